Background: an optimization exercise with open tools, aiming at small area. Do not read the settings as production practice. Where RTL was checked, it was by simulation tests only, not by an equivalence proof against the original. The runs stand in the order in which they began. Some may have run side by side, so a run need not build on the results above it, and the first need not be the original design. The series may have gaps, and a smaller design here may also do less where the tests do not look. Function not checked in run 7: the RTL went through the layout flow alone. Power figures rest on the tool's default switching activity, not on a simulated workload.

## config.mk

```make
export PLATFORM = sky130hd
export DESIGN_NAME = dds_synth
export DESIGN_NICKNAME = dds_synth
export VERILOG_FILES = /design/flow/design.v
export SDC_FILE = /design/flow/constraint.sdc
export NUM_CORES = 4
export LEC_CHECK = 0
export CAP_MARGIN = 20
export CORE_MARGIN = 2
export CORE_UTILIZATION = 30
export SLEW_MARGIN = 20
```

## constraint.sdc

```tcl
create_clock -name core_clock -period 6.0 [get_ports {CLK}]
set_input_delay 1.2000 -clock core_clock [delete_from_list [all_inputs] [get_ports {CLK}]]
set_output_delay 1.2000 -clock core_clock [all_outputs]
set_load 0.01 [all_outputs]
```

## design.v

```verilog
module note2dds_1st_gen(
input wire CLK,
input wire RESET,
input wire [7:0] NOTE,
output reg [31:0] ADDER
);
always @ (posedge CLK or posedge RESET)  begin
  if (RESET)
    ADDER <= 32'd0;
  else
    case(NOTE)
8'd00: ADDER <= 32'd0702;
8'd01: ADDER <= 32'd0744;
8'd02: ADDER <= 32'd0788;
8'd03: ADDER <= 32'd0835;
8'd04: ADDER <= 32'd0885;
8'd05: ADDER <= 32'd0937;
8'd06: ADDER <= 32'd0993;
8'd07: ADDER <= 32'd01052;
8'd08: ADDER <= 32'd01115;
8'd09: ADDER <= 32'd01181;
8'd010: ADDER <= 32'd01251;
8'd011: ADDER <= 32'd01326;
8'd012: ADDER <= 32'd01405;
8'd013: ADDER <= 32'd01488;
8'd014: ADDER <= 32'd01577;
8'd015: ADDER <= 32'd01670;
8'd016: ADDER <= 32'd01770;
8'd017: ADDER <= 32'd01875;
8'd018: ADDER <= 32'd01986;
8'd019: ADDER <= 32'd02105;
8'd020: ADDER <= 32'd02230;
8'd021: ADDER <= 32'd02362;
8'd022: ADDER <= 32'd02503;
8'd023: ADDER <= 32'd02652;
8'd024: ADDER <= 32'd02809;
8'd025: ADDER <= 32'd02976;
8'd026: ADDER <= 32'd03153;
8'd027: ADDER <= 32'd03341;
8'd028: ADDER <= 32'd03539;
8'd029: ADDER <= 32'd03750;
8'd030: ADDER <= 32'd03973;
8'd031: ADDER <= 32'd04209;
8'd032: ADDER <= 32'd04459;
8'd033: ADDER <= 32'd04724;
8'd034: ADDER <= 32'd05005;
8'd035: ADDER <= 32'd05303;
8'd036: ADDER <= 32'd05618;
8'd037: ADDER <= 32'd05952;
8'd038: ADDER <= 32'd06306;
8'd039: ADDER <= 32'd06681;
8'd040: ADDER <= 32'd07079;
8'd041: ADDER <= 32'd07500;
8'd042: ADDER <= 32'd07946;
8'd043: ADDER <= 32'd08418;
8'd044: ADDER <= 32'd08919;
8'd045: ADDER <= 32'd09449;
8'd046: ADDER <= 32'd010011;
8'd047: ADDER <= 32'd010606;
8'd048: ADDER <= 32'd011237;
8'd049: ADDER <= 32'd011905;
8'd050: ADDER <= 32'd012613;
8'd051: ADDER <= 32'd013363;
8'd052: ADDER <= 32'd014157;
8'd053: ADDER <= 32'd014999;
8'd054: ADDER <= 32'd015891;
8'd055: ADDER <= 32'd016836;
8'd056: ADDER <= 32'd017837;
8'd057: ADDER <= 32'd018898;
8'd058: ADDER <= 32'd020022;
8'd059: ADDER <= 32'd021212;
8'd060: ADDER <= 32'd022473;
8'd061: ADDER <= 32'd023810;
8'd062: ADDER <= 32'd025226;
8'd063: ADDER <= 32'd026726;
8'd064: ADDER <= 32'd028315;
8'd065: ADDER <= 32'd029998;
8'd066: ADDER <= 32'd031782;
8'd067: ADDER <= 32'd033672;
8'd068: ADDER <= 32'd035674;
8'd069: ADDER <= 32'd037796;
8'd070: ADDER <= 32'd040043;
8'd071: ADDER <= 32'd042424;
8'd072: ADDER <= 32'd044947;
8'd073: ADDER <= 32'd047620;
8'd074: ADDER <= 32'd050451;
8'd075: ADDER <= 32'd053451;
8'd076: ADDER <= 32'd056630;
8'd077: ADDER <= 32'd059997;
8'd078: ADDER <= 32'd063565;
8'd079: ADDER <= 32'd067344;
8'd080: ADDER <= 32'd071349;
8'd081: ADDER <= 32'd075591;
8'd082: ADDER <= 32'd080086;
8'd083: ADDER <= 32'd084849;
8'd084: ADDER <= 32'd089894;
8'd085: ADDER <= 32'd095239;
8'd086: ADDER <= 32'd0100902;
8'd087: ADDER <= 32'd0106902;
8'd088: ADDER <= 32'd0113259;
8'd089: ADDER <= 32'd0119994;
8'd090: ADDER <= 32'd0127129;
8'd091: ADDER <= 32'd0134689;
8'd092: ADDER <= 32'd0142698;
8'd093: ADDER <= 32'd0151183;
8'd094: ADDER <= 32'd0160173;
8'd095: ADDER <= 32'd0169697;
8'd096: ADDER <= 32'd0179788;
8'd097: ADDER <= 32'd0190478;
8'd098: ADDER <= 32'd0201805;
8'd099: ADDER <= 32'd0213805;
8'd0100: ADDER <= 32'd0226518;
8'd0101: ADDER <= 32'd0239988;
8'd0102: ADDER <= 32'd0254258;
8'd0103: ADDER <= 32'd0269377;
8'd0104: ADDER <= 32'd0285395;
8'd0105: ADDER <= 32'd0302366;
8'd0106: ADDER <= 32'd0320345;
8'd0107: ADDER <= 32'd0339394;
8'd0108: ADDER <= 32'd0359575;
8'd0109: ADDER <= 32'd0380957;
8'd0110: ADDER <= 32'd0403610;
8'd0111: ADDER <= 32'd0427610;
8'd0112: ADDER <= 32'd0453037;
8'd0113: ADDER <= 32'd0479976;
8'd0114: ADDER <= 32'd0508516;
8'd0115: ADDER <= 32'd0538754;
8'd0116: ADDER <= 32'd0570790;
8'd0117: ADDER <= 32'd0604731;
8'd0118: ADDER <= 32'd0640691;
8'd0119: ADDER <= 32'd0678788;
8'd0120: ADDER <= 32'd0719151;
8'd0121: ADDER <= 32'd0761914;
8'd0122: ADDER <= 32'd0807220;
8'd0123: ADDER <= 32'd0855219;
8'd0124: ADDER <= 32'd0906073;
8'd0125: ADDER <= 32'd0959951;
8'd0126: ADDER <= 32'd01017033;
8'd0127: ADDER <= 32'd01077509;
8'd0128: ADDER <= 32'd01141581;
8'd0129: ADDER <= 32'd01209463;
8'd0130: ADDER <= 32'd01281381;
8'd0131: ADDER <= 32'd01357576;
8'd0132: ADDER <= 32'd01438302;
8'd0133: ADDER <= 32'd01523828;
8'd0134: ADDER <= 32'd01614439;
8'd0135: ADDER <= 32'd01710439;
8'd0136: ADDER <= 32'd01812147;
8'd0137: ADDER <= 32'd01919903;
8'd0138: ADDER <= 32'd02034066;
8'd0139: ADDER <= 32'd02155018;
8'd0140: ADDER <= 32'd02283162;
8'd0141: ADDER <= 32'd02418926;
8'd0142: ADDER <= 32'd02562762;
8'd0143: ADDER <= 32'd02715152;
8'd0144: ADDER <= 32'd02876604;
8'd0145: ADDER <= 32'd03047655;
8'd0146: ADDER <= 32'd03228878;
8'd0147: ADDER <= 32'd03420877;
8'd0148: ADDER <= 32'd03624293;
8'd0149: ADDER <= 32'd03839805;
8'd0150: ADDER <= 32'd04068132;
8'd0151: ADDER <= 32'd04310035;
8'd0152: ADDER <= 32'd04566323;
8'd0153: ADDER <= 32'd04837851;
8'd0154: ADDER <= 32'd05125525;
8'd0155: ADDER <= 32'd05430304;
8'd0156: ADDER <= 32'd05753207;
8'd0157: ADDER <= 32'd06095311;
8'd0158: ADDER <= 32'd06457757;
8'd0159: ADDER <= 32'd06841755;
8'd0160: ADDER <= 32'd07248587;
8'd0161: ADDER <= 32'd07679610;
8'd0162: ADDER <= 32'd08136263;
8'd0163: ADDER <= 32'd08620071;
8'd0164: ADDER <= 32'd09132647;
8'd0165: ADDER <= 32'd09675702;
8'd0166: ADDER <= 32'd010251050;
8'd0167: ADDER <= 32'd010860609;
    endcase
end
endmodule
module DDS( 
input wire CLK,
input wire RESET,
input wire [31:0] ADDER,
output reg [31:0]  DDS 
);
always@(posedge CLK or posedge RESET)
begin
  if(RESET)
   DDS <= 0;
    else
   DDS <= DDS + ADDER;
 end
endmodule
module form_wave (
input  wire [31:0] DDS,
input  wire [2:0]  form,
output reg  [31:0] WAVE
);
always @(*)
case (form)
3'b000: WAVE = DDS;
3'b001: WAVE = -DDS;
3'b010: WAVE = DDS[31] ? -DDS : DDS;
3'b011: WAVE = {32{DDS[31]}};
3'b100: WAVE = {32{DDS[31:30] == 2'b11}};
default: WAVE = 32'd0;
endcase
endmodule
module dds_synth (
input  wire        CLK,
input  wire        RESET,
input  wire [7:0]  NOTE,
input  wire [2:0]  FORM,
output wire [31:0] WAVE
);
wire [31:0] ADDER;
wire [31:0] DDS;
note2dds_1st_gen n2d (.CLK(CLK), .RESET(RESET), .NOTE(NOTE), .ADDER(ADDER));
DDS dds2 (.CLK(CLK), .RESET(RESET), .ADDER(ADDER), .DDS(DDS));
form_wave formw (.DDS(DDS), .form(FORM), .WAVE(WAVE));
endmodule
```

## run.sh

```bash
#!/bin/bash
# synth_recipe.tcl (not shown) runs the flow's synth.tcl, then flattens the netlist and writes it again
# the make line also repeats each setting of config.mk as NAME=value (left out here)
make -C /OpenROAD-flow-scripts/flow DESIGN_CONFIG=/design/flow/config.mk WORK_HOME=/design/flow/orfs CLKGATE_MAP_FILE= SYNTH_SCRIPT=/design/flow/synth_recipe.tcl finish
```

==> results.json, run 1 <==
{
  "synth-main-ff-cell": "dfrtp_1",
  "fin_crit_sh": 0.865,
  "run_status": "finished clean",
  "timing.max_cap.violations": 0,
  "tightest_slew_ns": 1.18,
  "gr_overflow_total": 0,
  "synth_sequential_area_ratio": 0.156,
  "wire_length_of_the_first_global_routing_pass_mm": 78.2,
  "first_iter_violations": 2001,
  "start_util": 0.303,
  "clock-skew-final_ns": 0.00975,
  "grt_setup_unrepaired": "no",
  "synth_area_leader_cell": "dfrtp_1",
  "drive_gt1_frac": 0.107,
  "post_cts_hold_buffer_count": 0,
  "worstSetupPathType": "register to output pin",
  "syn-instance-count": 1311,
  "finalWeightedCongestion": 1.09,
  "worst_r2r_path_depth": 9,
  "number_of_global_route_vias_before_repair": 11100,
  "worst_ir_drop_vdd_uv": 134,
  "synthToLayoutAreaGrowth_pct": 13.8,
  "cts_root_buf": "clkbuf_16",
  "netlist_area_sq_um": 8970,
  "die_area_sq_um": 31300,
  "floorplan.io_pins": 45,
  "dp.final_hpwl_mm": 38.1,
  "synth-edff-count": 0,
  "tritoncts.num_buffers": 5,
  "rows": 63,
  "crit_arrival_ns": 3.99,
  "footprint_of_the_multi_input_gates_sq_um": 6930,
  "synth_nets": 1351,
  "max_slew_margin": 0.210,
  "fin_tns_setup_ns": 0,
  "port_buffers": 44,
  "synth-async-reset-ratio": 1.00,
  "max_clock_freq_mhz": 193,
  "layout.core_utilization": 0.345,
  "vias": 11900,
  "combined_flip_flop_and_latch_cell_area_sq_um": 1400,
  "critical_path_required_ns": 4.80,
  "clk_pin_slew_ns": 0.07,
  "hold-path-cell-count": 1,
  "worst-path-max-fanout": 8,
  "detail_route.drc_violations": 0,
  "setup_viol_count_final": 0,
  "power.density_cell_area_nw_per_um2": 272,
  "vias_per_cell": 7.03,
  "power.static_leakage_nw": 3.79,
  "yosysWarningCount": 3,
  "endpoint_kind": "output pin",
  "drv_slew": 0,
  "synth_area_leaders": "dfrtp_1 (16%), a21oi_1 (7.1%), o21ai_0 (5.9%), nand2_1 (4.5%), nor2_1 (4.5%)",
  "tritoncts": "done",
  "antenna_left": 0,
  "track_usage": 0.338,
  "wl_mm": 53.5,
  "clock_insertion_delay_worst_skew_ns": 0.30,
  "post-cts-setup-buffer-count": 0,
  "layout.filler_cells": 3206,
  "timing_hold_violations_final": 0,
  "die_y_um": 177,
  "grt_antenna_before_repair": 0,
  "clkSinkCount": 56,
  "type_of_element_launching_the_critical_path": "register",
  "cts.path.max_buffers": 2,
  "share_of_yosys_cell_area_claimed_by_the_top_area_cell_type": 0.156,
  "layout_net_count": 1345,
  "core-area_sq_um": 29600,
  "h-tree-depth": 2,
  "routed_wire_length_per_instance_um": 31.5,
  "pin_count_of_the_biggest_net_entering_global_routing": 57,
  "finalWorstPathRequiredPeriod_ns": 5.19,
  "synthesis.area_per_instance_sq_um": 6.84,
  "yosys_register_bits": 56,
  "min_path_type": "register to register",
  "cts-resized-gates": 0,
  "drt-pass1-iter-count": 9,
  "die_w_um": 177,
  "synth_cell_type_count": 80
}
-- critical path, cell delays in order (launching register included) --
cell             delay [ns]
dfrtp_1                0.45
inv_1                  0.11
ha_1                   0.19
or3b_4                 0.41
or4_4                  0.47
or4_4                  0.54
or4_4                  0.57
nor4_2                 0.15
o21ai_0                0.12
o311ai_1               0.11
clkdlybuf4s50_1        0.59
-- flip-flops by register name, indices dropped and copies added (netlist names) --
register   flops
dds2.DDS      32
n2d.ADDER     24
-- per-stage QoR --
| step | instances | hold WS, ns | power (mW) | area [sq um] | setup WS [ns] |
|---|---|---|---|---|---|
| final | 1697 | 0.493 | 2.77 | 10200 | 0.809 |
| after global routing | 1696 | 0.529 | 2.99 | 10200 | 0.656 |
| after CTS | 1696 | 0.498 | 2.75 | 10200 | 0.806 |
| after detailed placement | 1688 | 0.482 | 2.38 | 10000 | 0.971 |
| after global placement | 1688 | 0.480 | 2.35 | 10000 | 0.967 |
| after floorplan | 1311 | 0.456 | 1.83 | 8970 | 1.78 |
-- cell usage after synthesis, types with 13 or more instances --
| master | count |
|---|---|
| ha_1 | 26 |
| a22oi_1 | 20 |
| a21oi_1 | 127 |
| o211ai_1 | 24 |
| nand2_1 | 108 |
| o311ai_0 | 17 |
| a211oi_1 | 17 |
| nand4_1 | 17 |
| buf_2 | 40 |
| nor3_1 | 51 |
| nand2b_1 | 13 |
| xnor2_1 | 13 |
| nor4_1 | 19 |
| nor2b_1 | 17 |
| inv_1 | 29 |
| nor2_1 | 107 |
| a31oi_1 | 22 |
| dfrtp_1 | 56 |
| nand3_1 | 38 |
| buf_1 | 17 |
| a32oi_1 | 17 |
| a21o_1 | 18 |
| o21ai_0 | 106 |
| o22ai_1 | 46 |
| clkbuf_1 | 86 |
| xor2_1 | 17 |
-- where the power goes --
| group | leakage (nW) | switching (mW) | internal (mW) |
|---|---|---|---|
| clock network | 0.0901 | 0.134 | 0.220 |
| logic | 3.03 | 0.953 | 0.712 |
| registers | 0.666 | 0.226 | 0.527 |
| total | 3.79 | 1.31 | 1.46 |
-- area by class of cell --
type	instances	area share
Multi-Input combinational cell	1078	0.678
Clock buffer	7	0.0150
Sequential cell	56	0.137
Timing Repair Buffer	133	0.107
Clock inverter	1	0.00294
Tap cell	390	0.0478
Antenna cell	1	0.000245
Inverter	31	0.0114
-- cell usage in the layout, fill, tap and decap left out, types with 8 or more instances in the layout --
master / netlist / final
or3_1: 10 / 10
a2111oi_0: 8 / 8
a22oi_1: 20 / 20
nand3_1: 38 / 38
dfrtp_1: 56 / 56
and3_1: 9 / 9
clkdlybuf4s50_1: 0 / 40
a211oi_1: 17 / 17
nand2b_1: 13 / 13
nand3b_1: 9 / 9
o21ai_0: 106 / 105
a211o_1: 9 / 9
o221ai_1: 8 / 8
a32oi_1: 17 / 17
nor2_1: 107 / 107
nand2_1: 108 / 108
a21oi_1: 127 / 127
xor2_1: 17 / 17
nor2b_1: 17 / 16
o211ai_1: 24 / 24
o22ai_1: 46 / 46
buf_4: 2 / 90
nand4_1: 17 / 17
a21o_1: 18 / 18
a31oi_1: 22 / 22
a2111o_1: 8 / 8
inv_1: 29 / 28
xnor2_1: 13 / 13
nand4b_1: 8 / 8
ha_1: 26 / 26
o2111ai_1: 10 / 10
a221oi_1: 9 / 9
nand4bb_1: 9 / 9
o211a_1: 10 / 10
nor3_1: 51 / 50
o311ai_0: 17 / 17
nor4_1: 19 / 18
-- metal layers --
metal | routed length, um | global-route usage
met1 | 20900 | 0.437
met4 | 4090 | 0.203
met2 | 22400 | 0.511
met3 | 6070 | 0.0745
met5 | 0 | 0
-- path summary, 6_finish.rpt --
check	startpoint	endpoint	slack, ns
min in group asynchronous	RESET	dds2.DDS[29]$_DFF_PP0_	1.41
max in group asynchronous	RESET	dds2.DDS[1]$_DFF_PP0_	4.09
min reg2reg	n2d.ADDER[22]$_DFFE_PP0P_	n2d.ADDER[22]$_DFFE_PP0P_	0.49
max reg2reg	n2d.ADDER[0]$_DFFE_PP0P_	dds2.DDS[30]$_DFF_PP0_	2.91
max	dds2.DDS[1]$_DFF_PP0_	WAVE[26]	0.81
min	n2d.ADDER[22]$_DFFE_PP0P_	n2d.ADDER[22]$_DFFE_PP0P_	0.49
-- logic make-up (layout without fill, tap and decap cells) --
logic type | after synthesis | count (layout) | share of synthesized area
simple gates | 483 | 483 | 0.294
xor+xnor | 30 | 30 | 0.0293
other cells | 0 | 1 | 0
fa+ha+maj | 27 | 27 | 0.0385
flops | 56 | 56 | 0.156
compound gates | 534 | 534 | 0.396
mux | 4 | 4 | 0.00460
buf+inv | 177 | 172 | 0.0813
==> run 2, diff against run 1 <==
==> design.v (replaced) <==
module note2dds_1st_gen(
input wire CLK,
input wire RESET,
input wire [7:0] NOTE,
output wire [31:0] ADDER,
output wire ROUND
);
reg [3:0] K;
reg [3:0] S;
wire [5:0] m = NOTE[7:2];
reg [3:0] k_n;
reg [1:0] r_n;
always @(*) begin
  case (m)
    6'd0, 6'd1, 6'd2:    begin k_n = 4'd13; end
    6'd3, 6'd4, 6'd5:    begin k_n = 4'd12; end
    6'd6, 6'd7, 6'd8:    begin k_n = 4'd11; end
    6'd9, 6'd10, 6'd11:  begin k_n = 4'd10; end
    6'd12, 6'd13, 6'd14: begin k_n = 4'd9; end
    6'd15, 6'd16, 6'd17: begin k_n = 4'd8; end
    6'd18, 6'd19, 6'd20: begin k_n = 4'd7; end
    6'd21, 6'd22, 6'd23: begin k_n = 4'd6; end
    6'd24, 6'd25, 6'd26: begin k_n = 4'd5; end
    6'd27, 6'd28, 6'd29: begin k_n = 4'd4; end
    6'd30, 6'd31, 6'd32: begin k_n = 4'd3; end
    6'd33, 6'd34, 6'd35: begin k_n = 4'd2; end
    6'd36, 6'd37, 6'd38: begin k_n = 4'd1; end
    default:             begin k_n = 4'd0; end
  endcase
  r_n = m % 3;
end
wire valid = NOTE < 8'd168;
always @(posedge CLK or posedge RESET) begin
  if (RESET) begin
    K <= 4'd0;
    S <= 4'b1100;
  end else if (valid) begin
    K <= k_n;
    S <= {r_n, NOTE[1:0]};
  end
end
reg [24:0] B;
always @(*) begin
  case (S)
    4'd0: B = 25'd11506414;
    4'd1: B = 25'd12190621;
    4'd2: B = 25'd12915513;
    4'd3: B = 25'd13683509;
    4'd4: B = 25'd14497173;
    4'd5: B = 25'd15359220;
    4'd6: B = 25'd16272526;
    4'd7: B = 25'd17240141;
    4'd8: B = 25'd18265293;
    4'd9: B = 25'd19351404;
    4'd10: B = 25'd20502099;
    4'd11: B = 25'd21721217;
    default: B = 25'd0;
  endcase
end
wire [24:0] C = B >> K;
assign ADDER = {8'd0, C[24:1]};
assign ROUND = C[0];
endmodule
module DDS(
input wire CLK,
input wire RESET,
input wire [31:0] ADDER,
input wire ROUND,
output reg [31:0] DDS
);
always @(posedge CLK or posedge RESET)
begin
  if (RESET)
    DDS <= 0;
  else
    DDS <= DDS + ADDER + {31'd0, ROUND};
end
endmodule
module form_wave (
input  wire [31:0] DDS,
input  wire [2:0]  form,
output wire [31:0] WAVE
);
wire [31:0] lower_or;
assign lower_or[0] = 1'b0;
genvar i;
generate
  for (i = 1; i < 32; i = i + 1) begin : g_or
    assign lower_or[i] = lower_or[i-1] | DDS[i-1];
  end
endgenerate
wire ramp = ~form[2] & ~(form[1] & form[0]);          
wire neg  = ~form[2] & (form[1] ? DDS[31] : form[0]) & ~(form[1] & form[0]);
wire sq   = (form == 3'b011) ? DDS[31] :
            (form == 3'b100) ? (DDS[31] & DDS[30]) : 1'b0;
assign WAVE = ({32{ramp}} & (DDS ^ ({32{neg}} & lower_or))) | {32{sq}};
endmodule
module dds_synth (
input  wire        CLK,
input  wire        RESET,
input  wire [7:0]  NOTE,
input  wire [2:0]  FORM,
output wire [31:0] WAVE
);
wire [31:0] ADDER;
wire        ROUND;
wire [31:0] DDS;
note2dds_1st_gen n2d (.CLK(CLK), .RESET(RESET), .NOTE(NOTE), .ADDER(ADDER), .ROUND(ROUND));
DDS dds2 (.CLK(CLK), .RESET(RESET), .ADDER(ADDER), .ROUND(ROUND), .DDS(DDS));
form_wave formw (.DDS(DDS), .form(FORM), .WAVE(WAVE));
endmodule
--- a/config.mk
+++ b/config.mk
@@ -5,6 +5,7 @@
 export SDC_FILE = /design/flow/constraint.sdc
 export NUM_CORES = 4
 export LEC_CHECK = 0
+export ABC_AREA = 1
 export CAP_MARGIN = 20
 export CORE_MARGIN = 2
 export CORE_UTILIZATION = 30
==> run 2 against run 1 <==
  * Still clean
  * Synthesized cell count is 41% lower
  * Design area decreased by 42%
  * Cell count shrank 40%
  * Fmax fell by 4.9%
  * Setup slack got worse by 0.27 ns
  * Sequential power is 25% lower
  * Non-clock buffer count decreased by 81
  * Via count fell by 58%
  * Clock power down 3%
  * Combinational power barely moved
  * Register-to-register slack worse by 2.4 ns
  * Largest power group unchanged
  * Highest routed layer unchanged
==> results.json, run 2 <==
{
  "rows": 47,
  "synth_nets": 829,
  "hold-path-cell-count": 1,
  "synth-main-ff-cell": "dfrtp_1",
  "drive_gt1_frac": 0.0659,
  "worst_hold_path.endpoint": "dds2.DDS[29]$_DFF_PP0_",
  "type_of_element_launching_the_critical_path": "input pin",
  "largest_register_ff_count": 32,
  "die_y_um": 134,
  "timing.max_cap.violations": 0,
  "share_of_yosys_cell_area_claimed_by_the_top_area_cell_type": 0.187,
  "routed_wire_length_per_instance_um": 12.6,
  "hold_path.startpoint": "dds2.DDS[29]$_DFF_PP0_",
  "finalWorstPathRequiredPeriod_ns": 5.46,
  "synth-edff-count": 0,
  "die_area_sq_um": 18000,
  "critPathSlowestCell": "clkdlybuf4s50_1",
  "tightest_slew_ns": 0.650,
  "power.density_cell_area_nw_per_um2": 434,
  "tritoncts.num_buffers": 5,
  "netlist_area_sq_um": 5090,
  "port_buffers": 44,
  "die_w_um": 134,
  "layout.cells.most_common_list": "nand2_1 (185), o21ai_0 (126), inv_1 (73), nor2_1 (57), a21oi_1 (45)",
  "vias": 5045,
  "drv_slew": 0,
  "floorplan.io_pins": 45,
  "clock-skew-final_ns": 0.00438,
  "crit-reg2reg-launch": "n2d.S[1]$_DFFE_PP0N_",
  "diodes": 0,
  "timing_hold_violations_final": 0,
  "clkSinkCount": 40,
  "setup_viol_count_final": 0,
  "clk_pin_slew_ns": 0.06,
  "wl_mm": 12.9,
  "timing.critical_path.cells": "clkdlybuf4s50_1 > nor2_1 > a21oi_1 > nand2_1 > inv_1 > nand2_1 > nand4_4 > nor2_4 > nand4_4 > nor2_4 > nand4_2 > nor2_4 > nand4_4 > nor2_2 > nand3_1 > nand2_1 > nand3_1 > nand2_1 > clkdlybuf4s50_1",
  "cts_root_buf": "clkbuf_16",
  "critPathTopFamily": "simple AND/OR/NAND/NOR gates",
  "tritoncts": "done",
  "synthesis.area_per_instance_sq_um": 6.54,
  "gr_overflow_total": 0,
  "h-tree-depth": 2,
  "worst_ir_drop_vdd_uv": 148,
  "dr_wl_met3_um": 542,
  "vias_per_cell": 4.93,
  "crit_arrival_ns": 4.26,
  "synthMostInstantiatedCell": "nand2_1",
  "yosys-top-cells-count": "nand2_1 (185), o21ai_0 (127), inv_1 (74)",
  "first_iter_violations": 274,
  "synth_area_leader_cell": "dfrtp_1",
  "critical_path.n_buffers_inverters": 3,
  "detail_route.drc_violations": 0,
  "synth_sequential_area_ratio": 0.197,
  "drt-pass1-iter-count": 5,
  "syn-instance-count": 779,
  "worstSetupPathType": "input pin to output pin",
  "post-cts-setup-buffer-count": 0,
  "max_clock_freq_mhz": 183,
  "synth-async-reset-ratio": 1.00,
  "yosys_register_bits": 40,
  "dp.final_hpwl_mm": 10.4,
  "finalInstanceArea_sq_um": 5910,
  "synthToLayoutAreaGrowth_pct": 16.1,
  "grt_setup_unrepaired": "no",
  "wire_length_of_the_first_global_routing_pass_mm": 22.0,
  "footprint_of_the_multi_input_gates_sq_um": 3640,
  "track_usage": 0.146,
  "endpoint_kind": "output pin",
  "placement.cell_area_sq_um": 5720,
  "maxUsedRoutingLayer": "met4",
  "synth_area_leaders": "dfrtp_1 (19%), nand2_1 (14%), o21ai_0 (12%), ha_1 (8.6%), xor2_1 (6.2%)",
  "worst-path-max-fanout": 15,
  "core-area_sq_um": 16600,
  "cts.path.max_buffers": 2,
  "critPathMaxStageDelay_ns": 0.55,
  "start_util": 0.307,
  "fin_crit_sh": 0.910,
  "synth_cell_type_count": 51,
  "detailroute.wirelength.met2_mm": 6.15,
  "r2r_setup_slack_ns": 0.56,
  "layout_commonest_cell": "nand2_1",
  "fin_tns_setup_ns": 0,
  "critical_path_required_ns": 4.80,
  "run_status": "finished clean",
  "layout_net_count": 854,
  "combined_flip_flop_and_latch_cell_area_sq_um": 1000,
  "finalWeightedCongestion": 0.918,
  "number_of_global_route_vias_before_repair": 4704,
  "max_slew_margin": 0.566,
  "critical-path-top-cell-by-count": "nand2_1",
  "pin_count_of_the_biggest_net_entering_global_routing": 41,
  "yosysWarningCount": 2,
  "grt_antenna_before_repair": 0,
  "clock_insertion_delay_worst_skew_ns": 0.28,
  "routed_metal_1_wirelength_mm": 6.08,
  "power.static_leakage_nw": 2.72,
  "worstReg2RegEnd": "dds2.DDS[30]$_DFF_PP0_",
  "antenna_left": 0,
  "layout.filler_cells": 1836,
  "worst_r2r_path_depth": 26,
  "reg.largest.list": "dds2.DDS (32), n2d.K (4), n2d.S (4)",
  "min_path_type": "register to register",
  "register_with_the_highest_flop_count": "dds2.DDS"
}
-- run 2: cells by family (layout without fill, tap and decap cells) --
| family | after synthesis | in the layout | synth area share |
|---|---|---|---|
| XOR/XNOR | 47 | 47 | 0.0809 |
| adder cells (fa/ha/maj) | 37 | 37 | 0.0939 |
| flip-flops | 40 | 40 | 0.197 |
| AND/OR/NAND/NOR | 311 | 311 | 0.282 |
| buffers and inverters | 114 | 139 | 0.0880 |
| AO/OA/AOI/OAI | 224 | 224 | 0.246 |
| multiplexers | 6 | 6 | 0.0118 |
-- run 2: worst max path at each step --
stage	startpoint	endpoint	slack, ns	cells after the start
2_1_floorplan	n2d.S[1]$_DFFE_PP0N_	dds2.DDS[30]$_DFF_PP0_	1.39	28
3_3_place_gp	n2d.S[1]$_DFFE_PP0N_	dds2.DDS[30]$_DFF_PP0_	0.53	28
3_5_place_dp	n2d.S[1]$_DFFE_PP0N_	dds2.DDS[30]$_DFF_PP0_	0.48	28
4_1_cts	n2d.S[1]$_DFFE_PP0N_	dds2.DDS[30]$_DFF_PP0_	0.44	26
5_1_grt	n2d.S[1]$_DFFE_PP0N_	dds2.DDS[30]$_DFF_PP0_	0.03	29
6_report	FORM[1]	WAVE[31]	0.54	19
-- run 2: layer usage --
metal / global-route usage / vias to the layer above
met2: 0.256 / 110
met3: 0.0238 / 8
met5: 0 / -
met1: 0.190 / 2270
met4: 0.0269 / 0
li1: - / 2657
-- run 2: metrics by stage --
stage / total power, mW / hold slack (ns) / setup WS [ns] / utilization / instances
finish: 2.57 / 0.549 / 0.541 / 0.356 / 1024
global route: 2.84 / 0.582 / 0.0331 / 0.356 / 1024
CTS: 2.59 / 0.556 / 0.441 / 0.356 / 1024
detailed placement: 2.23 / 0.548 / 0.475 / 0.345 / 1017
global placement: 2.21 / 0.542 / 0.533 / 0.345 / 1017
floorplan: 1.79 / 0.497 / 1.39 / - / 779
-- run 2: final cells by class --
| cell class | count | share of cell area |
|---|---|---|
| Timing Repair Buffer | 52 | 0.0847 |
| Clock inverter | 2 | 0.0102 |
| Multi-Input combinational cell | 625 | 0.617 |
| Inverter | 80 | 0.0508 |
| Clock buffer | 5 | 0.0212 |
| Sequential cell | 40 | 0.170 |
| Tap cell | 220 | 0.0466 |
-- run 2: timing repair --
action                     4_1_cts  5_1_grt
hold buffers                     0        0
gates resized for setup          0        1
setup endpoints to repair        0        2
hold endpoints to repair         0        0
-- run 2: where the power goes --
part           internal [mW]  switching, mW  total, mW  leakage (nW)
combinational          0.693          0.967       1.66          2.15
clock                  0.236          0.107      0.343        0.0899
sequential             0.400          0.162      0.562         0.480
-- run 2: worst register-to-register path, cell delays in order, from the launching register on --
cell,delay (ns)
dfrtp_1,0.52
inv_1,0.18
ha_1,0.36
o21ai_0,0.27
o21ai_0,0.19
o22ai_1,0.25
o21ai_0,0.16
o21ai_0,0.25
o21ai_0,0.15
fa_1,0.44
fa_1,0.43
nor2_1,0.12
a211oi_1,0.08
o21ai_1,0.24
a21oi_1,0.10
o21ai_1,0.22
a21boi_1,0.16
inv_1,0.08
nand2_1,0.04
nand2_1,0.12
a21oi_2,0.10
o21bai_1,0.21
a21boi_1,0.15
nor2_1,0.17
nand2_1,0.12
nor2_1,0.12
xor2_1,0.15
==> run 3, diff against run 2 <==
--- a/design.v
+++ b/design.v
@@ -9,34 +9,36 @@
 reg [3:0] S;
 wire [5:0] m = NOTE[7:2];
 reg [3:0] k_n;
-reg [1:0] r_n;
 always @(*) begin
   case (m)
-    6'd0, 6'd1, 6'd2:    begin k_n = 4'd13; end
-    6'd3, 6'd4, 6'd5:    begin k_n = 4'd12; end
-    6'd6, 6'd7, 6'd8:    begin k_n = 4'd11; end
-    6'd9, 6'd10, 6'd11:  begin k_n = 4'd10; end
-    6'd12, 6'd13, 6'd14: begin k_n = 4'd9; end
-    6'd15, 6'd16, 6'd17: begin k_n = 4'd8; end
-    6'd18, 6'd19, 6'd20: begin k_n = 4'd7; end
-    6'd21, 6'd22, 6'd23: begin k_n = 4'd6; end
-    6'd24, 6'd25, 6'd26: begin k_n = 4'd5; end
-    6'd27, 6'd28, 6'd29: begin k_n = 4'd4; end
-    6'd30, 6'd31, 6'd32: begin k_n = 4'd3; end
-    6'd33, 6'd34, 6'd35: begin k_n = 4'd2; end
-    6'd36, 6'd37, 6'd38: begin k_n = 4'd1; end
-    default:             begin k_n = 4'd0; end
+    6'd0, 6'd1, 6'd2: k_n = 4'd13;
+    6'd3, 6'd4, 6'd5: k_n = 4'd12;
+    6'd6, 6'd7, 6'd8: k_n = 4'd11;
+    6'd9, 6'd10, 6'd11: k_n = 4'd10;
+    6'd12, 6'd13, 6'd14: k_n = 4'd9;
+    6'd15, 6'd16, 6'd17: k_n = 4'd8;
+    6'd18, 6'd19, 6'd20: k_n = 4'd7;
+    6'd21, 6'd22, 6'd23: k_n = 4'd6;
+    6'd24, 6'd25, 6'd26: k_n = 4'd5;
+    6'd27, 6'd28, 6'd29: k_n = 4'd4;
+    6'd30, 6'd31, 6'd32: k_n = 4'd3;
+    6'd33, 6'd34, 6'd35: k_n = 4'd2;
+    6'd36, 6'd37, 6'd38: k_n = 4'd1;
+    default: k_n = 4'd0;
   endcase
-  r_n = m % 3;
-end
+end
+wire [1:0] r_n = m % 3;
 wire valid = NOTE < 8'd168;
 always @(posedge CLK or posedge RESET) begin
-  if (RESET) begin
-    K <= 4'd0;
-    S <= 4'b1100;
-  end else if (valid) begin
+  if (RESET)
+    S[3:2] <= 2'b11;
+  else if (valid)
+    S[3:2] <= r_n;
+end
+always @(posedge CLK) begin
+  if (valid) begin
     K <= k_n;
-    S <= {r_n, NOTE[1:0]};
+    S[1:0] <= NOTE[1:0];
   end
 end
 reg [24:0] B;
@@ -57,7 +59,11 @@
     default: B = 25'd0;
   endcase
 end
-wire [24:0] C = B >> K;
+wire [24:0] c0 = K[0] ? (B >> 1) : B;
+wire [24:0] c1 = K[1] ? (c0 >> 2) : c0;
+wire [24:0] c2 = K[2] ? (c1 >> 4) : c1;
+wire [24:0] c3 = K[3] ? (c2 >> 8) : c2;
+wire [24:0] C = c3;
 assign ADDER = {8'd0, C[24:1]};
 assign ROUND = C[0];
 endmodule
@@ -66,14 +72,136 @@
 input wire RESET,
 input wire [31:0] ADDER,
 input wire ROUND,
-output reg [31:0] DDS
-);
+output wire [31:0] DDS
+);
+reg [31:0] P;
+assign DDS = P;
+wire [31:0] sum;
+wire [24:0] c;
+assign c[0] = ROUND;
+wire [23:0] p = P[23:0] ^ ADDER[23:0];
+wire [23:0] g = P[23:0] & ADDER[23:0];
+wire g0c = g[0] | (p[0] & ROUND);
+wire x1g = g[1] | (p[1] & g0c);
+wire x1p = p[1] & p[0];
+wire x2g = g[3] | (p[3] & g[2]);
+wire x2p = p[3] & p[2];
+wire x3g = g[5] | (p[5] & g[4]);
+wire x3p = p[5] & p[4];
+wire x4g = g[7] | (p[7] & g[6]);
+wire x4p = p[7] & p[6];
+wire x5g = g[9] | (p[9] & g[8]);
+wire x5p = p[9] & p[8];
+wire x6g = g[11] | (p[11] & g[10]);
+wire x6p = p[11] & p[10];
+wire x7g = g[13] | (p[13] & g[12]);
+wire x7p = p[13] & p[12];
+wire x8g = g[15] | (p[15] & g[14]);
+wire x8p = p[15] & p[14];
+wire x9g = g[17] | (p[17] & g[16]);
+wire x9p = p[17] & p[16];
+wire x10g = g[19] | (p[19] & g[18]);
+wire x10p = p[19] & p[18];
+wire x11g = g[21] | (p[21] & g[20]);
+wire x11p = p[21] & p[20];
+wire x12g = g[23] | (p[23] & g[22]);
+wire x12p = p[23] & p[22];
+wire x13g = x2g | (x2p & x1g);
+wire x13p = x2p & x1p;
+wire x14g = x4g | (x4p & x3g);
+wire x14p = x4p & x3p;
+wire x15g = x6g | (x6p & x5g);
+wire x15p = x6p & x5p;
+wire x16g = x8g | (x8p & x7g);
+wire x16p = x8p & x7p;
+wire x17g = x10g | (x10p & x9g);
+wire x17p = x10p & x9p;
+wire x18g = x12g | (x12p & x11g);
+wire x18p = x12p & x11p;
+wire x19g = x14g | (x14p & x13g);
+wire x19p = x14p & x13p;
+wire x20g = x16g | (x16p & x15g);
+wire x20p = x16p & x15p;
+wire x21g = x18g | (x18p & x17g);
+wire x21p = x18p & x17p;
+wire x22g = x20g | (x20p & x19g);
+wire x22p = x20p & x19p;
+wire x23g = x21g | (x21p & x22g);
+wire x23p = x21p & x22p;
+wire x24g = x15g | (x15p & x19g);
+wire x24p = x15p & x19p;
+wire x25g = x17g | (x17p & x22g);
+wire x25p = x17p & x22p;
+wire x26g = x3g | (x3p & x13g);
+wire x26p = x3p & x13p;
+wire x27g = x5g | (x5p & x19g);
+wire x27p = x5p & x19p;
+wire x28g = x7g | (x7p & x24g);
+wire x28p = x7p & x24p;
+wire x29g = x9g | (x9p & x22g);
+wire x29p = x9p & x22p;
+wire x30g = x11g | (x11p & x25g);
+wire x30p = x11p & x25p;
+wire x31g = g[2] | (p[2] & x1g);
+wire x31p = p[2] & x1p;
+wire x32g = g[4] | (p[4] & x13g);
+wire x32p = p[4] & x13p;
+wire x33g = g[6] | (p[6] & x26g);
+wire x33p = p[6] & x26p;
+wire x34g = g[8] | (p[8] & x19g);
+wire x34p = p[8] & x19p;
+wire x35g = g[10] | (p[10] & x27g);
+wire x35p = p[10] & x27p;
+wire x36g = g[12] | (p[12] & x24g);
+wire x36p = p[12] & x24p;
+wire x37g = g[14] | (p[14] & x28g);
+wire x37p = p[14] & x28p;
+wire x38g = g[16] | (p[16] & x22g);
+wire x38p = p[16] & x22p;
+wire x39g = g[18] | (p[18] & x29g);
+wire x39p = p[18] & x29p;
+wire x40g = g[20] | (p[20] & x25g);
+wire x40p = p[20] & x25p;
+wire x41g = g[22] | (p[22] & x30g);
+wire x41p = p[22] & x30p;
+assign c[1] = g0c;
+assign c[2] = x1g;
+assign c[3] = x31g;
+assign c[4] = x13g;
+assign c[5] = x32g;
+assign c[6] = x26g;
+assign c[7] = x33g;
+assign c[8] = x19g;
+assign c[9] = x34g;
+assign c[10] = x27g;
+assign c[11] = x35g;
+assign c[12] = x24g;
+assign c[13] = x36g;
+assign c[14] = x28g;
+assign c[15] = x37g;
+assign c[16] = x22g;
+assign c[17] = x38g;
+assign c[18] = x29g;
+assign c[19] = x39g;
+assign c[20] = x25g;
+assign c[21] = x40g;
+assign c[22] = x30g;
+assign c[23] = x41g;
+assign c[24] = x23g;
+assign sum[23:0] = p ^ c[23:0];
+wire [7:0] hp;
+assign hp[0] = 1'b1;
+genvar k;
+generate for (k=1;k<8;k=k+1) begin: ginc
+ assign hp[k] = hp[k-1] & P[23+k];
+end endgenerate
+assign sum[31:24] = P[31:24] ^ ({8{c[24]}} & hp);
 always @(posedge CLK or posedge RESET)
 begin
   if (RESET)
-    DDS <= 0;
+    P <= 32'd0;
   else
-    DDS <= DDS + ADDER + {31'd0, ROUND};
+    P <= sum;
 end
 endmodule
 module form_wave (
--- a/config.mk
+++ b/config.mk
@@ -8,5 +8,6 @@
 export ABC_AREA = 1
 export CAP_MARGIN = 20
 export CORE_MARGIN = 2
-export CORE_UTILIZATION = 30
+export CORE_UTILIZATION = 60
+export CTS_BUF_LIST = sky130_fd_sc_hd__clkbuf_8
 export SLEW_MARGIN = 20
==> run 3 against run 2 <==
  * Critical path depth down 1
  * Largest cell class unchanged
  * Sequential power barely moved
  * Fmax down 2.3%
  * First-iteration DRC count decreased by 13%
  * Largest power group unchanged
==> results.json, run 3 <==
{
  "run_status": "finished clean",
  "layout.cells.most_common_list": "nand2_1 (170), o21ai_0 (105), inv_1 (73), nor2_1 (58), clkdlybuf4s50_1 (44)",
  "dr_wl_met3_um": 492,
  "synth_sequential_area_ratio": 0.212,
  "layout_net_count": 800,
  "share_of_yosys_cell_area_claimed_by_the_top_area_cell_type": 0.164,
  "max_clock_freq_mhz": 179,
  "cts_root_buf": "clkbuf_8",
  "clkSinkCount": 40,
  "power.switching_mw": 1.19,
  "min_path_type": "register to register",
  "power.density_cell_area_nw_per_um2": 426,
  "endpoint_kind": "output pin",
  "number_of_global_route_vias_before_repair": 4666,
  "wire_length_of_the_first_global_routing_pass_mm": 20.7,
  "die_y_um": 94.2,
  "synth_area_leader_cell": "dfrtp_1",
  "layout_commonest_cell": "nand2_1",
  "h-tree-depth": 2,
  "hold-worst-slack_ns": 0.566,
  "worstSetupPathType": "input pin to output pin",
  "netlist_area_sq_um": 4880,
  "synthToLayoutAreaGrowth_pct": 12.1,
  "detail_route.drc_violations": 0,
  "synthesis.area_per_instance_sq_um": 6.87,
  "power.combinational.fraction": 0.677,
  "synth_nets": 771,
  "pin_count_of_the_biggest_net_entering_global_routing": 37,
  "port_buffers": 44,
  "synth-async-reset-ratio": 0.850,
  "yosys_register_bits": 40,
  "drv_slew": 0,
  "tritoncts": "done",
  "finalWeightedCongestion": 0.939,
  "vias": 4842,
  "rows": 32,
  "detailroute.wirelength.met2_mm": 6.11,
  "yosysWarningCount": 2,
  "worst-path-max-fanout": 28,
  "crit_arrival_ns": 4.39,
  "routed_metal_1_wirelength_mm": 5.13,
  "post-cts-setup-buffer-count": 0,
  "synth-main-ff-cell": "dfrtp_1",
  "max_slew_margin": 0.440,
  "clock_power_share": 0.082,
  "swShare": 0.511,
  "synth-edff-count": 6,
  "vias_per_cell": 5.75,
  "fin_tns_setup_ns": 0,
  "yosys-top-cells-count": "nand2_1 (170), o21ai_0 (105), inv_1 (73)",
  "clk_pin_slew_ns": 0.09,
  "diodes": 0,
  "first_iter_violations": 238,
  "finalWorstPathRequiredPeriod_ns": 5.59,
  "power.static_leakage_nw": 2.59,
  "synthMostInstantiatedCell": "nand2_1",
  "grt_antenna_before_repair": 0,
  "timing.max_cap.violations": 0,
  "drt-pass1-iter-count": 5,
  "floorplan.io_pins": 45,
  "internal-power_mw": 1.14,
  "synth_area_leaders": "dfrtp_1 (16%), nand2_1 (13%), o21ai_0 (11%), ha_1 (9.0%), inv_1 (5.6%)",
  "gr_overflow_total": 0,
  "dp.final_hpwl_mm": 9.37,
  "antenna_left": 0,
  "synth_cell_type_count": 51,
  "tightest_slew_ns": 0.840,
  "syn-instance-count": 710,
  "largest_register_ff_count": 32,
  "grt_setup_unrepaired": "no",
  "die_area_sq_um": 8870,
  "clock_insertion_delay_worst_skew_ns": 0.30,
  "reg.largest.list": "dds2.P (32), n2d.K (4), n2d.S (4)",
  "drive_gt1_frac": 0.0662,
  "worst_ir_drop_vdd_uv": 166,
  "cts-resized-gates": 0,
  "start_util": 0.625,
  "routed_wire_length_per_instance_um": 14.1,
  "critical_path_required_ns": 4.80,
  "tritoncts.num_buffers": 5,
  "type_of_element_launching_the_critical_path": "input pin",
  "post_cts_hold_buffer_count": 0,
  "die_w_um": 94.2,
  "cts.path.max_buffers": 2,
  "track_usage": 0.285,
  "timing_hold_violations_final": 0,
  "setup_viol_count_final": 0,
  "maxUsedRoutingLayer": "met4",
  "register_with_the_highest_flop_count": "dds2.P",
  "sequentialPowerShare": 0.241,
  "fin_crit_sh": 0.931,
  "wl_mm": 11.9,
  "clock-skew-final_ns": 0.00535,
  "core-area_sq_um": 7810
}
run 3: through the flow:
stage               power, mW   util  instances  area, sq um  setup slack [ns]
global route             2.57  0.701        842         5470            0.0135
CTS                      2.32  0.700        842         5470             0.429
detailed placement       2.11  0.689        834         5380             0.434
floorplan                1.68      -        710         4880              1.27
finish                   2.33  0.701        842         5470             0.414
global placement         2.02  0.689        834         5380             0.524
run 3: path summary, 6_finish.rpt:
kind                                       from              endpoint  slack [ns]  depth (start not counted)
max                                     FORM[1]              WAVE[30]        0.41                         18
min                        dds2.P[25]$_DFF_PP0_  dds2.P[25]$_DFF_PP0_        0.57                          1
max reg2reg                n2d.S[2]$_DFFE_PP1N_  dds2.P[22]$_DFF_PP0_        0.56                         25
min reg2reg                dds2.P[25]$_DFF_PP0_  dds2.P[25]$_DFF_PP0_        0.57                          1
max in group asynchronous                 RESET  n2d.S[2]$_DFFE_PP1N_        4.35                          3
min in group asynchronous                 RESET  dds2.P[25]$_DFF_PP0_        1.30                          3
run 3: logic make-up (layout without fill, tap and decap cells):
kind of cell	count (synthesis)	count (layout)	synth area share
xor+xnor	30	30	0.0539
flops	40	40	0.212
simple gates	290	290	0.275
buf+inv	110	140	0.0887
compound gates	185	185	0.213
mux	7	7	0.0144
fa+ha+maj	48	48	0.143
run 3: layout make-up:
cell class	count	area, sq um
Multi-Input combinational cell	560	3420
Fill cell	677	2340
Sequential cell	40	1030
Timing Repair Buffer	53	508
Inverter	79	297
Tap cell	102	128
Clock buffer	5	68.8
Clock inverter	3	18.8
run 3: per-layer routing:
metal / vias up / GRT usage
li1: 2436 / -
met1: 2267 / 0.353
met2: 124 / 0.526
met3: 15 / 0.0273
met4: 0 / 0.0737
met5: - / 0
run 3: power groups by stage:
stage	registers (mW)	logic, mW	clock network (mW)
CTS	0.561	1.56	0.193
detailed placement	0.567	1.55	0
floorplan	0.516	1.16	0
global route	0.583	1.78	0.201
finish	0.563	1.58	0.191
global placement	0.560	1.46	0
run 3: critical path, stage by stage:
cell             delay (ns)
clkdlybuf4s50_1        0.52
a21oi_2                0.14
nand2_2                0.20
inv_2                  0.23
nand2_1                0.19
nand4_4                0.14
nor2_4                 0.13
nand4_4                0.11
nor2_4                 0.14
nand4_4                0.11
nor2_4                 0.17
nand4_4                0.13
nor2_4                 0.16
nand2_1                0.06
nand2_1                0.06
nand3_1                0.07
nand2_1                0.08
clkdlybuf4s50_1        0.55
==> run 4, diff against run 3 <==
==> flow/run.sh (new file) <==
#!/bin/bash
# Standard ORFS layout (standard.sh) with two changes:
#  - synthesis maps with the ABC script in flow/abc_area.script (no change to
#    the rest of the synthesis: same registers, same names and cell types);
#  - the port buffers that buffer_ports inserts are sky130_fd_sc_hd__buf_1.
# Every tool's output is kept in the ORFS logs under orfs/logs/ and in
# flow_make.log here.
set -euo pipefail
rm -rf scripts_local
cp -r "$FLOW_HOME/scripts" scripts_local
cp flow/abc_area.script scripts_local/abc_area.script
bash standard.sh "SCRIPTS_DIR=$PWD/scripts_local" \
  "BUFFER_PORTS_ARGS=-buffer_cell sky130_fd_sc_hd__buf_1" finish > flow_make.log 2>&1
==> flow/abc_area.script (new file) <==
strash
dch
map -D 4000
topo
stime -c
==> standard.sh (new file) <==
#!/bin/bash
# synth_recipe.tcl (not shown) runs the flow's synth.tcl, then flattens the netlist and writes it again
# the make line also repeats each setting of config.mk as NAME=value (left out here)
make -C /OpenROAD-flow-scripts/flow DESIGN_CONFIG=/design/flow/config.mk WORK_HOME=/design/flow/orfs CLKGATE_MAP_FILE= SYNTH_SCRIPT=/design/flow/synth_recipe.tcl "${@:-finish}"
removed: run.sh
==> run 4 against run 3 <==
  * The layout now fails its checks (negative setup slack)
  * Synthesized area shrank 7.0%
  * Sequential power shrank 2%
  * Die area shrank 6.7%
  * Largest cell class unchanged
  * Largest power group unchanged
  * Highest routed layer unchanged
==> results.json, run 4 <==
{
  "synth-main-ff-cell": "dfrtp_1",
  "synth-async-reset-ratio": 0.850,
  "synthSimpleGateAreaFrac": 0.250,
  "layout.cells.most_common_list": "nand2_1 (139), clkinv_1 (89), o21ai_0 (81), buf_4 (79), nor2_1 (67)",
  "finalInstanceArea_sq_um": 5810,
  "tritoncts": "done",
  "clock_insertion_delay_worst_skew_ns": 0.32,
  "drv_slew": 0,
  "dp.final_hpwl_mm": 9.16,
  "synth-edff-count": 6,
  "finalWorstPathRequiredPeriod_ns": 6.19,
  "share_of_yosys_cell_area_claimed_by_the_top_area_cell_type": 0.176,
  "port_buffers": 44,
  "layoutNonFillerInstCount": 922,
  "tightest_slew_ns": 1.17,
  "syn-instance-count": 690,
  "rows": 31,
  "worst-path-max-fanout": 3,
  "preCtsSetupSlack_ns": -0.454,
  "detail_route.drc_violations": 0,
  "crit_arrival_ns": 4.99,
  "synth_area_leader_cell": "dfrtp_1",
  "timing.critical_path.depth": 42,
  "hold-worst-slack_ns": 0.507,
  "first_iter_violations": 350,
  "worstSetupPathType": "register to output pin",
  "min_path_type": "register to register",
  "yosysWarningCount": 2,
  "gr_overflow_total": 0,
  "layout_setup_ws_ns": -0.193,
  "max_slew_margin": 0.216,
  "clock-skew-final_ns": 0.00751,
  "drive_gt1_frac": 0.194,
  "antenna_left": 0,
  "synthToLayoutAreaGrowth_pct": 28.0,
  "h-tree-depth": 2,
  "netlist_area_sq_um": 4540,
  "pin_count_of_the_biggest_net_entering_global_routing": 35,
  "die_area_sq_um": 8280,
  "crit-reg2reg-launch": "n2d.S[1]$_DFFE_PN_",
  "timing_hold_violations_final": 0,
  "wire_length_of_the_first_global_routing_pass_mm": 21.1,
  "yosys-top-cells-count": "nand2_1 (148), o21ai_0 (103), clkinv_1 (100)",
  "place_inst": 886,
  "routed_wire_length_per_instance_um": 15.5,
  "synth_nets": 751,
  "synth_sequential_area_ratio": 0.228,
  "drt-pass1-iter-count": 5,
  "vias_per_cell": 5.70,
  "power.total_mw": 2.46,
  "wl_mm": 14.3,
  "worst_r2r_path_depth": 38,
  "worst_ir_drop_vdd_uv": 192,
  "critical_path.n_buffers_inverters": 11,
  "power.density_cell_area_nw_per_um2": 424,
  "r2r_setup_slack_ns": 0.16,
  "grt_antenna_before_repair": 0,
  "fin_crit_sh": 1.03,
  "critPathMaxStageDelay_ns": 0.39,
  "finalWeightedCongestion": 0.932,
  "critical-path-top-cell-by-count": "nor2_4",
  "floorplan.io_pins": 45,
  "critical_path_required_ns": 4.80,
  "placement.cell_area_sq_um": 5230,
  "layout_commonest_cell": "nand2_1",
  "synthesis.area_per_instance_sq_um": 6.58,
  "diodes": 0,
  "worstSetupStartpoint": "dds2.P[0]$_DFF_PP0_",
  "yosys.area_share.xor_xnor": 0.0618,
  "layout_net_count": 883,
  "reg.largest.list": "dds2.P (32), n2d.K (4), n2d.S (4)",
  "grt_setup_unrepaired": "yes",
  "synth-adder-area-share": 0.154,
  "number_of_global_route_vias_before_repair": 4695,
  "clk_pin_slew_ns": 0.08,
  "die_w_um": 91.0,
  "core-area_sq_um": 7290,
  "synth_top_family_by_area": "simple AND/OR/NAND/NOR gates",
  "max_clock_freq_mhz": 161,
  "type_of_element_launching_the_critical_path": "register",
  "die_y_um": 91.0,
  "vias": 5253,
  "checkFailReasons": "negative setup slack",
  "run_status": "complete, but fails checks",
  "synthMostInstantiatedCell": "nand2_1",
  "clkSinkCount": 40,
  "critPathSlowestCell": "dfrtp_1",
  "worstReg2RegEnd": "dds2.P[31]$_DFF_PP0_",
  "synth_compound_area_frac": 0.216,
  "cts.path.max_buffers": 2,
  "timing.max_cap.violations": 0,
  "synth_cell_type_count": 28,
  "critPathTopFamily": "simple AND/OR/NAND/NOR gates",
  "largest_register_ff_count": 32,
  "cts_root_buf": "clkbuf_8",
  "muxShareOfSynthArea": 0.00662,
  "setup_viol_count_final": 2,
  "track_usage": 0.311,
  "start_util": 0.622,
  "power.static_leakage_nw": 2.56,
  "endpoint": "WAVE[30]",
  "yosys_register_bits": 40,
  "endpoint_kind": "output pin",
  "tritoncts.num_buffers": 5,
  "register_with_the_highest_flop_count": "dds2.P",
  "synth_area_leaders": "dfrtp_1 (18%), nand2_1 (12%), o21ai_0 (11%), ha_1 (9.6%), clkinv_1 (8.3%)"
}
[run 4: power breakdown]
part           total, mW  internal [mW]  leakage, nW  switching (mW)
combinational       1.66          0.690         2.03           0.972
clock              0.248          0.136       0.0614           0.112
sequential         0.553          0.403        0.468           0.149
[run 4: layout make-up]
type                       instances  area, sq um
inverter                         100          379
sequential                        40         1030
timing repair buffer             126          798
multi-input combinational        549         3350
clock inverter                     2         38.8
tap                               99          124
fill                             529         1480
clock buffer                       6         82.6
[run 4: repair_timing]
action                                  in CTS  in global routing
setup buffers                               20                 13
endpoints found under the setup margin      11                 23
hold buffers                                 0                  0
pin swaps                                    3                 29
resized for setup                           27                 80
[run 4: cells by family after synthesis]
group,after synthesis
simple gates,285
compound gates,181
buf+inv,101
fa+ha+maj,48
flops,40
xor+xnor,32
mux,3
[run 4: worst min-delay path by stage]
stage,start,end,slack (ns),depth (start not counted)
after global placement,dds2.P[31]$_DFF_PP0_,dds2.P[31]$_DFF_PP0_,0.49,1
after global routing,dds2.P[31]$_DFF_PP0_,dds2.P[31]$_DFF_PP0_,0.52,1
after CTS,dds2.P[31]$_DFF_PP0_,dds2.P[31]$_DFF_PP0_,0.51,1
after detailed placement,dds2.P[31]$_DFF_PP0_,dds2.P[31]$_DFF_PP0_,0.49,1
after floorplan,dds2.P[26]$_DFF_PP0_,dds2.P[26]$_DFF_PP0_,0.47,2
final,dds2.P[31]$_DFF_PP0_,dds2.P[31]$_DFF_PP0_,0.51,1
[run 4: worst reg2reg max path: cells and delay by family (launching register included)]
family | cells | cell delay [ns]
compound gates | 12 | 1.65
fa+ha+maj | 3 | 0.97
mux | 1 | 0.16
xor+xnor | 1 | 0.16
simple gates | 16 | 1.79
flops | 1 | 0.47
buf+inv | 5 | 0.56
[run 4: through the flow]
stage | util | TNS, ns
6_report | 0.797 | -0.368
5_1_grt | 0.797 | -2.31
4_1_cts | 0.761 | -0.637
3_5_place_dp | 0.717 | -1.54
3_3_place_gp | 0.717 | -0.279
2_1_floorplan | - | 0
[run 4: routing by layer]
layer	GRT usage	vias up	wire length [um]
met5	0	-	0
met4	0.117	0	597
met3	0.0432	62	716
met2	0.578	220	7390
met1	0.360	2403	5570
li1	-	2568	-
==> run 5, diff against run 4 <==
==> flow/abc_area.script (replaced) <==
strash
dch
map -B 0.9
topo
stime -c
==> run 5 against run 4 <==
  * Now clean on timing, DRC and antenna
  * Worst hold slack better by 0.056 ns
  * Sequential cell count stayed put
  * Routed wire length down 20%
  * Cell count fell by 8.7%
  * First-iteration DRC count fell by 21%
  * Non-clock buffer count shrank 70
  * Global-route usage fell by 2.2 points
  * Core utilization decreased by 11 points
  * Largest power group unchanged
==> results.json, run 5 <==
{
  "run_status": "finished clean",
  "first_iter_violations": 275,
  "share_of_yosys_cell_area_claimed_by_the_top_area_cell_type": 0.175,
  "yosys_register_bits": 40,
  "synth_cell_type_count": 34,
  "power.switching_mw": 1.15,
  "power.density_cell_area_nw_per_um2": 438,
  "critical_path_required_ns": 4.80,
  "synth-edff-count": 6,
  "cts_root_buf": "clkbuf_8",
  "power.static_leakage_nw": 2.21,
  "wl_mm": 11.4,
  "clock_insertion_delay_worst_skew_ns": 0.30,
  "drive_gt1_frac": 0.0431,
  "tightest_slew_ns": 1.02,
  "hold-worst-slack_ns": 0.564,
  "setup_viol_count_final": 0,
  "max_clock_freq_mhz": 182,
  "synth-main-ff-cell": "dfrtp_1",
  "finalInstanceArea_sq_um": 5050,
  "synthMostInstantiatedCell": "nand2_1",
  "diodes": 0,
  "grt_antenna_before_repair": 0,
  "max_slew_margin": 0.319,
  "detail_route.drc_violations": 0,
  "die_area_sq_um": 8340,
  "clk_pin_slew_ns": 0.08,
  "cts.path.max_buffers": 2,
  "largest_register_ff_count": 32,
  "worst-path-max-fanout": 15,
  "worst_ir_drop_vdd_uv": 206,
  "start_util": 0.624,
  "drt-pass1-iter-count": 5,
  "type_of_element_launching_the_critical_path": "input pin",
  "placement.cell_area_sq_um": 4950,
  "core-area_sq_um": 7330,
  "layout.cells.most_common_list": "nand2_1 (172), o21ai_0 (106), clkinv_1 (79), nor2_1 (66), buf_1 (44)",
  "timing.max_cap.violations": 0,
  "h-tree-depth": 2,
  "finalWeightedCongestion": 0.927,
  "yosys-top-cells-count": "nand2_1 (172), o21ai_0 (107), clkinv_1 (79)",
  "synth-async-reset-ratio": 0.850,
  "floorplan.io_pins": 45,
  "syn-instance-count": 680,
  "routed_wire_length_per_instance_um": 13.6,
  "antenna_left": 0,
  "crit_arrival_ns": 4.30,
  "synth_sequential_area_ratio": 0.226,
  "sequentialPowerShare": 0.250,
  "wire_length_of_the_first_global_routing_pass_mm": 20.0,
  "drv_slew": 0,
  "power.combinational.fraction": 0.667,
  "clock-skew-final_ns": 0.00599,
  "register_with_the_highest_flop_count": "dds2.P",
  "die_y_um": 91.3,
  "hold-path-cell-count": 1,
  "port_buffers": 44,
  "synth_nets": 741,
  "worst_r2r_path_depth": 27,
  "synthToLayoutAreaGrowth_pct": 10.3,
  "reg.largest.list": "dds2.P (32), n2d.K (4), n2d.S (4)",
  "rows": 31,
  "layout_net_count": 803,
  "fin_crit_sh": 0.917,
  "pin_count_of_the_biggest_net_entering_global_routing": 37,
  "tritoncts.num_buffers": 5,
  "die_w_um": 91.3,
  "dp.final_hpwl_mm": 9.12,
  "layout_commonest_cell": "nand2_1",
  "grt_setup_unrepaired": "yes",
  "number_of_global_route_vias_before_repair": 4513,
  "synth_area_leaders": "dfrtp_1 (18%), nand2_1 (14%), o21ai_0 (12%), ha_1 (9.6%), clkinv_1 (6.5%)",
  "clock_power_share": 0.083,
  "post-cts-setup-buffer-count": 0,
  "timing_hold_violations_final": 0,
  "track_usage": 0.289,
  "clkSinkCount": 40,
  "endpoint_kind": "output pin",
  "tritoncts": "done",
  "min_path_type": "register to register",
  "vias": 4872,
  "yosysWarningCount": 2,
  "gr_overflow_total": 0,
  "swShare": 0.520,
  "worstSetupPathType": "input pin to output pin",
  "vias_per_cell": 5.79,
  "synth_area_leader_cell": "dfrtp_1",
  "synthesis.area_per_instance_sq_um": 6.73,
  "finalWorstPathRequiredPeriod_ns": 5.50,
  "internal-power_mw": 1.06,
  "post_cts_hold_buffer_count": 0,
  "netlist_area_sq_um": 4570
}
## run 5: cell count changes after synthesis, sizes merged, moves of 4 or more
cell	before	now
nand2	148	172
nor2	90	66
clkinv	100	79
nor3	18	7
nand4	2	9
o22ai	6	0
mux2i	3	7
nand3	23	27
o211ai	5	9
o21ai	103	107
xor2	25	21
## run 5: final timing paths
kind / startpoint / slack, ns / end
min reg2reg: dds2.P[25]$_DFF_PP0_ / 0.56 / dds2.P[25]$_DFF_PP0_
max: FORM[1] / 0.50 / WAVE[31]
min in group asynchronous: RESET / 0.96 / dds2.P[24]$_DFF_PP0_
max reg2reg: n2d.S[0]$_DFFE_PN_ / 0.57 / dds2.P[22]$_DFF_PP0_
min: dds2.P[25]$_DFF_PP0_ / 0.56 / dds2.P[25]$_DFF_PP0_
max in group asynchronous: RESET / 4.69 / n2d.S[2]$_DFFE_PP1N_
## run 5: what timing repair did
action,4_1_cts,5_1_grt
endpoints found under the setup margin,0,8
endpoints found under the hold margin,0,0
gates resized for setup,0,4
## run 5: metrics by stage
stage,power [mW],TNS (ns),utilization,setup slack [ns],cells
after floorplan,1.63,0,-,0.937,680
after global placement,1.92,0,0.675,0.517,834
after detailed placement,2.00,0,0.675,0.342,834
final,2.21,0,0.688,0.496,842
after CTS,2.19,0,0.687,0.324,842
after global routing,2.47,-0.00541,0.688,-0.00541,842
## run 5: final cells by class
cell class	instances	area, sq um
repair buffers	56	255
multi-input cells	560	3250
well taps	99	124
clock inverters	3	18.8
flip-flops and latches	40	1030
fillers	651	2280
inverters	79	297
clock buffers	5	68.8
## run 5: worst max-delay path, cell delays in order
cell and delay (ns):
buf_1 0.12, a21oi_1 0.22, nand2_1 0.16, clkinv_1 0.32
nand2_1 0.23, nand4_1 0.18, nor2_1 0.17, nand4_1 0.16
nor2_1 0.16, nand4_1 0.14, nor2_1 0.25, nand4_1 0.20
nor2_1 0.29, nand3_1 0.11, nand2_1 0.07, nand3_1 0.06
nand2_1 0.08, buf_1 0.17
## run 5: per-layer routing
| layer | up-vias | routed length, um | global-route usage |
|---|---|---|---|
| met5 | - | 0 | 0 |
| met4 | 0 | 272 | 0.0947 |
| met3 | 24 | 505 | 0.0299 |
| met2 | 163 | 5710 | 0.522 |
| met1 | 2240 | 4930 | 0.360 |
| li1 | 2445 | - | - |
## run 5: kinds of logic after synthesis
family	after synthesis	share of synthesized area
compound gates	185	0.225
xor+xnor	30	0.0574
fa+ha+maj	48	0.153
buf+inv	80	0.0656
flops	40	0.226
mux	7	0.0153
simple gates	290	0.258
## run 5: power groups by stage
stage	registers, mW	logic [mW]	clock network [mW]
after floorplan	0.537	1.09	0
after global placement	0.548	1.37	0
after detailed placement	0.556	1.44	0
after CTS	0.551	1.45	0.187
after global routing	0.573	1.70	0.196
final	0.552	1.47	0.184
==> run 6, diff against run 5 <==
==> flow/run.sh (replaced) <==
#!/bin/bash
# Standard ORFS layout (standard.sh) with three changes:
#  - synthesis maps with the ABC script in flow/abc_area.script;
#  - synthesis does not extract full/half adder cells (ADDER_MAP_FILE empty),
#    so ABC maps the adder logic itself.
#    Registers are unchanged: same count, names and cell types;
#  - the port buffers that buffer_ports inserts are sky130_fd_sc_hd__buf_1.
# Every tool's output is kept in the ORFS logs under orfs/logs/ and in
# flow_make.log here.
set -euo pipefail
rm -rf scripts_local
cp -r "$FLOW_HOME/scripts" scripts_local
cp flow/abc_area.script scripts_local/abc_area.script
bash standard.sh "SCRIPTS_DIR=$PWD/scripts_local" "ADDER_MAP_FILE=" \
  "BUFFER_PORTS_ARGS=-buffer_cell sky130_fd_sc_hd__buf_1" finish > flow_make.log 2>&1
==> run 6 against run 5 <==
  * Still clean
  * Count of clock-buffer cells in the layout unchanged
  * Core utilization is 0.41 points lower
  * Sequential cell count stayed put
  * Setup slack better by 0.53 ns
  * Routed wire length increased by 11%
  * Critical path depth rose by 1
  * Critical path type is now register to output pin
  * Largest power group unchanged
==> results.json, run 6 <==
{
  "drv_slew": 0,
  "track_usage": 0.315,
  "endpoint_kind": "output pin",
  "tightest_slew_ns": 0.874,
  "rows": 31,
  "power.switching_mw": 1.15,
  "sequentialPowerShare": 0.253,
  "hold-worst-slack_ns": 0.559,
  "power.density_cell_area_nw_per_um2": 428,
  "synthToLayoutAreaGrowth_pct": 9.71,
  "h-tree-depth": 2,
  "critPathTopFamily": "simple AND/OR/NAND/NOR gates",
  "clk_pin_slew_ns": 0.10,
  "synth_sequential_area_ratio": 0.227,
  "clkSinkCount": 40,
  "core-area_sq_um": 7290,
  "share_of_yosys_cell_area_claimed_by_the_top_area_cell_type": 0.239,
  "yosys_register_bits": 40,
  "type_of_element_launching_the_critical_path": "register",
  "clock_insertion_delay_worst_skew_ns": 0.31,
  "timing_hold_violations_final": 0,
  "layout_commonest_cell": "nand2_1",
  "internal-power_mw": 0.986,
  "first_iter_violations": 413,
  "vias_per_cell": 5.74,
  "tritoncts": "done",
  "critical_path.n_buffers_inverters": 1,
  "crit_arrival_ns": 3.77,
  "yosys-top-cells-count": "nand2_1 (289), nand3_1 (139), clkinv_1 (85)",
  "number_of_global_route_vias_before_repair": 4938,
  "cts-resized-gates": 0,
  "vias": 5492,
  "dp.final_hpwl_mm": 9.78,
  "worst-path-max-fanout": 6,
  "layout_net_count": 869,
  "drive_gt1_frac": 0.0292,
  "pin_count_of_the_biggest_net_entering_global_routing": 33,
  "diodes": 0,
  "post-cts-setup-buffer-count": 0,
  "synth_cell_type_count": 24,
  "netlist_area_sq_um": 4550,
  "layout.filler_cells": 756,
  "routed_wire_length_per_instance_um": 13.3,
  "start_util": 0.624,
  "die_area_sq_um": 8290,
  "gr_overflow_total": 0,
  "syn-instance-count": 801,
  "timing.max_cap.violations": 0,
  "timing.critical_path.cells": "nor2_1 > nand4_1 > nor2_1 > nand4_1 > nor3_1 > nand4_1 > nor2_1 > nand4_1 > nor2_1 > nand4_1 > nor2_1 > nand4_1 > nor2_1 > nand4_1 > nand2_1 > nand3_1 > nand3_1 > nand2_1 > buf_1",
  "synth-edff-count": 6,
  "grt_setup_unrepaired": "no",
  "synth_nets": 814,
  "port_buffers": 44,
  "wire_length_of_the_first_global_routing_pass_mm": 21.9,
  "layout.cells.most_common_list": "nand2_1 (289), nand3_1 (138), clkinv_1 (85), o21ai_0 (62), nor2_1 (57)",
  "synthMostInstantiatedCell": "nand2_1",
  "grt_antenna_before_repair": 0,
  "die_y_um": 91.1,
  "cts.path.max_buffers": 2,
  "cts_root_buf": "clkbuf_8",
  "critical_path_required_ns": 4.80,
  "swShare": 0.538,
  "finalWeightedCongestion": 1.02,
  "power.combinational.fraction": 0.633,
  "critical-path-top-cell-by-count": "nand4_1",
  "synth_area_leaders": "nand2_1 (24%), dfrtp_1 (18%), nand3_1 (15%), clkinv_1 (7.0%), o21ai_0 (6.8%)",
  "largest_register_ff_count": 32,
  "power.static_leakage_nw": 2.26,
  "worstSetupPathType": "register to output pin",
  "synth-main-ff-cell": "dfrtp_1",
  "max_slew_margin": 0.418,
  "detail_route.drc_violations": 0,
  "floorplan.io_pins": 45,
  "min_path_type": "register to register",
  "synthesis.area_per_instance_sq_um": 5.68,
  "fin_crit_sh": 0.829,
  "clock_power_share": 0.113,
  "register_with_the_highest_flop_count": "dds2.P",
  "setup_viol_count_final": 0,
  "worst_ir_drop_vdd_uv": 340,
  "yosysWarningCount": 2,
  "antenna_left": 0,
  "wl_mm": 12.7,
  "reg.largest.list": "dds2.P (32), n2d.K (4), n2d.S (4)",
  "run_status": "finished clean",
  "synth-async-reset-ratio": 0.850,
  "synth_area_leader_cell": "nand2_1",
  "finalWorstPathRequiredPeriod_ns": 4.97,
  "post_cts_hold_buffer_count": 0,
  "max_clock_freq_mhz": 201,
  "die_w_um": 91.1,
  "tritoncts.num_buffers": 5,
  "fin_tns_setup_ns": 0,
  "critPathMaxStageDelay_ns": 0.45,
  "clock-skew-final_ns": 0.0142,
  "critPathSlowestCell": "dfrtp_1",
  "drt-pass1-iter-count": 5
}
[run 6: cell types whose count changed after synthesis, sizes merged, moves of 7 or more]
cell    before  now
o211ai       9   25
fa          13    0
nand2      172  289
nor2        66   57
a21oi       39   30
nand4        9   17
nand3       27  139
a31oi        7    0
o21ai      107   62
ha          35    0
[run 6: final cells by class]
type | instances | area, sq um | area share
Inverter | 85 | 319 | 0.0639
Clock inverter | 3 | 45.0 | 0.00903
Clock buffer | 5 | 68.8 | 0.0138
Multi-Input combinational cell | 676 | 3200 | 0.642
Timing Repair Buffer | 48 | 195 | 0.0391
Tap cell | 99 | 124 | 0.0248
Sequential cell | 40 | 1030 | 0.207
[run 6: logic make-up (layout without fill, tap and decap cells)]
group           count (synthesis)  count (layout)  synth area share
simple gates                  516             516             0.479
compound gates                131             131             0.168
buf+inv                        85             141            0.0702
flops                          40              40             0.227
xor+xnor                       28              28            0.0539
mux                             1               1           0.00220
[run 6: worst reg2reg max path, cell delays in order, from the launching register on]
cell,delay (ns)
edfxtp_1,0.80
clkinv_1,0.72
nand4_1,0.30
o21ai_0,0.15
o21ai_0,0.25
nand2_1,0.09
nand2_1,0.13
nand2_1,0.06
nand2_1,0.13
o21ai_0,0.14
nand2_1,0.10
nand2_1,0.10
nand2_1,0.08
nand2_1,0.10
nand2_1,0.08
nand2_1,0.14
nand2_1,0.10
nand2_1,0.10
nand2_1,0.08
nand2_1,0.13
a21oi_1,0.52
nor2_1,0.09
nand2_1,0.08
nand2_1,0.05
[run 6: worst paths after layout]
check / from / endpoint / slack, ns / depth (start not counted)
min: dds2.P[31]$_DFF_PP0_ / dds2.P[31]$_DFF_PP0_ / 0.56 / 2
min reg2reg: dds2.P[31]$_DFF_PP0_ / dds2.P[31]$_DFF_PP0_ / 0.56 / 2
max in group asynchronous: RESET / n2d.S[3]$_DFFE_PP1N_ / 4.61 / 3
max reg2reg: n2d.K[0]$_DFFE_PN_ / dds2.P[28]$_DFF_PP0_ / 1.38 / 23
max: dds2.P[0]$_DFF_PP0_ / WAVE[31] / 1.03 / 19
min in group asynchronous: RESET / dds2.P[1]$_DFF_PP0_ / 0.72 / 2
[run 6: stage by stage]
step	cell area (sq um)	cells	util	worst slack, ns	total power, mW
after floorplan	4550	801	-	1.16	1.56
after global placement	4870	948	0.668	1.51	1.82
after detailed placement	4870	948	0.668	1.43	1.87
after CTS	4980	956	0.684	1.07	2.12
after global routing	4990	956	0.684	0.554	2.36
final	4990	956	0.684	1.03	2.14
[run 6: power by group through the flow]
stage          combinational [mW]  sequential, mW  clock [mW]
2_1_floorplan                1.05           0.508           0
3_3_place_gp                 1.28           0.541           0
3_5_place_dp                 1.32           0.544           0
4_1_cts                      1.34           0.539       0.241
5_1_grt                      1.55           0.562       0.253
6_report                     1.35           0.541       0.242
[run 6: layer usage]
| layer | global-route usage | wire length [um] | up-vias |
|---|---|---|---|
| li1 | - | - | 2810 |
| met1 | 0.432 | 5720 | 2424 |
| met2 | 0.502 | 5640 | 227 |
| met3 | 0.0465 | 937 | 31 |
| met4 | 0.116 | 367 | 0 |
| met5 | 0 | 0 | - |
==> run 7, diff against run 6 <==
--- a/design.v
+++ b/design.v
@@ -209,18 +209,53 @@
 input  wire [2:0]  form,
 output wire [31:0] WAVE
 );
+wire ramp = ~form[2] & ~(form[1] & form[0]);          
+wire neg  = ~form[2] & ~(form[1] & form[0]) & (form[1] ? DDS[31] : form[0]);
+wire sq   = (form == 3'b011) ? DDS[31] :
+            (form == 3'b100) ? (DDS[31] & DDS[30]) : 1'b0;
 wire [31:0] lower_or;
 assign lower_or[0] = 1'b0;
-genvar i;
-generate
-  for (i = 1; i < 32; i = i + 1) begin : g_or
-    assign lower_or[i] = lower_or[i-1] | DDS[i-1];
-  end
-endgenerate
-wire ramp = ~form[2] & ~(form[1] & form[0]);          
-wire neg  = ~form[2] & (form[1] ? DDS[31] : form[0]) & ~(form[1] & form[0]);
-wire sq   = (form == 3'b011) ? DDS[31] :
-            (form == 3'b100) ? (DDS[31] & DDS[30]) : 1'b0;
+wire [8:0] grp;
+assign grp[0] = 1'b0;
+assign grp[1] = grp[0] | (|DDS[3:0]);
+assign lower_or[1] = grp[0] | (|DDS[0:0]);
+assign lower_or[2] = grp[0] | (|DDS[1:0]);
+assign lower_or[3] = grp[0] | (|DDS[2:0]);
+assign grp[2] = grp[1] | (|DDS[7:4]);
+assign lower_or[5] = grp[1] | (|DDS[4:4]);
+assign lower_or[6] = grp[1] | (|DDS[5:4]);
+assign lower_or[7] = grp[1] | (|DDS[6:4]);
+assign lower_or[4] = grp[1];
+assign grp[3] = grp[2] | (|DDS[11:8]);
+assign lower_or[9] = grp[2] | (|DDS[8:8]);
+assign lower_or[10] = grp[2] | (|DDS[9:8]);
+assign lower_or[11] = grp[2] | (|DDS[10:8]);
+assign lower_or[8] = grp[2];
+assign grp[4] = grp[3] | (|DDS[15:12]);
+assign lower_or[13] = grp[3] | (|DDS[12:12]);
+assign lower_or[14] = grp[3] | (|DDS[13:12]);
+assign lower_or[15] = grp[3] | (|DDS[14:12]);
+assign lower_or[12] = grp[3];
+assign grp[5] = grp[4] | (|DDS[19:16]);
+assign lower_or[17] = grp[4] | (|DDS[16:16]);
+assign lower_or[18] = grp[4] | (|DDS[17:16]);
+assign lower_or[19] = grp[4] | (|DDS[18:16]);
+assign lower_or[16] = grp[4];
+assign grp[6] = grp[5] | (|DDS[23:20]);
+assign lower_or[21] = grp[5] | (|DDS[20:20]);
+assign lower_or[22] = grp[5] | (|DDS[21:20]);
+assign lower_or[23] = grp[5] | (|DDS[22:20]);
+assign lower_or[20] = grp[5];
+assign grp[7] = grp[6] | (|DDS[27:24]);
+assign lower_or[25] = grp[6] | (|DDS[24:24]);
+assign lower_or[26] = grp[6] | (|DDS[25:24]);
+assign lower_or[27] = grp[6] | (|DDS[26:24]);
+assign lower_or[24] = grp[6];
+assign grp[8] = grp[7] | (|DDS[31:28]);
+assign lower_or[29] = grp[7] | (|DDS[28:28]);
+assign lower_or[30] = grp[7] | (|DDS[29:28]);
+assign lower_or[31] = grp[7] | (|DDS[30:28]);
+assign lower_or[28] = grp[7];
 assign WAVE = ({32{ramp}} & (DDS ^ ({32{neg}} & lower_or))) | {32{sq}};
 endmodule
 module dds_synth (
==> flow/abc_area.script (replaced) <==
strash
dch
map -a
topo
stime -c
==> run 7 against run 6 <==
  * Still clean
  * Core utilization grew 3.1 points
  * Routed wire length shrank 8.2%
  * Clock power shrank 25%
  * Largest cell class unchanged
==> results.json, run 7 <==
{
  "yosys_register_bits": 40,
  "synth-async-reset-ratio": 0.850,
  "synth-main-ff-cell": "dfrtp_1",
  "synth_sequential_area_ratio": 0.245,
  "yosysWarningCount": 2,
  "critPathSlowestCell": "dfrtp_2",
  "layout_commonest_cell": "nand2_1",
  "drive_gt1_frac": 0.0873,
  "critical-path-top-cell-by-count": "nor2_2",
  "number_of_global_route_vias_before_repair": 4181,
  "synth_cell_type_count": 33,
  "timing_hold_violations_final": 0,
  "endpoint_kind": "output pin",
  "power.density_cell_area_nw_per_um2": 413,
  "diodes": 0,
  "setup_viol_count_final": 0,
  "min_path_type": "register to register",
  "max_slew_margin": 0.424,
  "worst_ir_drop_vdd_uv": 247,
  "track_usage": 0.300,
  "start_util": 0.621,
  "tightest_slew_ns": 0.864,
  "power.static_leakage_nw": 1.94,
  "layout_net_count": 792,
  "type_of_element_launching_the_critical_path": "register",
  "dp.final_hpwl_mm": 8.75,
  "tritoncts.num_buffers": 5,
  "finalWorstPathRequiredPeriod_ns": 5.68,
  "hold-worst-slack_ns": 0.481,
  "routed_wire_length_per_instance_um": 13.3,
  "h-tree-depth": 2,
  "finalInstanceArea_sq_um": 4860,
  "post_cts_hold_buffer_count": 0,
  "r2r_setup_slack_ns": 0.45,
  "synth_area_leaders": "dfrtp_1 (19%), nand2_1 (13%), nor2_1 (12%), o21ai_0 (12%), clkinv_1 (8.4%)",
  "tritoncts": "done",
  "core-area_sq_um": 6790,
  "place_inst": 858,
  "run_status": "finished clean",
  "drt-pass1-iter-count": 7,
  "synth_area_leader_cell": "dfrtp_1",
  "synthMostInstantiatedCell": "nand2_1",
  "share_of_yosys_cell_area_claimed_by_the_top_area_cell_type": 0.190,
  "largest_register_ff_count": 32,
  "preCtsSetupSlack_ns": -0.0588,
  "worstSetupPathType": "register to output pin",
  "synthToLayoutAreaGrowth_pct": 15.1,
  "clkSinkCount": 40,
  "wl_mm": 11.6,
  "synth_nets": 721,
  "fin_crit_sh": 0.947,
  "synthesis.area_per_instance_sq_um": 5.96,
  "layout.cells.most_common_list": "nand2_1 (145), nor2_1 (117), o21ai_0 (92), clkinv_1 (90), a21oi_1 (55)",
  "layout.filler_cells": 608,
  "clock_insertion_delay_worst_skew_ns": 0.30,
  "vias": 4962,
  "detail_route.drc_violations": 0,
  "antenna_left": 0,
  "clock-skew-final_ns": 0.00732,
  "timing.max_cap.violations": 0,
  "netlist_area_sq_um": 4220,
  "floorplan.io_pins": 45,
  "max_clock_freq_mhz": 176,
  "layoutNonFillerInstCount": 875,
  "rows": 30,
  "port_buffers": 44,
  "finalWeightedCongestion": 0.987,
  "critical_path_required_ns": 4.80,
  "drv_slew": 0,
  "wire_length_of_the_first_global_routing_pass_mm": 18.7,
  "reg.largest.list": "dds2.P (32), n2d.K (4), n2d.S (4)",
  "placement.cell_area_sq_um": 4590,
  "die_area_sq_um": 7720,
  "yosys-top-cells-count": "nand2_1 (145), nor2_1 (130), o21ai_0 (97)",
  "synth-edff-count": 6,
  "die_w_um": 87.9,
  "grt_antenna_before_repair": 0,
  "clk_pin_slew_ns": 0.09,
  "register_with_the_highest_flop_count": "dds2.P",
  "die_y_um": 87.9,
  "crit_arrival_ns": 4.48,
  "critPathMaxStageDelay_ns": 0.45,
  "pin_count_of_the_biggest_net_entering_global_routing": 35,
  "layout_setup_ws_ns": 0.317,
  "cts_root_buf": "clkbuf_8",
  "first_iter_violations": 474,
  "cts.path.max_buffers": 2,
  "vias_per_cell": 5.67,
  "worst-path-max-fanout": 5,
  "gr_overflow_total": 0,
  "syn-instance-count": 708
}
-- run 7: cell types whose count changed in the layout (fill, tap and decap cells not counted), moves of 16 or more --
| cell | change |
|---|---|
| nor2_1 | +60 |
| nand2_1 | -144 |
| o211ai_1 | -17 |
| o21ai_0 | +30 |
| a21oi_1 | +26 |
| nand3_1 | -119 |
| buf_4 | +16 |
-- run 7: power breakdown --
part / internal [mW] / leakage (nW) / switching (mW)
Combinational: 0.467 / 1.43 / 0.819
Sequential: 0.400 / 0.461 / 0.137
Clock: 0.0790 / 0.0400 / 0.103
-- run 7: per-stage QoR --
stage | util | setup TNS (ns) | power [mW]
after floorplan | - | 0 | 1.46
after global placement | 0.675 | 0 | 1.70
after detailed placement | 0.675 | -0.198 | 1.73
after CTS | 0.690 | 0 | 1.92
after global routing | 0.715 | -0.192 | 2.20
final | 0.715 | 0 | 2.01
-- run 7: final cells by class --
cell class / instances / area [sq um] / area share
tap: 96 / 120 / 0.0247
clock inverter: 2 / 12.5 / 0.00258
sequential: 40 / 1030 / 0.213
multi-input combinational: 574 / 2950 / 0.606
timing repair buffer: 64 / 315 / 0.0649
clock buffer: 5 / 68.8 / 0.0142
inverter: 94 / 360 / 0.0742
-- run 7: cell families (layout without fill, tap and decap cells) --
logic type,after synthesis,after routing,synth area share
xor+xnor,35,35,0.0726
fa+ha+maj,2,2,0.00474
buf+inv,94,165,0.0836
flops,40,40,0.245
mux,3,3,0.00712
compound gates,211,211,0.280
simple gates,323,323,0.307
-- run 7: worst paths after layout --
check | from | to | cells after the start
max in group asynchronous | RESET | n2d.S[3]$_DFFE_PP1N_ | 3
min in group asynchronous | RESET | dds2.P[3]$_DFF_PP0_ | 3
max | dds2.P[1]$_DFF_PP0_ | WAVE[31] | 29
max reg2reg | n2d.S[3]$_DFFE_PP1N_ | dds2.P[15]$_DFF_PP0_ | 29
min | dds2.P[31]$_DFF_PP0_ | dds2.P[31]$_DFF_PP0_ | 1
min reg2reg | dds2.P[31]$_DFF_PP0_ | dds2.P[31]$_DFF_PP0_ | 1
-- run 7: worst max-delay path, delay by kind of cell (launching register included) --
| kind | cells | cell delay, ns |
|---|---|---|
| flip-flops | 1 | 0.45 |
| buffers and inverters | 5 | 0.46 |
| AO/OA/AOI/OAI | 4 | 0.50 |
| AND/OR/NAND/NOR | 20 | 2.75 |
-- run 7: what timing repair did --
action / in CTS / in global routing
endpoints found under the setup margin: 11 / 22
resized for setup: 4 / 34
pin swaps: 0 / 7
setup buffers: 0 / 10
endpoints found under the hold margin: 0 / 0
-- run 7: metal layers --
metal  track usage  routed length [um]
met4        0.0643                 185
met5             0                   0
met1         0.423                5310
met2         0.501                5400
met3        0.0311                 738
==> run 8, diff against run 7 <==
--- a/design.v
+++ b/design.v
@@ -215,47 +215,43 @@
             (form == 3'b100) ? (DDS[31] & DDS[30]) : 1'b0;
 wire [31:0] lower_or;
 assign lower_or[0] = 1'b0;
-wire [8:0] grp;
+wire [4:0] grp;
 assign grp[0] = 1'b0;
-assign grp[1] = grp[0] | (|DDS[3:0]);
+assign grp[1] = grp[0] | (|DDS[7:0]);
 assign lower_or[1] = grp[0] | (|DDS[0:0]);
 assign lower_or[2] = grp[0] | (|DDS[1:0]);
 assign lower_or[3] = grp[0] | (|DDS[2:0]);
-assign grp[2] = grp[1] | (|DDS[7:4]);
-assign lower_or[5] = grp[1] | (|DDS[4:4]);
-assign lower_or[6] = grp[1] | (|DDS[5:4]);
-assign lower_or[7] = grp[1] | (|DDS[6:4]);
-assign lower_or[4] = grp[1];
-assign grp[3] = grp[2] | (|DDS[11:8]);
-assign lower_or[9] = grp[2] | (|DDS[8:8]);
-assign lower_or[10] = grp[2] | (|DDS[9:8]);
-assign lower_or[11] = grp[2] | (|DDS[10:8]);
-assign lower_or[8] = grp[2];
-assign grp[4] = grp[3] | (|DDS[15:12]);
-assign lower_or[13] = grp[3] | (|DDS[12:12]);
-assign lower_or[14] = grp[3] | (|DDS[13:12]);
-assign lower_or[15] = grp[3] | (|DDS[14:12]);
-assign lower_or[12] = grp[3];
-assign grp[5] = grp[4] | (|DDS[19:16]);
-assign lower_or[17] = grp[4] | (|DDS[16:16]);
-assign lower_or[18] = grp[4] | (|DDS[17:16]);
-assign lower_or[19] = grp[4] | (|DDS[18:16]);
-assign lower_or[16] = grp[4];
-assign grp[6] = grp[5] | (|DDS[23:20]);
-assign lower_or[21] = grp[5] | (|DDS[20:20]);
-assign lower_or[22] = grp[5] | (|DDS[21:20]);
-assign lower_or[23] = grp[5] | (|DDS[22:20]);
-assign lower_or[20] = grp[5];
-assign grp[7] = grp[6] | (|DDS[27:24]);
-assign lower_or[25] = grp[6] | (|DDS[24:24]);
-assign lower_or[26] = grp[6] | (|DDS[25:24]);
-assign lower_or[27] = grp[6] | (|DDS[26:24]);
-assign lower_or[24] = grp[6];
-assign grp[8] = grp[7] | (|DDS[31:28]);
-assign lower_or[29] = grp[7] | (|DDS[28:28]);
-assign lower_or[30] = grp[7] | (|DDS[29:28]);
-assign lower_or[31] = grp[7] | (|DDS[30:28]);
-assign lower_or[28] = grp[7];
+assign lower_or[4] = grp[0] | (|DDS[3:0]);
+assign lower_or[5] = grp[0] | (|DDS[4:0]);
+assign lower_or[6] = grp[0] | (|DDS[5:0]);
+assign lower_or[7] = grp[0] | (|DDS[6:0]);
+assign grp[2] = grp[1] | (|DDS[15:8]);
+assign lower_or[9] = grp[1] | (|DDS[8:8]);
+assign lower_or[10] = grp[1] | (|DDS[9:8]);
+assign lower_or[11] = grp[1] | (|DDS[10:8]);
+assign lower_or[12] = grp[1] | (|DDS[11:8]);
+assign lower_or[13] = grp[1] | (|DDS[12:8]);
+assign lower_or[14] = grp[1] | (|DDS[13:8]);
+assign lower_or[15] = grp[1] | (|DDS[14:8]);
+assign lower_or[8] = grp[1];
+assign grp[3] = grp[2] | (|DDS[23:16]);
+assign lower_or[17] = grp[2] | (|DDS[16:16]);
+assign lower_or[18] = grp[2] | (|DDS[17:16]);
+assign lower_or[19] = grp[2] | (|DDS[18:16]);
+assign lower_or[20] = grp[2] | (|DDS[19:16]);
+assign lower_or[21] = grp[2] | (|DDS[20:16]);
+assign lower_or[22] = grp[2] | (|DDS[21:16]);
+assign lower_or[23] = grp[2] | (|DDS[22:16]);
+assign lower_or[16] = grp[2];
+assign grp[4] = grp[3] | (|DDS[31:24]);
+assign lower_or[25] = grp[3] | (|DDS[24:24]);
+assign lower_or[26] = grp[3] | (|DDS[25:24]);
+assign lower_or[27] = grp[3] | (|DDS[26:24]);
+assign lower_or[28] = grp[3] | (|DDS[27:24]);
+assign lower_or[29] = grp[3] | (|DDS[28:24]);
+assign lower_or[30] = grp[3] | (|DDS[29:24]);
+assign lower_or[31] = grp[3] | (|DDS[30:24]);
+assign lower_or[24] = grp[3];
 assign WAVE = ({32{ramp}} & (DDS ^ ({32{neg}} & lower_or))) | {32{sq}};
 endmodule
 module dds_synth (
--- a/config.mk
+++ b/config.mk
@@ -10,4 +10,6 @@
 export CORE_MARGIN = 2
 export CORE_UTILIZATION = 60
 export CTS_BUF_LIST = sky130_fd_sc_hd__clkbuf_8
+export CTS_CLUSTER_DIAMETER = 500
+export CTS_CLUSTER_SIZE = 40
 export SLEW_MARGIN = 20
==> run 8 against run 7 <==
  * Largest cell class unchanged
  * Still clean on timing, DRC and antenna
  * Fmax rose by 2.7%
  * Critical path depth grew 2
  * Highest routed layer unchanged
  * Via count is 1.4% lower
  * Critical endpoint unchanged
  * Non-clock buffer count is 1 higher
==> results.json, run 8 <==
{
  "rows": 30,
  "die_w_um": 87.5,
  "clock_insertion_delay_worst_skew_ns": 0.31,
  "register_with_the_highest_flop_count": "dds2.P",
  "number_of_global_route_vias_before_repair": 4260,
  "run_status": "finished clean",
  "post_cts_hold_buffer_count": 0,
  "core-area_sq_um": 6760,
  "largest_register_ff_count": 32,
  "diodes": 0,
  "synth-main-ff-cell": "dfrtp_1",
  "synthToLayoutAreaGrowth_pct": 14.2,
  "place_inst": 830,
  "detail_route.drc_violations": 0,
  "h-tree-depth": 2,
  "fin_tns_setup_ns": 0,
  "worst-path-max-fanout": 5,
  "floorplan.io_pins": 45,
  "wire_length_of_the_first_global_routing_pass_mm": 18.1,
  "port_buffers": 44,
  "timing.max_cap.violations": 0,
  "synthesis.area_per_instance_sq_um": 6.05,
  "power.density_cell_area_nw_per_um2": 402,
  "drive_gt1_frac": 0.0772,
  "critPathMaxStageDelay_ns": 0.45,
  "antenna_left": 0,
  "critPathSlowestCell": "dfrtp_2",
  "wl_mm": 11.1,
  "first_iter_violations": 195,
  "gr_overflow_total": 0,
  "tightest_slew_ns": 0.592,
  "worstSetupPathType": "register to output pin",
  "max_slew_margin": 0.603,
  "drv_slew": 0,
  "syn-instance-count": 691,
  "synthMostInstantiatedCell": "nand2_1",
  "grt_antenna_before_repair": 0,
  "synth_area_leaders": "dfrtp_1 (19%), nand2_1 (13%), nor2_1 (11%), o21ai_0 (11%), clkinv_1 (8.1%)",
  "clk_pin_slew_ns": 0.09,
  "synth_area_leader_cell": "dfrtp_1",
  "share_of_yosys_cell_area_claimed_by_the_top_area_cell_type": 0.192,
  "crit_arrival_ns": 4.33,
  "synth_cell_type_count": 29,
  "synth_nets": 704,
  "cts.path.max_buffers": 2,
  "synth_sequential_area_ratio": 0.247,
  "dp.final_hpwl_mm": 8.63,
  "layout_commonest_cell": "nand2_1",
  "layoutNonFillerInstCount": 844,
  "track_usage": 0.293,
  "critical_path_required_ns": 4.80,
  "drt-pass1-iter-count": 6,
  "min_path_type": "register to register",
  "synth-async-reset-ratio": 0.850,
  "max_clock_freq_mhz": 181,
  "endpoint_kind": "output pin",
  "routed_wire_length_per_instance_um": 13.2,
  "finalWorstPathRequiredPeriod_ns": 5.53,
  "preCtsSetupSlack_ns": 0.110,
  "type_of_element_launching_the_critical_path": "register",
  "yosysWarningCount": 2,
  "reg.largest.list": "dds2.P (32), n2d.K (4), n2d.S (4)",
  "start_util": 0.619,
  "netlist_area_sq_um": 4180,
  "clock-skew-final_ns": 0.0148,
  "vias_per_cell": 5.80,
  "setup_viol_count_final": 0,
  "pin_count_of_the_biggest_net_entering_global_routing": 35,
  "power.static_leakage_nw": 1.91,
  "cts_root_buf": "clkbuf_8",
  "yosys-top-cells-count": "nand2_1 (150), nor2_1 (120), clkinv_1 (90), o21ai_0 (90), a21oi_1 (49)",
  "layout.cells.most_common_list": "nand2_1 (150), nor2_1 (107), clkinv_1 (87), o21ai_0 (87), a21oi_1 (45)",
  "layout_setup_ws_ns": 0.467,
  "critical-path-top-cell-by-count": "nor2_2",
  "fin_crit_sh": 0.922,
  "vias": 4893,
  "die_area_sq_um": 7650,
  "yosys_register_bits": 40,
  "synth-edff-count": 6,
  "clkSinkCount": 40,
  "tritoncts": "done",
  "die_y_um": 87.5,
  "finalInstanceArea_sq_um": 4780,
  "layout.core_utilization": 0.707,
  "placement.cell_area_sq_um": 4560,
  "worst_ir_drop_vdd_uv": 169,
  "timing_hold_violations_final": 0,
  "tritoncts.num_buffers": 5,
  "finalWeightedCongestion": 0.944,
  "layout_net_count": 776
}
## run 8: routing by layer
metal / wire (um) / GRT usage / vias up
li1: - / - / 2493
met1: 4880 / 0.352 / 2203
met2: 5410 / 0.532 / 170
met3: 550 / 0.0341 / 27
met4: 290 / 0.108 / 0
met5: 0 / 0 / -
## run 8: logic make-up (layout without fill, tap and decap cells)
kind of cell             count (synthesis)  in the layout  synth area share
AND/OR/NAND/NOR                        311            311             0.295
AO/OA/AOI/OAI                          204            204             0.279
buffers and inverters                   90            163            0.0808
flip-flops                              40             40             0.247
XOR/XNOR                                39             39            0.0817
multiplexers                             5              5            0.0120
adder cells (fa/ha/maj)                  2              2           0.00479
## run 8: worst paths after layout
kind	from	endpoint	slack (ns)	cells past startpoint
setup / recovery	dds2.P[1]$_DFF_PP0_	WAVE[31]	0.47	31
hold reg to reg	dds2.P[31]$_DFF_PP0_	dds2.P[31]$_DFF_PP0_	0.49	1
hold / removal	dds2.P[31]$_DFF_PP0_	dds2.P[31]$_DFF_PP0_	0.49	1
max in group asynchronous	RESET	n2d.S[3]$_DFFE_PP1N_	4.68	3
setup reg to reg	n2d.S[2]$_DFFE_PP1N_	dds2.P[23]$_DFF_PP0_	0.50	36
min in group asynchronous	RESET	dds2.P[12]$_DFF_PP0_	0.96	3
## run 8: area by class of cell
type | count | area [sq um]
inverters | 90 | 342
fillers | 609 | 1980
clock buffers | 5 | 68.8
multi-input cells | 561 | 2890
flip-flops and latches | 40 | 1030
repair buffers | 65 | 324
well taps | 80 | 100
clock inverters | 3 | 18.8
## run 8: critical path, delay by kind of cell (launching register included)
family / cells / cell delay, ns
simple gates: 22 / 2.61
xor+xnor: 1 / 0.14
compound gates: 2 / 0.21
flops: 1 / 0.45
buf+inv: 6 / 0.62
## run 8: stage by stage
step	hold WS (ns)	power, mW
after floorplan	0.449	1.40
after global placement	0.472	1.63
after detailed placement	0.476	1.67
after CTS	0.492	1.85
after global routing	0.514	2.10
final	0.489	1.92
## run 8: where the power goes
part           switching, mW  total (mW)  internal (mW)
sequential             0.145       0.545          0.400
clock                  0.102       0.183         0.0812
combinational          0.752        1.19          0.438
## run 8: repair_timing
item	4_1_cts	5_1_grt
gates resized for setup	0	32
setup endpoints to repair	0	23
setup buffers	0	6
hold endpoints to repair	0	0
==> run 9, diff against run 8 <==
--- a/config.mk
+++ b/config.mk
@@ -6,10 +6,8 @@
 export NUM_CORES = 4
 export LEC_CHECK = 0
 export ABC_AREA = 1
-export CAP_MARGIN = 20
+export CAP_MARGIN = 0
 export CORE_MARGIN = 2
 export CORE_UTILIZATION = 60
 export CTS_BUF_LIST = sky130_fd_sc_hd__clkbuf_8
-export CTS_CLUSTER_DIAMETER = 500
-export CTS_CLUSTER_SIZE = 40
-export SLEW_MARGIN = 20
+export SLEW_MARGIN = 0
==> run 9 against run 8 <==
  * Synthesized area unchanged
  * Power unchanged
  * Register-to-register slack about the same
  * Global-route usage unchanged
  * Setup slack unchanged
  * Highest routed layer unchanged
  * Routed wire length unchanged
  * Cell count unchanged
==> results.json, run 9 <==
{
  "run_status": "finished clean",
  "synth_area_leader_cell": "dfrtp_1",
  "post_cts_hold_buffer_count": 0,
  "power.static_leakage_nw": 1.91,
  "synth_compound_area_frac": 0.279,
  "clock-skew-final_ns": 0.0148,
  "min_path_type": "register to register",
  "power.density_cell_area_nw_per_um2": 402,
  "number_of_global_route_vias_before_repair": 4260,
  "synth_sequential_area_ratio": 0.247,
  "h-tree-depth": 2,
  "start_util": 0.619,
  "first_iter_violations": 195,
  "critical-path-top-cell-by-count": "nor2_2",
  "die_area_sq_um": 7650,
  "maxUsedRoutingLayer": "met4",
  "type_of_element_launching_the_critical_path": "register",
  "critical_path_required_ns": 4.80,
  "worstSetupPathType": "register to output pin",
  "pin_count_of_the_biggest_net_entering_global_routing": 35,
  "yosys_register_bits": 40,
  "yosys.area_share.xor_xnor": 0.0817,
  "synthSimpleGateAreaFrac": 0.295,
  "drt-pass1-iter-count": 6,
  "core-area_sq_um": 6760,
  "largest_register_ff_count": 32,
  "die_y_um": 87.5,
  "hold_path.startpoint": "dds2.P[31]$_DFF_PP0_",
  "port_buffers": 44,
  "reg.largest.list": "dds2.P (32), n2d.K (4), n2d.S (4)",
  "layout.core_utilization": 0.707,
  "vias_per_cell": 5.80,
  "floorplan.io_pins": 45,
  "layout_commonest_cell": "nand2_1",
  "worst-path-max-fanout": 5,
  "timing_hold_violations_final": 0,
  "critical_path.n_buffers_inverters": 6,
  "setup_viol_count_final": 0,
  "synthToLayoutAreaGrowth_pct": 14.2,
  "dp.final_hpwl_mm": 8.63,
  "synth-adder-area-share": 0.00479,
  "finalWorstPathRequiredPeriod_ns": 5.53,
  "worst_ir_drop_vdd_uv": 169,
  "max_clock_freq_mhz": 181,
  "critPathTopFamily": "simple AND/OR/NAND/NOR gates",
  "timing.max_cap.violations": 0,
  "tritoncts.num_buffers": 5,
  "max_slew_margin": 0.603,
  "fin_crit_sh": 0.922,
  "gr_overflow_total": 0,
  "rows": 30,
  "synth_area_leaders": "dfrtp_1 (19%), nand2_1 (13%), nor2_1 (11%), o21ai_0 (11%), clkinv_1 (8.1%)",
  "routed_wire_length_per_instance_um": 13.2,
  "layout.cells.most_common_list": "nand2_1 (150), nor2_1 (107), clkinv_1 (87), o21ai_0 (87), a21oi_1 (45)",
  "r2r_setup_slack_ns": 0.50,
  "vias": 4893,
  "finalInstanceArea_sq_um": 4780,
  "synth-edff-count": 6,
  "layout.filler_cells": 609,
  "synth_top_family_by_area": "simple AND/OR/NAND/NOR gates",
  "critPathSlowestCell": "dfrtp_2",
  "muxShareOfSynthArea": 0.0120,
  "wl_mm": 11.1,
  "synth_nets": 704,
  "die_w_um": 87.5,
  "tritoncts": "done",
  "worstReg2RegEnd": "dds2.P[23]$_DFF_PP0_",
  "endpoint_kind": "output pin",
  "detail_route.drc_violations": 0,
  "worst_r2r_path_depth": 36,
  "yosysWarningCount": 2,
  "finalWeightedCongestion": 0.944,
  "share_of_yosys_cell_area_claimed_by_the_top_area_cell_type": 0.192,
  "crit_arrival_ns": 4.33,
  "hold-path-cell-count": 1,
  "detailroute.wirelength.met2_mm": 5.41,
  "layoutNonFillerInstCount": 844,
  "synthesis.area_per_instance_sq_um": 6.05,
  "netlist_area_sq_um": 4180,
  "yosys-top-cells-count": "nand2_1 (150), nor2_1 (120), clkinv_1 (90), o21ai_0 (90), a21oi_1 (49)",
  "cts.path.max_buffers": 2,
  "clk_pin_slew_ns": 0.09,
  "cts_root_buf": "clkbuf_8",
  "antenna_left": 0,
  "placement.cell_area_sq_um": 4560,
  "syn-instance-count": 691,
  "register_with_the_highest_flop_count": "dds2.P",
  "drv_slew": 0,
  "clock_insertion_delay_worst_skew_ns": 0.31,
  "synthMostInstantiatedCell": "nand2_1",
  "crit-reg2reg-launch": "n2d.S[2]$_DFFE_PP1N_",
  "diodes": 0,
  "dr_wl_met3_um": 550,
  "worst_hold_path.endpoint": "dds2.P[31]$_DFF_PP0_",
  "layout_net_count": 776,
  "track_usage": 0.293,
  "synth_cell_type_count": 29,
  "power.total_mw": 1.92,
  "critPathMaxStageDelay_ns": 0.45,
  "place_inst": 830,
  "wire_length_of_the_first_global_routing_pass_mm": 18.1,
  "synth-async-reset-ratio": 0.850,
  "routed_metal_1_wirelength_mm": 4.88,
  "drive_gt1_frac": 0.0772,
  "clkSinkCount": 40,
  "fin_tns_setup_ns": 0,
  "synth-main-ff-cell": "dfrtp_1",
  "grt_antenna_before_repair": 0,
  "tightest_slew_ns": 0.592
}
## run 9: cell counts in the layout (fill, tap and decap cells not counted)
No cell type changed its count.
## run 9: per-stage QoR
step,hold WS (ns),setup WS (ns)
2_1_floorplan,0.449,0.694
3_3_place_gp,0.472,0.296
3_5_place_dp,0.476,0.110
4_1_cts,0.492,0.0323
5_1_grt,0.514,-0.0578
6_report,0.489,0.467
## run 9: layout make-up
cell class / count / area [sq um] / share of cell area
Inverter: 90 / 342 / 0.0715
Clock inverter: 3 / 18.8 / 0.00393
Tap cell: 80 / 100 / 0.0210
Sequential cell: 40 / 1030 / 0.217
Multi-Input combinational cell: 561 / 2890 / 0.605
Clock buffer: 5 / 68.8 / 0.0144
Timing Repair Buffer: 65 / 324 / 0.0679
## run 9: routing by layer
| layer | global-route usage | up-vias |
|---|---|---|
| met5 | 0 | - |
| met3 | 0.0341 | 27 |
| met1 | 0.352 | 2203 |
| met4 | 0.108 | 0 |
| li1 | - | 2493 |
| met2 | 0.532 | 170 |
## run 9: how the worst max path moves through the flow
| stage | slack [ns] | cells after the start | endpoint | start |
|---|---|---|---|---|
| 2_1_floorplan | 0.69 | 37 | dds2.P[23]$_DFF_PP0_ | n2d.S[1]$_DFFE_PN_ |
| 3_5_place_dp | 0.11 | 38 | dds2.P[30]$_DFF_PP0_ | n2d.S[1]$_DFFE_PN_ |
| 3_3_place_gp | 0.30 | 38 | dds2.P[30]$_DFF_PP0_ | n2d.S[1]$_DFFE_PN_ |
| 4_1_cts | 0.03 | 31 | WAVE[31] | dds2.P[1]$_DFF_PP0_ |
| 5_1_grt | -0.06 | 31 | WAVE[31] | dds2.P[1]$_DFF_PP0_ |
| 6_report | 0.47 | 31 | WAVE[31] | dds2.P[1]$_DFF_PP0_ |
## run 9: where the power goes
part           switching [mW]  total, mW  internal (mW)
clock                   0.102      0.183         0.0812
combinational           0.752       1.19          0.438
sequential              0.145      0.545          0.400
## run 9: worst register-to-register path, delay by kind of cell, from the launching register on
kind / cells / cell delay, ns
AO/OA/AOI/OAI: 13 / 1.90
AND/OR/NAND/NOR: 16 / 1.72
flip-flops: 1 / 0.63
buffers and inverters: 5 / 0.61
adder cells (fa/ha/maj): 1 / 0.38
XOR/XNOR: 1 / 0.15
## run 9: logic make-up (layout without fill, tap and decap cells)
logic type               after synthesis  in the layout
buffers and inverters                 90            163
flip-flops                            40             40
AND/OR/NAND/NOR                      311            311
adder cells (fa/ha/maj)                2              2
multiplexers                           5              5
XOR/XNOR                              39             39
AO/OA/AOI/OAI                        204            204
## run 9: repair_timing
| item | CTS | global route |
|---|---|---|
| buffers inserted | 0 | 6 |
| endpoints found under the setup margin | 0 | 23 |
| gates resized for setup | 0 | 32 |
| endpoints found under the hold margin | 0 | 0 |
==> run 10, diff against run 9 <==
==> flow/run.sh (replaced) <==
#!/bin/bash
# Standard ORFS layout (standard.sh) with these changes:
#  - synthesis maps with the ABC script in flow/abc_area.script;
#  - synthesis does not extract full/half adder cells (ADDER_MAP_FILE empty),
#    so ABC maps the adder logic itself.
#    Registers are unchanged: same count, names and cell types;
#  - the port buffers that buffer_ports inserts are sky130_fd_sc_hd__buf_1;
#  - extra make variables, one per line, from flow/make_args.txt (if any).
# Every tool's output is kept in the ORFS logs under orfs/logs/ and in
# flow_make.log here.
set -euo pipefail
rm -rf scripts_local
cp -r "$FLOW_HOME/scripts" scripts_local
cp flow/abc_area.script scripts_local/abc_area.script
extra=()
if [[ -f flow/make_args.txt ]]; then
  while IFS= read -r line; do
    [[ -n "$line" ]] && extra+=("$line")
  done < flow/make_args.txt
fi
bash standard.sh "SCRIPTS_DIR=$PWD/scripts_local" "ADDER_MAP_FILE=" \
  "BUFFER_PORTS_ARGS=-buffer_cell sky130_fd_sc_hd__buf_1" "${extra[@]}" finish > flow_make.log 2>&1
==> flow/make_args.txt (new file) <==
CTS_ARGS=-sink_clustering_enable -repair_clock_nets -buf_list sky130_fd_sc_hd__clkbuf_16 -root_buf sky130_fd_sc_hd__clkbuf_16 -sink_clustering_size 40 -sink_clustering_max_diameter 500 -sink_buffer_max_cap_derate 1.0
--- a/config.mk
+++ b/config.mk
@@ -6,8 +6,8 @@
 export NUM_CORES = 4
 export LEC_CHECK = 0
 export ABC_AREA = 1
-export CAP_MARGIN = 0
+export CAP_MARGIN = 20
 export CORE_MARGIN = 2
 export CORE_UTILIZATION = 60
 export CTS_BUF_LIST = sky130_fd_sc_hd__clkbuf_8
-export SLEW_MARGIN = 0
+export SLEW_MARGIN = 20
==> run 10 against run 9 <==
  * Synthesized cell count stayed put
  * Via count is 0.72% higher
  * Routed wire length is 1.3% higher
  * Sequential share of layout area is 0.27 points lower
  * Fmax is 0.65% lower
  * Power is 5.0% higher
  * Critical path type unchanged
  * Highest routed layer unchanged
==> results.json, run 10 <==
{
  "drt-pass1-iter-count": 5,
  "power.static_leakage_nw": 1.94,
  "hold-worst-slack_ns": 0.485,
  "reg.largest.list": "dds2.P (32), n2d.K (4), n2d.S (4)",
  "netlist_area_sq_um": 4180,
  "synth_nets": 704,
  "floorplan.io_pins": 45,
  "synthesis.area_per_instance_sq_um": 6.05,
  "clock_power_share": 0.131,
  "worst-path-max-fanout": 5,
  "setup_viol_count_final": 0,
  "vias_per_cell": 5.83,
  "start_util": 0.619,
  "first_iter_violations": 252,
  "cts_root_buf": "clkbuf_16",
  "power.density_cell_area_nw_per_um2": 416,
  "antenna_left": 0,
  "h-tree-depth": 2,
  "diodes": 0,
  "die_y_um": 87.5,
  "die_w_um": 87.5,
  "share_of_yosys_cell_area_claimed_by_the_top_area_cell_type": 0.192,
  "muxShareOfSynthArea": 0.0120,
  "critical-path-top-cell-by-count": "nor2_2",
  "syn-instance-count": 691,
  "synth_area_leader_cell": "dfrtp_1",
  "grt_antenna_before_repair": 0,
  "die_area_sq_um": 7650,
  "max_clock_freq_mhz": 180,
  "synthToLayoutAreaGrowth_pct": 15.7,
  "finalWorstPathRequiredPeriod_ns": 5.57,
  "wire_length_of_the_first_global_routing_pass_mm": 18.3,
  "yosys_register_bits": 40,
  "timing_hold_violations_final": 0,
  "synth_compound_area_frac": 0.279,
  "synth-edff-count": 6,
  "crit-reg2reg-launch": "n2d.S[0]$_DFFE_PN_",
  "layout.cells.most_common_list": "nand2_1 (150), nor2_1 (108), clkinv_1 (87), o21ai_0 (87), a21oi_1 (45)",
  "vias": 4928,
  "routed_wire_length_per_instance_um": 13.3,
  "number_of_global_route_vias_before_repair": 4299,
  "synth-main-ff-cell": "dfrtp_1",
  "timing.max_cap.violations": 0,
  "worst_ir_drop_vdd_uv": 195,
  "synthMostInstantiatedCell": "nand2_1",
  "run_status": "finished clean",
  "drive_gt1_frac": 0.0771,
  "yosys-top-cells-count": "nand2_1 (150), nor2_1 (120), clkinv_1 (90), o21ai_0 (90), a21oi_1 (49)",
  "fin_crit_sh": 0.928,
  "clock-skew-final_ns": 0.00803,
  "detail_route.drc_violations": 0,
  "clock_insertion_delay_worst_skew_ns": 0.29,
  "critPathSlowestCell": "dfrtp_2",
  "track_usage": 0.295,
  "r2r_setup_slack_ns": 0.48,
  "synth-async-reset-ratio": 0.850,
  "min_path_type": "register to register",
  "preCtsSetupSlack_ns": 0.110,
  "internal-power_mw": 0.998,
  "critPathMaxStageDelay_ns": 0.44,
  "hold_path.startpoint": "dds2.P[31]$_DFF_PP0_",
  "tightest_slew_ns": 0.586,
  "type_of_element_launching_the_critical_path": "register",
  "worstSetupPathType": "register to output pin",
  "core-area_sq_um": 6760,
  "power.switching_mw": 1.02,
  "layout_commonest_cell": "nand2_1",
  "placement.cell_area_sq_um": 4560,
  "synth_top_family_by_area": "simple AND/OR/NAND/NOR gates",
  "synth_area_leaders": "dfrtp_1 (19%), nand2_1 (13%), nor2_1 (11%), o21ai_0 (11%), clkinv_1 (8.1%)",
  "worst_hold_path.endpoint": "dds2.P[31]$_DFF_PP0_",
  "register_with_the_highest_flop_count": "dds2.P",
  "layout_net_count": 777,
  "sequentialPowerShare": 0.271,
  "layout_setup_ws_ns": 0.431,
  "synth-adder-area-share": 0.00479,
  "synthSimpleGateAreaFrac": 0.295,
  "tritoncts.num_buffers": 5,
  "critical_path_required_ns": 4.80,
  "cts.path.max_buffers": 2,
  "largest_register_ff_count": 32,
  "synth_sequential_area_ratio": 0.247,
  "swShare": 0.504,
  "worstReg2RegEnd": "dds2.P[23]$_DFF_PP0_",
  "fin_tns_setup_ns": 0,
  "power.combinational.fraction": 0.599,
  "rows": 30,
  "endpoint_kind": "output pin",
  "max_slew_margin": 0.607,
  "clkSinkCount": 40,
  "yosysWarningCount": 2,
  "yosys.area_share.xor_xnor": 0.0817,
  "worst_r2r_path_depth": 35,
  "pin_count_of_the_biggest_net_entering_global_routing": 35,
  "crit_arrival_ns": 4.37,
  "gr_overflow_total": 0,
  "finalInstanceArea_sq_um": 4840,
  "wl_mm": 11.3,
  "tritoncts": "done",
  "port_buffers": 44,
  "finalWeightedCongestion": 0.944,
  "drv_slew": 0,
  "synth_cell_type_count": 29,
  "hold-path-cell-count": 1,
  "dp.final_hpwl_mm": 8.63,
  "clk_pin_slew_ns": 0.06
}
## run 10: cell count changes in the layout (fill, tap and decap cells not counted)
cell / delta
clkbuf_16: +5
clkbuf_2: +1
buf_2: -1
clkbuf_8: -5
nor2_1: +1
buf_4: +1
nor2_2: -1
## run 10: what timing repair did
action | CTS | global route
hold endpoints to repair | 0 | 0
setup buffers | 0 | 7
gates resized for setup | 0 | 30
hold buffers | 0 | 0
endpoints found under the setup margin | 0 | 23
## run 10: kinds of logic after synthesis
logic type                 after synthesis
and+or+nand+nor                        311
AOI/OAI and AO/OA                      204
buffers and inverters                   90
DFF                                     40
xor gates and xnor gates                39
muxes                                    5
adders and majority gates                2
## run 10: layout make-up
class                           count  area, sq um
Sequential cell                    40         1030
Clock buffer                        5          125
Fill cell                         596         1920
Multi-Input combinational cell    561         2890
Tap cell                           80          100
Timing Repair Buffer               66          332
Clock inverter                      3         18.8
Inverter                           90          342
## run 10: power by group through the flow
stage,combinational (mW),sequential (mW),clock (mW)
6_report,1.21,0.545,0.263
5_1_grt,1.36,0.563,0.275
4_1_cts,1.14,0.531,0.265
3_5_place_dp,1.13,0.536,0
3_3_place_gp,1.10,0.528,0
2_1_floorplan,0.885,0.516,0
## run 10: worst max path at each step
stage	endpoint	from
6_report	WAVE[31]	dds2.P[1]$_DFF_PP0_
5_1_grt	WAVE[31]	dds2.P[1]$_DFF_PP0_
4_1_cts	WAVE[31]	dds2.P[1]$_DFF_PP0_
3_5_place_dp	dds2.P[30]$_DFF_PP0_	n2d.S[1]$_DFFE_PN_
3_3_place_gp	dds2.P[30]$_DFF_PP0_	n2d.S[1]$_DFFE_PN_
2_1_floorplan	dds2.P[23]$_DFF_PP0_	n2d.S[1]$_DFFE_PN_
## run 10: through the flow
step / cells / power, mW / util
detailed placement: 830 / 1.67 / 0.675
CTS: 838 / 1.94 / 0.696
global placement: 830 / 1.63 / 0.675
floorplan: 691 / 1.40 / -
finish: 845 / 2.01 / 0.716
global route: 845 / 2.19 / 0.716
## run 10: critical path: cells and delay by family, from the launching register on
kind	cells	cell delay, ns
buffers and inverters	6	0.64
xor gates and xnor gates	1	0.14
DFF	1	0.44
AOI/OAI and AO/OA	2	0.22
and+or+nand+nor	22	2.64
## run 10: routing by layer
metal | routed length (um) | GRT usage
met1 | 4880 | 0.349
met5 | 0 | 0
met3 | 520 | 0.0332
met4 | 296 | 0.112
met2 | 5580 | 0.542
==> run 11, diff against run 10 <==
==> flow/make_args.txt (replaced) <==
CTS_ARGS=-repair_clock_nets -buf_list sky130_fd_sc_hd__clkbuf_8 -root_buf sky130_fd_sc_hd__clkbuf_16
==> run 11 against run 10 <==
  * Register-to-register slack about the same
  * Clock skew is the same
  * Critical endpoint unchanged
  * Core utilization is the same
  * Still clean
  * Sequential power about the same
  * Critical path depth unchanged
  * Largest cell class unchanged
  * Global-route usage stayed put
  * Sequential share of layout area stayed put
==> results.json, run 11 <==
{
  "run_status": "finished clean",
  "synthMostInstantiatedCell": "nand2_1",
  "crit_arrival_ns": 4.37,
  "synth_area_leaders": "dfrtp_1 (19%), nand2_1 (13%), nor2_1 (11%), o21ai_0 (11%), clkinv_1 (8.1%)",
  "timing.max_cap.violations": 0,
  "synth_cell_type_count": 29,
  "layout.cells.most_common_list": "nand2_1 (150), nor2_1 (108), clkinv_1 (87), o21ai_0 (87), a21oi_1 (45)",
  "synth_nets": 704,
  "type_of_element_launching_the_critical_path": "register",
  "finalWorstPathRequiredPeriod_ns": 5.57,
  "clk_pin_slew_ns": 0.06,
  "power.combinational.fraction": 0.599,
  "worst_ir_drop_vdd_uv": 195,
  "die_w_um": 87.5,
  "fin_crit_sh": 0.928,
  "start_util": 0.619,
  "synth-async-reset-ratio": 0.850,
  "min_path_type": "register to register",
  "yosys_register_bits": 40,
  "yosysWarningCount": 2,
  "timing_hold_violations_final": 0,
  "floorplan.io_pins": 45,
  "vias_per_cell": 5.83,
  "drive_gt1_frac": 0.0771,
  "wire_length_of_the_first_global_routing_pass_mm": 18.3,
  "critPathSlowestCell": "dfrtp_2",
  "layout_net_count": 777,
  "synth-edff-count": 6,
  "synth_sequential_area_ratio": 0.247,
  "post_cts_hold_buffer_count": 0,
  "worstSetupPathType": "register to output pin",
  "core-area_sq_um": 6760,
  "synth-main-ff-cell": "dfrtp_1",
  "rows": 30,
  "wl_mm": 11.3,
  "layout_commonest_cell": "nand2_1",
  "diodes": 0,
  "syn-instance-count": 691,
  "sequentialPowerShare": 0.271,
  "clock-skew-final_ns": 0.00803,
  "internal-power_mw": 0.998,
  "swShare": 0.504,
  "preCtsSetupSlack_ns": 0.110,
  "die_area_sq_um": 7650,
  "pin_count_of_the_biggest_net_entering_global_routing": 35,
  "power.switching_mw": 1.02,
  "fin_tns_setup_ns": 0,
  "place_inst": 830,
  "grt_antenna_before_repair": 0,
  "finalWeightedCongestion": 0.944,
  "yosys-top-cells-count": "nand2_1 (150), nor2_1 (120), clkinv_1 (90), o21ai_0 (90), a21oi_1 (49)",
  "r2r_setup_slack_ns": 0.48,
  "tightest_slew_ns": 0.586,
  "track_usage": 0.295,
  "layout.core_utilization": 0.716,
  "layout.filler_cells": 596,
  "cts_root_buf": "clkbuf_16",
  "critPathMaxStageDelay_ns": 0.44,
  "worst-path-max-fanout": 5,
  "power.static_leakage_nw": 1.94,
  "gr_overflow_total": 0,
  "max_clock_freq_mhz": 180,
  "layoutNonFillerInstCount": 845,
  "detail_route.drc_violations": 0,
  "register_with_the_highest_flop_count": "dds2.P",
  "port_buffers": 44,
  "number_of_global_route_vias_before_repair": 4299,
  "clkSinkCount": 40,
  "routed_wire_length_per_instance_um": 13.3,
  "tritoncts.num_buffers": 5,
  "synth_area_leader_cell": "dfrtp_1",
  "drt-pass1-iter-count": 5,
  "setup_viol_count_final": 0,
  "netlist_area_sq_um": 4180,
  "clock_insertion_delay_worst_skew_ns": 0.29,
  "largest_register_ff_count": 32,
  "antenna_left": 0,
  "power.density_cell_area_nw_per_um2": 416,
  "layout_setup_ws_ns": 0.431,
  "die_y_um": 87.5,
  "vias": 4928,
  "first_iter_violations": 252,
  "synthToLayoutAreaGrowth_pct": 15.7,
  "clock_power_share": 0.131,
  "share_of_yosys_cell_area_claimed_by_the_top_area_cell_type": 0.192,
  "reg.largest.list": "dds2.P (32), n2d.K (4), n2d.S (4)",
  "endpoint_kind": "output pin",
  "dp.final_hpwl_mm": 8.63,
  "synthesis.area_per_instance_sq_um": 6.05,
  "cts.path.max_buffers": 2,
  "max_slew_margin": 0.607,
  "critical-path-top-cell-by-count": "nor2_2",
  "h-tree-depth": 2,
  "critical_path_required_ns": 4.80,
  "tritoncts": "done",
  "drv_slew": 0
}
run 11: cell counts after synthesis:
Identical to the previous run, type by type.
run 11: metrics by stage:
step | power (mW) | area, sq um | hold slack, ns
6_report | 2.01 | 4840 | 0.485
2_1_floorplan | 1.40 | 4180 | 0.449
3_3_place_gp | 1.63 | 4560 | 0.472
4_1_cts | 1.94 | 4700 | 0.489
3_5_place_dp | 1.67 | 4560 | 0.476
5_1_grt | 2.19 | 4840 | 0.510
run 11: path summary, 6_finish.rpt:
kind | start | end | cells after the start
worst max-delay path | dds2.P[1]$_DFF_PP0_ | WAVE[31] | 31
worst min-delay path | dds2.P[31]$_DFF_PP0_ | dds2.P[31]$_DFF_PP0_ | 1
worst max register to register | n2d.S[0]$_DFFE_PN_ | dds2.P[23]$_DFF_PP0_ | 35
worst min register to register | dds2.P[31]$_DFF_PP0_ | dds2.P[31]$_DFF_PP0_ | 1
max in group asynchronous | RESET | n2d.S[3]$_DFFE_PP1N_ | 3
min in group asynchronous | RESET | dds2.P[12]$_DFF_PP0_ | 3
run 11: layer usage:
layer / up-vias / track usage / part of all wire
met5: - / 0 / 0
met4: 0 / 0.112 / 0.026
met3: 27 / 0.0332 / 0.046
met2: 180 / 0.542 / 0.50
met1: 2226 / 0.349 / 0.43
li1: 2495 / - / -
run 11: worst max-delay path: cells and delay by family, from the launching register on:
kind / cells / cell delay (ns)
AO/OA/AOI/OAI: 2 / 0.22
XOR/XNOR: 1 / 0.14
AND/OR/NAND/NOR: 22 / 2.64
buffers and inverters: 6 / 0.64
flip-flops: 1 / 0.44
run 11: area by class of cell:
cell class,count,area (sq um),area share
Multi-Input combinational cell,561,2890,0.596
Inverter,90,342,0.0706
Tap cell,80,100,0.0207
Sequential cell,40,1030,0.214
Clock inverter,3,18.8,0.00388
Timing Repair Buffer,66,332,0.0685
Clock buffer,5,125,0.0259
run 11: power groups by stage:
stage	clock [mW]	combinational [mW]	sequential [mW]
after floorplan	0	0.885	0.516
after global placement	0	1.10	0.528
after detailed placement	0	1.13	0.536
after CTS	0.265	1.14	0.531
after global routing	0.275	1.36	0.563
final	0.263	1.21	0.545
run 11: logic make-up after synthesis:
kind of cell | synth area share
AO/OA/AOI/OAI | 0.279
XOR/XNOR | 0.0817
adder cells (fa/ha/maj) | 0.00479
buffers and inverters | 0.0808
flip-flops | 0.247
multiplexers | 0.0120
AND/OR/NAND/NOR | 0.295
run 11: what timing repair did:
item / 4_1_cts / 5_1_grt
endpoints found under the setup margin: 0 / 23
setup buffers: 0 / 7
gates resized for setup: 0 / 30
==> run 12, diff against run 11 <==
--- a/design.v
+++ b/design.v
@@ -59,10 +59,10 @@
     default: B = 25'd0;
   endcase
 end
-wire [24:0] c0 = K[0] ? (B >> 1) : B;
-wire [24:0] c1 = K[1] ? (c0 >> 2) : c0;
-wire [24:0] c2 = K[2] ? (c1 >> 4) : c1;
-wire [24:0] c3 = K[3] ? (c2 >> 8) : c2;
+wire [24:0] c0 = K[3] ? (B >> 8) : B;
+wire [24:0] c1 = K[2] ? (c0 >> 4) : c0;
+wire [24:0] c2 = K[1] ? (c1 >> 2) : c1;
+wire [24:0] c3 = K[0] ? (c2 >> 1) : c2;
 wire [24:0] C = c3;
 assign ADDER = {8'd0, C[24:1]};
 assign ROUND = C[0];
==> flow/run.sh (replaced) <==
#!/bin/bash
# Standard ORFS layout (standard.sh) with three changes:
#  - synthesis maps with the ABC script in flow/abc_area.script;
#  - synthesis does not extract full/half adder cells (ADDER_MAP_FILE empty),
#    so ABC maps the adder logic itself.
#    Registers are unchanged: same count, names and cell types;
#  - the port buffers that buffer_ports inserts are sky130_fd_sc_hd__buf_1.
# Every tool's output is kept in the ORFS logs under orfs/logs/ and in
# flow_make.log here.
set -euo pipefail
rm -rf scripts_local
cp -r "$FLOW_HOME/scripts" scripts_local
cp flow/abc_area.script scripts_local/abc_area.script
bash standard.sh "SCRIPTS_DIR=$PWD/scripts_local" "ADDER_MAP_FILE=" \
  "BUFFER_PORTS_ARGS=-buffer_cell sky130_fd_sc_hd__buf_1" finish > flow_make.log 2>&1
==> flow/abc_area.script (replaced) <==
strash
dch
amap
topo
stime -c
removed: flow/make_args.txt
==> run 12 against run 11 <==
  * Still clean on timing, DRC and antenna
  * Die area is 5.7% lower
  * Core utilization grew 1.6 points
  * Via count decreased by 0.57%
  * Design area is 3.9% lower
  * Cell count shrank 11%
  * Sequential share of layout area increased by 0.91 points
  * Global-route usage up 0.56 points
  * First-iteration DRC count increased to 2.7 times the previous value
  * Critical path depth is 2 higher
  * Synthesized area fell by 6.0%
  * Critical endpoint is now dds2.P[31]$_DFF_PP0_
  * Largest cell class unchanged
  * Highest routed layer unchanged
==> results.json, run 12 <==
{
  "synth_cell_type_count": 34,
  "crit_arrival_ns": 6.05,
  "yosysWarningCount": 2,
  "die_y_um": 84.9,
  "die_w_um": 84.9,
  "share_of_yosys_cell_area_claimed_by_the_top_area_cell_type": 0.204,
  "cts_root_buf": "clkbuf_8",
  "internal-power_mw": 1.09,
  "floorplan.io_pins": 45,
  "r2r_setup_slack_ns": 0.17,
  "port_buffers": 44,
  "clock_power_share": 0.122,
  "worstSetupPathType": "register to register",
  "netlist_area_sq_um": 3930,
  "wire_length_of_the_first_global_routing_pass_mm": 18.0,
  "critPathMaxStageDelay_ns": 0.72,
  "core-area_sq_um": 6350,
  "worst_r2r_path_depth": 33,
  "tritoncts": "done",
  "worstReg2RegEnd": "dds2.P[31]$_DFF_PP0_",
  "finalWorstPathRequiredPeriod_ns": 5.83,
  "clock-skew-final_ns": 0.0164,
  "fin_crit_sh": 0.971,
  "largest_register_ff_count": 32,
  "tritoncts.num_buffers": 5,
  "crit-reg2reg-launch": "n2d.S[3]$_DFFE_PP1N_",
  "critPathSlowestCell": "dfstp_4",
  "worst_hold_path.endpoint": "dds2.P[29]$_DFF_PP0_",
  "grt_antenna_before_repair": 0,
  "layout_commonest_cell": "nor2_1",
  "yosys-top-cells-count": "nor2_1 (128), nand2_1 (81), clkinv_1 (63)",
  "synth-main-ff-cell": "dfrtp_1",
  "first_iter_violations": 676,
  "max_clock_freq_mhz": 172,
  "die_area_sq_um": 7210,
  "gr_overflow_total": 0,
  "layout.cells.most_common_list": "nor2_1 (119), nand2_1 (76), clkinv_1 (57), a21oi_1 (53), o21ai_0 (48)",
  "clkSinkCount": 40,
  "critical_path_required_ns": 6.23,
  "antenna_left": 0,
  "synthMostInstantiatedCell": "nor2_1",
  "power.switching_mw": 1.10,
  "diodes": 0,
  "cts.path.max_buffers": 2,
  "pin_count_of_the_biggest_net_entering_global_routing": 35,
  "fin_tns_setup_ns": 0,
  "drive_gt1_frac": 0.108,
  "swShare": 0.503,
  "finalWeightedCongestion": 0.970,
  "drt-pass1-iter-count": 5,
  "syn-instance-count": 604,
  "drv_slew": 0,
  "register_with_the_highest_flop_count": "dds2.P",
  "track_usage": 0.301,
  "synth_nets": 617,
  "synth_sequential_area_ratio": 0.263,
  "sequentialPowerShare": 0.232,
  "synthesis.area_per_instance_sq_um": 6.51,
  "power.combinational.fraction": 0.646,
  "worst-path-max-fanout": 16,
  "yosys_register_bits": 40,
  "reg.largest.list": "dds2.P (32), n2d.K (4), n2d.S (4)",
  "dp.final_hpwl_mm": 8.13,
  "timing_hold_violations_final": 0,
  "rows": 29,
  "synthToLayoutAreaGrowth_pct": 18.3,
  "synth-async-reset-ratio": 0.850,
  "routed_wire_length_per_instance_um": 15.1,
  "number_of_global_route_vias_before_repair": 4053,
  "synth_area_leaders": "dfrtp_1 (20%), nor2_1 (12%), o22a_1 (8.7%), nand2_1 (7.7%), a21oi_1 (7.1%)",
  "clk_pin_slew_ns": 0.08,
  "setup_viol_count_final": 0,
  "hold-path-cell-count": 2,
  "endpoint_kind": "register",
  "hold-worst-slack_ns": 0.543,
  "start_util": 0.619,
  "clock_insertion_delay_worst_skew_ns": 0.31,
  "critical-path-top-cell-by-count": "nand2_1",
  "detail_route.drc_violations": 0,
  "timing.max_cap.violations": 0,
  "post_cts_hold_buffer_count": 0,
  "vias": 4900,
  "worst_ir_drop_vdd_uv": 339,
  "min_path_type": "register to register",
  "h-tree-depth": 2,
  "synth-edff-count": 6,
  "tightest_slew_ns": 0.707,
  "vias_per_cell": 6.49,
  "layout_net_count": 691,
  "synth_area_leader_cell": "dfrtp_1",
  "type_of_element_launching_the_critical_path": "register",
  "power.density_cell_area_nw_per_um2": 471,
  "run_status": "finished clean",
  "wl_mm": 11.4,
  "max_slew_margin": 0.526,
  "hold_path.startpoint": "dds2.P[29]$_DFF_PP0_",
  "power.static_leakage_nw": 1.69
}
==> run 12: cells by family after synthesis <==
family / count (synthesis) / synth area share
flops: 40 / 0.263
simple gates: 244 / 0.248
compound gates: 256 / 0.426
buf+inv: 63 / 0.0602
xor+xnor: 1 / 0.00223
==> run 12: what timing repair did <==
action | in CTS | in global routing
hold endpoints to repair | 0 | 0
cloned | 0 | 0
pin swaps | 0 | 16
setup endpoints to repair | 1 | 21
setup buffers | 0 | 9
gates resized for setup | 1 | 49
==> run 12: layout make-up <==
cell class	instances	area, sq um
Multi-Input combinational cell	501	2800
Fill cell	502	1700
Sequential cell	40	1040
Timing Repair Buffer	67	338
Inverter	63	246
Tap cell	77	96.3
Clock buffer	5	68.8
Clock inverter	2	60.1
==> run 12: how the worst max path moves through the flow <==
stage,start,depth (start not counted),end
global placement,n2d.S[2]$_DFFE_PP1N_,36,dds2.P[31]$_DFF_PP0_
finish,n2d.S[3]$_DFFE_PP1N_,33,dds2.P[31]$_DFF_PP0_
global route,n2d.S[1]$_DFFE_PN_,37,dds2.P[31]$_DFF_PP0_
CTS,n2d.S[1]$_DFFE_PN_,38,dds2.P[31]$_DFF_PP0_
detailed placement,n2d.S[2]$_DFFE_PP1N_,36,dds2.P[31]$_DFF_PP0_
floorplan,n2d.S[2]$_DFFE_PP1N_,36,dds2.P[31]$_DFF_PP0_
==> run 12: per-layer routing <==
| metal | part of all wire | wire (um) | global-route usage | vias up |
|---|---|---|---|---|
| met5 | 0 | 0 | 0 | - |
| met4 | 0.017 | 195 | 0.0736 | 0 |
| met3 | 0.067 | 761 | 0.0447 | 29 |
| met2 | 0.46 | 5260 | 0.491 | 212 |
| met1 | 0.45 | 5170 | 0.423 | 2273 |
| li1 | - | - | - | 2386 |
==> run 12: critical path, delay by kind of cell (launching register included) <==
kind,cells,cell delay (ns)
flip-flops,1,0.72
AND/OR/NAND/NOR,15,2.26
buffers and inverters,3,0.46
AO/OA/AOI/OAI,15,2.33
==> run 12: power groups by stage <==
stage | clock (mW) | combinational, mW | sequential, mW
2_1_floorplan | 0 | 0.968 | 0.496
3_3_place_gp | 0 | 1.22 | 0.497
3_5_place_dp | 0 | 1.25 | 0.503
4_1_cts | 0.268 | 1.26 | 0.497
5_1_grt | 0.276 | 1.57 | 0.523
6_report | 0.267 | 1.41 | 0.507
==> run 12: per-stage QoR <==
step | total power [mW] | instance area (sq um) | util | instances | worst slack (ns)
finish | 2.19 | 4650 | 0.732 | 755 | 0.175
detailed placement | 1.75 | 4300 | 0.677 | 739 | 0.0191
global placement | 1.72 | 4300 | 0.677 | 739 | 0.322
floorplan | 1.46 | 3930 | - | 604 | 0.797
global route | 2.37 | 4650 | 0.732 | 755 | -0.184
CTS | 2.02 | 4430 | 0.697 | 746 | 0.0365
==> run 13, diff against run 12 <==
--- a/design.v
+++ b/design.v
@@ -59,10 +59,10 @@
     default: B = 25'd0;
   endcase
 end
-wire [24:0] c0 = K[3] ? (B >> 8) : B;
-wire [24:0] c1 = K[2] ? (c0 >> 4) : c0;
-wire [24:0] c2 = K[1] ? (c1 >> 2) : c1;
-wire [24:0] c3 = K[0] ? (c2 >> 1) : c2;
+wire [24:0] c0 = K[0] ? (B >> 1) : B;
+wire [24:0] c1 = K[1] ? (c0 >> 2) : c0;
+wire [24:0] c2 = K[2] ? (c1 >> 4) : c1;
+wire [24:0] c3 = K[3] ? (c2 >> 8) : c2;
 wire [24:0] C = c3;
 assign ADDER = {8'd0, C[24:1]};
 assign ROUND = C[0];
==> flow/abc_area.script (replaced) <==
strash
dch
map -a
topo
stime -c
==> run 13 against run 12 <==
  * Still clean
  * Fmax grew 5.3%
  * Clock power shrank 31%
  * Design area is 2.7% higher
  * Count of clock-buffer cells in the layout did not move
  * Register-to-register slack improved by 0.33 ns
  * Routed wire length shrank 2.3%
  * Cell count grew 12%
  * Combinational power down 16%
  * Sequential power grew 7.5%
  * Critical endpoint is now WAVE[31]
  * Largest cell class unchanged
  * Highest routed layer unchanged
==> results.json, run 13 <==
{
  "first_iter_violations": 195,
  "start_util": 0.619,
  "register_with_the_highest_flop_count": "dds2.P",
  "core-area_sq_um": 6760,
  "finalWorstPathRequiredPeriod_ns": 5.53,
  "preCtsSetupSlack_ns": 0.110,
  "clkSinkCount": 40,
  "wl_mm": 11.1,
  "synth_area_leaders": "dfrtp_1 (19%), nand2_1 (13%), nor2_1 (11%), o21ai_0 (11%), clkinv_1 (8.1%)",
  "floorplan.io_pins": 45,
  "grt_antenna_before_repair": 0,
  "place_inst": 830,
  "clock-skew-final_ns": 0.0148,
  "synthMostInstantiatedCell": "nand2_1",
  "finalWeightedCongestion": 0.944,
  "yosysWarningCount": 2,
  "post_cts_hold_buffer_count": 0,
  "layout_net_count": 776,
  "synth-main-ff-cell": "dfrtp_1",
  "die_w_um": 87.5,
  "track_usage": 0.293,
  "critical_path_required_ns": 4.80,
  "cts_root_buf": "clkbuf_8",
  "layout.cells.most_common_list": "nand2_1 (150), nor2_1 (107), clkinv_1 (87), o21ai_0 (87), a21oi_1 (45)",
  "synth_nets": 704,
  "yosys-top-cells-count": "nand2_1 (150), nor2_1 (120), clkinv_1 (90), o21ai_0 (90), a21oi_1 (49)",
  "critical-path-top-cell-by-count": "nor2_2",
  "wire_length_of_the_first_global_routing_pass_mm": 18.1,
  "worst_ir_drop_vdd_uv": 169,
  "power.density_cell_area_nw_per_um2": 402,
  "crit-reg2reg-launch": "n2d.S[2]$_DFFE_PP1N_",
  "endpoint_kind": "output pin",
  "tightest_slew_ns": 0.592,
  "critPathTopFamily": "simple AND/OR/NAND/NOR gates",
  "diodes": 0,
  "drive_gt1_frac": 0.0772,
  "worstReg2RegEnd": "dds2.P[23]$_DFF_PP0_",
  "vias": 4893,
  "timing.max_cap.violations": 0,
  "largest_register_ff_count": 32,
  "worst-path-max-fanout": 5,
  "share_of_yosys_cell_area_claimed_by_the_top_area_cell_type": 0.192,
  "pin_count_of_the_biggest_net_entering_global_routing": 35,
  "detail_route.drc_violations": 0,
  "die_y_um": 87.5,
  "timing_hold_violations_final": 0,
  "layout_commonest_cell": "nand2_1",
  "max_slew_margin": 0.603,
  "drt-pass1-iter-count": 6,
  "critPathMaxStageDelay_ns": 0.45,
  "number_of_global_route_vias_before_repair": 4260,
  "clk_pin_slew_ns": 0.09,
  "reg.largest.list": "dds2.P (32), n2d.K (4), n2d.S (4)",
  "power.static_leakage_nw": 1.91,
  "synth_cell_type_count": 29,
  "hold_path.startpoint": "dds2.P[31]$_DFF_PP0_",
  "tritoncts.num_buffers": 5,
  "rows": 30,
  "r2r_setup_slack_ns": 0.50,
  "tritoncts": "done",
  "gr_overflow_total": 0,
  "routed_wire_length_per_instance_um": 13.2,
  "antenna_left": 0,
  "worst_r2r_path_depth": 36,
  "dp.final_hpwl_mm": 8.63,
  "critPathSlowestCell": "dfrtp_2",
  "synthToLayoutAreaGrowth_pct": 14.2,
  "vias_per_cell": 5.80,
  "type_of_element_launching_the_critical_path": "register",
  "synthesis.area_per_instance_sq_um": 6.05,
  "worst_hold_path.endpoint": "dds2.P[31]$_DFF_PP0_",
  "setup_viol_count_final": 0,
  "hold-worst-slack_ns": 0.489,
  "footprint_of_the_multi_input_gates_sq_um": 2890,
  "synth_area_leader_cell": "dfrtp_1",
  "combined_flip_flop_and_latch_cell_area_sq_um": 1030,
  "netlist_area_sq_um": 4180,
  "synth-edff-count": 6,
  "hold-path-cell-count": 1,
  "worstSetupPathType": "register to output pin",
  "crit_arrival_ns": 4.33,
  "syn-instance-count": 691,
  "h-tree-depth": 2,
  "layout.filler_cells": 609,
  "cts.path.max_buffers": 2,
  "critical_path.n_buffers_inverters": 6,
  "port_buffers": 44,
  "synth_sequential_area_ratio": 0.247,
  "max_clock_freq_mhz": 181,
  "drv_slew": 0,
  "min_path_type": "register to register",
  "run_status": "finished clean",
  "fin_crit_sh": 0.922,
  "layout_setup_ws_ns": 0.467,
  "yosys_register_bits": 40,
  "die_area_sq_um": 7650,
  "clock_insertion_delay_worst_skew_ns": 0.31,
  "layout.core_utilization": 0.707,
  "synth-async-reset-ratio": 0.850,
  "layoutNonFillerInstCount": 844
}
-- run 13: worst max path at each step --
stage / startpoint / endpoint / slack (ns) / depth (start not counted)
global placement: n2d.S[1]$_DFFE_PN_ / dds2.P[30]$_DFF_PP0_ / 0.30 / 38
CTS: dds2.P[1]$_DFF_PP0_ / WAVE[31] / 0.03 / 31
finish: dds2.P[1]$_DFF_PP0_ / WAVE[31] / 0.47 / 31
floorplan: n2d.S[1]$_DFFE_PN_ / dds2.P[23]$_DFF_PP0_ / 0.69 / 37
detailed placement: n2d.S[1]$_DFFE_PN_ / dds2.P[30]$_DFF_PP0_ / 0.11 / 38
global route: dds2.P[1]$_DFF_PP0_ / WAVE[31] / -0.06 / 31
-- run 13: final cells by class --
cell class / instances / area share
Clock buffer: 5 / 0.0144
Clock inverter: 3 / 0.00393
Inverter: 90 / 0.0715
Multi-Input combinational cell: 561 / 0.605
Sequential cell: 40 / 0.217
Tap cell: 80 / 0.0210
Timing Repair Buffer: 65 / 0.0679
-- run 13: logic make-up (layout without fill, tap and decap cells) --
family,count (synthesis),count (layout),synth area share
AOI/OAI and AO/OA,204,204,0.279
xor gates and xnor gates,39,39,0.0817
adders and majority gates,2,2,0.00479
buffers and inverters,90,163,0.0808
DFF,40,40,0.247
muxes,5,5,0.0120
and+or+nand+nor,311,311,0.295
-- run 13: metal layers --
| layer | up-vias | global-route usage | share of wire |
|---|---|---|---|
| li1 | 2493 | - | - |
| met1 | 2203 | 0.352 | 0.44 |
| met2 | 170 | 0.532 | 0.49 |
| met3 | 27 | 0.0341 | 0.049 |
| met4 | 0 | 0.108 | 0.026 |
| met5 | - | 0 | 0 |
-- run 13: repair_timing --
item	4_1_cts	5_1_grt
setup endpoints to repair	0	23
hold endpoints to repair	0	0
resized for setup	0	32
buffers inserted	0	6
-- run 13: through the flow --
stage	setup TNS, ns	power (mW)	area [sq um]
4_1_cts	0	1.85	4650
6_report	0	1.92	4780
3_3_place_gp	0	1.63	4560
3_5_place_dp	0	1.67	4560
2_1_floorplan	0	1.40	4180
5_1_grt	-0.0652	2.10	4780
-- run 13: where the power goes --
| group | internal, mW | leakage, nW | switching, mW |
|---|---|---|---|
| combinational | 0.438 | 1.39 | 0.752 |
| sequential | 0.400 | 0.465 | 0.145 |
| clock | 0.0812 | 0.0479 | 0.102 |
-- run 13: worst reg2reg max path, delay by kind of cell, from the launching register on --
family / cells / cell delay [ns]
AOI/OAI and AO/OA: 13 / 1.90
DFF: 1 / 0.63
buffers and inverters: 5 / 0.61
xor gates and xnor gates: 1 / 0.15
and+or+nand+nor: 16 / 1.72
adders and majority gates: 1 / 0.38
==> run 14, diff against run 13 <==
--- a/design.v
+++ b/design.v
@@ -59,10 +59,10 @@
     default: B = 25'd0;
   endcase
 end
-wire [24:0] c0 = K[0] ? (B >> 1) : B;
-wire [24:0] c1 = K[1] ? (c0 >> 2) : c0;
-wire [24:0] c2 = K[2] ? (c1 >> 4) : c1;
-wire [24:0] c3 = K[3] ? (c2 >> 8) : c2;
+wire [24:0] c0 = K[3] ? (B >> 8) : B;
+wire [24:0] c1 = K[2] ? (c0 >> 4) : c0;
+wire [24:0] c2 = K[1] ? (c1 >> 2) : c1;
+wire [24:0] c3 = K[0] ? (c2 >> 1) : c2;
 wire [24:0] C = c3;
 assign ADDER = {8'd0, C[24:1]};
 assign ROUND = C[0];
==> flow/abc_area.script (replaced) <==
strash
dch
amap -m
topo
stime -c
==> run 14 against run 13 <==
  * Still clean
  * Count of clock-buffer cells in the layout rose by 1
  * Cell count fell by 12%
  * Synthesized cell count fell by 14%
  * Routed wire length fell by 0.97%
  * Sequential power fell by 4.0%
  * Fmax fell by 1.7%
  * Non-clock buffer count rose by 3
  * Critical endpoint is now dds2.P[31]$_DFF_PP0_
==> results.json, run 14 <==
{
  "first_iter_violations": 370,
  "yosys_register_bits": 40,
  "layout.core_utilization": 0.727,
  "post_cts_hold_buffer_count": 0,
  "clk_pin_slew_ns": 0.09,
  "syn-instance-count": 592,
  "synth-main-ff-cell": "dfrtp_1",
  "crit-reg2reg-launch": "n2d.S[1]$_DFFE_PN_",
  "synthMostInstantiatedCell": "nor2_1",
  "synth-edff-count": 6,
  "wl_mm": 11.0,
  "synth_cell_type_count": 33,
  "synthesis.area_per_instance_sq_um": 6.60,
  "tritoncts": "done",
  "grt_use_met3": 0.0511,
  "worst_ir_drop_vdd_uv": 341,
  "vias_per_cell": 6.37,
  "die_area_sq_um": 7170,
  "run_status": "finished clean",
  "clock_insertion_delay_worst_skew_ns": 0.30,
  "endpoint_kind": "register",
  "grt.met1_usage": 0.420,
  "cts_root_buf": "clkbuf_8",
  "globalRoute.busiestLayer": "met2",
  "finalInstanceArea_sq_um": 4590,
  "clock_power_share": 0.115,
  "type_of_element_launching_the_critical_path": "register",
  "routed_wire_length_per_instance_um": 14.8,
  "netlist_area_sq_um": 3910,
  "gr_overflow_total": 0,
  "grt_setup_unrepaired": "yes",
  "synth-async-reset-ratio": 0.850,
  "detail_route.drc_violations": 0,
  "timing_hold_violations_final": 0,
  "layout_commonest_cell": "nor2_1",
  "reg.largest.list": "dds2.P (32), n2d.K (4), n2d.S (4)",
  "synth_area_leader_cell": "dfrtp_1",
  "placement.cell_area_sq_um": 4270,
  "internal-power_mw": 1.05,
  "hold_path.startpoint": "dds2.P[29]$_DFF_PP0_",
  "track_usage": 0.298,
  "critical-path-top-cell-by-count": "nor2_1",
  "setup_viol_count_final": 0,
  "pin_count_of_the_biggest_net_entering_global_routing": 35,
  "layout.filler_cells": 518,
  "place_inst": 727,
  "combined_flip_flop_and_latch_cell_area_sq_um": 1030,
  "synth_nets": 605,
  "wire_length_of_the_first_global_routing_pass_mm": 18.0,
  "clkSinkCount": 40,
  "layoutNonFillerInstCount": 745,
  "crit_arrival_ns": 5.81,
  "port_buffers": 44,
  "timing.max_cap.violations": 0,
  "critical_path_required_ns": 6.19,
  "drt-pass1-iter-count": 5,
  "tightest_slew_ns": 0.764,
  "preCtsSetupSlack_ns": -0.0143,
  "worst-path-max-fanout": 6,
  "global_route.usage.met2": 0.472,
  "register_with_the_highest_flop_count": "dds2.P",
  "cts.path.max_buffers": 2,
  "number_of_global_route_vias_before_repair": 4051,
  "synth_area_leaders": "dfrtp_1 (20%), o22a_1 (11%), nor2_1 (11%), o21ai_0 (9.5%), nand2_1 (8.1%)",
  "power.density_cell_area_nw_per_um2": 459,
  "layout_net_count": 680,
  "power.combinational.fraction": 0.637,
  "drive_gt1_frac": 0.0988,
  "max_slew_margin": 0.491,
  "swShare": 0.501,
  "floorplan.io_pins": 45,
  "drv_slew": 0,
  "tritoncts.num_buffers": 5,
  "fin_crit_sh": 0.938,
  "sequentialPowerShare": 0.248,
  "grt_antenna_before_repair": 0,
  "clock-skew-final_ns": 0.0153,
  "start_util": 0.619,
  "diodes": 0,
  "finalWeightedCongestion": 0.932,
  "h-tree-depth": 2,
  "worstSetupStartpoint": "n2d.S[1]$_DFFE_PN_",
  "dp.final_hpwl_mm": 8.05,
  "finalWorstPathRequiredPeriod_ns": 5.63,
  "hold-worst-slack_ns": 0.518,
  "footprint_of_the_multi_input_gates_sq_um": 2780,
  "core-area_sq_um": 6310,
  "layout.cells.most_common_list": "nor2_1 (104), nand2_1 (81), o21ai_0 (69), clkinv_1 (51), o22a_1 (50)",
  "share_of_yosys_cell_area_claimed_by_the_top_area_cell_type": 0.205,
  "worstSetupPathType": "register to register",
  "power.switching_mw": 1.06,
  "layout_setup_ws_ns": 0.371,
  "die_w_um": 84.7,
  "min_path_type": "register to register",
  "critPathSlowestCell": "edfxtp_1",
  "fin_tns_setup_ns": 0,
  "synthToLayoutAreaGrowth_pct": 17.6,
  "power.static_leakage_nw": 1.68,
  "yosys-top-cells-count": "nor2_1 (110), nand2_1 (84), o21ai_0 (74)",
  "die_y_um": 84.7,
  "yosysWarningCount": 2,
  "critPathMaxStageDelay_ns": 0.45,
  "vias": 4745,
  "rows": 29,
  "largest_register_ff_count": 32,
  "synth_sequential_area_ratio": 0.265,
  "max_clock_freq_mhz": 178,
  "antenna_left": 0,
  "power.total_mw": 2.11
}
-- run 14: cell count changes in the layout (fill, tap and decap cells not counted), sizes merged, moves of 18 or more --
cell    change
o22ai      +21
nand2      -66
o22a       +50
clkinv     -37
xor2       -31
nand3      -18
-- run 14: cells by family after synthesis --
family,after synthesis,share of synthesized area
and+or+nand+nor,229,0.236
xor gates and xnor gates,1,0.00224
AOI/OAI and AO/OA,266,0.444
buffers and inverters,56,0.0538
DFF,40,0.265
-- run 14: layout make-up --
type / count / area share
Clock buffer: 6 / 0.0180
Clock inverter: 2 / 0.00845
Inverter: 56 / 0.0469
Multi-Input combinational cell: 496 / 0.606
Sequential cell: 40 / 0.225
Tap cell: 77 / 0.0210
Timing Repair Buffer: 68 / 0.0747
-- run 14: layer usage --
layer	up-vias	routed length, um
li1	2384	-
met1	2182	5270
met2	153	4970
met3	26	558
met4	0	232
met5	-	0
-- run 14: worst max-delay path, delay by kind of cell (launching register included) --
kind	cells	cell delay, ns
DFF	1	0.45
and+or+nand+nor	18	2.01
AOI/OAI and AO/OA	16	2.31
buffers and inverters	6	0.72
-- run 14: power groups by stage --
stage	combinational (mW)	sequential, mW	clock (mW)
after floorplan	0.923	0.508	0
after global placement	1.17	0.515	0
after detailed placement	1.20	0.520	0
after CTS	1.21	0.515	0.245
after global routing	1.51	0.542	0.254
final	1.34	0.523	0.243
-- run 14: final timing paths --
path	to	slack [ns]	depth (start not counted)
max	dds2.P[31]$_DFF_PP0_	0.37	40
max in group asynchronous	n2d.S[3]$_DFFE_PP1N_	4.69	3
max reg2reg	dds2.P[31]$_DFF_PP0_	0.37	40
min reg2reg	dds2.P[29]$_DFF_PP0_	0.52	2
min in group asynchronous	dds2.P[0]$_DFF_PP0_	0.95	3
min	dds2.P[29]$_DFF_PP0_	0.52	2
-- run 14: what timing repair did --
action	CTS	global route
cloned	0	0
endpoints found under the setup margin	3	21
pin swaps	0	7
resized for setup	1	36
setup buffers	0	10
==> run 15, diff against run 14 <==
==> flow/run.sh (replaced) <==
#!/bin/bash
# Standard ORFS layout (standard.sh) with these changes:
#  - synthesis maps with the ABC script in flow/abc_area.script;
#  - synthesis does not extract full/half adder cells (ADDER_MAP_FILE empty),
#    so ABC maps the adder logic itself.
#    Registers are unchanged: same count, names and cell types;
#  - the port buffers that buffer_ports inserts are sky130_fd_sc_hd__buf_1;
#  - extra make variables, one per line, from flow/make_args.txt (if any).
# Every tool's output is kept in the ORFS logs under orfs/logs/ and in
# flow_make.log here.
set -euo pipefail
rm -rf scripts_local
cp -r "$FLOW_HOME/scripts" scripts_local
cp flow/abc_area.script scripts_local/abc_area.script
extra=()
if [[ -f flow/make_args.txt ]]; then
  while IFS= read -r line; do
    [[ -n "$line" ]] && extra+=("$line")
  done < flow/make_args.txt
fi
bash standard.sh "SCRIPTS_DIR=$PWD/scripts_local" "ADDER_MAP_FILE=" \
  "BUFFER_PORTS_ARGS=-buffer_cell sky130_fd_sc_hd__buf_1" "${extra[@]}" finish > flow_make.log 2>&1
==> flow/abc_area.script (replaced) <==
strash
dch
amap
topo
stime -c
==> flow/make_args.txt (new file) <==
CTS_ARGS=-sink_clustering_enable -repair_clock_nets -buf_list sky130_fd_sc_hd__clkbuf_8 -dont_use_dummy_load
==> run 15 against run 14 <==
  * Still clean on timing, DRC and antenna
  * Critical path depth is 7 lower
  * Sequential share of layout area is 0.088 points higher
  * First-iteration DRC count is 66% higher
  * Count of clock-buffer cells in the layout is 1 lower
  * Clock skew is 0.013 ns higher
  * Core utilization is 0.44 points lower
  * Synthesized cell count is 2.0% higher
  * Largest cell class unchanged
==> results.json, run 15 <==
{
  "run_status": "finished clean",
  "grt_use_met3": 0.0477,
  "max_slew_margin": 0.515,
  "grt_antenna_before_repair": 0,
  "syn-instance-count": 604,
  "yosys_register_bits": 40,
  "die_y_um": 84.9,
  "antenna_left": 0,
  "synth-edff-count": 6,
  "endpoint_kind": "register",
  "fin_tns_setup_ns": 0,
  "yosysWarningCount": 2,
  "core-area_sq_um": 6350,
  "grt.met1_usage": 0.421,
  "clkSinkCount": 40,
  "port_buffers": 44,
  "dp.final_hpwl_mm": 8.13,
  "yosys-top-cells-count": "nor2_1 (128), nand2_1 (81), clkinv_1 (63)",
  "layout_net_count": 691,
  "clock-skew-final_ns": 0.0278,
  "synthSimpleGateAreaFrac": 0.248,
  "power.density_cell_area_nw_per_um2": 456,
  "synth_top_family_by_area": "compound AO/OA/AOI/OAI gates",
  "number_of_global_route_vias_before_repair": 4072,
  "global_route.usage.met2": 0.490,
  "synth_sequential_area_ratio": 0.263,
  "globalRoute.busiestLayer": "met2",
  "muxShareOfSynthArea": 0,
  "max_clock_freq_mhz": 173,
  "critPathMaxStageDelay_ns": 0.72,
  "setup_viol_count_final": 0,
  "finalWeightedCongestion": 0.970,
  "critical_path_required_ns": 6.23,
  "synthToLayoutAreaGrowth_pct": 16.8,
  "synthesis.area_per_instance_sq_um": 6.51,
  "power.static_leakage_nw": 1.67,
  "register_with_the_highest_flop_count": "dds2.P",
  "synth_area_leaders": "dfrtp_1 (20%), nor2_1 (12%), o22a_1 (8.7%), nand2_1 (7.7%), a21oi_1 (7.1%)",
  "vias_per_cell": 6.45,
  "tritoncts.num_buffers": 5,
  "vias": 4854,
  "worstSetupPathType": "register to register",
  "drive_gt1_frac": 0.105,
  "tightest_slew_ns": 0.722,
  "detail_route.drc_violations": 0,
  "routed_wire_length_per_instance_um": 15.2,
  "fin_crit_sh": 0.966,
  "synth_cell_type_count": 34,
  "drv_slew": 0,
  "synth_nets": 617,
  "layout_commonest_cell": "nor2_1",
  "clock_insertion_delay_worst_skew_ns": 0.31,
  "synth-async-reset-ratio": 0.850,
  "first_iter_violations": 616,
  "start_util": 0.619,
  "layout.filler_cells": 507,
  "type_of_element_launching_the_critical_path": "register",
  "clk_pin_slew_ns": 0.08,
  "wl_mm": 11.5,
  "tritoncts": "done",
  "share_of_yosys_cell_area_claimed_by_the_top_area_cell_type": 0.204,
  "synth_area_leader_cell": "dfrtp_1",
  "synth-main-ff-cell": "dfrtp_1",
  "pin_count_of_the_biggest_net_entering_global_routing": 35,
  "finalWorstPathRequiredPeriod_ns": 5.79,
  "worst-path-max-fanout": 16,
  "critical-path-top-cell-by-count": "nand2_1",
  "layout.core_utilization": 0.723,
  "rows": 29,
  "h-tree-depth": 2,
  "critPathSlowestCell": "dfstp_4",
  "cts.path.max_buffers": 2,
  "gr_overflow_total": 0,
  "layout_setup_ws_ns": 0.207,
  "preCtsSetupSlack_ns": 0.0191,
  "synth-adder-area-share": 0,
  "yosys.area_share.xor_xnor": 0.00223,
  "cts_root_buf": "clkbuf_8",
  "synthMostInstantiatedCell": "nor2_1",
  "drt-pass1-iter-count": 5,
  "layout.cells.most_common_list": "nor2_1 (119), nand2_1 (76), clkinv_1 (57), a21oi_1 (53), o21ai_0 (48)",
  "netlist_area_sq_um": 3930,
  "largest_register_ff_count": 32,
  "die_area_sq_um": 7210,
  "worst_ir_drop_vdd_uv": 308,
  "floorplan.io_pins": 45,
  "die_w_um": 84.9,
  "diodes": 0,
  "min_path_type": "register to register",
  "reg.largest.list": "dds2.P (32), n2d.K (4), n2d.S (4)",
  "synth_compound_area_frac": 0.426,
  "crit_arrival_ns": 6.02,
  "timing_hold_violations_final": 0,
  "track_usage": 0.303,
  "wire_length_of_the_first_global_routing_pass_mm": 18.0,
  "timing.max_cap.violations": 0
}
-- run 15: changes by cell type in the layout (fill, tap and decap cells not counted), moves of 5 or more --
| cell | before | now |
|---|---|---|
| o22ai_1 | 24 | 30 |
| clkinv_1 | 51 | 57 |
| nand2_1 | 81 | 76 |
| a21oi_1 | 46 | 53 |
| o21a_1 | 8 | 14 |
| nor2_1 | 104 | 119 |
| o21ai_0 | 69 | 48 |
| o22a_1 | 50 | 39 |
-- run 15: path summary, 6_finish.rpt --
check	start	end	slack (ns)	cells after the start
max	n2d.S[3]$_DFFE_PP1N_	dds2.P[31]$_DFF_PP0_	0.21	33
min	dds2.P[29]$_DFF_PP0_	dds2.P[29]$_DFF_PP0_	0.54	2
max reg2reg	n2d.S[3]$_DFFE_PP1N_	dds2.P[31]$_DFF_PP0_	0.21	33
min reg2reg	dds2.P[29]$_DFF_PP0_	dds2.P[29]$_DFF_PP0_	0.54	2
max in group asynchronous	RESET	n2d.S[2]$_DFFE_PP1N_	4.69	3
min in group asynchronous	RESET	dds2.P[19]$_DFF_PP0_	0.96	3
-- run 15: logic make-up (layout without fill, tap and decap cells) --
family | Yosys count | in the layout
xor gates and xnor gates | 1 | 1
buffers and inverters | 63 | 135
and+or+nand+nor | 244 | 244
DFF | 40 | 40
AOI/OAI and AO/OA | 256 | 256
-- run 15: cell type report --
| type | instances | area, sq um | area share |
|---|---|---|---|
| multi-input cells | 501 | 2800 | 0.611 |
| flip-flops and latches | 40 | 1040 | 0.226 |
| repair buffers | 67 | 338 | 0.0736 |
| inverters | 63 | 246 | 0.0537 |
| well taps | 77 | 96.3 | 0.0210 |
| clock buffers | 5 | 68.8 | 0.0150 |
-- run 15: stage by stage --
stage | power, mW | std cells | hold WS, ns | cell area [sq um]
global placement | 1.72 | 739 | 0.537 | 4300
finish | 2.09 | 753 | 0.543 | 4590
CTS | 1.93 | 744 | 0.551 | 4370
global route | 2.27 | 753 | 0.599 | 4590
floorplan | 1.46 | 604 | 0.474 | 3930
detailed placement | 1.75 | 739 | 0.532 | 4300
-- run 15: what timing repair did --
action / CTS / global route
pin swaps: 0 / 16
resized for setup: 1 / 49
hold buffers: 0 / 0
setup endpoints to repair: 1 / 21
buffers inserted: 0 / 9
-- run 15: routing by layer --
| layer | up-vias | wire length (um) |
|---|---|---|
| li1 | 2385 | - |
| met1 | 2243 | 5190 |
| met2 | 207 | 5340 |
| met3 | 19 | 775 |
| met4 | 0 | 150 |
| met5 | - | 0 |
-- run 15: where the power goes --
group / internal (mW) / switching [mW] / total, mW / leakage [nW]
clock network: 0.0752 / 0.0948 / 0.170 / 0.0359
registers: 0.403 / 0.105 / 0.508 / 0.452
logic: 0.520 / 0.895 / 1.41 / 1.18
total: 0.998 / 1.09 / 2.09 / 1.67
-- run 15: worst max-delay path: cells and delay by family (launching register included) --
kind	cells	cell delay, ns
compound gates	15	2.29
simple gates	15	2.25
flops	1	0.72
buf+inv	3	0.46
==> run 16, diff against run 15 <==
==> flow/abc_area.script (replaced) <==
strash
dch
amap -m
topo
stime -c
==> flow/make_args.txt (replaced) <==
CTS_ARGS=-sink_clustering_enable -repair_clock_nets -buf_list sky130_fd_sc_hd__clkbuf_8 -dont_use_dummy_load -sink_clustering_size 20 -sink_buffer_max_cap_derate 1.0
==> run 16 against run 15 <==
  * Still clean on timing, DRC and antenna
  * Critical path depth grew 6
  * Register-to-register slack improved by 0.18 ns
  * Synthesized area shrank 0.60%
  * Synthesized cell count shrank 2.0%
  * Sequential power up 3%
==> results.json, run 16 <==
{
  "run_status": "finished clean",
  "clock-skew-final_ns": 0.0196,
  "synthToLayoutAreaGrowth_pct": 16.2,
  "synth_nets": 605,
  "drv_slew": 0,
  "worstReg2RegEnd": "dds2.P[31]$_DFF_PP0_",
  "layout.cells.most_common_list": "nor2_1 (104), nand2_1 (81), o21ai_0 (69), clkinv_1 (51), o22a_1 (50)",
  "tritoncts.num_buffers": 5,
  "min_path_type": "register to register",
  "preCtsSetupSlack_ns": -0.0143,
  "critical_path.n_buffers_inverters": 6,
  "tritoncts": "done",
  "critPathSlowestCell": "edfxtp_1",
  "worst_r2r_path_depth": 39,
  "timing_hold_violations_final": 0,
  "netlist_area_sq_um": 3910,
  "maxUsedRoutingLayer": "met4",
  "start_util": 0.619,
  "first_iter_violations": 331,
  "worst-path-max-fanout": 6,
  "share_of_yosys_cell_area_claimed_by_the_top_area_cell_type": 0.205,
  "worst_ir_drop_vdd_uv": 341,
  "power.density_cell_area_nw_per_um2": 449,
  "yosys-top-cells-count": "nor2_1 (110), nand2_1 (84), o21ai_0 (74)",
  "critical_path_required_ns": 6.18,
  "rows": 29,
  "wl_mm": 11.0,
  "detail_route.drc_violations": 0,
  "layout_setup_ws_ns": 0.385,
  "place_inst": 727,
  "synth_area_leaders": "dfrtp_1 (20%), o22a_1 (11%), nor2_1 (11%), o21ai_0 (9.5%), nand2_1 (8.1%)",
  "r2r_setup_slack_ns": 0.39,
  "finalWeightedCongestion": 0.932,
  "clkSinkCount": 40,
  "dr_wl_met3_um": 632,
  "port_buffers": 44,
  "wire_length_of_the_first_global_routing_pass_mm": 17.9,
  "grt_antenna_before_repair": 0,
  "clk_pin_slew_ns": 0.08,
  "gr_overflow_total": 0,
  "h-tree-depth": 2,
  "placement.cell_area_sq_um": 4270,
  "worst_hold_path.endpoint": "dds2.P[29]$_DFF_PP0_",
  "synth_area_leader_cell": "dfrtp_1",
  "dp.final_hpwl_mm": 8.05,
  "post_cts_hold_buffer_count": 0,
  "drt-pass1-iter-count": 5,
  "drive_gt1_frac": 0.0947,
  "yosys_register_bits": 40,
  "largest_register_ff_count": 32,
  "die_area_sq_um": 7170,
  "finalWorstPathRequiredPeriod_ns": 5.61,
  "max_slew_margin": 0.485,
  "diodes": 0,
  "synthMostInstantiatedCell": "nor2_1",
  "layout_commonest_cell": "nor2_1",
  "synth_cell_type_count": 33,
  "layout_net_count": 680,
  "hold_path.startpoint": "dds2.P[29]$_DFF_PP0_",
  "worstSetupPathType": "register to register",
  "register_with_the_highest_flop_count": "dds2.P",
  "cts_root_buf": "clkbuf_8",
  "setup_viol_count_final": 0,
  "floorplan.io_pins": 45,
  "synthesis.area_per_instance_sq_um": 6.60,
  "cts.path.max_buffers": 2,
  "crit-reg2reg-launch": "n2d.S[1]$_DFFE_PN_",
  "detailroute.wirelength.met2_mm": 4.97,
  "layoutNonFillerInstCount": 742,
  "antenna_left": 0,
  "fin_crit_sh": 0.936,
  "endpoint_kind": "register",
  "routed_wire_length_per_instance_um": 14.8,
  "type_of_element_launching_the_critical_path": "register",
  "number_of_global_route_vias_before_repair": 4049,
  "power.static_leakage_nw": 1.65,
  "track_usage": 0.297,
  "layout.core_utilization": 0.719,
  "critPathTopFamily": "compound AO/OA/AOI/OAI gates",
  "tightest_slew_ns": 0.773,
  "critPathMaxStageDelay_ns": 0.44,
  "synth-async-reset-ratio": 0.850,
  "vias": 4732,
  "reg.largest.list": "dds2.P (32), n2d.K (4), n2d.S (4)",
  "die_w_um": 84.7,
  "synth-edff-count": 6,
  "syn-instance-count": 592,
  "die_y_um": 84.7,
  "finalInstanceArea_sq_um": 4540,
  "hold-worst-slack_ns": 0.516,
  "yosysWarningCount": 2,
  "grt_setup_unrepaired": "yes",
  "crit_arrival_ns": 5.79,
  "synth-main-ff-cell": "dfrtp_1",
  "hold-path-cell-count": 2,
  "timing.max_cap.violations": 0,
  "max_clock_freq_mhz": 178,
  "pin_count_of_the_biggest_net_entering_global_routing": 35,
  "critical-path-top-cell-by-count": "nor2_1",
  "synth_sequential_area_ratio": 0.265,
  "clock_insertion_delay_worst_skew_ns": 0.30,
  "vias_per_cell": 6.38,
  "core-area_sq_um": 6310,
  "routed_metal_1_wirelength_mm": 5.14
}
## run 16: cell types whose count changed after synthesis, sizes merged, moves of 2 or more
cell	before	now
a21o	3	1
a21oi	56	51
clkinv	63	56
nand2	81	84
nor2	128	110
o21a	14	8
o21ai	55	74
o221ai	5	7
o22a	39	50
o22ai	31	26
o32a	3	0
or2	1	3
## run 16: timing repair
action	CTS	global route
buffers inserted	0	10
gates resized for setup	1	36
hold endpoints to repair	0	0
pin swaps	0	7
setup endpoints to repair	2	21
## run 16: cell families after synthesis
kind of cell	synth area share
flops	0.265
xor+xnor	0.00224
compound gates	0.444
buf+inv	0.0538
simple gates	0.236
## run 16: layout make-up
cell class	count	area, sq um
clock buffers	5	68.8
fillers	532	1770
inverters	56	215
multi-input cells	496	2780
flip-flops and latches	40	1030
well taps	77	96.3
repair buffers	68	343
## run 16: worst max-delay path by stage
stage | depth (start not counted) | to | start | slack [ns]
after global placement | 35 | dds2.P[31]$_DFF_PP0_ | n2d.S[2]$_DFFE_PP1N_ | 0.20
after detailed placement | 35 | dds2.P[31]$_DFF_PP0_ | n2d.S[2]$_DFFE_PP1N_ | -0.01
final | 39 | dds2.P[31]$_DFF_PP0_ | n2d.S[1]$_DFFE_PN_ | 0.39
after floorplan | 33 | dds2.P[31]$_DFF_PP0_ | n2d.K[3]$_SDFFCE_PP0N_ | 0.34
after CTS | 38 | dds2.P[31]$_DFF_PP0_ | n2d.S[1]$_DFFE_PN_ | 0.02
after global routing | 39 | dds2.P[31]$_DFF_PP0_ | n2d.S[1]$_DFFE_PN_ | -0.16
## run 16: power by group
group          internal [mW]  switching [mW]
clock network         0.0752          0.0941
logic                  0.513           0.831
registers              0.403           0.121
## run 16: routing by layer
layer / GRT usage / vias up
li1: - / 2378
met5: 0 / -
met3: 0.0501 / 23
met1: 0.418 / 2169
met4: 0.0924 / 0
met2: 0.468 / 162
## run 16: worst min-delay path: cells and delay by family, from the launching register on
family / cells / cell delay, ns
flip-flops: 1 / 0.36
AND/OR/NAND/NOR: 2 / 0.12
## run 16: through the flow
step / setup TNS (ns) / power [mW]
detailed placement: -0.0143 / 1.72
finish: 0 / 2.04
floorplan: 0 / 1.43
global route: -0.671 / 2.23
global placement: 0 / 1.69
CTS: 0 / 1.90
==> run 17, diff against run 16 <==
==> flow/make_args.txt (replaced) <==
CTS_ARGS=-sink_clustering_enable -repair_clock_nets -buf_list sky130_fd_sc_hd__clkbuf_8 -dont_use_dummy_load
==> run 17 against run 16 <==
  * Sequential share of layout area unchanged
  * Sequential cell count unchanged
  * Clock skew unchanged
  * Design area unchanged
  * Combinational power about the same
  * Non-clock buffer count unchanged
  * Critical path depth unchanged
  * Power unchanged
  * Worst hold slack unchanged
  * Clock power about the same
  * Core utilization unchanged
  * Global-route usage unchanged
  * Critical endpoint unchanged
  * Largest power group unchanged
==> results.json, run 17 <==
{
  "synth-main-ff-cell": "dfrtp_1",
  "internal-power_mw": 0.991,
  "layout_commonest_cell": "nor2_1",
  "drt-pass1-iter-count": 5,
  "synth_area_leader_cell": "dfrtp_1",
  "synth-edff-count": 6,
  "max_slew_margin": 0.485,
  "number_of_global_route_vias_before_repair": 4049,
  "register_with_the_highest_flop_count": "dds2.P",
  "fin_crit_sh": 0.936,
  "sequentialPowerShare": 0.257,
  "pin_count_of_the_biggest_net_entering_global_routing": 35,
  "synthMostInstantiatedCell": "nor2_1",
  "yosys_register_bits": 40,
  "power.switching_mw": 1.05,
  "clk_pin_slew_ns": 0.08,
  "combined_flip_flop_and_latch_cell_area_sq_um": 1030,
  "cts_root_buf": "clkbuf_8",
  "critical-path-top-cell-by-count": "nor2_1",
  "drv_slew": 0,
  "timing_hold_violations_final": 0,
  "finalWorstPathRequiredPeriod_ns": 5.61,
  "first_iter_violations": 331,
  "muxShareOfSynthArea": 0,
  "crit_arrival_ns": 5.79,
  "die_area_sq_um": 7170,
  "floorplan.io_pins": 45,
  "grt_antenna_before_repair": 0,
  "clock-skew-final_ns": 0.0196,
  "detail_route.drc_violations": 0,
  "layout.core_utilization": 0.719,
  "clkSinkCount": 40,
  "grt_setup_unrepaired": "yes",
  "hold-worst-slack_ns": 0.516,
  "yosys-top-cells-count": "nor2_1 (110), nand2_1 (84), o21ai_0 (74)",
  "tightest_slew_ns": 0.773,
  "clock_power_share": 0.083,
  "port_buffers": 44,
  "cts.path.max_buffers": 2,
  "synth-adder-area-share": 0,
  "h-tree-depth": 2,
  "synthSimpleGateAreaFrac": 0.236,
  "layout.cells.most_common_list": "nor2_1 (104), nand2_1 (81), o21ai_0 (69), clkinv_1 (51), o22a_1 (50)",
  "synth_compound_area_frac": 0.444,
  "critPathSlowestCell": "edfxtp_1",
  "vias_per_cell": 6.38,
  "tritoncts.num_buffers": 5,
  "layout_setup_ws_ns": 0.385,
  "wire_length_of_the_first_global_routing_pass_mm": 17.9,
  "tritoncts": "done",
  "wl_mm": 11.0,
  "synth_nets": 605,
  "max_clock_freq_mhz": 178,
  "synthToLayoutAreaGrowth_pct": 16.2,
  "post_cts_hold_buffer_count": 0,
  "footprint_of_the_multi_input_gates_sq_um": 2780,
  "min_path_type": "register to register",
  "share_of_yosys_cell_area_claimed_by_the_top_area_cell_type": 0.205,
  "clock_insertion_delay_worst_skew_ns": 0.30,
  "layout.filler_cells": 532,
  "yosysWarningCount": 2,
  "worstSetupPathType": "register to register",
  "die_y_um": 84.7,
  "layout_net_count": 680,
  "worst-path-max-fanout": 6,
  "setup_viol_count_final": 0,
  "core-area_sq_um": 6310,
  "type_of_element_launching_the_critical_path": "register",
  "power.combinational.fraction": 0.660,
  "routed_wire_length_per_instance_um": 14.8,
  "gr_overflow_total": 0,
  "worst_ir_drop_vdd_uv": 341,
  "syn-instance-count": 592,
  "preCtsSetupSlack_ns": -0.0143,
  "placement.cell_area_sq_um": 4270,
  "synthesis.area_per_instance_sq_um": 6.60,
  "reg.largest.list": "dds2.P (32), n2d.K (4), n2d.S (4)",
  "run_status": "finished clean",
  "yosys.area_share.xor_xnor": 0.00224,
  "start_util": 0.619,
  "antenna_left": 0,
  "power.density_cell_area_nw_per_um2": 449,
  "synth_area_leaders": "dfrtp_1 (20%), o22a_1 (11%), nor2_1 (11%), o21ai_0 (9.5%), nand2_1 (8.1%)",
  "rows": 29,
  "die_w_um": 84.7,
  "swShare": 0.513,
  "largest_register_ff_count": 32,
  "timing.max_cap.violations": 0,
  "drive_gt1_frac": 0.0947,
  "finalWeightedCongestion": 0.932,
  "vias": 4732,
  "netlist_area_sq_um": 3910,
  "critPathMaxStageDelay_ns": 0.44,
  "critical_path_required_ns": 6.18,
  "diodes": 0,
  "finalInstanceArea_sq_um": 4540,
  "synth-async-reset-ratio": 0.850,
  "synth_top_family_by_area": "compound AO/OA/AOI/OAI gates",
  "synth_sequential_area_ratio": 0.265,
  "fin_tns_setup_ns": 0,
  "synth_cell_type_count": 33,
  "power.static_leakage_nw": 1.65,
  "endpoint_kind": "register",
  "track_usage": 0.297,
  "dp.final_hpwl_mm": 8.05
}
run 17: cell counts in the layout (fill, tap and decap cells not counted):
No cell type changed its count.
run 17: logic make-up after synthesis:
group	Yosys count
XOR/XNOR	1
buffers and inverters	56
flip-flops	40
AO/OA/AOI/OAI	266
AND/OR/NAND/NOR	229
run 17: final cells by class:
cell class,instances,share of cell area
inverters,56,0.0474
multi-input cells,496,0.613
repair buffers,68,0.0755
well taps,77,0.0212
flip-flops and latches,40,0.228
clock buffers,5,0.0152
run 17: final timing paths:
check	cells past startpoint	endpoint	slack, ns	start
min	2	dds2.P[29]$_DFF_PP0_	0.52	dds2.P[29]$_DFF_PP0_
max in group asynchronous	3	n2d.S[3]$_DFFE_PP1N_	4.67	RESET
max	39	dds2.P[31]$_DFF_PP0_	0.39	n2d.S[1]$_DFFE_PN_
min in group asynchronous	3	dds2.P[3]$_DFF_PP0_	0.95	RESET
max reg2reg	39	dds2.P[31]$_DFF_PP0_	0.39	n2d.S[1]$_DFFE_PN_
min reg2reg	2	dds2.P[29]$_DFF_PP0_	0.52	dds2.P[29]$_DFF_PP0_
run 17: power groups by stage:
stage	registers, mW	logic, mW	clock network [mW]
CTS	0.515	1.21	0.170
global route	0.542	1.51	0.179
detailed placement	0.520	1.20	0
global placement	0.515	1.17	0
finish	0.523	1.34	0.169
floorplan	0.508	0.923	0
run 17: metrics by stage:
stage / power (mW) / instances
5_1_grt: 2.23 / 742
2_1_floorplan: 1.43 / 592
6_report: 2.04 / 742
3_3_place_gp: 1.69 / 727
3_5_place_dp: 1.72 / 727
4_1_cts: 1.90 / 732
run 17: critical path, delay by kind of cell, from the launching register on:
| family | cells | cell delay (ns) |
|---|---|---|
| buf+inv | 6 | 0.71 |
| compound gates | 16 | 2.47 |
| simple gates | 17 | 1.87 |
| flops | 1 | 0.44 |
run 17: what timing repair did:
action,in CTS,in global routing
pin swaps,0,7
endpoints found under the setup margin,2,21
buffers inserted,0,10
resized for setup,1,36
run 17: layer usage:
layer	track usage	wire, um	up-vias
li1	-	-	2378
met1	0.418	5140	2169
met2	0.468	4970	162
met3	0.0501	632	23
met4	0.0924	243	0
met5	0	0	-
==> run 18, diff against run 17 <==
--- a/config.mk
+++ b/config.mk
@@ -8,6 +8,7 @@
 export ABC_AREA = 1
 export CAP_MARGIN = 20
 export CORE_MARGIN = 2
-export CORE_UTILIZATION = 60
+export CORE_UTILIZATION = 67
 export CTS_BUF_LIST = sky130_fd_sc_hd__clkbuf_8
+export GPL_TIMING_DRIVEN = 0
 export SLEW_MARGIN = 20
==> run 18 against run 17 <==
  * Synthesized cell count stayed put
  * Core utilization is 11 points higher
  * Count of clock-buffer cells in the layout stayed put
  * Cell count is 1.1% lower
  * Critical endpoint is now WAVE[26]
  * Setup slack worse by 0.17 ns
  * Clock power hardly changed
  * Die area is 10% lower
  * Sequential share of layout area is 0.28 points lower
  * Critical path depth is 31 lower
  * Via count is 7.5% higher
==> results.json, run 18 <==
{
  "drive_gt1_frac": 0.116,
  "yosys_register_bits": 40,
  "die_w_um": 80.4,
  "layout_setup_ws_ns": 0.211,
  "worst-path-max-fanout": 18,
  "timing.critical_path.cells": "buf_1 > a21oi_2 > clkinvlp_4 > o211ai_1 > clkinv_1 > a31oi_1 > o21ai_0 > buf_1",
  "start_util": 0.701,
  "place_inst": 710,
  "worst_ir_drop_vdd_uv": 355,
  "floorplan.io_pins": 45,
  "share_of_yosys_cell_area_claimed_by_the_top_area_cell_type": 0.205,
  "layout_net_count": 677,
  "post_cts_hold_buffer_count": 0,
  "critPathMaxStageDelay_ns": 0.84,
  "first_iter_violations": 776,
  "placement.cell_area_sq_um": 4190,
  "max_clock_freq_mhz": 173,
  "routed_wire_length_per_instance_um": 16.7,
  "preCtsSetupSlack_ns": -1.18,
  "finalWorstPathRequiredPeriod_ns": 5.79,
  "register_with_the_highest_flop_count": "dds2.P",
  "vias": 5089,
  "antenna_left": 0,
  "worstSetupPathType": "input pin to output pin",
  "gr_overflow_total": 0,
  "largest_register_ff_count": 32,
  "finalWeightedCongestion": 1.01,
  "synth_sequential_area_ratio": 0.265,
  "clock_insertion_delay_worst_skew_ns": 0.32,
  "finalInstanceArea_sq_um": 4610,
  "synthMostInstantiatedCell": "nor2_1",
  "port_buffers": 44,
  "critical_path_required_ns": 4.80,
  "run_status": "finished clean",
  "synthToLayoutAreaGrowth_pct": 18.1,
  "synth_area_leaders": "dfrtp_1 (20%), o22a_1 (11%), nor2_1 (11%), o21ai_0 (9.5%), nand2_1 (8.1%)",
  "synth_cell_type_count": 33,
  "tritoncts.num_buffers": 5,
  "layout.core_utilization": 0.827,
  "synth_nets": 605,
  "netlist_area_sq_um": 3910,
  "layoutNonFillerInstCount": 734,
  "min_path_type": "register to register",
  "detail_route.drc_violations": 0,
  "wire_length_of_the_first_global_routing_pass_mm": 17.9,
  "max_slew_margin": 0.301,
  "number_of_global_route_vias_before_repair": 4193,
  "layout.cells.most_common_list": "nor2_1 (98), nand2_1 (82), o21ai_0 (70), o22a_1 (50)",
  "reg.largest.list": "dds2.P (32), n2d.K (4), n2d.S (4)",
  "power.density_cell_area_nw_per_um2": 466,
  "rows": 27,
  "timing_hold_violations_final": 0,
  "fin_crit_sh": 0.965,
  "critPathSlowestCell": "a21oi_2",
  "track_usage": 0.348,
  "syn-instance-count": 592,
  "layout_commonest_cell": "nor2_1",
  "endpoint_kind": "output pin",
  "type_of_element_launching_the_critical_path": "input pin",
  "setup_viol_count_final": 0,
  "drt-pass1-iter-count": 7,
  "grt_antenna_before_repair": 0,
  "synthesis.area_per_instance_sq_um": 6.60,
  "pin_count_of_the_biggest_net_entering_global_routing": 35,
  "diodes": 0,
  "clkSinkCount": 40,
  "synth-main-ff-cell": "dfrtp_1",
  "vias_per_cell": 6.93,
  "core-area_sq_um": 5570,
  "die_area_sq_um": 6460,
  "tightest_slew_ns": 1.05,
  "cts_root_buf": "clkbuf_8",
  "yosys-top-cells-count": "nor2_1 (110), nand2_1 (84), o21ai_0 (74)",
  "clock-skew-final_ns": 0.0229,
  "tritoncts": "done",
  "clk_pin_slew_ns": 0.08,
  "drv_slew": 0,
  "fin_tns_setup_ns": 0,
  "synth-async-reset-ratio": 0.850,
  "cts.path.max_buffers": 2,
  "wl_mm": 12.3,
  "timing.max_cap.violations": 0,
  "h-tree-depth": 2,
  "layout.filler_cells": 369,
  "power.static_leakage_nw": 1.66,
  "die_y_um": 80.4,
  "dp.final_hpwl_mm": 7.98,
  "synth_area_leader_cell": "dfrtp_1",
  "hold-worst-slack_ns": 0.511,
  "yosysWarningCount": 2,
  "critical-path-top-cell-by-count": "buf_1",
  "crit_arrival_ns": 4.59,
  "synth-edff-count": 6,
  "power.total_mw": 2.15
}
## run 18: changes by cell type in the layout (fill, tap and decap cells not counted), moves of 2 or more
cell,change
nor4_1,-2
buf_4,-3
nor2_4,+2
clkinv_2,+4
clkinv_1,-6
nor2_2,+4
nor2_1,-6
clkinvlp_4,+2
## run 18: final timing paths
check	start	slack (ns)	depth (start not counted)	end
min in group asynchronous	RESET	0.92	2	dds2.P[22]$_DFF_PP0_
setup / recovery	FORM[0]	0.21	8	WAVE[26]
hold / removal	dds2.P[29]$_DFF_PP0_	0.51	2	dds2.P[29]$_DFF_PP0_
max in group asynchronous	RESET	4.66	2	dds2.P[10]$_DFF_PP0_
setup reg to reg	n2d.S[3]$_DFFE_PP1N_	0.21	35	dds2.P[31]$_DFF_PP0_
hold reg to reg	dds2.P[29]$_DFF_PP0_	0.51	2	dds2.P[29]$_DFF_PP0_
## run 18: power breakdown
| group | switching [mW] | internal [mW] |
|---|---|---|
| Combinational | 0.902 | 0.530 |
| Clock | 0.0966 | 0.0751 |
| Sequential | 0.141 | 0.404 |
## run 18: critical path, delay by kind of cell
family                 cells  cell delay, ns
AO/OA/AOI/OAI              4            1.88
buffers and inverters      4            1.49
## run 18: cell type report
cell class	count	area [sq um]	area share
clock buffer	5	68.8	0.0149
sequential	40	1040	0.225
timing repair buffer	65	327	0.0708
multi-input combinational	496	2860	0.620
tap	72	90.1	0.0195
inverter	56	230	0.0499
## run 18: per-layer routing
metal / part of all wire / global-route usage / routed length, um / vias to the layer above
met3: 0.11 / 0.0629 / 1300 / 74
met5: 0 / 0 / 0 / -
met4: 0.038 / 0.142 / 461 / 0
met2: 0.47 / 0.583 / 5720 / 363
li1: - / - / - / 2374
met1: 0.39 / 0.440 / 4790 / 2278
## run 18: cell families after synthesis
| group | Yosys count | share of synthesized area |
|---|---|---|
| XOR/XNOR | 1 | 0.00224 |
| buffers and inverters | 56 | 0.0538 |
| flip-flops | 40 | 0.265 |
| AND/OR/NAND/NOR | 229 | 0.236 |
| AO/OA/AOI/OAI | 266 | 0.444 |
## run 18: what timing repair did
item | CTS | global route
pin swaps | 4 | 10
resized for setup | 15 | 42
buffers inserted | 8 | 11
setup endpoints to repair | 11 | 24
==> run 19, diff against run 18 <==
--- a/config.mk
+++ b/config.mk
@@ -8,7 +8,7 @@
 export ABC_AREA = 1
 export CAP_MARGIN = 20
 export CORE_MARGIN = 2
-export CORE_UTILIZATION = 67
+export CORE_UTILIZATION = 50
 export CTS_BUF_LIST = sky130_fd_sc_hd__clkbuf_8
 export GPL_TIMING_DRIVEN = 0
 export SLEW_MARGIN = 20
==> run 19 against run 18 <==
  * Clock power hardly changed
  * Routed wire length is 8.7% lower
  * Worst hold slack worse by 0.0019 ns
  * Register-to-register slack better by 0.18 ns
  * Global-route usage is 8.5 points lower
  * Highest routed layer unchanged
  * Clock skew is 0.0048 ns higher
  * Sequential power hardly changed
  * Critical path type is now register to register
==> results.json, run 19 <==
{
  "run_status": "finished clean",
  "layout.core_utilization": 0.607,
  "layout_commonest_cell": "nor2_1",
  "place_inst": 741,
  "drive_gt1_frac": 0.116,
  "synth_sequential_area_ratio": 0.265,
  "diodes": 0,
  "drv_slew": 0,
  "worstSetupPathType": "register to register",
  "cts_root_buf": "clkbuf_8",
  "port_buffers": 44,
  "synth_area_leader_cell": "dfrtp_1",
  "synth_cell_type_count": 33,
  "share_of_yosys_cell_area_claimed_by_the_top_area_cell_type": 0.205,
  "core-area_sq_um": 7650,
  "pin_count_of_the_biggest_net_entering_global_routing": 35,
  "preCtsSetupSlack_ns": -1.18,
  "worst-path-max-fanout": 17,
  "layout_net_count": 678,
  "layout_setup_ws_ns": 0.394,
  "power.combinational.fraction": 0.660,
  "endpoint_kind": "register",
  "largest_register_ff_count": 32,
  "yosys-top-cells-count": "nor2_1 (110), nand2_1 (84), o21ai_0 (74)",
  "timing_hold_violations_final": 0,
  "h-tree-depth": 2,
  "power.density_cell_area_nw_per_um2": 453,
  "cts.path.max_buffers": 2,
  "synth_nets": 605,
  "wire_length_of_the_first_global_routing_pass_mm": 18.6,
  "clock_insertion_delay_worst_skew_ns": 0.31,
  "yosysWarningCount": 2,
  "finalWeightedCongestion": 0.903,
  "vias_per_cell": 6.09,
  "detail_route.drc_violations": 0,
  "globalRoute.busiestLayer": "met2",
  "timing.max_cap.violations": 0,
  "yosys_register_bits": 40,
  "first_iter_violations": 253,
  "layoutNonFillerInstCount": 765,
  "synthMostInstantiatedCell": "nor2_1",
  "type_of_element_launching_the_critical_path": "register",
  "internal-power_mw": 1.02,
  "rows": 32,
  "clock-skew-final_ns": 0.0277,
  "sequentialPowerShare": 0.260,
  "critical_path_required_ns": 6.18,
  "min_path_type": "register to register",
  "max_slew_margin": 0.408,
  "routed_wire_length_per_instance_um": 14.6,
  "critPathSlowestCell": "edfxtp_1",
  "netlist_area_sq_um": 3910,
  "critical-path-top-cell-by-count": "nor2_1",
  "antenna_left": 0,
  "dp.final_hpwl_mm": 8.02,
  "layout.cells.most_common_list": "nor2_1 (99), nand2_1 (80), o21ai_0 (69), o22a_1 (50), a21oi_1 (46)",
  "tritoncts": "done",
  "swShare": 0.515,
  "r2r_setup_slack_ns": 0.39,
  "tightest_slew_ns": 0.888,
  "fin_tns_setup_ns": 0,
  "clkSinkCount": 40,
  "finalWorstPathRequiredPeriod_ns": 5.61,
  "syn-instance-count": 592,
  "fin_crit_sh": 0.934,
  "worst_ir_drop_vdd_uv": 272,
  "reg.largest.list": "dds2.P (32), n2d.K (4), n2d.S (4)",
  "synth_area_leaders": "dfrtp_1 (20%), o22a_1 (11%), nor2_1 (11%), o21ai_0 (9.5%), nand2_1 (8.1%)",
  "drt-pass1-iter-count": 5,
  "synth-main-ff-cell": "dfrtp_1",
  "die_y_um": 92.4,
  "grt_use_met3": 0.0374,
  "wl_mm": 11.2,
  "synthesis.area_per_instance_sq_um": 6.60,
  "die_w_um": 92.4,
  "grt_antenna_before_repair": 0,
  "register_with_the_highest_flop_count": "dds2.P",
  "max_clock_freq_mhz": 178,
  "power.switching_mw": 1.08,
  "synth-async-reset-ratio": 0.850,
  "die_area_sq_um": 8540,
  "grt_setup_unrepaired": "yes",
  "crit_arrival_ns": 5.78,
  "post_cts_hold_buffer_count": 0,
  "grt.met1_usage": 0.360,
  "gr_overflow_total": 0,
  "vias": 4659,
  "critPathMaxStageDelay_ns": 0.74,
  "synthToLayoutAreaGrowth_pct": 18.8,
  "number_of_global_route_vias_before_repair": 4222,
  "floorplan.io_pins": 45,
  "clock_power_share": 0.080,
  "start_util": 0.511,
  "clk_pin_slew_ns": 0.08,
  "power.static_leakage_nw": 1.67,
  "synth-edff-count": 6,
  "global_route.usage.met2": 0.428,
  "setup_viol_count_final": 0,
  "track_usage": 0.262,
  "tritoncts.num_buffers": 5
}
## run 19: cell types whose count changed in the layout (fill, tap and decap cells not counted), sizes merged
cell      change
clkbuf        +1
clkinvlp      -1
clkinv        +1
## run 19: kinds of logic (layout without fill, tap and decap cells)
logic type             count (synthesis)  in the layout  share of synthesized area
buffers and inverters                 56            127                     0.0538
AO/OA/AOI/OAI                        266            266                      0.444
flip-flops                            40             40                      0.265
AND/OR/NAND/NOR                      229            229                      0.236
XOR/XNOR                               1              1                    0.00224
## run 19: critical path: cells and delay by family (launching register included)
family,cells,cell delay (ns)
compound gates,14,2.58
buf+inv,3,0.66
flops,1,0.74
simple gates,14,1.51
## run 19: area by class of cell
cell class	instances	area (sq um)
well taps	102	128
flip-flops and latches	40	1030
inverters	56	228
repair buffers	66	335
multi-input cells	496	2850
fillers	756	3010
clock buffers	5	68.8
## run 19: path summary, 6_finish.rpt
path / from / to / depth (start not counted)
worst min-delay path: dds2.P[29]$_DFF_PP0_ / dds2.P[29]$_DFF_PP0_ / 2
min in group asynchronous: RESET / dds2.P[2]$_DFF_PP0_ / 2
worst max register to register: n2d.K[3]$_SDFFCE_PP0N_ / dds2.P[25]$_DFF_PP0_ / 31
worst max-delay path: n2d.K[3]$_SDFFCE_PP0N_ / dds2.P[25]$_DFF_PP0_ / 31
max in group asynchronous: RESET / dds2.P[8]$_DFF_PP0_ / 2
worst min register to register: dds2.P[29]$_DFF_PP0_ / dds2.P[29]$_DFF_PP0_ / 2
## run 19: per-layer routing
layer	vias up	share of wire
met3	18	0.043
met1	2132	0.48
met4	0	0.017
li1	2373	-
met5	-	0
met2	136	0.46
## run 19: power by group through the flow
stage          combinational (mW)  clock, mW  sequential (mW)
3_3_place_gp                 1.12          0            0.538
3_5_place_dp                 1.15          0            0.543
5_1_grt                      1.56      0.182            0.564
2_1_floorplan               0.923          0            0.508
4_1_cts                      1.24      0.173            0.533
6_report                     1.39      0.169            0.547
## run 19: per-stage QoR
stage / instance area, sq um / hold WS, ns / total power [mW]
after floorplan: 3910 / 0.474 / 1.43
after global placement: 4200 / 0.498 / 1.66
after detailed placement: 4240 / 0.501 / 1.70
after CTS: 4430 / 0.520 / 1.95
after global routing: 4640 / 0.542 / 2.31
final: 4640 / 0.509 / 2.10
## run 19: repair_timing
item                       4_1_cts  5_1_grt
setup endpoints to repair       11       17
pin swaps                        4       14
setup buffers                   10        9
gates resized for setup         17       39
==> run 20, diff against run 19 <==
==> flow/abc_area.script (replaced) <==
strash
dch
amap -m -Q 0.1
topo
stime -c
--- a/config.mk
+++ b/config.mk
@@ -8,7 +8,7 @@
 export ABC_AREA = 1
 export CAP_MARGIN = 20
 export CORE_MARGIN = 2
-export CORE_UTILIZATION = 50
+export CORE_UTILIZATION = 60
 export CTS_BUF_LIST = sky130_fd_sc_hd__clkbuf_8
 export GPL_TIMING_DRIVEN = 0
 export SLEW_MARGIN = 20
==> run 20 against run 19 <==
  * Clock skew up 0.0027 ns
  * Sequential share of layout area up 0.62 points
  * Clock power about the same
  * First-iteration DRC count up 10%
  * Critical path type is now register to output pin
==> results.json, run 20 <==
{
  "reg.largest.list": "dds2.P (32), n2d.K (4), n2d.S (4)",
  "detail_route.drc_violations": 0,
  "tritoncts": "done",
  "clock_power_share": 0.082,
  "rows": 29,
  "cts.path.max_buffers": 2,
  "grt_antenna_before_repair": 0,
  "synth-edff-count": 6,
  "port_buffers": 44,
  "setup_viol_count_final": 0,
  "worst_ir_drop_vdd_uv": 325,
  "internal-power_mw": 1.00,
  "synth_area_leader_cell": "dfrtp_1",
  "cts_root_buf": "clkbuf_8",
  "vias_per_cell": 6.54,
  "clkSinkCount": 40,
  "synth_nets": 578,
  "number_of_global_route_vias_before_repair": 4137,
  "power.static_leakage_nw": 1.58,
  "worstReg2RegEnd": "dds2.P[31]$_DFF_PP0_",
  "synthesis.area_per_instance_sq_um": 7.00,
  "tritoncts.num_buffers": 5,
  "worst-path-max-fanout": 4,
  "floorplan.io_pins": 45,
  "h-tree-depth": 2,
  "layout.filler_cells": 556,
  "r2r_setup_slack_ns": 0.44,
  "core-area_sq_um": 6350,
  "power.switching_mw": 1.04,
  "layout.cells.most_common_list": "nor2_1 (78), nand2_1 (74), clkinv_1 (55), o22a_1 (51), o21ai_0 (50)",
  "start_util": 0.623,
  "die_area_sq_um": 7260,
  "antenna_left": 0,
  "wire_length_of_the_first_global_routing_pass_mm": 18.0,
  "share_of_yosys_cell_area_claimed_by_the_top_area_cell_type": 0.202,
  "hold_path.startpoint": "dds2.P[31]$_DFF_PP0_",
  "drv_slew": 0,
  "layout_commonest_cell": "nor2_1",
  "gr_overflow_total": 0,
  "sequentialPowerShare": 0.273,
  "layout_setup_ws_ns": 0.377,
  "yosys-top-cells-count": "nor2_1 (86), nand2_1 (75), clkinv_1 (64)",
  "synth_area_leaders": "dfrtp_1 (20%), o22a_1 (11%), nor2_1 (8.2%), nand2_1 (7.1%), o21ai_0 (6.6%)",
  "clk_pin_slew_ns": 0.09,
  "yosysWarningCount": 2,
  "finalWeightedCongestion": 0.940,
  "type_of_element_launching_the_critical_path": "register",
  "endpoint_kind": "output pin",
  "drive_gt1_frac": 0.0800,
  "synth_sequential_area_ratio": 0.261,
  "diodes": 0,
  "swShare": 0.509,
  "track_usage": 0.298,
  "timing.max_cap.violations": 0,
  "synth-main-ff-cell": "dfrtp_1",
  "die_w_um": 85.2,
  "synth_cell_type_count": 40,
  "synthToLayoutAreaGrowth_pct": 14.2,
  "power.combinational.fraction": 0.645,
  "min_path_type": "register to register",
  "run_status": "finished clean",
  "clock-skew-final_ns": 0.0304,
  "worstSetupPathType": "register to output pin",
  "drt-pass1-iter-count": 6,
  "routed_wire_length_per_instance_um": 15.3,
  "hold-path-cell-count": 1,
  "critical_path_required_ns": 4.80,
  "grt_setup_unrepaired": "yes",
  "layout.core_utilization": 0.711,
  "synthMostInstantiatedCell": "nor2_1",
  "synth-async-reset-ratio": 0.850,
  "first_iter_violations": 279,
  "power.density_cell_area_nw_per_um2": 453,
  "worst_hold_path.endpoint": "dds2.P[31]$_DFF_PP0_",
  "crit-reg2reg-launch": "n2d.S[2]$_DFFE_PP1N_",
  "layout_net_count": 640,
  "die_y_um": 85.2,
  "clock_insertion_delay_worst_skew_ns": 0.31,
  "preCtsSetupSlack_ns": -0.618,
  "tightest_slew_ns": 0.880,
  "syn-instance-count": 565,
  "max_slew_margin": 0.413,
  "fin_crit_sh": 0.937,
  "yosys_register_bits": 40,
  "wl_mm": 10.7,
  "timing_hold_violations_final": 0,
  "largest_register_ff_count": 32,
  "crit_arrival_ns": 4.42,
  "dp.final_hpwl_mm": 7.84,
  "finalWorstPathRequiredPeriod_ns": 5.62,
  "register_with_the_highest_flop_count": "dds2.P",
  "max_clock_freq_mhz": 178,
  "worst_r2r_path_depth": 28,
  "netlist_area_sq_um": 3960,
  "pin_count_of_the_biggest_net_entering_global_routing": 35,
  "vias": 4594
}
run 20: changes by cell type after synthesis, sizes merged, moves of 4 or more:
cell / previous run / this run
o21a: 8 / 12
nand2: 84 / 75
o2bb2ai: 0 / 5
o21ai: 74 / 52
clkinv: 56 / 64
a31o: 0 / 4
a31oi: 13 / 9
nor2: 110 / 86
a2bb2oi: 0 / 9
o311ai: 10 / 15
a21oi: 51 / 32
run 20: logic make-up (layout without fill, tap and decap cells):
logic type / count (synthesis) / count (layout) / share of synthesized area
AOI/OAI and AO/OA: 260 / 260 / 0.465
DFF: 40 / 40 / 0.261
xor gates and xnor gates: 5 / 5 / 0.0111
and+or+nand+nor: 196 / 196 / 0.202
buffers and inverters: 64 / 124 / 0.0607
run 20: repair_timing:
action | CTS | global route
hold buffers | 0 | 0
setup endpoints to repair | 11 | 20
gates resized for setup | 9 | 25
setup buffers | 2 | 6
cloned | 0 | 0
endpoints found under the hold margin | 0 | 0
pin swaps | 1 | 3
run 20: layer usage:
metal | share of wire | GRT usage
met5 | 0 | 0
met4 | 0.012 | 0.0794
met3 | 0.053 | 0.0340
met2 | 0.47 | 0.494
met1 | 0.46 | 0.414
run 20: worst max-delay path by stage:
stage | from | to | depth (start not counted)
global route | n2d.S[0]$_DFFE_PN_ | dds2.P[31]$_DFF_PP0_ | 32
finish | dds2.P[0]$_DFF_PP0_ | WAVE[31] | 27
detailed placement | n2d.K[3]$_SDFFCE_PP0N_ | dds2.P[31]$_DFF_PP0_ | 26
CTS | dds2.P[0]$_DFF_PP0_ | WAVE[31] | 27
global placement | FORM[1] | WAVE[12] | 8
floorplan | n2d.K[3]$_SDFFCE_PP0N_ | dds2.P[31]$_DFF_PP0_ | 28
run 20: stage by stage:
step / total power, mW / setup TNS (ns) / instance area, sq um / hold WS [ns] / instances
floorplan: 1.49 / 0 / 3960 / 0.494 / 565
global route: 2.23 / -0.265 / 4520 / 0.580 / 702
CTS: 1.96 / 0 / 4370 / 0.555 / 696
finish: 2.05 / 0 / 4520 / 0.557 / 702
global placement: 1.71 / -7.23 / 4220 / 0.520 / 686
detailed placement: 1.76 / -3.58 / 4260 / 0.542 / 689
run 20: worst max-delay path: stages, from the launching register on:
cell,delay [ns]
dfrtp_1,0.43
nor3_2,0.20
nand2b_1,0.12
nor2_2,0.12
nand2_1,0.09
nor2_2,0.14
nand2_1,0.14
nor4_4,0.17
nand2_1,0.11
nor2_1,0.15
nand2_1,0.09
nor2_1,0.13
nand2_1,0.13
nor4_2,0.27
nand2_1,0.13
nor2_1,0.15
nand2_1,0.11
nor2_2,0.13
nand2_2,0.12
nor4_4,0.19
nand2_1,0.13
nor2_2,0.11
a21oi_1,0.09
clkinv_1,0.06
o21ai_0,0.09
or2_0,0.21
a31o_1,0.20
buf_1,0.12
run 20: cell type report:
| class | instances | area [sq um] | share of cell area |
|---|---|---|---|
| multi-input combinational | 461 | 2810 | 0.622 |
| tap | 77 | 96.3 | 0.0213 |
| sequential | 40 | 1030 | 0.229 |
| clock buffer | 5 | 68.8 | 0.0152 |
| inverter | 64 | 253 | 0.0560 |
| timing repair buffer | 55 | 255 | 0.0565 |
run 20: power by group through the flow:
stage               Combinational (mW)  Clock (mW)  Sequential [mW]
floorplan                        0.982           0            0.509
global placement                  1.17           0            0.541
detailed placement                1.21           0            0.547
CTS                               1.25       0.170            0.537
global route                      1.47       0.180            0.576
finish                            1.32       0.168            0.559
==> run 21, diff against run 20 <==
==> flow/abc_area.script (replaced) <==
strash
dch
amap -m -Q 0.3
topo
stime -c
==> run 21 against run 20 <==
  * Routed wire length increased by 0.14%
  * Global-route usage decreased by 1.4 points
  * Sequential share of layout area about the same
  * Synthesized area decreased by 0.35%
  * Die area decreased by 0.33%
  * Sequential cell count unchanged
  * Critical path depth increased by 4
  * Core utilization about the same
  * Clock skew decreased by 0.0062 ns
  * Largest power group unchanged
==> results.json, run 21 <==
{
  "detail_route.drc_violations": 0,
  "power.static_leakage_nw": 1.59,
  "tritoncts.num_buffers": 5,
  "wl_mm": 10.8,
  "core-area_sq_um": 6350,
  "critPathMaxStageDelay_ns": 0.43,
  "die_w_um": 85.1,
  "routed_wire_length_per_instance_um": 15.3,
  "drv_slew": 0,
  "synthesis.area_per_instance_sq_um": 7.01,
  "worst-path-max-fanout": 6,
  "worst_ir_drop_vdd_uv": 284,
  "synth_sequential_area_ratio": 0.262,
  "pin_count_of_the_biggest_net_entering_global_routing": 35,
  "largest_register_ff_count": 32,
  "critical_path_required_ns": 6.22,
  "tightest_slew_ns": 0.888,
  "clock-skew-final_ns": 0.0242,
  "grt_antenna_before_repair": 0,
  "synth-edff-count": 6,
  "clk_pin_slew_ns": 0.08,
  "number_of_global_route_vias_before_repair": 3827,
  "gr_overflow_total": 0,
  "timing_hold_violations_final": 0,
  "layout_net_count": 640,
  "max_clock_freq_mhz": 177,
  "synth-main-ff-cell": "dfrtp_1",
  "setup_viol_count_final": 0,
  "yosysWarningCount": 2,
  "wire_length_of_the_first_global_routing_pass_mm": 17.1,
  "fin_crit_sh": 0.944,
  "critPathSlowestCell": "edfxtp_1",
  "type_of_element_launching_the_critical_path": "register",
  "drt-pass1-iter-count": 5,
  "share_of_yosys_cell_area_claimed_by_the_top_area_cell_type": 0.203,
  "drive_gt1_frac": 0.0752,
  "start_util": 0.621,
  "power.density_cell_area_nw_per_um2": 453,
  "endpoint_kind": "register",
  "synth_nets": 575,
  "reg.largest.list": "dds2.P (32), n2d.K (4), n2d.S (4)",
  "diodes": 0,
  "synth_cell_type_count": 40,
  "synth-async-reset-ratio": 0.850,
  "clkSinkCount": 40,
  "die_y_um": 85.1,
  "dp.final_hpwl_mm": 7.79,
  "min_path_type": "register to register",
  "synthToLayoutAreaGrowth_pct": 14.7,
  "hold-path-cell-count": 2,
  "h-tree-depth": 2,
  "layout.cells.most_common_list": "nand2_1 (76), nor2_1 (76), clkinv_1 (54), o22a_1 (50), o21ai_0 (49)",
  "timing.max_cap.violations": 0,
  "worstSetupPathType": "register to register",
  "vias": 4568,
  "vias_per_cell": 6.51,
  "rows": 29,
  "crit_arrival_ns": 5.88,
  "layout.core_utilization": 0.712,
  "yosys-top-cells-count": "nor2_1 (80), nand2_1 (76), clkinv_1 (61)",
  "critical-path-top-cell-by-count": "clkinv_1",
  "layoutNonFillerInstCount": 702,
  "track_usage": 0.284,
  "layout_setup_ws_ns": 0.337,
  "synth_area_leader_cell": "dfrtp_1",
  "place_inst": 686,
  "preCtsSetupSlack_ns": -0.619,
  "finalWorstPathRequiredPeriod_ns": 5.66,
  "syn-instance-count": 562,
  "power.total_mw": 2.05,
  "max_slew_margin": 0.408,
  "floorplan.io_pins": 45,
  "netlist_area_sq_um": 3940,
  "yosys_register_bits": 40,
  "register_with_the_highest_flop_count": "dds2.P",
  "post_cts_hold_buffer_count": 0,
  "first_iter_violations": 260,
  "tritoncts": "done",
  "cts.path.max_buffers": 2,
  "cts_root_buf": "clkbuf_8",
  "die_area_sq_um": 7230,
  "run_status": "finished clean",
  "finalWeightedCongestion": 0.914,
  "synthMostInstantiatedCell": "nor2_1",
  "antenna_left": 0,
  "port_buffers": 44,
  "clock_insertion_delay_worst_skew_ns": 0.30,
  "worst_r2r_path_depth": 31,
  "synth_area_leaders": "dfrtp_1 (20%), o22a_1 (11%), nor2_1 (7.6%), nand2_1 (7.2%), o21ai_0 (6.6%)"
}
## run 21: cell types whose count changed after synthesis, sizes merged, moves of 2 or more
cell and delta:
a2bb2oi -2, a21oi +4, nand3 +2, nor2 -6
o31ai +2, o32ai -2, o221ai +2, clkinv -3
## run 21: where the power goes
group	leakage, nW	switching (mW)	internal [mW]
Combinational	1.09	0.806	0.528
Clock	0.0359	0.0869	0.0750
Sequential	0.456	0.148	0.402
## run 21: timing repair
| action | CTS | global route |
|---|---|---|
| endpoints found under the setup margin | 9 | 19 |
| endpoints found under the hold margin | 0 | 0 |
| cloned | 0 | 0 |
| gates resized for setup | 9 | 22 |
| pin swaps | 1 | 4 |
| setup buffers | 1 | 10 |
## run 21: final timing paths
kind / end / slack [ns] / start
max: dds2.P[31]$_DFF_PP0_ / 0.34 / n2d.S[0]$_DFFE_PN_
min: dds2.P[27]$_DFF_PP0_ / 0.57 / dds2.P[27]$_DFF_PP0_
min in group asynchronous: dds2.P[25]$_DFF_PP0_ / 0.93 / RESET
max reg2reg: dds2.P[31]$_DFF_PP0_ / 0.34 / n2d.S[0]$_DFFE_PN_
min reg2reg: dds2.P[27]$_DFF_PP0_ / 0.57 / dds2.P[27]$_DFF_PP0_
max in group asynchronous: n2d.S[2]$_DFFE_PP1N_ / 4.65 / RESET
## run 21: metal layers
metal  part of all wire  vias up  global-route usage
met5                  0        -                   0
met4              0.011        0              0.0736
met3              0.058       13              0.0379
met2               0.46      175               0.442
met1               0.47     2083               0.418
li1                   -     2297                   -
## run 21: per-stage QoR
step	setup TNS, ns	hold WS, ns	instance area [sq um]
6_report	0	0.574	4520
5_1_grt	-0.0973	0.594	4520
4_1_cts	0	0.572	4340
3_5_place_dp	-2.84	0.560	4240
3_3_place_gp	-7.67	0.521	4200
2_1_floorplan	0	0.494	3940
## run 21: kinds of logic (layout without fill, tap and decap cells)
kind of cell              Yosys count  after routing  synth area share
DFF                                40             40             0.262
AOI/OAI and AO/OA                 260            260             0.463
xor gates and xnor gates            6              6            0.0133
buffers and inverters              61            124            0.0581
and+or+nand+nor                   195            195             0.203
## run 21: critical path: cells and delay by family (launching register included)
family / cells / cell delay [ns]
AO/OA/AOI/OAI: 17 / 3.34
AND/OR/NAND/NOR: 10 / 1.32
flip-flops: 1 / 0.43
buffers and inverters: 4 / 0.51
## run 21: final cells by class
| cell class | instances | area [sq um] |
|---|---|---|
| multi-input combinational | 461 | 2800 |
| fill | 564 | 1830 |
| sequential | 40 | 1030 |
| timing repair buffer | 58 | 278 |
| inverter | 61 | 248 |
| tap | 77 | 96.3 |
| clock buffer | 5 | 68.8 |
==> run 22, diff against run 21 <==
==> flow/abc_area.script (replaced) <==
strash
dch
amap -m
topo
stime -c
==> run 22 against run 21 <==
  * Combinational power about the same
  * Sequential cell count unchanged
  * Synthesized cell count increased by 5.3%
  * Clock skew about the same
  * Cell count increased by 4.0%
  * Power increased by 1.2%
  * Design area decreased by 0.19%
  * Critical path depth increased by 4
  * Via count increased by 2.5%
  * Clock power about the same
  * Still clean
  * First-iteration DRC count increased by 20%
  * Die area decreased by 0.86%
==> results.json, run 22 <==
{
  "reg.largest.list": "dds2.P (32), n2d.K (4), n2d.S (4)",
  "layout.filler_cells": 537,
  "layout.cells.most_common_list": "nor2_1 (102), nand2_1 (81), o21ai_0 (69), o22a_1 (50), a21oi_1 (47)",
  "combined_flip_flop_and_latch_cell_area_sq_um": 1030,
  "internal-power_mw": 1.00,
  "drive_gt1_frac": 0.0919,
  "sequentialPowerShare": 0.264,
  "layout_setup_ws_ns": 0.358,
  "clock_insertion_delay_worst_skew_ns": 0.30,
  "grt_setup_unrepaired": "yes",
  "power.density_cell_area_nw_per_um2": 459,
  "port_buffers": 44,
  "synth_nets": 605,
  "swShare": 0.516,
  "grt_antenna_before_repair": 0,
  "drv_slew": 0,
  "cts_root_buf": "clkbuf_8",
  "register_with_the_highest_flop_count": "dds2.P",
  "yosys_register_bits": 40,
  "synth_cell_type_count": 33,
  "diodes": 0,
  "tightest_slew_ns": 1.03,
  "routed_wire_length_per_instance_um": 14.8,
  "synth-async-reset-ratio": 0.850,
  "synth-main-ff-cell": "dfrtp_1",
  "gr_overflow_total": 0,
  "detail_route.drc_violations": 0,
  "worst_ir_drop_vdd_uv": 329,
  "core-area_sq_um": 6310,
  "preCtsSetupSlack_ns": -1.03,
  "critPathSlowestCell": "edfxtp_1",
  "endpoint_kind": "register",
  "run_status": "finished clean",
  "layout_commonest_cell": "nor2_1",
  "power.static_leakage_nw": 1.60,
  "dp.final_hpwl_mm": 7.62,
  "max_clock_freq_mhz": 177,
  "worst-path-max-fanout": 5,
  "critPathTopFamily": "compound AO/OA/AOI/OAI gates",
  "critical_path.n_buffers_inverters": 3,
  "setup_viol_count_final": 0,
  "clock_power_share": 0.079,
  "vias_per_cell": 6.42,
  "finalWorstPathRequiredPeriod_ns": 5.64,
  "clkSinkCount": 40,
  "share_of_yosys_cell_area_claimed_by_the_top_area_cell_type": 0.205,
  "track_usage": 0.294,
  "synth_sequential_area_ratio": 0.265,
  "yosys-top-cells-count": "nor2_1 (110), nand2_1 (84), o21ai_0 (74)",
  "h-tree-depth": 2,
  "start_util": 0.619,
  "crit_arrival_ns": 5.82,
  "fin_crit_sh": 0.940,
  "cts.path.max_buffers": 2,
  "type_of_element_launching_the_critical_path": "register",
  "layout.core_utilization": 0.714,
  "critPathMaxStageDelay_ns": 0.50,
  "floorplan.io_pins": 45,
  "rows": 29,
  "synth-edff-count": 6,
  "wl_mm": 10.8,
  "drt-pass1-iter-count": 5,
  "synth_area_leaders": "dfrtp_1 (20%), o22a_1 (11%), nor2_1 (11%), o21ai_0 (9.5%), nand2_1 (8.1%)",
  "synthesis.area_per_instance_sq_um": 6.60,
  "footprint_of_the_multi_input_gates_sq_um": 2830,
  "pin_count_of_the_biggest_net_entering_global_routing": 35,
  "number_of_global_route_vias_before_repair": 4090,
  "critical-path-top-cell-by-count": "nor2_1",
  "netlist_area_sq_um": 3910,
  "largest_register_ff_count": 32,
  "layout_net_count": 668,
  "synthMostInstantiatedCell": "nor2_1",
  "power.combinational.fraction": 0.657,
  "tritoncts.num_buffers": 5,
  "yosysWarningCount": 2,
  "power.total_mw": 2.07,
  "timing.max_cap.violations": 0,
  "finalWeightedCongestion": 0.913,
  "r2r_setup_slack_ns": 0.36,
  "power.switching_mw": 1.07,
  "clock-skew-final_ns": 0.0245,
  "synth_area_leader_cell": "dfrtp_1",
  "worstSetupPathType": "register to register",
  "wire_length_of_the_first_global_routing_pass_mm": 17.6,
  "syn-instance-count": 592,
  "die_y_um": 84.7,
  "die_w_um": 84.7,
  "die_area_sq_um": 7170,
  "clk_pin_slew_ns": 0.08,
  "tritoncts": "done",
  "post_cts_hold_buffer_count": 0,
  "first_iter_violations": 311,
  "synthToLayoutAreaGrowth_pct": 15.5,
  "max_slew_margin": 0.310,
  "min_path_type": "register to register",
  "antenna_left": 0,
  "critical_path_required_ns": 6.18,
  "timing_hold_violations_final": 0,
  "vias": 4684
}
==> run 22: changes by cell type in the layout (fill, tap and decap cells not counted), moves of 4 or more <==
| cell | before | now |
|---|---|---|
| o21a_1 | 12 | 8 |
| a21oi_1 | 34 | 47 |
| o21ai_0 | 49 | 69 |
| nor2_1 | 76 | 102 |
| clkinv_1 | 54 | 46 |
| a31oi_1 | 9 | 13 |
| o2bb2ai_1 | 5 | 0 |
| o311ai_0 | 15 | 10 |
| a2bb2oi_1 | 7 | 0 |
| a31o_1 | 4 | 0 |
| nand2_1 | 76 | 81 |
==> run 22: cells by family after synthesis <==
group                     synth area share
AOI/OAI and AO/OA                    0.444
xor gates and xnor gates           0.00224
and+or+nand+nor                      0.236
DFF                                  0.265
buffers and inverters               0.0538
==> run 22: layout make-up <==
cell class | count | area share
Clock buffer | 5 | 0.0153
Inverter | 56 | 0.0508
Multi-Input combinational cell | 496 | 0.627
Sequential cell | 40 | 0.229
Tap cell | 77 | 0.0214
Timing Repair Buffer | 56 | 0.0566
==> run 22: layer usage <==
layer | global-route usage | share of wire | vias to the layer above
met3 | 0.0393 | 0.057 | 14
met4 | 0.104 | 0.015 | 0
met5 | 0 | 0 | -
met2 | 0.484 | 0.48 | 161
met1 | 0.400 | 0.45 | 2147
li1 | - | - | 2362
==> run 22: power by group through the flow <==
| stage | logic [mW] | registers (mW) | clock network (mW) |
|---|---|---|---|
| finish | 1.36 | 0.546 | 0.165 |
| detailed placement | 1.15 | 0.540 | 0 |
| CTS | 1.23 | 0.531 | 0.168 |
| global route | 1.51 | 0.565 | 0.174 |
| floorplan | 0.923 | 0.508 | 0 |
| global placement | 1.11 | 0.535 | 0 |
==> run 22: worst register-to-register path: cells and delay by family (launching register included) <==
family	cells	cell delay, ns
AOI/OAI and AO/OA	16	2.76
and+or+nand+nor	16	1.92
buffers and inverters	3	0.38
DFF	1	0.50
==> run 22: final timing paths <==
kind | start | cells past startpoint | to
worst max register to register | n2d.S[1]$_DFFE_PN_ | 35 | dds2.P[31]$_DFF_PP0_
min in group asynchronous | RESET | 2 | dds2.P[3]$_DFF_PP0_
worst min-delay path | dds2.P[29]$_DFF_PP0_ | 2 | dds2.P[29]$_DFF_PP0_
worst min register to register | dds2.P[29]$_DFF_PP0_ | 2 | dds2.P[29]$_DFF_PP0_
max in group asynchronous | RESET | 2 | dds2.P[9]$_DFF_PP0_
worst max-delay path | n2d.S[1]$_DFFE_PN_ | 35 | dds2.P[31]$_DFF_PP0_
==> run 22: per-stage QoR <==
stage / setup TNS [ns] / cells / cell area (sq um) / hold WS, ns
finish: 0 / 730 / 4510 / 0.542
global route: -0.109 / 730 / 4510 / 0.580
CTS: 0 / 726 / 4360 / 0.546
detailed placement: -7.77 / 714 / 4190 / 0.527
global placement: -12.09 / 713 / 4170 / 0.496
floorplan: 0 / 592 / 3910 / 0.474
==> run 22: what timing repair did <==
item / 4_1_cts / 5_1_grt
pin swaps: 5 / 11
setup buffers: 7 / 4
resized for setup: 17 / 32
endpoints found under the setup margin: 10 / 25
==> run 23, diff against run 22 <==
==> flow/make_args.txt (replaced) <==
CTS_ARGS=-sink_clustering_enable -repair_clock_nets -buf_list sky130_fd_sc_hd__clkbuf_4 -root_buf sky130_fd_sc_hd__clkbuf_8 -dont_use_dummy_load
==> run 23 against run 22 <==
  * Worst hold slack is the same
  * Sequential share of layout area is the same
  * Clock power is essentially flat
  * Synthesized area is the same
  * Highest routed layer unchanged
  * Cell count is the same
  * Synthesized cell count is the same
  * Power is the same
  * Sequential power is essentially flat
  * Sequential cell count is the same
  * Largest cell class unchanged
==> results.json, run 23 <==
{
  "timing_hold_violations_final": 0,
  "tritoncts": "done",
  "vias_per_cell": 6.42,
  "synth_sequential_area_ratio": 0.265,
  "drive_gt1_frac": 0.0919,
  "critical_path_required_ns": 6.18,
  "first_iter_violations": 311,
  "synth_area_leader_cell": "dfrtp_1",
  "gr_overflow_total": 0,
  "start_util": 0.619,
  "core-area_sq_um": 6310,
  "drt-pass1-iter-count": 5,
  "synth_nets": 605,
  "run_status": "finished clean",
  "layout_setup_ws_ns": 0.358,
  "tightest_slew_ns": 1.03,
  "finalWeightedCongestion": 0.913,
  "die_area_sq_um": 7170,
  "yosys-top-cells-count": "nor2_1 (110), nand2_1 (84), o21ai_0 (74)",
  "synth_area_leaders": "dfrtp_1 (20%), o22a_1 (11%), nor2_1 (11%), o21ai_0 (9.5%), nand2_1 (8.1%)",
  "max_slew_margin": 0.310,
  "cts.path.max_buffers": 2,
  "pin_count_of_the_biggest_net_entering_global_routing": 35,
  "layout.filler_cells": 537,
  "drv_slew": 0,
  "vias": 4684,
  "yosysWarningCount": 2,
  "finalWorstPathRequiredPeriod_ns": 5.64,
  "clock-skew-final_ns": 0.0245,
  "syn-instance-count": 592,
  "floorplan.io_pins": 45,
  "clkSinkCount": 40,
  "track_usage": 0.294,
  "synth-async-reset-ratio": 0.850,
  "worst_ir_drop_vdd_uv": 329,
  "rows": 29,
  "power.density_cell_area_nw_per_um2": 459,
  "grt_setup_unrepaired": "yes",
  "critPathMaxStageDelay_ns": 0.50,
  "dp.final_hpwl_mm": 7.62,
  "synth-edff-count": 6,
  "netlist_area_sq_um": 3910,
  "endpoint_kind": "register",
  "footprint_of_the_multi_input_gates_sq_um": 2830,
  "register_with_the_highest_flop_count": "dds2.P",
  "detail_route.drc_violations": 0,
  "h-tree-depth": 2,
  "power.total_mw": 2.07,
  "worst-path-max-fanout": 5,
  "worstSetupPathType": "register to register",
  "die_w_um": 84.7,
  "synth-main-ff-cell": "dfrtp_1",
  "synthesis.area_per_instance_sq_um": 6.60,
  "die_y_um": 84.7,
  "grt_antenna_before_repair": 0,
  "critical-path-top-cell-by-count": "nor2_1",
  "number_of_global_route_vias_before_repair": 4090,
  "reg.largest.list": "dds2.P (32), n2d.K (4), n2d.S (4)",
  "post_cts_hold_buffer_count": 0,
  "crit_arrival_ns": 5.82,
  "share_of_yosys_cell_area_claimed_by_the_top_area_cell_type": 0.205,
  "finalInstanceArea_sq_um": 4510,
  "placement.cell_area_sq_um": 4190,
  "diodes": 0,
  "setup_viol_count_final": 0,
  "synthToLayoutAreaGrowth_pct": 15.5,
  "critPathSlowestCell": "edfxtp_1",
  "antenna_left": 0,
  "clk_pin_slew_ns": 0.08,
  "layout_net_count": 668,
  "clock_insertion_delay_worst_skew_ns": 0.30,
  "routed_wire_length_per_instance_um": 14.8,
  "timing.max_cap.violations": 0,
  "yosys_register_bits": 40,
  "largest_register_ff_count": 32,
  "power.static_leakage_nw": 1.60,
  "layout_commonest_cell": "nor2_1",
  "port_buffers": 44,
  "synthMostInstantiatedCell": "nor2_1",
  "combined_flip_flop_and_latch_cell_area_sq_um": 1030,
  "min_path_type": "register to register",
  "tritoncts.num_buffers": 5,
  "synth_cell_type_count": 33,
  "type_of_element_launching_the_critical_path": "register",
  "max_clock_freq_mhz": 177,
  "preCtsSetupSlack_ns": -1.03,
  "wire_length_of_the_first_global_routing_pass_mm": 17.6,
  "fin_crit_sh": 0.940,
  "cts_root_buf": "clkbuf_8",
  "layout.core_utilization": 0.714,
  "hold-worst-slack_ns": 0.542,
  "wl_mm": 10.8,
  "layout.cells.most_common_list": "nor2_1 (102), nand2_1 (81), o21ai_0 (69), o22a_1 (50), a21oi_1 (47)"
}
run 23: through the flow:
stage                     setup TNS (ns)  std cells
final                                  0        730
after global routing              -0.109        730
after detailed placement           -7.77        714
after floorplan                        0        592
after global placement            -12.09        713
after CTS                              0        726
run 23: logic make-up after synthesis:
kind of cell,count (synthesis),share of synthesized area
simple gates,229,0.236
xor+xnor,1,0.00224
buf+inv,56,0.0538
compound gates,266,0.444
flops,40,0.265
run 23: power by group:
part | internal [mW] | switching, mW | leakage, nW
clock | 0.0751 | 0.0895 | 0.0359
combinational | 0.525 | 0.835 | 1.11
sequential | 0.403 | 0.143 | 0.455
total | 1.00 | 1.07 | 1.60
run 23: worst max-delay path: cells and delay by family, from the launching register on:
kind	cells	cell delay [ns]
compound gates	16	2.74
flops	1	0.50
simple gates	16	1.92
buf+inv	3	0.38
run 23: layout make-up:
type	count	share of cell area
inverter	56	0.0508
timing repair buffer	56	0.0566
multi-input combinational	496	0.627
clock buffer	5	0.0153
tap	77	0.0214
sequential	40	0.229
run 23: repair_timing:
item / 4_1_cts / 5_1_grt
buffers inserted: 7 / 4
gates resized for setup: 17 / 32
pin swaps: 5 / 11
endpoints found under the setup margin: 10 / 25
run 23: layer usage:
layer / vias to the layer above / wire length (um) / global-route usage / part of all wire
li1: 2362 / - / - / -
met5: - / 0 / 0 / 0
met3: 14 / 613 / 0.0393 / 0.057
met2: 161 / 5160 / 0.484 / 0.48
met1: 2147 / 4860 / 0.400 / 0.45
met4: 0 / 159 / 0.104 / 0.015
run 23: final timing paths:
kind,start,endpoint,slack (ns),cells after the start
min in group asynchronous,RESET,dds2.P[3]$_DFF_PP0_,0.92,2
setup reg to reg,n2d.S[1]$_DFFE_PN_,dds2.P[31]$_DFF_PP0_,0.36,35
hold / removal,dds2.P[29]$_DFF_PP0_,dds2.P[29]$_DFF_PP0_,0.54,2
setup / recovery,n2d.S[1]$_DFFE_PN_,dds2.P[31]$_DFF_PP0_,0.36,35
max in group asynchronous,RESET,dds2.P[9]$_DFF_PP0_,4.65,2
hold reg to reg,dds2.P[29]$_DFF_PP0_,dds2.P[29]$_DFF_PP0_,0.54,2

## afterwards: timing with drivers on the ports
How much do the figures lean on ideal ports? The routed layouts below were timed once more, with nothing changed but the port constraints.
Step 1 sets driving cells, clkbuf_16 on the clock port and buf_2 on the other inputs (assumed; they add their load-dependent delay and slew).
Step 2, shift: input delay + t, output delay - t, t = (earliest + latest rising clock arrival at the registers) / 2. This alone moves slack from input paths to output paths.
Slacks: ideal ports / drivers / drivers and shift; pairs: ideal ports / drivers.
run | t (ns) | setup slack, ns | worst setup path at the end | clock arrival spread, ns | worst slew at a driven data input, ns
run 1 | 0.336 | 0.809 / 0.767 / 0.790 | input to register | 0.010 / 0.010 | 0.03
run 2 | 0.320 | 0.541 / 0.518 / 0.518 | input to output | 0.004 / 0.005 | 0.04
run 3 | 0.333 | 0.414 / 0.388 / 0.388 | input to output | 0.006 / 0.005 | 0.03
run 4 | 0.348 | -0.193 / -0.228 / 0.120 | register to output | 0.008 / 0.008 | 0.03
run 5 | 0.326 | 0.496 / 0.472 / 0.472 | input to output | 0.006 / 0.006 | 0.03
run 6 | 0.334 | 1.028 / 0.997 / 1.331 | register to output | 0.015 / 0.014 | 0.03
run 7 | 0.327 | 0.317 / 0.287 / 0.452 | register to register | 0.008 / 0.007 | 0.03
run 8 | 0.328 | 0.467 / 0.437 / 0.501 | register to register | 0.015 / 0.015 | 0.03
run 9 | 0.328 | 0.467 / 0.437 / 0.501 | register to register | 0.015 / 0.015 | 0.03
run 10 | 0.317 | 0.431 / 0.396 / 0.482 | register to register | 0.008 / 0.008 | 0.03
run 11 | 0.317 | 0.431 / 0.396 / 0.482 | register to register | 0.008 / 0.008 | 0.03
run 12 | 0.333 | 0.175 / 0.175 / 0.175 | register to register | 0.017 / 0.016 | 0.03
run 13 | 0.328 | 0.467 / 0.437 / 0.501 | register to register | 0.015 / 0.015 | 0.03
run 14 | 0.327 | 0.371 / 0.371 / 0.371 | register to register | 0.016 / 0.016 | 0.03
run 15 | 0.326 | 0.207 / 0.207 / 0.207 | register to register | 0.028 / 0.028 | 0.03
run 16 | 0.319 | 0.385 / 0.385 / 0.385 | register to register | 0.020 / 0.020 | 0.03
run 17 | 0.319 | 0.385 / 0.385 / 0.385 | register to register | 0.020 / 0.020 | 0.03
run 18 | 0.337 | 0.211 / 0.179 / 0.179 | input to output | 0.023 / 0.023 | 0.04
run 19 | 0.327 | 0.394 / 0.394 / 0.394 | register to register | 0.027 / 0.028 | 0.03
run 20 | 0.328 | 0.377 / 0.345 / 0.440 | register to register | 0.030 / 0.031 | 0.03
run 21 | 0.321 | 0.337 / 0.337 / 0.337 | register to register | 0.024 / 0.024 | 0.03
run 22 | 0.321 | 0.358 / 0.339 / 0.339 | input to output | 0.025 / 0.025 | 0.03
run 23 | 0.321 | 0.358 / 0.339 / 0.339 | input to output | 0.025 / 0.025 | 0.03
The setup slack of run 18, which loses most, moves by -0.032 ns with the drivers and by -0.032 ns with both steps.
